Context: an optimization exercise on an open-source flow, tuned for small area and a short achievable clock period. The choices shown serve that exercise and are no tape-out recipe. At most, simulation tests tie the RTL to the original design; equivalence was not proved. The runs stand in the order in which they began. Some may have run side by side, so a run need not build on the results above it, and the first need not be the original design. Not every run is shown, and edits may drop behaviour that the tests do not exercise. Function not checked in runs 3 and 4: the RTL went through the layout flow alone.

<file path="constraint.sdc">
create_clock -name core_clock -period 8.0 [get_ports {clk}]
set_input_delay 1.6000 -clock core_clock [delete_from_list [all_inputs] [get_ports {clk}]]
set_output_delay 1.6000 -clock core_clock [all_outputs]
set_load 0.01 [all_outputs]
</file>
<file path="config.mk">
export PLATFORM = sky130hd
export DESIGN_NAME = mmu_array
export DESIGN_NICKNAME = mmu_array
export VERILOG_FILES = /design/flow/design.v
export SDC_FILE = /design/flow/constraint.sdc
export NUM_CORES = 4
export LEC_CHECK = 0
export CAP_MARGIN = 20
export CORE_MARGIN = 2
export CORE_UTILIZATION = 40
export SLEW_MARGIN = 20
</file>
<file path="design.v">
module mac #(
    parameter int DW = 8,
    parameter int AW = 32
) (
    input logic clk,  
    input logic [DW-1:0] act_in,  
    input logic [DW-1:0] weight_in,  
    output logic [DW-1:0] act_out,  
    output logic [DW-1:0] weight_out,  
    input logic valid_i,  
    output logic valid_o,  
    output logic signed [AW-1:0] psum_o  
);
    logic [DW-1:0] a_q, w_q;  
    always_ff @(posedge clk) begin
        a_q <= act_in;
        w_q <= weight_in;
    end
    assign act_out = a_q;
    assign weight_out = w_q;
    logic signed [AW-1:0] acc_r;  
    always_ff @(posedge clk) begin
        valid_o <= valid_i;
        if (valid_i) 
            acc_r <= acc_r + $signed(act_in) * $signed(weight_in);
        else
            acc_r <= '0;
    end
    assign psum_o = acc_r;
endmodule
module mmu_array #(
    parameter int N = 4,
    parameter int DW = 8,
    parameter int AW = 32
) (
    input logic clk,
    input logic valid_i,  
    input logic [N*DW-1:0] activation_rows,  
    input logic [N*DW-1:0] weight_columns,  
    output logic valid_o,
    output logic [N*N*AW-1:0] psums  
);
    logic [DW-1:0] a_bus [N][N+1];
    logic [DW-1:0] w_bus [N+1][N];
    logic valid_bus [N][N];
    logic signed [AW-1:0] psum_bus [N][N];
    for (genvar r = 0; r < N; r++) assign a_bus[r][0] = activation_rows[r*DW +: DW];
    for (genvar c = 0; c < N; c++) assign w_bus[0][c] = weight_columns[c*DW +: DW];
    generate
        for (genvar i = 0; i < N; i++) begin : ROW
            for (genvar j = 0; j < N; j++) begin : COL
                logic valid_in;
                logic [DW-1:0] act_out_wire;
                logic [DW-1:0] weight_out_wire;
                logic valid_out_wire;
                logic signed [AW-1:0] psum_out_wire;
                if (j == 0) begin
                    assign valid_in = valid_i;
                end else begin
                    assign valid_in = valid_bus[i][j-1];
                end
                mac #(.DW(DW), .AW(AW)) mac_i (
                    .clk(clk),
                    .valid_i(valid_in),
                    .valid_o(valid_out_wire),
                    .act_in(a_bus[i][j]), 
                    .weight_in(w_bus[i][j]),
                    .act_out(act_out_wire),
                    .weight_out(weight_out_wire),
                    .psum_o(psum_out_wire)
                );
                assign valid_bus[i][j] = valid_out_wire;
                assign a_bus[i][j+1] = act_out_wire;
                assign w_bus[i+1][j] = weight_out_wire;
                assign psum_bus[i][j] = psum_out_wire;
            end
        end
    endgenerate
    for (genvar i = 0; i < N; i++) begin
        for (genvar j = 0; j < N; j++) begin
            assign psums[(i*N+j)*AW +: AW] = psum_bus[i][j];
        end
    end
    assign valid_o = valid_bus[N-1][N-1];
endmodule
</file>
<file path="run.sh">
#!/bin/bash
# synth_recipe.tcl (not shown) runs the flow's synth.tcl, then flattens the netlist and writes it again
# the make line also repeats each setting of config.mk as NAME=value (left out here)
make -C /OpenROAD-flow-scripts/flow DESIGN_CONFIG=/design/flow/config.mk WORK_HOME=/design/flow/orfs CLKGATE_MAP_FILE= SYNTH_SCRIPT=/design/flow/synth_recipe.tcl finish
</file>
==> results of run 1 <==
state kept, by name (all words and copies together) (netlist names):
register               flops
ROW.COL.mac_i.a_q         96
ROW.COL.mac_i.acc_r      512
ROW.COL.mac_i.valid_o      4
ROW.COL.mac_i.w_q         96
layout make-up:
cell class | count | area share, %
clock inverters | 29 | 0.5610
clock buffers | 151 | 3.100
inverters | 1459 | 5.640
diodes | 6 | 0.01544
multi-input cells | 6670 | 61.89
flip-flops and latches | 708 | 14.58
well taps | 2640 | 3.397
repair buffers | 1204 | 10.81
logic make-up (layout without fill, tap and decap cells):
kind of cell,after synthesis,in the layout,share of synthesized area (%)
buffers and inverters,1534,2843,7.215
multiplexers,26,26,0.3527
adder cells (fa/ha/maj),1888,1888,38.03
XOR/XNOR,654,654,7.215
flip-flops,708,708,17.76
other,0,6,0
AND/OR/NAND/NOR,2576,2576,16.68
AO/OA/AOI/OAI,1526,1526,12.75
how the worst max path moves through the flow:
stage / start / to / slack, ns
floorplan: activation_rows[29] / ROW[3].COL[0].mac_i.acc_r[30] / 0.04
global placement: activation_rows[11] / ROW[1].COL[0].mac_i.acc_r[31] / -0.75
detailed placement: activation_rows[2] / ROW[0].COL[0].mac_i.acc_r[30] / -0.74
CTS: weight_columns[0] / ROW[0].COL[0].mac_i.acc_r[30] / 0.03
global route: weight_columns[26] / ROW[0].COL[3].mac_i.acc_r[26] / -0.07
finish: weight_columns[25] / ROW[0].COL[3].mac_i.acc_r[26] / 0.17
metrics by stage:
stage | utilization (%) | hold WS, ns | instances | setup slack (ns)
after global routing | 49.15 | 0.5108 | 12866 | -0.07255
after CTS | 48.98 | 0.4939 | 12854 | 0.03035
after detailed placement | 47.18 | 0.4844 | 12674 | -0.7447
after floorplan | - | 0.3789 | 8912 | 0.04309
after global placement | 47.18 | 0.4867 | 12674 | -0.7515
final | 49.15 | 0.4894 | 12867 | 0.1679
critical path, stage by stage:
cell	delay [ns]
clkdlybuf4s50_1	0.50
and2_1	0.22
fa_1	0.50
inv_1	0.05
fa_1	0.49
inv_1	0.05
fa_1	0.53
inv_1	0.05
fa_1	0.47
inv_1	0.04
ha_1	0.31
nor2b_1	0.17
o41ai_2	0.34
o21ai_1	0.17
o41a_1	0.36
xnor2_2	0.26
buf_4	0.23
ha_1	0.25
a21oi_1	0.20
o21bai_1	0.09
a2111oi_1	0.41
buf_4	0.18
a211oi_1	0.11
o41ai_2	0.29
buf_4	0.17
o21bai_1	0.08
xor2_1	0.14
and2_1	0.15
timing repair:
action / 4_1_cts / 5_1_grt
setup endpoints to repair: 0 / 42
resized for setup: 0 / 55
buffers inserted: 0 / 7
routing by layer:
layer | track usage [%] | up-vias | part of all wire (%)
met4 | 5.942 | 24 | 2.8
met2 | 35.90 | 976 | 49
li1 | - | 31673 | -
met1 | 25.20 | 31151 | 43
met3 | 4.141 | 275 | 4.9
met5 | 0 | - | 0.075
layout by cell type (no fill, tap or decap), types with 17 or more instances in the layout:
master,count
a2111oi_0,17
a211oi_1,61
a21o_1,233
a21oi_1,460
a21oi_2,18
a31oi_1,49
and2_1,787
and3_1,55
buf_4,625
clkbuf_1,19
clkbuf_16,100
clkbuf_8,32
clkdlybuf4s50_1,571
dfxtp_1,705
fa_1,896
ha_1,992
inv_1,1455
mux2_2,17
nand2_1,424
nand2b_1,84
nand3_1,100
nand4_1,43
nor2_1,649
nor2b_1,161
nor3_1,113
nor3b_1,22
nor4_1,17
o211ai_1,24
o21a_1,72
o21ai_0,220
o21ai_1,27
o21bai_1,90
o31ai_1,22
or2_2,25
or3_1,36
xnor2_1,421
xor2_1,218
==> run summary, run 1 <==
* Status: timing/DRC/antenna clean
* FF-to-FF End: ROW[3].COL[2].mac_i.acc_r[28]
* CTS tree: built
* Num CTS Buffers at 98
* Minimum clock period at 7.832 ns
* Crit share post-route at 97.90%
* CP max FO at 9
* Largest net degree at the start of global routing at 75
* Avg Inst Size Synth at 8.955 µm²
* Syn. warnings at 10
* EDFF count, synth at 0
* Syn_nets at 10866
* Antenna Nets Post-Route at 0
* Seq/Total Area, Yosys at 17.76%
* Post-synth top flop: dfxtp_1
* Netlist cell types at 94
* Die Area at 203100 µm²
* Area leader, netlist: fa_1
* GPL Wtd Cong at 0.8852
* WL/cell at 16.17 µm
* Clock Latency Late Sink at 0.76 ns
* Seq cells post-synth at 708
* Area of the multi-input gates at 60180 µm²
* FMAX at 127.7 MHz
* Post-synth top area share at 22.48%
* R2R Setup Slk at 0.50 ns
* Critical Path AT at 8.46 ns
* Depth of the CTS H-tree at 3
* Final Cell Area at 97240 µm²
* Worst hold path type: flop to flop
* Root buf cell: clkbuf_16
* # IOs at 579
* Total Routing Usage GR at 20.46%
* Vias in the first global route at 66906
* DRT Wirelength at 208.1 mm
* Die height at 450.7 µm
* Site Rows at 163
* DP Area at 93340 µm²
* Post-synthesis async set-or-reset flop share at 0%
* Area grow syn2layout at 21.84%
* Slew Viols, Final at 0
* Hold worst-path end: ROW[2].COL[0].mac_i.w_q[4]
* Drt drc at 0
* # setup viols final at 0
* Worst hold start: ROW[1].COL[0].mac_i.w_q[4]
* Layout cells sized above 1 at 9.246%
* R2R depth at 27
* Fill cell count at 18690
* Post-synthesis cell area at 79810 µm²
* Post-synthesis cell count at 8912
* Largest cells by area after synthesis: fa_1, dfxtp_1, ha_1, inv_1, and2_1
* Slew Limit Headroom at 38.28%
* Storage cell area at 14180 µm²
* Slew @ Worst Pin at 0.9192 ns
* Post-synth top cells: inv_1, ha_1, fa_1
* Clock Tree Buf Depth at 3
* Max Cap Viol at 0
* Number of vias per cell at 4.982
* Setup TNS Final at 0 ns
* Post-CTS Hold Buffers at 0
* First-pass GRT wire length at 342.9 mm
* Startpoint types: input port
* Core Area at 197800 µm²
* CTS sink cnt at 708
* Worst endpoint required time at 8.63 ns
* Horiz. Die Dim at 450.7 µm
* Crit end category: flop
* Vias at 64099
* # nets final at 12095
* 1st-iter DRT viols at 2492
* Setup CP Type: input port to flop
* TritonRoute pass-1 iters at 5
* WHS Path Cells at 0
* Clk_skew at 0.03733 ns
* Initial Util at 40.34%
* Port buffer count at 578
* Worst-path clk slew at 0.05 ns
* Overflow left after global routing at 0
* Cell with the most instances after synthesis: inv_1
* Endpoints failing hold at 0
* RR Startpoint: ROW[3].COL[1].mac_i.a_q[5]
* Initial antenna violation count at 17
* Post-DP HPWL at 170.6 mm
Power of run 1 is left out: the tool's default activity adds up to more than one toggle a clock period on the data nets, which glitch-free logic cannot reach.
==> run 2, diff against run 1 <==
==> design.v (replaced) <==
module mac (
    input  logic        clk,
    input  logic        v,
    input  logic [7:0]  a,
    input  logic [7:0]  w,
    output logic [31:0] acc_o
);
    logic [15:0] L, U;
    logic up, dn;
    wire pp0 = (a[0] & w[0]);
    wire pp1 = (a[0] & w[1]);
    wire pp2 = (a[0] & w[2]);
    wire pp3 = (a[0] & w[3]);
    wire pp4 = (a[0] & w[4]);
    wire pp5 = (a[0] & w[5]);
    wire pp6 = (a[0] & w[6]);
    wire pp7 = ~(a[0] & w[7]);
    wire pp8 = (a[1] & w[0]);
    wire pp9 = (a[1] & w[1]);
    wire pp10 = (a[1] & w[2]);
    wire pp11 = (a[1] & w[3]);
    wire pp12 = (a[1] & w[4]);
    wire pp13 = (a[1] & w[5]);
    wire pp14 = (a[1] & w[6]);
    wire pp15 = ~(a[1] & w[7]);
    wire pp16 = (a[2] & w[0]);
    wire pp17 = (a[2] & w[1]);
    wire pp18 = (a[2] & w[2]);
    wire pp19 = (a[2] & w[3]);
    wire pp20 = (a[2] & w[4]);
    wire pp21 = (a[2] & w[5]);
    wire pp22 = (a[2] & w[6]);
    wire pp23 = ~(a[2] & w[7]);
    wire pp24 = (a[3] & w[0]);
    wire pp25 = (a[3] & w[1]);
    wire pp26 = (a[3] & w[2]);
    wire pp27 = (a[3] & w[3]);
    wire pp28 = (a[3] & w[4]);
    wire pp29 = (a[3] & w[5]);
    wire pp30 = (a[3] & w[6]);
    wire pp31 = ~(a[3] & w[7]);
    wire pp32 = (a[4] & w[0]);
    wire pp33 = (a[4] & w[1]);
    wire pp34 = (a[4] & w[2]);
    wire pp35 = (a[4] & w[3]);
    wire pp36 = (a[4] & w[4]);
    wire pp37 = (a[4] & w[5]);
    wire pp38 = (a[4] & w[6]);
    wire pp39 = ~(a[4] & w[7]);
    wire pp40 = (a[5] & w[0]);
    wire pp41 = (a[5] & w[1]);
    wire pp42 = (a[5] & w[2]);
    wire pp43 = (a[5] & w[3]);
    wire pp44 = (a[5] & w[4]);
    wire pp45 = (a[5] & w[5]);
    wire pp46 = (a[5] & w[6]);
    wire pp47 = ~(a[5] & w[7]);
    wire pp48 = (a[6] & w[0]);
    wire pp49 = (a[6] & w[1]);
    wire pp50 = (a[6] & w[2]);
    wire pp51 = (a[6] & w[3]);
    wire pp52 = (a[6] & w[4]);
    wire pp53 = (a[6] & w[5]);
    wire pp54 = (a[6] & w[6]);
    wire pp55 = ~(a[6] & w[7]);
    wire pp56 = ~(a[7] & w[0]);
    wire pp57 = ~(a[7] & w[1]);
    wire pp58 = ~(a[7] & w[2]);
    wire pp59 = ~(a[7] & w[3]);
    wire pp60 = ~(a[7] & w[4]);
    wire pp61 = ~(a[7] & w[5]);
    wire pp62 = ~(a[7] & w[6]);
    wire pp63 = (a[7] & w[7]);
    wire s64 = L[5] ^ pp5;
    wire c65 = L[5] & pp5;
    wire s66 = L[6] ^ pp6 ^ pp13;
    wire c67 = (L[6] & pp6) | (pp13 & (L[6] ^ pp6));
    wire s68 = pp20 ^ pp27;
    wire c69 = pp20 & pp27;
    wire s70 = L[7] ^ pp7 ^ pp14;
    wire c71 = (L[7] & pp7) | (pp14 & (L[7] ^ pp7));
    wire s72 = pp21 ^ pp28 ^ pp35;
    wire c73 = (pp21 & pp28) | (pp35 & (pp21 ^ pp28));
    wire s74 = pp42 ^ pp49;
    wire c75 = pp42 & pp49;
    wire s76 = 1'b1 ^ L[8] ^ pp15;
    wire c77 = (1'b1 & L[8]) | (pp15 & (1'b1 ^ L[8]));
    wire s78 = pp22 ^ pp29 ^ pp36;
    wire c79 = (pp22 & pp29) | (pp36 & (pp22 ^ pp29));
    wire s80 = pp43 ^ pp50 ^ pp57;
    wire c81 = (pp43 & pp50) | (pp57 & (pp43 ^ pp50));
    wire s82 = L[9] ^ pp23 ^ pp30;
    wire c83 = (L[9] & pp23) | (pp30 & (L[9] ^ pp23));
    wire s84 = pp37 ^ pp44 ^ pp51;
    wire c85 = (pp37 & pp44) | (pp51 & (pp37 ^ pp44));
    wire s86 = L[10] ^ pp31 ^ pp38;
    wire c87 = (L[10] & pp31) | (pp38 & (L[10] ^ pp31));
    wire s88 = L[3] ^ pp3;
    wire c89 = L[3] & pp3;
    wire s90 = L[4] ^ pp4 ^ pp11;
    wire c91 = (L[4] & pp4) | (pp11 & (L[4] ^ pp4));
    wire s92 = pp18 ^ pp25;
    wire c93 = pp18 & pp25;
    wire s94 = pp12 ^ pp19 ^ pp26;
    wire c95 = (pp12 & pp19) | (pp26 & (pp12 ^ pp19));
    wire s96 = pp33 ^ pp40 ^ s64;
    wire c97 = (pp33 & pp40) | (s64 & (pp33 ^ pp40));
    wire s98 = pp34 ^ pp41 ^ pp48;
    wire c99 = (pp34 & pp41) | (pp48 & (pp34 ^ pp41));
    wire s100 = c65 ^ s68 ^ s66;
    wire c101 = (c65 & s68) | (s66 & (c65 ^ s68));
    wire s102 = pp56 ^ c69 ^ s74;
    wire c103 = (pp56 & c69) | (s74 & (pp56 ^ c69));
    wire s104 = c67 ^ s70 ^ s72;
    wire c105 = (c67 & s70) | (s72 & (c67 ^ s70));
    wire s106 = c75 ^ c71 ^ c73;
    wire c107 = (c75 & c71) | (c73 & (c75 ^ c71));
    wire s108 = s76 ^ s78 ^ s80;
    wire c109 = (s76 & s78) | (s80 & (s76 ^ s78));
    wire s110 = pp58 ^ c77 ^ c79;
    wire c111 = (pp58 & c77) | (c79 & (pp58 ^ c77));
    wire s112 = c81 ^ s82 ^ s84;
    wire c113 = (c81 & s82) | (s84 & (c81 ^ s82));
    wire s114 = pp45 ^ pp52 ^ pp59;
    wire c115 = (pp45 & pp52) | (pp59 & (pp45 ^ pp52));
    wire s116 = c83 ^ c85 ^ s86;
    wire c117 = (c83 & c85) | (s86 & (c83 ^ c85));
    wire s118 = L[11] ^ pp39 ^ pp46;
    wire c119 = (L[11] & pp39) | (pp46 & (L[11] ^ pp39));
    wire s120 = pp53 ^ pp60 ^ c87;
    wire c121 = (pp53 & pp60) | (c87 & (pp53 ^ pp60));
    wire s122 = L[12] ^ pp47 ^ pp54;
    wire c123 = (L[12] & pp47) | (pp54 & (L[12] ^ pp47));
    wire s124 = L[2] ^ pp2;
    wire c125 = L[2] & pp2;
    wire s126 = pp10 ^ pp17 ^ pp24;
    wire c127 = (pp10 & pp17) | (pp24 & (pp10 ^ pp17));
    wire s128 = pp32 ^ c89 ^ s92;
    wire c129 = (pp32 & c89) | (s92 & (pp32 ^ c89));
    wire s130 = c93 ^ c91 ^ s94;
    wire c131 = (c93 & c91) | (s94 & (c93 ^ c91));
    wire s132 = c95 ^ s98 ^ c97;
    wire c133 = (c95 & s98) | (c97 & (c95 ^ s98));
    wire s134 = c99 ^ s102 ^ c101;
    wire c135 = (c99 & s102) | (c101 & (c99 ^ s102));
    wire s136 = c103 ^ c105 ^ s106;
    wire c137 = (c103 & c105) | (s106 & (c103 ^ c105));
    wire s138 = c107 ^ c109 ^ s110;
    wire c139 = (c107 & c109) | (s110 & (c107 ^ c109));
    wire s140 = s114 ^ c111 ^ c113;
    wire c141 = (s114 & c111) | (c113 & (s114 ^ c111));
    wire s142 = c115 ^ s118 ^ c117;
    wire c143 = (c115 & s118) | (c117 & (c115 ^ s118));
    wire s144 = pp61 ^ c119 ^ s122;
    wire c145 = (pp61 & c119) | (s122 & (pp61 ^ c119));
    wire s146 = L[13] ^ pp55 ^ pp62;
    wire c147 = (L[13] & pp55) | (pp62 & (L[13] ^ pp55));
    wire s148 = L[1] ^ pp1;
    wire c149 = L[1] & pp1;
    wire s150 = pp9 ^ pp16 ^ s124;
    wire c151 = (pp9 & pp16) | (s124 & (pp9 ^ pp16));
    wire s152 = c125 ^ s88 ^ s126;
    wire c153 = (c125 & s88) | (s126 & (c125 ^ s88));
    wire s154 = c127 ^ s90 ^ s128;
    wire c155 = (c127 & s90) | (s128 & (c127 ^ s90));
    wire s156 = c129 ^ s96 ^ s130;
    wire c157 = (c129 & s96) | (s130 & (c129 ^ s96));
    wire s158 = c131 ^ s100 ^ s132;
    wire c159 = (c131 & s100) | (s132 & (c131 ^ s100));
    wire s160 = s104 ^ c133 ^ s134;
    wire c161 = (s104 & c133) | (s134 & (s104 ^ c133));
    wire s162 = s108 ^ c135 ^ s136;
    wire c163 = (s108 & c135) | (s136 & (s108 ^ c135));
    wire s164 = s112 ^ c137 ^ s138;
    wire c165 = (s112 & c137) | (s138 & (s112 ^ c137));
    wire s166 = s116 ^ c139 ^ s140;
    wire c167 = (s116 & c139) | (s140 & (s116 ^ c139));
    wire s168 = s120 ^ c141 ^ s142;
    wire c169 = (s120 & c141) | (s142 & (s120 ^ c141));
    wire s170 = s144 ^ c121 ^ c143;
    wire c171 = (s144 & c121) | (c143 & (s144 ^ c121));
    wire s172 = s146 ^ c123 ^ c145;
    wire c173 = (s146 & c123) | (c145 & (s146 ^ c123));
    wire s174 = L[14] ^ pp63 ^ c147;
    wire c175 = (L[14] & pp63) | (c147 & (L[14] ^ pp63));
    wire s176 = 1'b1 ^ L[15];
    wire c177 = 1'b1 & L[15];
    wire [17:0] tx = {1'b1, c177, c175, c173, c171, c169, c167, c165, c163, c161, c159, c157, c155, c153, c151, c149, s148, L[0]};
    wire [17:0] ty = {1'b0, 1'b1, s176, s174, s172, s170, s168, s166, s164, s162, s160, s158, s156, s154, s152, s150, pp8, pp0};
    wire [17:0] T = tx + ty;
    wire [15:0] R = U + {{15{dn}}, up | dn};
    always_ff @(posedge clk) begin
        if (v) begin
            L <= T[15:0];
            U <= R;
            up <= T[16] & ~T[17];
            dn <= T[17];
        end else begin
            L <= '0;
            U <= '0;
            up <= 1'b0;
            dn <= 1'b0;
        end
    end
    assign acc_o = {R, L};
endmodule
module mmu_array #(
    parameter int N = 4,
    parameter int DW = 8,
    parameter int AW = 32
) (
    input  logic clk,
    input  logic valid_i,
    input  logic [N*DW-1:0] activation_rows,    
    input  logic [N*DW-1:0] weight_columns,     
    output logic valid_o,
    output logic [N*N*AW-1:0] psums             
);
    logic [N-1:0] vq;
    always_ff @(posedge clk) vq <= {vq[N-2:0], valid_i};
    assign valid_o = vq[N-1];
    logic [DW-1:0] a_bus [N][N];
    logic [DW-1:0] w_bus [N][N];
    for (genvar r = 0; r < N; r++) begin : ROW
        for (genvar c = 0; c < N; c++) begin : COL
            logic v;
            if (c == 0) begin : A0
                assign a_bus[r][c] = activation_rows[r*DW +: DW];
                assign v = valid_i;
            end else begin : AQ
                logic [DW-1:0] a_q;
                always_ff @(posedge clk) a_q <= a_bus[r][c-1];
                assign a_bus[r][c] = a_q;
                assign v = vq[c-1];
            end
            if (r == 0) begin : W0
                assign w_bus[r][c] = weight_columns[c*DW +: DW];
            end else begin : WQ
                logic [DW-1:0] w_q;
                always_ff @(posedge clk) w_q <= w_bus[r-1][c];
                assign w_bus[r][c] = w_q;
            end
            mac pe (
                .clk(clk), .v(v), .a(a_bus[r][c]), .w(w_bus[r][c]),
                .acc_o(psums[(r*N+c)*AW +: AW])
            );
        end
    end
endmodule
==> run 2 against run 1 <==
Against the previous run:
- die area down 17%
- fmax grew 25%
- hold slack gained 0.0050 ns
- synthesized area shrank 17%
- critical path type is now flop to primary output
- highest routed layer is now met4
==> run summary, run 2 <==
* FMAX at 159.2 MHz
* Post-synthesis async set-or-reset flop share at 0%
* Post-synth top flop: dfxtp_1
* Avg Inst Size Synth at 9.307 µm²
* Slowest cell delay on critical path at 0.64 ns
* Clk_skew at 0.03485 ns
* Worst hold path type: flop to flop
* Num CTS Buffers at 96
* CTS sink cnt at 740
* RSZ-0062 raised after global routing: no
* WHS Path Cells at 0
* Critical Path, Cell by Cell: or2_2 -> ha_1 -> inv_1 -> fa_1 -> nor2b_1 -> o21a_1 -> a311o_2 -> a311oi_4 -> o21bai_2 -> a41oi_2 -> xnor2_1 -> clkdlybuf4s50_1
* Dpl ws at 1.317 ns
* Post-synth top cells: inv_1, and2_1, fa_1
* Post-synthesis cell area at 66010 µm²
* Post-route worst setup slack at 1.719 ns
* WP buf/inv at 2
* Final Cell Area at 77550 µm²
* Number of vias per cell at 4.945
* DRT Wirelength at 178.8 mm
* Depth of the CTS H-tree at 3
* Site Rows at 149
* Syn_nets at 8599
* First-pass GRT wire length at 288.2 mm
* WL/cell at 17.94 µm
* TritonRoute pass-1 iters at 7
* Drt drc at 0
* Largest regs: ROW.COL.pe.L: 256 flops, ROW.COL.pe.U: 256 flops
* Overflow left after global routing at 0
* Post-CTS Hold Buffers at 0
* Critical Path Start: ROW[2].COL[1].pe.dn
* Most frequent cells in the layout: inv_1, and2_1, fa_1
* Total Routing Usage GR at 21.48%
* # setup viols final at 0
* Netlist cell types at 85
* Max Cap Viol at 0
* Vias at 49297
* Critical Path AT at 4.68 ns
* CP max FO at 17
* Setup CP Type: flop to primary output
* Clock Tree Buf Depth at 3
* Fin util at 47.16%
* # nets final at 9207
* Crit share post-route at 78.51%
* Die height at 410.2 µm
* Area leader, netlist: fa_1
* Worst-path clk slew at 0.06 ns
* Startpoint types: flop
* # IOs at 579
* Antenna Nets Post-Route at 0
* Slew Limit Headroom at 32.97%
* Critical path depth in cells at 12
* Vias in the first global route at 52270
* Core Area at 164400 µm²
* Root buf cell: clkbuf_16
* RR Startpoint: ROW[1].COL[2].WQ.w_q[5]
* Post-DP HPWL at 140.6 mm
* Minimum clock period at 6.281 ns
* Syn. warnings at 6
* Top delay family on crit path: compound AO/OA/AOI/OAI gates
* Initial antenna violation count at 1
* Initial Util at 40.15%
* PostCTS Resize Cnt at 0
* Setup TNS Final at 0 ns
* EDFF count, synth at 0
* Port buffer count at 578
* Seq/Total Area, Yosys at 22.44%
* Horiz. Die Dim at 410.2 µm
* GPL Wtd Cong at 0.8797
* R2R depth at 16
* Post-synthesis cell count at 7093
* Area grow syn2layout at 17.48%
* Slew @ Worst Pin at 1.005 ns
* Largest cells by area after synthesis: fa_1, dfxtp_1, ha_1, and2_1, inv_1
* Most common cell after layout, fill and taps aside: inv_1
* Status: timing/DRC/antenna clean
* Layout cells sized above 1 at 3.008%
* Die Area at 168300 µm²
* Worst endpoint required time at 6.40 ns
* Clock Latency Late Sink at 0.71 ns
* Worst hold start: ROW[2].COL[2].WQ.w_q[0]
* Post-CTS Repair Setup Buffers at 0
* Slowest cell on crit path: clkdlybuf4s50_1
* Cell with the most instances after synthesis: inv_1
* Seq cells post-synth at 740
* Endpoints failing hold at 0
* Largest net degree at the start of global routing at 86
* DP Area at 74260 µm²
* Post-synth top area share at 24.26%
* CTS tree: built
* 1st-iter DRT viols at 2354
* Slew Viols, Final at 0
* Fill cell count at 15775
* Crit end category: primary output
==> run 2: cell types whose count changed after synthesis, sizes merged, moves of 57 or more <==
| cell | change |
|---|---|
| nor3 | -57 |
| inv | -328 |
| nor2 | -278 |
| ha | -352 |
| and2 | +309 |
| o21bai | -61 |
| a21o | -88 |
| xnor2 | -167 |
| nor2b | -84 |
| nand3 | -58 |
| xor2 | -87 |
| fa | -96 |
| a21oi | -192 |
==> run 2: metrics by stage <==
step,instances,hold slack [ns]
3_3_place_gp,9792,0.5016
5_1_grt,9969,0.5280
6_report,9970,0.4944
2_1_floorplan,7093,0.3475
4_1_cts,9969,0.5059
3_5_place_dp,9792,0.4959
==> run 2: final timing paths <==
kind                             end  slack, ns
max                       psums[318]       1.72
max reg2reg      ROW[1].COL[2].pe.up       3.03
min reg2reg  ROW[3].COL[2].WQ.w_q[0]       0.49
min          ROW[3].COL[2].WQ.w_q[0]       0.49
==> run 2: cell type report <==
class,instances,area (µm²),share of cell area [%]
antenna,1,2.502,0.003227
clock buffer,125,2714,3.500
clock inverter,52,575.6,0.7422
inverter,1129,4238,5.465
multi-input combinational,5147,46610,60.11
sequential,740,14820,19.11
tap,2189,2739,3.532
timing repair buffer,587,5848,7.541
==> run 2: layer usage <==
layer	vias up	track usage (%)	part of all wire [%]
met5	-	0	0
met4	0	5.128	2.4
met3	233	5.015	5.9
met2	924	36.58	48
met1	24251	27.42	44
li1	23889	-	-
==> run 2: cells by family after synthesis <==
logic type / after synthesis / share of synthesized area [%]
multiplexers: 3 / 0.04549
XOR/XNOR: 399 / 5.294
AO/OA/AOI/OAI: 1062 / 10.57
flip-flops: 740 / 22.44
buffers and inverters: 1206 / 6.949
AND/OR/NAND/NOR: 2243 / 18.31
adder cells (fa/ha/maj): 1440 / 36.39
Power of run 2 is not shown: the default activity estimate is doubtful for this run.
==> run 3, diff against run 2 <==
--- a/design.v
+++ b/design.v
@@ -204,6 +204,496 @@
     end
     assign acc_o = {R, L};
 endmodule
+module mac_cs (
+    input  logic        clk,
+    input  logic        v,
+    input  logic [7:0]  a,
+    input  logic [7:0]  w,
+    output logic [31:0] acc_o
+);
+    logic [15:0] S, C, U;
+    logic [2:0] H;
+    wire zg0 = S[0] & C[0];
+    wire zg1 = S[1] & C[1];
+    wire zg2 = S[2] & C[2];
+    wire zg3 = S[3] & C[3];
+    wire zg4 = S[4] & C[4];
+    wire zg5 = S[5] & C[5];
+    wire zg6 = S[6] & C[6];
+    wire zg7 = S[7] & C[7];
+    wire zg8 = S[8] & C[8];
+    wire zg9 = S[9] & C[9];
+    wire zg10 = S[10] & C[10];
+    wire zg11 = S[11] & C[11];
+    wire zg12 = S[12] & C[12];
+    wire zg13 = S[13] & C[13];
+    wire zg14 = S[14] & C[14];
+    wire zg15 = S[15] & C[15];
+    wire zp16 = S[0] ^ C[0];
+    wire zp17 = S[1] ^ C[1];
+    wire zp18 = S[2] ^ C[2];
+    wire zp19 = S[3] ^ C[3];
+    wire zp20 = S[4] ^ C[4];
+    wire zp21 = S[5] ^ C[5];
+    wire zp22 = S[6] ^ C[6];
+    wire zp23 = S[7] ^ C[7];
+    wire zp24 = S[8] ^ C[8];
+    wire zp25 = S[9] ^ C[9];
+    wire zp26 = S[10] ^ C[10];
+    wire zp27 = S[11] ^ C[11];
+    wire zp28 = S[12] ^ C[12];
+    wire zp29 = S[13] ^ C[13];
+    wire zp30 = S[14] ^ C[14];
+    wire zp31 = S[15] ^ C[15];
+    wire zG32 = zg1 | (zp17 & zg0);
+    wire zP33 = zp17 & zp16;
+    wire zG34 = zg3 | (zp19 & zg2);
+    wire zP35 = zp19 & zp18;
+    wire zG36 = zg5 | (zp21 & zg4);
+    wire zP37 = zp21 & zp20;
+    wire zG38 = zg7 | (zp23 & zg6);
+    wire zP39 = zp23 & zp22;
+    wire zG40 = zg9 | (zp25 & zg8);
+    wire zP41 = zp25 & zp24;
+    wire zG42 = zg11 | (zp27 & zg10);
+    wire zP43 = zp27 & zp26;
+    wire zG44 = zg13 | (zp29 & zg12);
+    wire zP45 = zp29 & zp28;
+    wire zG46 = zg15 | (zp31 & zg14);
+    wire zP47 = zp31 & zp30;
+    wire zG48 = zg2 | (zp18 & zG32);
+    wire zP49 = zp18 & zP33;
+    wire zG50 = zG34 | (zP35 & zG32);
+    wire zP51 = zP35 & zP33;
+    wire zG52 = zg6 | (zp22 & zG36);
+    wire zP53 = zp22 & zP37;
+    wire zG54 = zG38 | (zP39 & zG36);
+    wire zP55 = zP39 & zP37;
+    wire zG56 = zg10 | (zp26 & zG40);
+    wire zP57 = zp26 & zP41;
+    wire zG58 = zG42 | (zP43 & zG40);
+    wire zP59 = zP43 & zP41;
+    wire zG60 = zg14 | (zp30 & zG44);
+    wire zP61 = zp30 & zP45;
+    wire zG62 = zG46 | (zP47 & zG44);
+    wire zP63 = zP47 & zP45;
+    wire zG64 = zg4 | (zp20 & zG50);
+    wire zP65 = zp20 & zP51;
+    wire zG66 = zG36 | (zP37 & zG50);
+    wire zP67 = zP37 & zP51;
+    wire zG68 = zG52 | (zP53 & zG50);
+    wire zP69 = zP53 & zP51;
+    wire zG70 = zG54 | (zP55 & zG50);
+    wire zP71 = zP55 & zP51;
+    wire zG72 = zg12 | (zp28 & zG58);
+    wire zP73 = zp28 & zP59;
+    wire zG74 = zG44 | (zP45 & zG58);
+    wire zP75 = zP45 & zP59;
+    wire zG76 = zG60 | (zP61 & zG58);
+    wire zP77 = zP61 & zP59;
+    wire zG78 = zG62 | (zP63 & zG58);
+    wire zP79 = zP63 & zP59;
+    wire zG80 = zg8 | (zp24 & zG70);
+    wire zP81 = zp24 & zP71;
+    wire zG82 = zG40 | (zP41 & zG70);
+    wire zP83 = zP41 & zP71;
+    wire zG84 = zG56 | (zP57 & zG70);
+    wire zP85 = zP57 & zP71;
+    wire zG86 = zG58 | (zP59 & zG70);
+    wire zP87 = zP59 & zP71;
+    wire zG88 = zG72 | (zP73 & zG70);
+    wire zP89 = zP73 & zP71;
+    wire zG90 = zG74 | (zP75 & zG70);
+    wire zP91 = zP75 & zP71;
+    wire zG92 = zG76 | (zP77 & zG70);
+    wire zP93 = zP77 & zP71;
+    wire zG94 = zG78 | (zP79 & zG70);
+    wire zP95 = zP79 & zP71;
+    wire zs96 = zp17 ^ zg0;
+    wire zs97 = zp18 ^ zG32;
+    wire zs98 = zp19 ^ zG48;
+    wire zs99 = zp20 ^ zG50;
+    wire zs100 = zp21 ^ zG64;
+    wire zs101 = zp22 ^ zG66;
+    wire zs102 = zp23 ^ zG68;
+    wire zs103 = zp24 ^ zG70;
+    wire zs104 = zp25 ^ zG80;
+    wire zs105 = zp26 ^ zG82;
+    wire zs106 = zp27 ^ zG84;
+    wire zs107 = zp28 ^ zG86;
+    wire zs108 = zp29 ^ zG88;
+    wire zs109 = zp30 ^ zG90;
+    wire zs110 = zp31 ^ zG92;
+    wire rg111 = U[0] & H[0];
+    wire rg112 = U[1] & H[1];
+    wire rg113 = U[2] & H[2];
+    wire rg114 = U[3] & H[2];
+    wire rg115 = U[4] & H[2];
+    wire rg116 = U[5] & H[2];
+    wire rg117 = U[6] & H[2];
+    wire rg118 = U[7] & H[2];
+    wire rg119 = U[8] & H[2];
+    wire rg120 = U[9] & H[2];
+    wire rg121 = U[10] & H[2];
+    wire rg122 = U[11] & H[2];
+    wire rg123 = U[12] & H[2];
+    wire rg124 = U[13] & H[2];
+    wire rg125 = U[14] & H[2];
+    wire rg126 = U[15] & H[2];
+    wire rp127 = U[0] ^ H[0];
+    wire rp128 = U[1] ^ H[1];
+    wire rp129 = U[2] ^ H[2];
+    wire rp130 = U[3] ^ H[2];
+    wire rp131 = U[4] ^ H[2];
+    wire rp132 = U[5] ^ H[2];
+    wire rp133 = U[6] ^ H[2];
+    wire rp134 = U[7] ^ H[2];
+    wire rp135 = U[8] ^ H[2];
+    wire rp136 = U[9] ^ H[2];
+    wire rp137 = U[10] ^ H[2];
+    wire rp138 = U[11] ^ H[2];
+    wire rp139 = U[12] ^ H[2];
+    wire rp140 = U[13] ^ H[2];
+    wire rp141 = U[14] ^ H[2];
+    wire rp142 = U[15] ^ H[2];
+    wire rG143 = rg112 | (rp128 & rg111);
+    wire rP144 = rp128 & rp127;
+    wire rG145 = rg114 | (rp130 & rg113);
+    wire rP146 = rp130 & rp129;
+    wire rG147 = rg116 | (rp132 & rg115);
+    wire rP148 = rp132 & rp131;
+    wire rG149 = rg118 | (rp134 & rg117);
+    wire rP150 = rp134 & rp133;
+    wire rG151 = rg120 | (rp136 & rg119);
+    wire rP152 = rp136 & rp135;
+    wire rG153 = rg122 | (rp138 & rg121);
+    wire rP154 = rp138 & rp137;
+    wire rG155 = rg124 | (rp140 & rg123);
+    wire rP156 = rp140 & rp139;
+    wire rG157 = rg126 | (rp142 & rg125);
+    wire rP158 = rp142 & rp141;
+    wire rG159 = rg113 | (rp129 & rG143);
+    wire rP160 = rp129 & rP144;
+    wire rG161 = rG145 | (rP146 & rG143);
+    wire rP162 = rP146 & rP144;
+    wire rG163 = rg117 | (rp133 & rG147);
+    wire rP164 = rp133 & rP148;
+    wire rG165 = rG149 | (rP150 & rG147);
+    wire rP166 = rP150 & rP148;
+    wire rG167 = rg121 | (rp137 & rG151);
+    wire rP168 = rp137 & rP152;
+    wire rG169 = rG153 | (rP154 & rG151);
+    wire rP170 = rP154 & rP152;
+    wire rG171 = rg125 | (rp141 & rG155);
+    wire rP172 = rp141 & rP156;
+    wire rG173 = rG157 | (rP158 & rG155);
+    wire rP174 = rP158 & rP156;
+    wire rG175 = rg115 | (rp131 & rG161);
+    wire rP176 = rp131 & rP162;
+    wire rG177 = rG147 | (rP148 & rG161);
+    wire rP178 = rP148 & rP162;
+    wire rG179 = rG163 | (rP164 & rG161);
+    wire rP180 = rP164 & rP162;
+    wire rG181 = rG165 | (rP166 & rG161);
+    wire rP182 = rP166 & rP162;
+    wire rG183 = rg123 | (rp139 & rG169);
+    wire rP184 = rp139 & rP170;
+    wire rG185 = rG155 | (rP156 & rG169);
+    wire rP186 = rP156 & rP170;
+    wire rG187 = rG171 | (rP172 & rG169);
+    wire rP188 = rP172 & rP170;
+    wire rG189 = rG173 | (rP174 & rG169);
+    wire rP190 = rP174 & rP170;
+    wire rG191 = rg119 | (rp135 & rG181);
+    wire rP192 = rp135 & rP182;
+    wire rG193 = rG151 | (rP152 & rG181);
+    wire rP194 = rP152 & rP182;
+    wire rG195 = rG167 | (rP168 & rG181);
+    wire rP196 = rP168 & rP182;
+    wire rG197 = rG169 | (rP170 & rG181);
+    wire rP198 = rP170 & rP182;
+    wire rG199 = rG183 | (rP184 & rG181);
+    wire rP200 = rP184 & rP182;
+    wire rG201 = rG185 | (rP186 & rG181);
+    wire rP202 = rP186 & rP182;
+    wire rG203 = rG187 | (rP188 & rG181);
+    wire rP204 = rP188 & rP182;
+    wire rG205 = rG189 | (rP190 & rG181);
+    wire rP206 = rP190 & rP182;
+    wire rc207 = rg111 | (rp127 & Z[16]);
+    wire rc208 = rG143 | (rP144 & Z[16]);
+    wire rc209 = rG159 | (rP160 & Z[16]);
+    wire rc210 = rG161 | (rP162 & Z[16]);
+    wire rc211 = rG175 | (rP176 & Z[16]);
+    wire rc212 = rG177 | (rP178 & Z[16]);
+    wire rc213 = rG179 | (rP180 & Z[16]);
+    wire rc214 = rG181 | (rP182 & Z[16]);
+    wire rc215 = rG191 | (rP192 & Z[16]);
+    wire rc216 = rG193 | (rP194 & Z[16]);
+    wire rc217 = rG195 | (rP196 & Z[16]);
+    wire rc218 = rG197 | (rP198 & Z[16]);
+    wire rc219 = rG199 | (rP200 & Z[16]);
+    wire rc220 = rG201 | (rP202 & Z[16]);
+    wire rc221 = rG203 | (rP204 & Z[16]);
+    wire rc222 = rG205 | (rP206 & Z[16]);
+    wire rs223 = rp127 ^ Z[16];
+    wire rs224 = rp128 ^ rc207;
+    wire rs225 = rp129 ^ rc208;
+    wire rs226 = rp130 ^ rc209;
+    wire rs227 = rp131 ^ rc210;
+    wire rs228 = rp132 ^ rc211;
+    wire rs229 = rp133 ^ rc212;
+    wire rs230 = rp134 ^ rc213;
+    wire rs231 = rp135 ^ rc214;
+    wire rs232 = rp136 ^ rc215;
+    wire rs233 = rp137 ^ rc216;
+    wire rs234 = rp138 ^ rc217;
+    wire rs235 = rp139 ^ rc218;
+    wire rs236 = rp140 ^ rc219;
+    wire rs237 = rp141 ^ rc220;
+    wire rs238 = rp142 ^ rc221;
+    wire [16:0] Z = {zG94, zs110, zs109, zs108, zs107, zs106, zs105, zs104, zs103, zs102, zs101, zs100, zs99, zs98, zs97, zs96, zp16};
+    wire [15:0] R = {rs238, rs237, rs236, rs235, rs234, rs233, rs232, rs231, rs230, rs229, rs228, rs227, rs226, rs225, rs224, rs223};
+    wire nz16 = ~Z[16];
+    wire pp0 = (a[0] & w[0]);
+    wire pp1 = (a[0] & w[1]);
+    wire pp2 = (a[0] & w[2]);
+    wire pp3 = (a[0] & w[3]);
+    wire pp4 = (a[0] & w[4]);
+    wire pp5 = (a[0] & w[5]);
+    wire pp6 = (a[0] & w[6]);
+    wire pp7 = ~(a[0] & w[7]);
+    wire pp8 = (a[1] & w[0]);
+    wire pp9 = (a[1] & w[1]);
+    wire pp10 = (a[1] & w[2]);
+    wire pp11 = (a[1] & w[3]);
+    wire pp12 = (a[1] & w[4]);
+    wire pp13 = (a[1] & w[5]);
+    wire pp14 = (a[1] & w[6]);
+    wire pp15 = ~(a[1] & w[7]);
+    wire pp16 = (a[2] & w[0]);
+    wire pp17 = (a[2] & w[1]);
+    wire pp18 = (a[2] & w[2]);
+    wire pp19 = (a[2] & w[3]);
+    wire pp20 = (a[2] & w[4]);
+    wire pp21 = (a[2] & w[5]);
+    wire pp22 = (a[2] & w[6]);
+    wire pp23 = ~(a[2] & w[7]);
+    wire pp24 = (a[3] & w[0]);
+    wire pp25 = (a[3] & w[1]);
+    wire pp26 = (a[3] & w[2]);
+    wire pp27 = (a[3] & w[3]);
+    wire pp28 = (a[3] & w[4]);
+    wire pp29 = (a[3] & w[5]);
+    wire pp30 = (a[3] & w[6]);
+    wire pp31 = ~(a[3] & w[7]);
+    wire pp32 = (a[4] & w[0]);
+    wire pp33 = (a[4] & w[1]);
+    wire pp34 = (a[4] & w[2]);
+    wire pp35 = (a[4] & w[3]);
+    wire pp36 = (a[4] & w[4]);
+    wire pp37 = (a[4] & w[5]);
+    wire pp38 = (a[4] & w[6]);
+    wire pp39 = ~(a[4] & w[7]);
+    wire pp40 = (a[5] & w[0]);
+    wire pp41 = (a[5] & w[1]);
+    wire pp42 = (a[5] & w[2]);
+    wire pp43 = (a[5] & w[3]);
+    wire pp44 = (a[5] & w[4]);
+    wire pp45 = (a[5] & w[5]);
+    wire pp46 = (a[5] & w[6]);
+    wire pp47 = ~(a[5] & w[7]);
+    wire pp48 = (a[6] & w[0]);
+    wire pp49 = (a[6] & w[1]);
+    wire pp50 = (a[6] & w[2]);
+    wire pp51 = (a[6] & w[3]);
+    wire pp52 = (a[6] & w[4]);
+    wire pp53 = (a[6] & w[5]);
+    wire pp54 = (a[6] & w[6]);
+    wire pp55 = ~(a[6] & w[7]);
+    wire pp56 = ~(a[7] & w[0]);
+    wire pp57 = ~(a[7] & w[1]);
+    wire pp58 = ~(a[7] & w[2]);
+    wire pp59 = ~(a[7] & w[3]);
+    wire pp60 = ~(a[7] & w[4]);
+    wire pp61 = ~(a[7] & w[5]);
+    wire pp62 = ~(a[7] & w[6]);
+    wire pp63 = (a[7] & w[7]);
+    wire s64 = S[7] ^ C[7];
+    wire c65 = S[7] & C[7];
+    wire s66 = 1'b1 ^ S[8] ^ C[8];
+    wire c67 = (1'b1 & S[8]) | (C[8] & (1'b1 ^ S[8]));
+    wire s68 = S[4] ^ C[4];
+    wire c69 = S[4] & C[4];
+    wire s70 = S[5] ^ C[5] ^ pp5;
+    wire c71 = (S[5] & C[5]) | (pp5 & (S[5] ^ C[5]));
+    wire s72 = pp12 ^ pp19;
+    wire c73 = pp12 & pp19;
+    wire s74 = S[6] ^ C[6] ^ pp6;
+    wire c75 = (S[6] & C[6]) | (pp6 & (S[6] ^ C[6]));
+    wire s76 = pp13 ^ pp20 ^ pp27;
+    wire c77 = (pp13 & pp20) | (pp27 & (pp13 ^ pp20));
+    wire s78 = pp34 ^ pp41;
+    wire c79 = pp34 & pp41;
+    wire s80 = s64 ^ pp7 ^ pp14;
+    wire c81 = (s64 & pp7) | (pp14 & (s64 ^ pp7));
+    wire s82 = pp21 ^ pp28 ^ pp35;
+    wire c83 = (pp21 & pp28) | (pp35 & (pp21 ^ pp28));
+    wire s84 = pp42 ^ pp49 ^ pp56;
+    wire c85 = (pp42 & pp49) | (pp56 & (pp42 ^ pp49));
+    wire s86 = c65 ^ s66 ^ pp15;
+    wire c87 = (c65 & s66) | (pp15 & (c65 ^ s66));
+    wire s88 = pp22 ^ pp29 ^ pp36;
+    wire c89 = (pp22 & pp29) | (pp36 & (pp22 ^ pp29));
+    wire s90 = pp43 ^ pp50 ^ pp57;
+    wire c91 = (pp43 & pp50) | (pp57 & (pp43 ^ pp50));
+    wire s92 = S[9] ^ C[9] ^ c67;
+    wire c93 = (S[9] & C[9]) | (c67 & (S[9] ^ C[9]));
+    wire s94 = pp23 ^ pp30 ^ pp37;
+    wire c95 = (pp23 & pp30) | (pp37 & (pp23 ^ pp30));
+    wire s96 = pp44 ^ pp51 ^ pp58;
+    wire c97 = (pp44 & pp51) | (pp58 & (pp44 ^ pp51));
+    wire s98 = S[10] ^ C[10] ^ pp31;
+    wire c99 = (S[10] & C[10]) | (pp31 & (S[10] ^ C[10]));
+    wire s100 = pp38 ^ pp45 ^ pp52;
+    wire c101 = (pp38 & pp45) | (pp52 & (pp38 ^ pp45));
+    wire s102 = S[11] ^ C[11] ^ pp39;
+    wire c103 = (S[11] & C[11]) | (pp39 & (S[11] ^ C[11]));
+    wire s104 = S[2] ^ C[2];
+    wire c105 = S[2] & C[2];
+    wire s106 = S[3] ^ C[3] ^ pp3;
+    wire c107 = (S[3] & C[3]) | (pp3 & (S[3] ^ C[3]));
+    wire s108 = pp10 ^ pp17;
+    wire c109 = pp10 & pp17;
+    wire s110 = s68 ^ pp4 ^ pp11;
+    wire c111 = (s68 & pp4) | (pp11 & (s68 ^ pp4));
+    wire s112 = pp18 ^ pp25 ^ pp32;
+    wire c113 = (pp18 & pp25) | (pp32 & (pp18 ^ pp25));
+    wire s114 = c69 ^ pp26 ^ pp33;
+    wire c115 = (c69 & pp26) | (pp33 & (c69 ^ pp26));
+    wire s116 = pp40 ^ s72 ^ s70;
+    wire c117 = (pp40 & s72) | (s70 & (pp40 ^ s72));
+    wire s118 = pp48 ^ c73 ^ s78;
+    wire c119 = (pp48 & c73) | (s78 & (pp48 ^ c73));
+    wire s120 = c71 ^ s74 ^ s76;
+    wire c121 = (c71 & s74) | (s76 & (c71 ^ s74));
+    wire s122 = c79 ^ c75 ^ c77;
+    wire c123 = (c79 & c75) | (c77 & (c79 ^ c75));
+    wire s124 = s80 ^ s82 ^ s84;
+    wire c125 = (s80 & s82) | (s84 & (s80 ^ s82));
+    wire s126 = c81 ^ c83 ^ c85;
+    wire c127 = (c81 & c83) | (c85 & (c81 ^ c83));
+    wire s128 = s86 ^ s88 ^ s90;
+    wire c129 = (s86 & s88) | (s90 & (s86 ^ s88));
+    wire s130 = s92 ^ c87 ^ c89;
+    wire c131 = (s92 & c87) | (c89 & (s92 ^ c87));
+    wire s132 = c91 ^ s94 ^ s96;
+    wire c133 = (c91 & s94) | (s96 & (c91 ^ s94));
+    wire s134 = c93 ^ pp59 ^ c95;
+    wire c135 = (c93 & pp59) | (c95 & (c93 ^ pp59));
+    wire s136 = c97 ^ s98 ^ s100;
+    wire c137 = (c97 & s98) | (s100 & (c97 ^ s98));
+    wire s138 = pp46 ^ pp53 ^ pp60;
+    wire c139 = (pp46 & pp53) | (pp60 & (pp46 ^ pp53));
+    wire s140 = c99 ^ c101 ^ s102;
+    wire c141 = (c99 & c101) | (s102 & (c99 ^ c101));
+    wire s142 = S[12] ^ C[12] ^ pp47;
+    wire c143 = (S[12] & C[12]) | (pp47 & (S[12] ^ C[12]));
+    wire s144 = pp54 ^ pp61 ^ c103;
+    wire c145 = (pp54 & pp61) | (c103 & (pp54 ^ pp61));
+    wire s146 = S[13] ^ C[13] ^ pp55;
+    wire c147 = (S[13] & C[13]) | (pp55 & (S[13] ^ C[13]));
+    wire s148 = S[1] ^ C[1];
+    wire c149 = S[1] & C[1];
+    wire s150 = s104 ^ pp2 ^ pp9;
+    wire c151 = (s104 & pp2) | (pp9 & (s104 ^ pp2));
+    wire s152 = c105 ^ pp24 ^ s108;
+    wire c153 = (c105 & pp24) | (s108 & (c105 ^ pp24));
+    wire s154 = c109 ^ c107 ^ s110;
+    wire c155 = (c109 & c107) | (s110 & (c109 ^ c107));
+    wire s156 = c111 ^ c113 ^ s114;
+    wire c157 = (c111 & c113) | (s114 & (c111 ^ c113));
+    wire s158 = c115 ^ s118 ^ c117;
+    wire c159 = (c115 & s118) | (c117 & (c115 ^ s118));
+    wire s160 = c119 ^ c121 ^ s122;
+    wire c161 = (c119 & c121) | (s122 & (c119 ^ c121));
+    wire s162 = c123 ^ c125 ^ s126;
+    wire c163 = (c123 & c125) | (s126 & (c123 ^ c125));
+    wire s164 = c127 ^ c129 ^ s130;
+    wire c165 = (c127 & c129) | (s130 & (c127 ^ c129));
+    wire s166 = c131 ^ c133 ^ s134;
+    wire c167 = (c131 & c133) | (s134 & (c131 ^ c133));
+    wire s168 = s138 ^ c135 ^ c137;
+    wire c169 = (s138 & c135) | (c137 & (s138 ^ c135));
+    wire s170 = c139 ^ s142 ^ c141;
+    wire c171 = (c139 & s142) | (c141 & (c139 ^ s142));
+    wire s172 = pp62 ^ c143 ^ s146;
+    wire c173 = (pp62 & c143) | (s146 & (pp62 ^ c143));
+    wire s174 = S[14] ^ C[14] ^ pp63;
+    wire c175 = (S[14] & C[14]) | (pp63 & (S[14] ^ C[14]));
+    wire s176 = 1'b1 ^ S[15];
+    wire c177 = 1'b1 & S[15];
+    wire s178 = S[0] ^ C[0];
+    wire c179 = S[0] & C[0];
+    wire s180 = s148 ^ pp1 ^ pp8;
+    wire c181 = (s148 & pp1) | (pp8 & (s148 ^ pp1));
+    wire s182 = c149 ^ pp16 ^ s150;
+    wire c183 = (c149 & pp16) | (s150 & (c149 ^ pp16));
+    wire s184 = c151 ^ s106 ^ s152;
+    wire c185 = (c151 & s106) | (s152 & (c151 ^ s106));
+    wire s186 = s112 ^ c153 ^ s154;
+    wire c187 = (s112 & c153) | (s154 & (s112 ^ c153));
+    wire s188 = c155 ^ s156 ^ s116;
+    wire c189 = (c155 & s156) | (s116 & (c155 ^ s156));
+    wire s190 = c157 ^ s120 ^ s158;
+    wire c191 = (c157 & s120) | (s158 & (c157 ^ s120));
+    wire s192 = s124 ^ c159 ^ s160;
+    wire c193 = (s124 & c159) | (s160 & (s124 ^ c159));
+    wire s194 = s128 ^ c161 ^ s162;
+    wire c195 = (s128 & c161) | (s162 & (s128 ^ c161));
+    wire s196 = s132 ^ c163 ^ s164;
+    wire c197 = (s132 & c163) | (s164 & (s132 ^ c163));
+    wire s198 = s136 ^ c165 ^ s166;
+    wire c199 = (s136 & c165) | (s166 & (s136 ^ c165));
+    wire s200 = s140 ^ c167 ^ s168;
+    wire c201 = (s140 & c167) | (s168 & (s140 ^ c167));
+    wire s202 = s144 ^ c169 ^ s170;
+    wire c203 = (s144 & c169) | (s170 & (s144 ^ c169));
+    wire s204 = s172 ^ c145 ^ c171;
+    wire c205 = (s172 & c145) | (c171 & (s172 ^ c145));
+    wire s206 = s174 ^ c147 ^ c173;
+    wire c207 = (s174 & c147) | (c173 & (s174 ^ c147));
+    wire s208 = C[15] ^ s176 ^ c175;
+    wire c209 = (C[15] & s176) | (c175 & (C[15] ^ s176));
+    wire s210 = c177 ^ nz16;
+    wire c211 = c177 & nz16;
+    wire hg212 = c209 & s210;
+    wire hg213 = c211 & 1'b1;
+    wire hg214 = 1'b1 & 1'b0;
+    wire hp215 = c209 ^ s210;
+    wire hp216 = c211 ^ 1'b1;
+    wire hp217 = 1'b1 ^ 1'b0;
+    wire hG218 = hg213 | (hp216 & hg212);
+    wire hP219 = hp216 & hp215;
+    wire hG220 = hg214 | (hp217 & hG218);
+    wire hP221 = hp217 & hP219;
+    wire hs222 = hp216 ^ hg212;
+    wire hs223 = hp217 ^ hG218;
+    always_ff @(posedge clk) begin
+        if (v) begin
+            S <= {c207, c205, c203, c201, c199, c197, c195, c193, c191, c189, c187, c185, c183, c181, c179, s178};
+            C <= {s208, s206, s204, s202, s200, s198, s196, s194, s192, s190, s188, s186, s184, s182, s180, pp0};
+            H <= {hs223, hs222, hp215};
+            U <= R;
+        end else begin
+            S <= '0;
+            C <= '0;
+            H <= '0;
+            U <= '0;
+        end
+    end
+    assign acc_o = {R, Z[15:0]};
+endmodule
 module mmu_array #(
     parameter int N = 4,
     parameter int DW = 8,
@@ -240,10 +730,17 @@
                 always_ff @(posedge clk) w_q <= w_bus[r-1][c];
                 assign w_bus[r][c] = w_q;
             end
-            mac pe (
-                .clk(clk), .v(v), .a(a_bus[r][c]), .w(w_bus[r][c]),
-                .acc_o(psums[(r*N+c)*AW +: AW])
-            );
+            if (r == 0 || c == 0) begin : CS
+                mac_cs pe (
+                    .clk(clk), .v(v), .a(a_bus[r][c]), .w(w_bus[r][c]),
+                    .acc_o(psums[(r*N+c)*AW +: AW])
+                );
+            end else begin : CP
+                mac pe (
+                    .clk(clk), .v(v), .a(a_bus[r][c]), .w(w_bus[r][c]),
+                    .acc_o(psums[(r*N+c)*AW +: AW])
+                );
+            end
         end
     end
 endmodule
==> run 3 against run 2 <==
Against the previous run:
- still clean on timing, DRC and antenna
- synthesized cell count grew 7.3%
- register-to-register slack got worse by 0.21 ns
- via count up 1.7%
- hold slack lost 0.037 ns
- flip-flop and latch count grew 112
- critical endpoint is now psums[127]
- largest cell class unchanged
==> run summary, run 3 <==
* Status: timing/DRC/antenna clean
* Slowest cell delay on critical path at 0.56 ns
* Die Area at 182600 µm²
* FMAX at 147.6 MHz
* Post-synth top cells: inv_1, and2_1, fa_1
* WL/cell at 17.74 µm
* Layout cells sized above 1 at 3.028%
* Setup TNS Final at 0 ns
* Most frequent cells in the layout: inv_1, and2_1, fa_1
* Crit end category: primary output
* # setup viols final at 0
* Minimum clock period at 6.773 ns
* # IOs at 579
* Worst-path clk slew at 0.06 ns
* Post-Layout Cell Count at 10461
* Slew Limit Headroom at 36.30%
* Root buf cell: clkbuf_16
* Overflow left after global routing at 0
* Post-synth top area share at 26.06%
* RSZ-0062 raised after global routing: no
* Syn. warnings at 7
* Post-synthesis async set-or-reset flop share at 0%
* CTS sink cnt at 852
* Area leader, netlist: fa_1
* Fill cell count at 17009
* Critical Path AT at 5.17 ns
* Horiz. Die Dim at 427.3 µm
* Most common cell after layout, fill and taps aside: inv_1
* Worst hold path type: flop to flop
* Clock Tree Buf Depth at 3
* Seq cells post-synth at 852
* Post-synthesis cell count at 7608
* Slowest cell on crit path: clkdlybuf4s50_1
* Syn_nets at 9219
* Drt drc at 0
* Post-CTS Hold Buffers at 0
* Endpoints failing hold at 0
* Largest cells by area after synthesis: fa_1, dfxtp_1, ha_1, and2_1, inv_1
* Site Rows at 155
* Largest regs: ROW.COL.CP.pe.L: 144 flops, ROW.COL.CP.pe.U: 144 flops
* First-pass GRT wire length at 296.6 mm
* Depth of the CTS H-tree at 3
* Slew Viols, Final at 0
* CP max FO at 4
* Initial antenna violation count at 24
* Placed cells at 10249
* Post-CTS Repair Setup Buffers at 0
* Slew @ Worst Pin at 0.9554 ns
* TritonRoute pass-1 iters at 7
* Setup CP Type: flop to primary output
* CTS tree: built
* Crit share post-route at 84.66%
* # nets final at 9615
* Port buffer count at 578
* Core Area at 178200 µm²
* Netlist cell types at 77
* Cell with the most instances after synthesis: inv_1
* Clock Latency Late Sink at 0.77 ns
* Die height at 427.3 µm
* Worst endpoint required time at 6.40 ns
* Vias at 50129
* Initial Util at 40.22%
* Number of vias per cell at 4.792
* DRT Wirelength at 185.6 mm
* Clk_skew at 0.04169 ns
* Area grow syn2layout at 14.65%
* Final Cell Area at 82180 µm²
* Critical Path, Cell by Cell: ha_1 -> inv_1 -> fa_1 -> nor2b_1 -> o21ai_0 -> a21o_1 -> a31oi_1 -> a21oi_1 -> o31a_1 -> nor2_1 -> nor2_1 -> inv_1 -> a21oi_1 -> o311ai_1 -> o31ai_1 -> o21bai_1 -> xnor2_1 -> clkdlybuf4s50_1
* Vias in the first global route at 54034
* Antenna Nets Post-Route at 0
* Largest net degree at the start of global routing at 109
* Max Cap Viol at 0
* Post-synth top flop: dfxtp_1
* EDFF count, synth at 0
* Total Routing Usage GR at 20.69%
* Post-synthesis cell area at 71680 µm²
* Seq/Total Area, Yosys at 23.79%
* Num CTS Buffers at 108
* Post-DP HPWL at 147.3 mm
* PostCTS Resize Cnt at 0
* Avg Inst Size Synth at 9.422 µm²
* Startpoint types: flop
* 1st-iter DRT viols at 1994
* GPL Wtd Cong at 0.8850
* DP Area at 78500 µm²
run 3: layer usage:
layer  GRT usage, %  vias up  wire length (µm)
li1               -    24169                 -
met1          24.56    24697             75540
met2          36.09      932             91740
met3          4.190      321              9603
met4          8.955       10              8680
met5              0        -                64
run 3: path summary, 6_finish.rpt:
check / start / endpoint / slack, ns / cells past startpoint
setup reg to reg: ROW[3].COL[1].AQ.a_q[4] / ROW[3].COL[1].CP.pe.L[15] / 2.82 / 20
hold / removal: ROW[1].COL[1].WQ.w_q[0] / ROW[2].COL[1].WQ.w_q[0] / 0.46 / 0
hold reg to reg: ROW[1].COL[1].WQ.w_q[0] / ROW[2].COL[1].WQ.w_q[0] / 0.46 / 0
setup / recovery: ROW[0].COL[3].CS.pe.C[0] / psums[127] / 1.23 / 18
run 3: worst max-delay path, delay by kind of cell, from the launching register on:
kind / cells / cell delay [ns]
buffers and inverters: 3 / 0.77
XOR/XNOR: 1 / 0.16
AO/OA/AOI/OAI: 9 / 2.29
flip-flops: 1 / 0.31
adder cells (fa/ha/maj): 2 / 0.57
AND/OR/NAND/NOR: 3 / 0.30
run 3: area by class of cell:
cell class	instances	area, µm²	area share [%]
antenna	16	40.04	0.04872
clock buffer	150	3123	3.800
multi-input combinational	5061	47390	57.67
clock inverter	46	518.0	0.6303
sequential	852	17070	20.77
timing repair buffer	590	5873	7.147
inverter	1391	5221	6.353
tap	2355	2947	3.585
run 3: per-stage QoR:
step                util, %  hold WS, ns  setup WS [ns]
floorplan                 -       0.3737          3.037
global placement      44.05       0.4689          2.069
detailed placement    44.05       0.4703          2.037
CTS                   46.09       0.4640          1.155
global route          46.10       0.4936         0.7955
finish                46.11       0.4576          1.227
run 3: kinds of logic after synthesis:
| family | count (synthesis) | share of synthesized area (%) |
|---|---|---|
| DFF | 852 | 23.79 |
| buffers and inverters | 1695 | 10.10 |
| and+or+nand+nor | 2375 | 17.68 |
| xor gates and xnor gates | 359 | 4.397 |
| adders and majority gates | 1545 | 36.74 |
| AOI/OAI and AO/OA | 759 | 6.970 |
| muxes | 23 | 0.3229 |
Power of run 3 is not shown: the default activity estimate is doubtful for this run.
==> run 4, diff against run 3 <==
--- a/design.v
+++ b/design.v
@@ -420,40 +420,183 @@
     wire rP204 = rP188 & rP182;
     wire rG205 = rG189 | (rP190 & rG181);
     wire rP206 = rP190 & rP182;
-    wire rc207 = rg111 | (rp127 & Z[16]);
-    wire rc208 = rG143 | (rP144 & Z[16]);
-    wire rc209 = rG159 | (rP160 & Z[16]);
-    wire rc210 = rG161 | (rP162 & Z[16]);
-    wire rc211 = rG175 | (rP176 & Z[16]);
-    wire rc212 = rG177 | (rP178 & Z[16]);
-    wire rc213 = rG179 | (rP180 & Z[16]);
-    wire rc214 = rG181 | (rP182 & Z[16]);
-    wire rc215 = rG191 | (rP192 & Z[16]);
-    wire rc216 = rG193 | (rP194 & Z[16]);
-    wire rc217 = rG195 | (rP196 & Z[16]);
-    wire rc218 = rG197 | (rP198 & Z[16]);
-    wire rc219 = rG199 | (rP200 & Z[16]);
-    wire rc220 = rG201 | (rP202 & Z[16]);
-    wire rc221 = rG203 | (rP204 & Z[16]);
-    wire rc222 = rG205 | (rP206 & Z[16]);
-    wire rs223 = rp127 ^ Z[16];
-    wire rs224 = rp128 ^ rc207;
-    wire rs225 = rp129 ^ rc208;
-    wire rs226 = rp130 ^ rc209;
-    wire rs227 = rp131 ^ rc210;
-    wire rs228 = rp132 ^ rc211;
-    wire rs229 = rp133 ^ rc212;
-    wire rs230 = rp134 ^ rc213;
-    wire rs231 = rp135 ^ rc214;
-    wire rs232 = rp136 ^ rc215;
-    wire rs233 = rp137 ^ rc216;
-    wire rs234 = rp138 ^ rc217;
-    wire rs235 = rp139 ^ rc218;
-    wire rs236 = rp140 ^ rc219;
-    wire rs237 = rp141 ^ rc220;
-    wire rs238 = rp142 ^ rc221;
+    wire rc207 = rg111 | (rp127 & 1'b0);
+    wire rc208 = rG143 | (rP144 & 1'b0);
+    wire rc209 = rG159 | (rP160 & 1'b0);
+    wire rc210 = rG161 | (rP162 & 1'b0);
+    wire rc211 = rG175 | (rP176 & 1'b0);
+    wire rc212 = rG177 | (rP178 & 1'b0);
+    wire rc213 = rG179 | (rP180 & 1'b0);
+    wire rc214 = rG181 | (rP182 & 1'b0);
+    wire rc215 = rG191 | (rP192 & 1'b0);
+    wire rc216 = rG193 | (rP194 & 1'b0);
+    wire rc217 = rG195 | (rP196 & 1'b0);
+    wire rc218 = rG197 | (rP198 & 1'b0);
+    wire rc219 = rG199 | (rP200 & 1'b0);
+    wire rc220 = rG201 | (rP202 & 1'b0);
+    wire rc221 = rG203 | (rP204 & 1'b0);
+    wire rc222 = rG205 | (rP206 & 1'b0);
+    wire rs223 = rp128 ^ rc207;
+    wire rs224 = rp129 ^ rc208;
+    wire rs225 = rp130 ^ rc209;
+    wire rs226 = rp131 ^ rc210;
+    wire rs227 = rp132 ^ rc211;
+    wire rs228 = rp133 ^ rc212;
+    wire rs229 = rp134 ^ rc213;
+    wire rs230 = rp135 ^ rc214;
+    wire rs231 = rp136 ^ rc215;
+    wire rs232 = rp137 ^ rc216;
+    wire rs233 = rp138 ^ rc217;
+    wire rs234 = rp139 ^ rc218;
+    wire rs235 = rp140 ^ rc219;
+    wire rs236 = rp141 ^ rc220;
+    wire rs237 = rp142 ^ rc221;
+    wire qg238 = U[0] & H[0];
+    wire qg239 = U[1] & H[1];
+    wire qg240 = U[2] & H[2];
+    wire qg241 = U[3] & H[2];
+    wire qg242 = U[4] & H[2];
+    wire qg243 = U[5] & H[2];
+    wire qg244 = U[6] & H[2];
+    wire qg245 = U[7] & H[2];
+    wire qg246 = U[8] & H[2];
+    wire qg247 = U[9] & H[2];
+    wire qg248 = U[10] & H[2];
+    wire qg249 = U[11] & H[2];
+    wire qg250 = U[12] & H[2];
+    wire qg251 = U[13] & H[2];
+    wire qg252 = U[14] & H[2];
+    wire qg253 = U[15] & H[2];
+    wire qp254 = U[0] ^ H[0];
+    wire qp255 = U[1] ^ H[1];
+    wire qp256 = U[2] ^ H[2];
+    wire qp257 = U[3] ^ H[2];
+    wire qp258 = U[4] ^ H[2];
+    wire qp259 = U[5] ^ H[2];
+    wire qp260 = U[6] ^ H[2];
+    wire qp261 = U[7] ^ H[2];
+    wire qp262 = U[8] ^ H[2];
+    wire qp263 = U[9] ^ H[2];
+    wire qp264 = U[10] ^ H[2];
+    wire qp265 = U[11] ^ H[2];
+    wire qp266 = U[12] ^ H[2];
+    wire qp267 = U[13] ^ H[2];
+    wire qp268 = U[14] ^ H[2];
+    wire qp269 = U[15] ^ H[2];
+    wire qG270 = qg239 | (qp255 & qg238);
+    wire qP271 = qp255 & qp254;
+    wire qG272 = qg241 | (qp257 & qg240);
+    wire qP273 = qp257 & qp256;
+    wire qG274 = qg243 | (qp259 & qg242);
+    wire qP275 = qp259 & qp258;
+    wire qG276 = qg245 | (qp261 & qg244);
+    wire qP277 = qp261 & qp260;
+    wire qG278 = qg247 | (qp263 & qg246);
+    wire qP279 = qp263 & qp262;
+    wire qG280 = qg249 | (qp265 & qg248);
+    wire qP281 = qp265 & qp264;
+    wire qG282 = qg251 | (qp267 & qg250);
+    wire qP283 = qp267 & qp266;
+    wire qG284 = qg253 | (qp269 & qg252);
+    wire qP285 = qp269 & qp268;
+    wire qG286 = qg240 | (qp256 & qG270);
+    wire qP287 = qp256 & qP271;
+    wire qG288 = qG272 | (qP273 & qG270);
+    wire qP289 = qP273 & qP271;
+    wire qG290 = qg244 | (qp260 & qG274);
+    wire qP291 = qp260 & qP275;
+    wire qG292 = qG276 | (qP277 & qG274);
+    wire qP293 = qP277 & qP275;
+    wire qG294 = qg248 | (qp264 & qG278);
+    wire qP295 = qp264 & qP279;
+    wire qG296 = qG280 | (qP281 & qG278);
+    wire qP297 = qP281 & qP279;
+    wire qG298 = qg252 | (qp268 & qG282);
+    wire qP299 = qp268 & qP283;
+    wire qG300 = qG284 | (qP285 & qG282);
+    wire qP301 = qP285 & qP283;
+    wire qG302 = qg242 | (qp258 & qG288);
+    wire qP303 = qp258 & qP289;
+    wire qG304 = qG274 | (qP275 & qG288);
+    wire qP305 = qP275 & qP289;
+    wire qG306 = qG290 | (qP291 & qG288);
+    wire qP307 = qP291 & qP289;
+    wire qG308 = qG292 | (qP293 & qG288);
+    wire qP309 = qP293 & qP289;
+    wire qG310 = qg250 | (qp266 & qG296);
+    wire qP311 = qp266 & qP297;
+    wire qG312 = qG282 | (qP283 & qG296);
+    wire qP313 = qP283 & qP297;
+    wire qG314 = qG298 | (qP299 & qG296);
+    wire qP315 = qP299 & qP297;
+    wire qG316 = qG300 | (qP301 & qG296);
+    wire qP317 = qP301 & qP297;
+    wire qG318 = qg246 | (qp262 & qG308);
+    wire qP319 = qp262 & qP309;
+    wire qG320 = qG278 | (qP279 & qG308);
+    wire qP321 = qP279 & qP309;
+    wire qG322 = qG294 | (qP295 & qG308);
+    wire qP323 = qP295 & qP309;
+    wire qG324 = qG296 | (qP297 & qG308);
+    wire qP325 = qP297 & qP309;
+    wire qG326 = qG310 | (qP311 & qG308);
+    wire qP327 = qP311 & qP309;
+    wire qG328 = qG312 | (qP313 & qG308);
+    wire qP329 = qP313 & qP309;
+    wire qG330 = qG314 | (qP315 & qG308);
+    wire qP331 = qP315 & qP309;
+    wire qG332 = qG316 | (qP317 & qG308);
+    wire qP333 = qP317 & qP309;
+    wire qc334 = qg238 | (qp254 & 1'b1);
+    wire qc335 = qG270 | (qP271 & 1'b1);
+    wire qc336 = qG286 | (qP287 & 1'b1);
+    wire qc337 = qG288 | (qP289 & 1'b1);
+    wire qc338 = qG302 | (qP303 & 1'b1);
+    wire qc339 = qG304 | (qP305 & 1'b1);
+    wire qc340 = qG306 | (qP307 & 1'b1);
+    wire qc341 = qG308 | (qP309 & 1'b1);
+    wire qc342 = qG318 | (qP319 & 1'b1);
+    wire qc343 = qG320 | (qP321 & 1'b1);
+    wire qc344 = qG322 | (qP323 & 1'b1);
+    wire qc345 = qG324 | (qP325 & 1'b1);
+    wire qc346 = qG326 | (qP327 & 1'b1);
+    wire qc347 = qG328 | (qP329 & 1'b1);
+    wire qc348 = qG330 | (qP331 & 1'b1);
+    wire qc349 = qG332 | (qP333 & 1'b1);
+    wire qs350 = qp254 ^ 1'b1;
+    wire qs351 = qp255 ^ qc334;
+    wire qs352 = qp256 ^ qc335;
+    wire qs353 = qp257 ^ qc336;
+    wire qs354 = qp258 ^ qc337;
+    wire qs355 = qp259 ^ qc338;
+    wire qs356 = qp260 ^ qc339;
+    wire qs357 = qp261 ^ qc340;
+    wire qs358 = qp262 ^ qc341;
+    wire qs359 = qp263 ^ qc342;
+    wire qs360 = qp264 ^ qc343;
+    wire qs361 = qp265 ^ qc344;
+    wire qs362 = qp266 ^ qc345;
+    wire qs363 = qp267 ^ qc346;
+    wire qs364 = qp268 ^ qc347;
+    wire qs365 = qp269 ^ qc348;
+    wire rm366 = Z[16] ? qs350 : rp127;
+    wire rm367 = Z[16] ? qs351 : rs223;
+    wire rm368 = Z[16] ? qs352 : rs224;
+    wire rm369 = Z[16] ? qs353 : rs225;
+    wire rm370 = Z[16] ? qs354 : rs226;
+    wire rm371 = Z[16] ? qs355 : rs227;
+    wire rm372 = Z[16] ? qs356 : rs228;
+    wire rm373 = Z[16] ? qs357 : rs229;
+    wire rm374 = Z[16] ? qs358 : rs230;
+    wire rm375 = Z[16] ? qs359 : rs231;
+    wire rm376 = Z[16] ? qs360 : rs232;
+    wire rm377 = Z[16] ? qs361 : rs233;
+    wire rm378 = Z[16] ? qs362 : rs234;
+    wire rm379 = Z[16] ? qs363 : rs235;
+    wire rm380 = Z[16] ? qs364 : rs236;
+    wire rm381 = Z[16] ? qs365 : rs237;
     wire [16:0] Z = {zG94, zs110, zs109, zs108, zs107, zs106, zs105, zs104, zs103, zs102, zs101, zs100, zs99, zs98, zs97, zs96, zp16};
-    wire [15:0] R = {rs238, rs237, rs236, rs235, rs234, rs233, rs232, rs231, rs230, rs229, rs228, rs227, rs226, rs225, rs224, rs223};
+    wire [15:0] R = {rm381, rm380, rm379, rm378, rm377, rm376, rm375, rm374, rm373, rm372, rm371, rm370, rm369, rm368, rm367, rm366};
     wire nz16 = ~Z[16];
     wire pp0 = (a[0] & w[0]);
     wire pp1 = (a[0] & w[1]);
--- a/config.mk
+++ b/config.mk
@@ -8,4 +8,6 @@
 export CAP_MARGIN = 20
 export CORE_MARGIN = 2
 export CORE_UTILIZATION = 40
+export SETUP_SLACK_MARGIN = 3.5
 export SLEW_MARGIN = 20
+export TNS_END_PERCENT = 10
==> run 4 against run 3 <==
Against the previous run:
- sequential share of layout area is 0.81 points lower
- synthesized cell count is 0.17% higher
- clock skew down 0.0025 ns
- die area increased by 0.91%
- hold slack gained 0.0036 ns
- critical path depth down 4
- critical endpoint is now psums[63]
==> run summary, run 4 <==
* Minimum clock period at 5.292 ns
* Area leader, netlist: fa_1
* Depth of the CTS H-tree at 3
* Most common cell after layout, fill and taps aside: inv_1
* Post-synthesis cell area at 72340 µm²
* WP buf/inv at 3
* Number of vias per cell at 4.866
* Critical Path AT at 3.69 ns
* Post-synth top flop: dfxtp_1
* Placed cells at 10274
* Crit end category: primary output
* Max Cap Viol at 0
* Largest regs: ROW.COL.CP.pe.L: 144 flops, ROW.COL.CP.pe.U: 144 flops
* Core Area at 180200 µm²
* Area grow syn2layout at 18.80%
* # nets final at 9769
* Netlist cell types at 85
* Worst-path clk slew at 0.06 ns
* CTS sink cnt at 852
* Initial antenna violation count at 14
* Total Routing Usage GR at 20.95%
* Largest net degree at the start of global routing at 105
* CP max FO at 4
* Setup TNS Final at 0 ns
* RSZ-0062 raised after global routing: yes
* Syn. warnings at 7
* Post-DP HPWL at 148.6 mm
* # setup viols final at 0
* Num CTS Buffers at 109
* Vias in the first global route at 55868
* Critical Path, Cell by Cell: ha_2 -> inv_2 -> fa_2 -> nand2b_4 -> a21o_1 -> a32oi_4 -> or3b_4 -> a21bo_1 -> a21oi_2 -> or4_4 -> buf_4 -> a211oi_2 -> nor3_2 -> buf_2
* Crit share post-route at 66.15%
* Slew Limit Headroom at 31.60%
* Slew @ Worst Pin at 1.026 ns
* Top delay family on crit path: simple AND/OR/NAND/NOR gates
* Drt drc at 0
* Post-CTS Hold Buffers at 0
* Setup CP Type: flop to primary output
* TritonRoute pass-1 iters at 5
* Post-synth top area share at 25.63%
* Slowest cell delay on critical path at 0.43 ns
* CTS tree: built
* Die height at 429.3 µm
* Vias at 51712
* Cell with the most instances after synthesis: inv_1
* Worst hold path type: flop to flop
* Seq/Total Area, Yosys at 23.58%
* Syn_nets at 9234
* 1st-iter DRT viols at 1831
* First-pass GRT wire length at 306.4 mm
* Antenna Nets Post-Route at 0
* Post-synthesis cell count at 7621
* Startpoint types: flop
* Clock Latency Late Sink at 0.78 ns
* Layout cells sized above 1 at 9.599%
* Post-Layout Cell Count at 10627
* Clock Tree Buf Depth at 3
* Overflow left after global routing at 0
* DRT Wirelength at 192.3 mm
* Port buffer count at 578
* Most frequent cells in the layout: inv_1, and2_1, fa_1
* Worst endpoint required time at 6.40 ns
* Largest cells by area after synthesis: fa_1, dfxtp_1, ha_1, and2_1, inv_1
* Avg Inst Size Synth at 9.492 µm²
* Clk_skew at 0.03914 ns
* WL/cell at 18.09 µm
* Slowest cell on crit path: or3b_4
* Post-synth top cells: inv_1, and2_1, fa_1
* EDFF count, synth at 0
* # IOs at 579
* Slew Viols, Final at 0
* FMAX at 189.0 MHz
* Endpoints failing hold at 0
* Site Rows at 156
* Status: timing/DRC/antenna clean
* Root buf cell: clkbuf_16
* Die Area at 184300 µm²
* Post-synthesis async set-or-reset flop share at 0%
* Seq cells post-synth at 852
* Fill cell count at 16908
* GPL Wtd Cong at 0.8782
* Horiz. Die Dim at 429.3 µm
* Initial Util at 40.15%
run 4: cell count changes after synthesis, sizes merged, moves of 18 or more:
cell / change
a21oi: +70
inv: -139
nand2: +21
nand2b: +19
nor2: -54
nor3: -18
o21ai: -18
or3: +23
xor2: +50
run 4: kinds of logic after synthesis:
| logic type | share of synthesized area [%] |
|---|---|
| AOI/OAI and AO/OA | 8.033 |
| xor gates and xnor gates | 4.988 |
| adders and majority gates | 36.37 |
| buffers and inverters | 9.283 |
| DFF | 23.58 |
| muxes | 0.1522 |
| and+or+nand+nor | 17.60 |
run 4: final timing paths:
path,startpoint,endpoint,slack [ns],depth (start not counted)
setup reg to reg,ROW[1].COL[2].WQ.w_q[5],ROW[1].COL[2].CP.pe.up,2.84,15
hold reg to reg,ROW[2].COL[2].WQ.w_q[7],ROW[3].COL[2].WQ.w_q[7],0.46,0
hold / removal,ROW[2].COL[2].WQ.w_q[7],ROW[3].COL[2].WQ.w_q[7],0.46,0
setup / recovery,ROW[0].COL[1].CS.pe.S[0],psums[63],2.71,14
run 4: cell type report:
class	count	area, µm²	share of cell area, %
Clock inverter	68	877.1	1.021
Sequential cell	852	17150	19.95
Antenna cell	6	15.01	0.01747
Clock buffer	138	3050	3.550
Inverter	1252	4705	5.474
Timing Repair Buffer	728	6710	7.808
Multi-Input combinational cell	5213	50470	58.72
Tap cell	2370	2965	3.451
run 4: timing repair:
item | in CTS | in global routing
endpoints found under the setup margin | 377 | 377
pin swaps | 156 | 101
setup buffers | 89 | 52
gates resized for setup | 496 | 288
hold endpoints to repair | 0 | 0
run 4: worst reg2reg max path: stages, from the launching register on:
cell	delay, ns
dfxtp_1	0.77
nand2_1	0.17
fa_1	0.43
fa_1	0.55
inv_1	0.06
fa_1	0.50
fa_1	0.50
ha_1	0.34
a21oi_1	0.24
nor2b_1	0.08
a311o_1	0.42
a2111oi_2	0.41
o21bai_1	0.14
a21oi_1	0.21
xnor2_1	0.09
a211oi_1	0.19
run 4: through the flow:
stage	setup slack, ns	hold WS, ns	area, µm²	util, %
after floorplan	3.459	0.3833	72340	-
after global placement	2.483	0.4394	79150	43.93
after global routing	2.514	0.4787	85930	47.69
after CTS	2.488	0.4575	84750	47.04
final	2.708	0.4612	85940	47.70
after detailed placement	2.389	0.4494	79150	43.93
run 4: metal layers:
metal | global-route usage (%) | part of all wire [%]
met3 | 3.753 | 4.4
met5 | 0 | 0.060
met2 | 36.95 | 50
met4 | 8.915 | 4.7
met1 | 24.93 | 41
Power of run 4 is not shown: the default activity estimate is doubtful for this run.
==> run 5, diff against run 4 <==
==> design.v: back to that of run 2 <==
==> run 5 against run 4 <==
Against the previous run:
- synthesized cell count down 6.9%
- synthesized area down 8.7%
- clock skew shrank 0.018 ns
- critical path depth stayed put
- final cell count shrank 4.4%
- die area is 8.7% lower
- setup slack better by 0.20 ns
- flip-flop and latch count fell by 112
- via count is 2.6% lower
- critical endpoint is now psums[382]
==> run summary, run 5 <==
* Depth of the CTS H-tree at 3
* TritonRoute pass-1 iters at 7
* 1st-iter DRT viols at 2252
* First-pass GRT wire length at 288.5 mm
* Post-Synth Adder-Cell Area at 36.39%
* Post-synthesis async set-or-reset flop share at 0%
* GPL Wtd Cong at 0.8759
* # nets final at 9396
* Area grow syn2layout at 23.80%
* Die height at 410.2 µm
* RSZ-0062 raised after global routing: yes
* Most frequent cells in the layout: inv_1, and2_1, fa_1
* Post-DP HPWL at 140.6 mm
* Netlist cell types at 85
* Avg Inst Size Synth at 9.307 µm²
* Largest family of logic cells by synthesized area: adder cells
* Layout cells sized above 1 at 12.35%
* Endpoints failing hold at 0
* CTS tree: built
* Total Routing Usage GR at 21.47%
* Seq/Total Area, Yosys at 22.44%
* Largest regs: ROW.COL.pe.L: 256 flops, ROW.COL.pe.U: 256 flops
* Crit share post-route at 63.62%
* Setup TNS Final at 0 ns
* Root buf cell: clkbuf_16
* # setup viols final at 0
* Setup CP Type: flop to primary output
* EDFF count, synth at 0
* Vias in the first global route at 52973
* Worst hold path type: flop to flop
* Initial Util at 40.15%
* Max Cap Viol at 0
* Clock Tree Buf Depth at 3
* Crit end category: primary output
* Post-synth top cells: inv_1, and2_1, fa_1
* Minimum clock period at 5.089 ns
* Overflow left after global routing at 0
* Post-synth top flop: dfxtp_1
* Horiz. Die Dim at 410.2 µm
* CTS sink cnt at 740
* Num CTS Buffers at 98
* Seq cells post-synth at 740
* Worst-path clk slew at 0.06 ns
* Critical Path AT at 3.49 ns
* Status: timing/DRC/antenna clean
* Slew Viols, Final at 0
* Top delay family on crit path: compound AO/OA/AOI/OAI gates
* Most common cell after layout, fill and taps aside: inv_1
* Core Area at 164400 µm²
* Startpoint types: flop
* Drt drc at 0
* Clk_skew at 0.02101 ns
* Die Area at 168300 µm²
* Post-synthesis cell area at 66010 µm²
* Slowest cell delay on critical path at 0.41 ns
* # IOs at 579
* WL/cell at 17.99 µm
* Simple-gate share of the synthesized area at 18.31%
* Worst endpoint required time at 6.40 ns
* Syn_nets at 8599
* Most frequent cell on the critical path: o21a_1
* Area share of xor/xnor cells in the synthesized design at 5.294%
* Post-synth top area share at 24.26%
* Slew Limit Headroom at 37.57%
* Largest net degree at the start of global routing at 85
* Compound-gate portion of the synthesized area at 10.57%
* Fill cell count at 15431
* Mux cell area share after synthesis at 0.04549%
* Port buffer count at 578
* Post-synthesis cell count at 7093
* FMAX at 196.5 MHz
* Vias at 50388
* Site Rows at 149
* Post-CTS Hold Buffers at 0
* DRT Wirelength at 182.7 mm
* Syn. warnings at 6
* Area leader, netlist: fa_1
* Clock Latency Late Sink at 0.71 ns
* Number of vias per cell at 4.962
* Slowest cell on crit path: a311o_1
* Slew @ Worst Pin at 0.9364 ns
* Cell with the most instances after synthesis: inv_1
* WP buf/inv at 3
* Initial antenna violation count at 4
* Antenna Nets Post-Route at 0
* Critical Path, Cell by Cell: or2_4 -> ha_4 -> inv_2 -> fa_2 -> nor2b_1 -> o21a_1 -> a311o_1 -> o41ai_4 -> buf_4 -> o22ai_2 -> o21a_1 -> o21ai_2 -> o31a_1 -> buf_2
* CP max FO at 3
* Largest cells by area after synthesis: fa_1, dfxtp_1, ha_1, and2_1, inv_1
[run 5: layout make-up]
type	instances	area, µm²	area share (%)
multi-input combinational	5147	49340	60.38
sequential	740	14880	18.21
clock inverter	34	447.9	0.5481
timing repair buffer	774	7316	8.952
inverter	1129	4239	5.187
clock buffer	141	2754	3.370
tap	2189	2739	3.351
antenna	1	2.502	0.003062
[run 5: logic make-up after synthesis]
kind of cell	count (synthesis)
AO/OA/AOI/OAI	1062
adder cells (fa/ha/maj)	1440
multiplexers	3
buffers and inverters	1206
flip-flops	740
XOR/XNOR	399
AND/OR/NAND/NOR	2243
[run 5: timing repair]
item | CTS | global route
gates resized for setup | 479 | 734
setup buffers | 105 | 80
setup endpoints to repair | 342 | 319
cloned | 0 | 2
pin swaps | 135 | 234
[run 5: worst paths after layout]
check / start / endpoint / slack, ns / depth (start not counted)
max: ROW[2].COL[3].pe.dn / psums[382] / 2.91 / 14
min: ROW[1].COL[2].AQ.a_q[1] / ROW[1].COL[3].AQ.a_q[1] / 0.49 / 0
min reg2reg: ROW[1].COL[2].AQ.a_q[1] / ROW[1].COL[3].AQ.a_q[1] / 0.49 / 0
max reg2reg: ROW[2].COL[1].AQ.a_q[6] / ROW[2].COL[1].pe.up / 3.14 / 15
[run 5: metal layers]
metal  track usage [%]  wire length, µm  part of all wire (%)
met1             26.89            78750                    43
met2             36.97            88410                    48
met3             4.935            10660                   5.8
met4             5.667             4910                   2.7
met5                 0                0                     0
[run 5: worst register-to-register path, cell delays in order, from the launching register on]
cell and delay, ns:
dfxtp_1 0.67, and2_1 0.22, ha_1 0.25, fa_1 0.54
inv_1 0.05, fa_1 0.49, inv_1 0.05, fa_1 0.48
ha_1 0.35, a2111oi_0 0.40, o2bb2ai_1 0.25, o31ai_1 0.20
a21o_1 0.23, nor2b_1 0.13, nor4_1 0.34, nor3_1 0.08
[run 5: per-stage QoR]
stage / utilization, % / cells / worst slack, ns / area, µm² / hold slack, ns
final: 49.70 / 10155 / 2.911 / 81730 / 0.4904
after global placement: 45.33 / 9792 / 1.783 / 74530 / 0.4757
after global routing: 49.70 / 10154 / 2.752 / 81720 / 0.5119
after floorplan: - / 7093 / 2.676 / 66310 / 0.3475
after CTS: 48.25 / 10072 / 2.780 / 79340 / 0.5047
after detailed placement: 45.33 / 9792 / 1.689 / 74530 / 0.4830
Power of run 5 is not shown: the default activity estimate is doubtful for this run.
==> run 6, diff against run 5 <==
--- a/design.v
+++ b/design.v
@@ -14,7 +14,7 @@
     wire pp4 = (a[0] & w[4]);
     wire pp5 = (a[0] & w[5]);
     wire pp6 = (a[0] & w[6]);
-    wire pp7 = ~(a[0] & w[7]);
+    wire pp7 = (~a[0] | ~w[7]);
     wire pp8 = (a[1] & w[0]);
     wire pp9 = (a[1] & w[1]);
     wire pp10 = (a[1] & w[2]);
@@ -22,7 +22,7 @@
     wire pp12 = (a[1] & w[4]);
     wire pp13 = (a[1] & w[5]);
     wire pp14 = (a[1] & w[6]);
-    wire pp15 = ~(a[1] & w[7]);
+    wire pp15 = (~a[1] | ~w[7]);
     wire pp16 = (a[2] & w[0]);
     wire pp17 = (a[2] & w[1]);
     wire pp18 = (a[2] & w[2]);
@@ -30,7 +30,7 @@
     wire pp20 = (a[2] & w[4]);
     wire pp21 = (a[2] & w[5]);
     wire pp22 = (a[2] & w[6]);
-    wire pp23 = ~(a[2] & w[7]);
+    wire pp23 = (~a[2] | ~w[7]);
     wire pp24 = (a[3] & w[0]);
     wire pp25 = (a[3] & w[1]);
     wire pp26 = (a[3] & w[2]);
@@ -38,7 +38,7 @@
     wire pp28 = (a[3] & w[4]);
     wire pp29 = (a[3] & w[5]);
     wire pp30 = (a[3] & w[6]);
-    wire pp31 = ~(a[3] & w[7]);
+    wire pp31 = (~a[3] | ~w[7]);
     wire pp32 = (a[4] & w[0]);
     wire pp33 = (a[4] & w[1]);
     wire pp34 = (a[4] & w[2]);
@@ -46,7 +46,7 @@
     wire pp36 = (a[4] & w[4]);
     wire pp37 = (a[4] & w[5]);
     wire pp38 = (a[4] & w[6]);
-    wire pp39 = ~(a[4] & w[7]);
+    wire pp39 = (~a[4] | ~w[7]);
     wire pp40 = (a[5] & w[0]);
     wire pp41 = (a[5] & w[1]);
     wire pp42 = (a[5] & w[2]);
@@ -54,7 +54,7 @@
     wire pp44 = (a[5] & w[4]);
     wire pp45 = (a[5] & w[5]);
     wire pp46 = (a[5] & w[6]);
-    wire pp47 = ~(a[5] & w[7]);
+    wire pp47 = (~a[5] | ~w[7]);
     wire pp48 = (a[6] & w[0]);
     wire pp49 = (a[6] & w[1]);
     wire pp50 = (a[6] & w[2]);
@@ -62,14 +62,14 @@
     wire pp52 = (a[6] & w[4]);
     wire pp53 = (a[6] & w[5]);
     wire pp54 = (a[6] & w[6]);
-    wire pp55 = ~(a[6] & w[7]);
-    wire pp56 = ~(a[7] & w[0]);
-    wire pp57 = ~(a[7] & w[1]);
-    wire pp58 = ~(a[7] & w[2]);
-    wire pp59 = ~(a[7] & w[3]);
-    wire pp60 = ~(a[7] & w[4]);
-    wire pp61 = ~(a[7] & w[5]);
-    wire pp62 = ~(a[7] & w[6]);
+    wire pp55 = (~a[6] | ~w[7]);
+    wire pp56 = (~a[7] | ~w[0]);
+    wire pp57 = (~a[7] | ~w[1]);
+    wire pp58 = (~a[7] | ~w[2]);
+    wire pp59 = (~a[7] | ~w[3]);
+    wire pp60 = (~a[7] | ~w[4]);
+    wire pp61 = (~a[7] | ~w[5]);
+    wire pp62 = (~a[7] | ~w[6]);
     wire pp63 = (a[7] & w[7]);
     wire s64 = L[5] ^ pp5;
     wire c65 = L[5] & pp5;
@@ -185,21 +185,237 @@
     wire c175 = (L[14] & pp63) | (c147 & (L[14] ^ pp63));
     wire s176 = 1'b1 ^ L[15];
     wire c177 = 1'b1 & L[15];
-    wire [17:0] tx = {1'b1, c177, c175, c173, c171, c169, c167, c165, c163, c161, c159, c157, c155, c153, c151, c149, s148, L[0]};
-    wire [17:0] ty = {1'b0, 1'b1, s176, s174, s172, s170, s168, s166, s164, s162, s160, s158, s156, s154, s152, s150, pp8, pp0};
-    wire [17:0] T = tx + ty;
-    wire [15:0] R = U + {{15{dn}}, up | dn};
+    wire tg178 = L[0] & pp0;
+    wire tg179 = s148 & pp8;
+    wire tg180 = c149 & s150;
+    wire tg181 = c151 & s152;
+    wire tg182 = c153 & s154;
+    wire tg183 = c155 & s156;
+    wire tg184 = c157 & s158;
+    wire tg185 = c159 & s160;
+    wire tg186 = c161 & s162;
+    wire tg187 = c163 & s164;
+    wire tg188 = c165 & s166;
+    wire tg189 = c167 & s168;
+    wire tg190 = c169 & s170;
+    wire tg191 = c171 & s172;
+    wire tg192 = c173 & s174;
+    wire tg193 = c175 & s176;
+    wire tg194 = c177 & 1'b1;
+    wire tg195 = 1'b1 & 1'b0;
+    wire tp196 = L[0] ^ pp0;
+    wire tp197 = s148 ^ pp8;
+    wire tp198 = c149 ^ s150;
+    wire tp199 = c151 ^ s152;
+    wire tp200 = c153 ^ s154;
+    wire tp201 = c155 ^ s156;
+    wire tp202 = c157 ^ s158;
+    wire tp203 = c159 ^ s160;
+    wire tp204 = c161 ^ s162;
+    wire tp205 = c163 ^ s164;
+    wire tp206 = c165 ^ s166;
+    wire tp207 = c167 ^ s168;
+    wire tp208 = c169 ^ s170;
+    wire tp209 = c171 ^ s172;
+    wire tp210 = c173 ^ s174;
+    wire tp211 = c175 ^ s176;
+    wire tp212 = c177 ^ 1'b1;
+    wire tp213 = 1'b1 ^ 1'b0;
+    wire tG214 = tg179 | (tp197 & tg178);
+    wire tP215 = tp197 & tp196;
+    wire tG216 = tg181 | (tp199 & tg180);
+    wire tP217 = tp199 & tp198;
+    wire tG218 = tg183 | (tp201 & tg182);
+    wire tP219 = tp201 & tp200;
+    wire tG220 = tg185 | (tp203 & tg184);
+    wire tP221 = tp203 & tp202;
+    wire tG222 = tg187 | (tp205 & tg186);
+    wire tP223 = tp205 & tp204;
+    wire tG224 = tg189 | (tp207 & tg188);
+    wire tP225 = tp207 & tp206;
+    wire tG226 = tg191 | (tp209 & tg190);
+    wire tP227 = tp209 & tp208;
+    wire tG228 = tg193 | (tp211 & tg192);
+    wire tP229 = tp211 & tp210;
+    wire tG230 = tg195 | (tp213 & tg194);
+    wire tP231 = tp213 & tp212;
+    wire tG232 = tg180 | (tp198 & tG214);
+    wire tP233 = tp198 & tP215;
+    wire tG234 = tG216 | (tP217 & tG214);
+    wire tP235 = tP217 & tP215;
+    wire tG236 = tg184 | (tp202 & tG218);
+    wire tP237 = tp202 & tP219;
+    wire tG238 = tG220 | (tP221 & tG218);
+    wire tP239 = tP221 & tP219;
+    wire tG240 = tg188 | (tp206 & tG222);
+    wire tP241 = tp206 & tP223;
+    wire tG242 = tG224 | (tP225 & tG222);
+    wire tP243 = tP225 & tP223;
+    wire tG244 = tg192 | (tp210 & tG226);
+    wire tP245 = tp210 & tP227;
+    wire tG246 = tG228 | (tP229 & tG226);
+    wire tP247 = tP229 & tP227;
+    wire tG248 = tg182 | (tp200 & tG234);
+    wire tP249 = tp200 & tP235;
+    wire tG250 = tG218 | (tP219 & tG234);
+    wire tP251 = tP219 & tP235;
+    wire tG252 = tG236 | (tP237 & tG234);
+    wire tP253 = tP237 & tP235;
+    wire tG254 = tG238 | (tP239 & tG234);
+    wire tP255 = tP239 & tP235;
+    wire tG256 = tg190 | (tp208 & tG242);
+    wire tP257 = tp208 & tP243;
+    wire tG258 = tG226 | (tP227 & tG242);
+    wire tP259 = tP227 & tP243;
+    wire tG260 = tG244 | (tP245 & tG242);
+    wire tP261 = tP245 & tP243;
+    wire tG262 = tG246 | (tP247 & tG242);
+    wire tP263 = tP247 & tP243;
+    wire tG264 = tg186 | (tp204 & tG254);
+    wire tP265 = tp204 & tP255;
+    wire tG266 = tG222 | (tP223 & tG254);
+    wire tP267 = tP223 & tP255;
+    wire tG268 = tG240 | (tP241 & tG254);
+    wire tP269 = tP241 & tP255;
+    wire tG270 = tG242 | (tP243 & tG254);
+    wire tP271 = tP243 & tP255;
+    wire tG272 = tG256 | (tP257 & tG254);
+    wire tP273 = tP257 & tP255;
+    wire tG274 = tG258 | (tP259 & tG254);
+    wire tP275 = tP259 & tP255;
+    wire tG276 = tG260 | (tP261 & tG254);
+    wire tP277 = tP261 & tP255;
+    wire tG278 = tG262 | (tP263 & tG254);
+    wire tP279 = tP263 & tP255;
+    wire tG280 = tg194 | (tp212 & tG278);
+    wire tP281 = tp212 & tP279;
+    wire tG282 = tG230 | (tP231 & tG278);
+    wire tP283 = tP231 & tP279;
+    wire ts284 = tp197 ^ tg178;
+    wire ts285 = tp198 ^ tG214;
+    wire ts286 = tp199 ^ tG232;
+    wire ts287 = tp200 ^ tG234;
+    wire ts288 = tp201 ^ tG248;
+    wire ts289 = tp202 ^ tG250;
+    wire ts290 = tp203 ^ tG252;
+    wire ts291 = tp204 ^ tG254;
+    wire ts292 = tp205 ^ tG264;
+    wire ts293 = tp206 ^ tG266;
+    wire ts294 = tp207 ^ tG268;
+    wire ts295 = tp208 ^ tG270;
+    wire ts296 = tp209 ^ tG272;
+    wire ts297 = tp210 ^ tG274;
+    wire ts298 = tp211 ^ tG276;
+    wire ts299 = tp212 ^ tG278;
+    wire ts300 = tp213 ^ tG280;
+    wire rn301 = ~U[0];
+    wire rn302 = ~U[1];
+    wire rn303 = ~U[2];
+    wire rn304 = ~U[3];
+    wire rn305 = ~U[4];
+    wire rn306 = ~U[5];
+    wire rn307 = ~U[6];
+    wire rn308 = ~U[7];
+    wire rn309 = ~U[8];
+    wire rn310 = ~U[9];
+    wire rn311 = ~U[10];
+    wire rn312 = ~U[11];
+    wire rn313 = ~U[12];
+    wire rn314 = ~U[13];
+    wire rn315 = ~U[14];
+    wire rn316 = ~U[15];
+    wire ra317 = U[1] & U[0];
+    wire rz318 = rn302 & rn301;
+    wire ra319 = U[3] & U[2];
+    wire rz320 = rn304 & rn303;
+    wire ra321 = U[5] & U[4];
+    wire rz322 = rn306 & rn305;
+    wire ra323 = U[7] & U[6];
+    wire rz324 = rn308 & rn307;
+    wire ra325 = U[9] & U[8];
+    wire rz326 = rn310 & rn309;
+    wire ra327 = U[11] & U[10];
+    wire rz328 = rn312 & rn311;
+    wire ra329 = U[13] & U[12];
+    wire rz330 = rn314 & rn313;
+    wire ra331 = U[15] & U[14];
+    wire rz332 = rn316 & rn315;
+    wire ra333 = U[2] & ra317;
+    wire rz334 = rn303 & rz318;
+    wire ra335 = ra319 & ra317;
+    wire rz336 = rz320 & rz318;
+    wire ra337 = U[6] & ra321;
+    wire rz338 = rn307 & rz322;
+    wire ra339 = ra323 & ra321;
+    wire rz340 = rz324 & rz322;
+    wire ra341 = U[10] & ra325;
+    wire rz342 = rn311 & rz326;
+    wire ra343 = ra327 & ra325;
+    wire rz344 = rz328 & rz326;
+    wire ra345 = U[14] & ra329;
+    wire rz346 = rn315 & rz330;
+    wire ra347 = ra331 & ra329;
+    wire rz348 = rz332 & rz330;
+    wire ra349 = U[4] & ra335;
+    wire rz350 = rn305 & rz336;
+    wire ra351 = ra321 & ra335;
+    wire rz352 = rz322 & rz336;
+    wire ra353 = ra337 & ra335;
+    wire rz354 = rz338 & rz336;
+    wire ra355 = ra339 & ra335;
+    wire rz356 = rz340 & rz336;
+    wire ra357 = U[12] & ra343;
+    wire rz358 = rn313 & rz344;
+    wire ra359 = ra329 & ra343;
+    wire rz360 = rz330 & rz344;
+    wire ra361 = ra345 & ra343;
+    wire rz362 = rz346 & rz344;
+    wire ra363 = ra347 & ra343;
+    wire rz364 = rz348 & rz344;
+    wire ra365 = U[8] & ra355;
+    wire rz366 = rn309 & rz356;
+    wire ra367 = ra325 & ra355;
+    wire rz368 = rz326 & rz356;
+    wire ra369 = ra341 & ra355;
+    wire rz370 = rz342 & rz356;
+    wire ra371 = ra343 & ra355;
+    wire rz372 = rz344 & rz356;
+    wire ra373 = ra357 & ra355;
+    wire rz374 = rz358 & rz356;
+    wire ra375 = ra359 & ra355;
+    wire rz376 = rz360 & rz356;
+    wire ra377 = ra361 & ra355;
+    wire rz378 = rz362 & rz356;
+    wire ra379 = ra363 & ra355;
+    wire rz380 = rz364 & rz356;
+    wire ro381 = U[0] ^ (up | dn);
+    wire ro382 = U[1] ^ ((up & U[0]) | (dn & rn301));
+    wire ro383 = U[2] ^ ((up & ra317) | (dn & rz318));
+    wire ro384 = U[3] ^ ((up & ra333) | (dn & rz334));
+    wire ro385 = U[4] ^ ((up & ra335) | (dn & rz336));
+    wire ro386 = U[5] ^ ((up & ra349) | (dn & rz350));
+    wire ro387 = U[6] ^ ((up & ra351) | (dn & rz352));
+    wire ro388 = U[7] ^ ((up & ra353) | (dn & rz354));
+    wire ro389 = U[8] ^ ((up & ra355) | (dn & rz356));
+    wire ro390 = U[9] ^ ((up & ra365) | (dn & rz366));
+    wire ro391 = U[10] ^ ((up & ra367) | (dn & rz368));
+    wire ro392 = U[11] ^ ((up & ra369) | (dn & rz370));
+    wire ro393 = U[12] ^ ((up & ra371) | (dn & rz372));
+    wire ro394 = U[13] ^ ((up & ra373) | (dn & rz374));
+    wire ro395 = U[14] ^ ((up & ra375) | (dn & rz376));
+    wire ro396 = U[15] ^ ((up & ra377) | (dn & rz378));
+    wire [15:0] R = {ro396, ro395, ro394, ro393, ro392, ro391, ro390, ro389, ro388, ro387, ro386, ro385, ro384, ro383, ro382, ro381};
     always_ff @(posedge clk) begin
         if (v) begin
-            L <= T[15:0];
+            L <= {ts298, ts297, ts296, ts295, ts294, ts293, ts292, ts291, ts290, ts289, ts288, ts287, ts286, ts285, ts284, tp196};
+            up <= ts299 & ~ts300;
+            dn <= ts300;
             U <= R;
-            up <= T[16] & ~T[17];
-            dn <= T[17];
         end else begin
             L <= '0;
-            U <= '0;
             up <= 1'b0;
             dn <= 1'b0;
+            U <= '0;
         end
     end
     assign acc_o = {R, L};
==> run 6 against run 5 <==
Against the previous run:
- die area down 4.5%
- via count shrank 10%
- clock skew grew 0.027 ns
- flip-flop and latch count unchanged
- final cell count shrank 8.3%
- count of clock-buffer cells in the layout is 8 lower
- still clean on timing, DRC and antenna
- final area down 8.9%
- synthesized area down 4.6%
- synthesized cell count shrank 4.0%
- fmax rose by 7.3%
- critical path type unchanged
- first-iteration DRC count decreased by 14%
- setup slack better by 0.35 ns
==> run summary, run 6 <==
* Largest net degree at the start of global routing at 63
* Clk_skew at 0.04791 ns
* Crit share post-route at 59.28%
* Minimum clock period at 4.743 ns
* Post-DP HPWL at 134.5 mm
* Root buf cell: clkbuf_16
* R2R depth at 14
* First-pass GRT wire length at 268.7 mm
* Slowest cell delay on critical path at 0.58 ns
* Syn. warnings at 6
* Die height at 400.9 µm
* Top delay family on crit path: simple AND/OR/NAND/NOR gates
* Clock Latency Late Sink at 0.71 ns
* Antenna Nets Post-Route at 0
* Port buffer count at 578
* Slew @ Worst Pin at 0.8304 ns
* Site Rows at 145
* Horiz. Die Dim at 400.9 µm
* Met2 Usage GRT at 37.29%
* Overflow left after global routing at 0
* Critical Path, Cell by Cell: nand4_1 -> or4_4 -> nor3_2 -> mux2i_1 -> xnor2_1 -> clkdlybuf4s50_1
* WP buf/inv at 1
* Seq/Total Area, Yosys at 23.51%
* Num CTS Buffers at 93
* Post-synth top cells: inv_1, and2_1, fa_1
* Vias in the first global route at 47684
* Critical Path AT at 3.14 ns
* WL/cell at 18.36 µm
* Status: timing/DRC/antenna clean
* Number of vias per cell at 4.859
* WHS Path Cells at 0
* GR Util met3 at 5.208%
* Slew Viols, Final at 0
* Setup CP Type: flop to primary output
* Most frequent cells in the layout: inv_1, and2_1, fa_1
* Worst endpoint required time at 6.40 ns
* Largest regs: ROW.COL.pe.L: 256 flops, ROW.COL.pe.U: 256 flops
* TritonRoute pass-1 iters at 5
* Clock Tree Buf Depth at 3
* Die Area at 160700 µm²
* Post-synthesis cell area at 63010 µm²
* Worst hold path type: flop to flop
* Netlist cell types at 72
* Post-synth top area share at 26.43%
* Slowest cell on crit path: or4_4
* Area leader, netlist: fa_1
* Most common cell after layout, fill and taps aside: inv_1
* Vias at 45270
* Post-synthesis cell count at 6806
* Worst-path clk slew at 0.06 ns
* Hold worst-path end: ROW[3].COL[3].WQ.w_q[6]
* Worst hold start: ROW[2].COL[3].WQ.w_q[6]
* CTS tree: built
* DRT Wirelength at 171.0 mm
* Max Cap Viol at 0
* Crit end category: primary output
* CTS sink cnt at 740
* EDFF count, synth at 0
* RR Startpoint: ROW[2].COL[1].AQ.a_q[2]
* Post-synthesis async set-or-reset flop share at 0%
* # nets final at 8448
* Slew Limit Headroom at 44.13%
* FF-to-FF End: ROW[2].COL[1].pe.L[9]
* RSZ-0062 raised after global routing: yes
* Setup TNS Final at 0 ns
* # setup viols final at 0
* Core Area at 156400 µm²
* CP max FO at 6
* Largest cells by area after synthesis: fa_1, dfxtp_1, and2_1, inv_1, ha_1
* Endpoints failing hold at 0
* Post-synth top flop: dfxtp_1
* Depth of the CTS H-tree at 3
* Area grow syn2layout at 18.13%
* Initial antenna violation count at 3
* Startpoint types: flop
* Seq cells post-synth at 740
* Drt drc at 0
* FMAX at 210.9 MHz
* Initial Util at 40.29%
* Busiest grt layer: met2
* Syn_nets at 8072
* Post-CTS Hold Buffers at 0
* GPL Wtd Cong at 0.8752
* Avg Inst Size Synth at 9.258 µm²
* Met1 usage at 25.73%
* Cell with the most instances after synthesis: inv_1
* 1st-iter DRT viols at 1927
* # IOs at 579
* R2R Setup Slk at 3.38 ns
* Total Routing Usage GR at 21.20%
* Layout cells sized above 1 at 9.398%
==> run 6: changes by cell type after synthesis, sizes merged, moves of 83 or more <==
cell,previous run,this run
o21ai,214,91
inv,1129,1239
nor2,371,247
ha,640,368
nand2,381,491
buf,17,282
a21oi,286,126
a21o,145,62
==> run 6: timing repair <==
| action | in CTS | in global routing |
|---|---|---|
| setup endpoints to repair | 282 | 290 |
| buffers inserted | 44 | 27 |
| gates resized for setup | 474 | 386 |
| hold endpoints to repair | 0 | 0 |
| cloned | 0 | 1 |
| pin swaps | 60 | 96 |
==> run 6: metrics by stage <==
step | util, % | area, µm² | cells | hold slack, ns | setup WS [ns]
after floorplan | - | 63270 | 6806 | 0.3290 | 2.960
after global placement | 44.28 | 69250 | 9073 | 0.4529 | 1.910
after detailed placement | 44.28 | 69250 | 9073 | 0.4651 | 1.860
after CTS | 47.02 | 73530 | 9287 | 0.4530 | 3.205
after global routing | 47.59 | 74430 | 9315 | 0.4426 | 3.097
final | 47.59 | 74430 | 9317 | 0.4307 | 3.258
==> run 6: final cells by class <==
| type | count | area, µm² |
|---|---|---|
| inverters | 1241 | 4659 |
| multi-input cells | 4445 | 42580 |
| flip-flops and latches | 740 | 14920 |
| clock inverters | 37 | 590.6 |
| diodes | 2 | 5.005 |
| well taps | 2058 | 2575 |
| fillers | 14864 | 81960 |
| clock buffers | 133 | 2743 |
| repair buffers | 661 | 6356 |
==> run 6: worst reg2reg max path: cells and delay by family (launching register included) <==
family	cells	cell delay, ns
DFF	1	0.57
buffers and inverters	2	0.09
xor gates and xnor gates	1	0.17
adders and majority gates	5	2.17
and+or+nand+nor	3	0.45
AOI/OAI and AO/OA	3	1.04
==> run 6: kinds of logic (layout without fill, tap and decap cells) <==
group | count (synthesis) | in the layout | synth area share, %
simple gates | 2293 | 2293 | 19.85
buf+inv | 1621 | 2072 | 11.29
fa+ha+maj | 1200 | 1200 | 33.74
flops | 740 | 740 | 23.51
compound gates | 538 | 538 | 5.709
xor+xnor | 371 | 371 | 5.181
mux | 43 | 43 | 0.7228
other cells | 0 | 2 | 0
==> run 6: metal layers <==
layer	share of wire, %	wire [µm]	vias up
li1	-	-	21607
met1	42	71220	22548
met2	50	84730	897
met3	6.1	10470	218
met4	2.7	4605	0
met5	0	0	-
==> run 6: worst max path at each step <==
stage,from,end,slack [ns],depth (start not counted)
3_3_place_gp,weight_columns[14],ROW[0].COL[1].pe.L[15],1.91,15
2_1_floorplan,activation_rows[16],ROW[2].COL[0].pe.L[8],2.96,13
3_5_place_dp,weight_columns[14],ROW[0].COL[1].pe.L[15],1.86,15
5_1_grt,ROW[2].COL[1].pe.U[3],psums[319],3.10,6
6_report,ROW[1].COL[0].pe.U[0],psums[158],3.26,6
4_1_cts,ROW[1].COL[0].pe.U[0],psums[158],3.21,6
Power of run 6 is not shown: the default activity estimate is doubtful for this run.
==> run 7, diff against run 6 <==
==> flow/run.sh (new file) <==
#!/bin/bash
# Standard synthesis and layout; the only change is the cell used to buffer the
# ports (buf_2 instead of the resizer's default pick, a slow delay cell).
set -euo pipefail
bash standard.sh "BUFFER_PORTS_ARGS=-buffer_cell sky130_fd_sc_hd__buf_2" finish > standard_flow.log 2>&1
==> standard.sh (new file) <==
#!/bin/bash
# synth_recipe.tcl (not shown) runs the flow's synth.tcl, then flattens the netlist and writes it again
# the make line also repeats each setting of config.mk as NAME=value (left out here)
make -C /OpenROAD-flow-scripts/flow DESIGN_CONFIG=/design/flow/config.mk WORK_HOME=/design/flow/orfs CLKGATE_MAP_FILE= SYNTH_SCRIPT=/design/flow/synth_recipe.tcl "${@:-finish}"
removed: run.sh
==> run 7 against run 6 <==
Against the previous run:
- via count hardly changed
- count of clock-buffer cells in the layout is 12 lower
- synthesized area stayed put
- setup slack gained 0.082 ns
- flip-flop and latch count did not move
- still clean on timing, DRC and antenna
- final area fell by 4.1%
- die area did not move
- hold slack worse by 0.013 ns
- register-to-register slack better by 0.10 ns
- routed wire length is 1.0% lower
- global-route usage shrank 0.23 points
==> run summary, run 7 <==
* Setup TNS Final at 0 ns
* Startpoint types: input port
* Top delay family on crit path: adder cells
* Layout cells sized above 1 at 15.26%
* Worst hold start: ROW[1].COL[2].WQ.w_q[3]
* Critical Path, Cell by Cell: buf_4 -> and2_4 -> fa_1 -> inv_1 -> fa_2 -> fa_1 -> inv_1 -> fa_1 -> inv_2 -> ha_4 -> a21o_1 -> nand2b_1 -> nand4b_1 -> or3_4 -> o31ai_4 -> mux2i_1
* RSZ-0062 raised after global routing: yes
* Post-synthesis async set-or-reset flop share at 0%
* Most frequent cell on the critical path: fa_1
* CP max FO at 9
* Max Cap Viol at 0
* Status: timing/DRC/antenna clean
* Minimum clock period at 4.660 ns
* Worst endpoint required time at 8.62 ns
* WP buf/inv at 4
* # nets final at 8415
* Post-synth top area share at 26.43%
* Port buffer count at 578
* Seq cells post-synth at 740
* Overflow left after global routing at 0
* Die height at 400.9 µm
* Horiz. Die Dim at 400.9 µm
* Slew @ Worst Pin at 0.8799 ns
* # setup viols final at 0
* Worst hold path type: flop to flop
* Number of vias per cell at 4.877
* Most frequent cells in the layout: inv_1, and2_1, fa_1
* Endpoints failing hold at 0
* Drt drc at 0
* WL/cell at 18.24 µm
* Core Area at 156400 µm²
* Critical Path Start: weight_columns[9]
* Initial Util at 40.29%
* Vias in the first global route at 47162
* Critical Path AT at 5.29 ns
* RR Startpoint: ROW[2].COL[1].AQ.a_q[5]
* Post-DP HPWL at 134.5 mm
* FMAX at 214.6 MHz
* Crit end category: flop
* Clk_skew at 0.04580 ns
* Site Rows at 145
* Clock Tree Buf Depth at 3
* DRT Wirelength at 169.2 mm
* Crit share post-route at 58.25%
* Most common cell after layout, fill and taps aside: inv_1
* Mux cell area share after synthesis at 0.7228%
* # IOs at 579
* Antenna Nets Post-Route at 0
* Total Routing Usage GR at 20.97%
* Area grow syn2layout at 13.30%
* CTS sink cnt at 740
* CTS tree: built
* Area share of xor/xnor cells in the synthesized design at 5.181%
* Root buf cell: clkbuf_16
* Slew Viols, Final at 0
* Diode count at 0
* Die Area at 160700 µm²
* Largest regs: ROW.COL.pe.L: 256 flops, ROW.COL.pe.U: 256 flops
* Syn_nets at 8072
* Initial antenna violation count at 9
* Post-synthesis cell count at 6806
* GPL Wtd Cong at 0.8858
* Area leader, netlist: fa_1
* First-pass GRT wire length at 265.9 mm
* Largest cells by area after synthesis: fa_1, dfxtp_1, and2_1, inv_1, ha_1
* 1st-iter DRT viols at 2051
* Syn. warnings at 6
* TritonRoute pass-1 iters at 5
* Seq/Total Area, Yosys at 23.51%
* Post-Synth Adder-Cell Area at 33.74%
* EDFF count, synth at 0
* Simple-gate share of the synthesized area at 19.85%
* Post-synth top flop: dfxtp_1
* Cell with the most instances after synthesis: inv_1
* Clock Latency Late Sink at 0.73 ns
* Vias at 45261
* Netlist cell types at 72
* Worst-path clk slew at 0.06 ns
* Avg Inst Size Synth at 9.258 µm²
* Largest net degree at the start of global routing at 65
* Compound-gate portion of the synthesized area at 5.709%
* Depth of the CTS H-tree at 3
* Post-synthesis cell area at 63010 µm²
* Largest family of logic cells by synthesized area: adder cells
* Slowest cell on crit path: fa_1
* Slew Limit Headroom at 41.34%
* Num CTS Buffers at 96
* Post-synth top cells: inv_1, and2_1, fa_1
* Setup CP Type: input port to flop
* Slowest cell delay on critical path at 0.50 ns
[run 7: cell count changes in the layout (fill, tap and decap cells not counted), sizes merged]
cell,before,now
buf,145,616
bufinv,13,15
clkbuf,140,130
dlygate4sd2,38,0
clkdlybuf4s15,9,0
dlymetal6s2s,7,0
diode,2,0
clkinv,12,25
clkdlybuf4s50,455,0
clkinvlp,11,10
[run 7: timing repair]
| item | in CTS | in global routing |
|---|---|---|
| setup endpoints to repair | 173 | 203 |
| setup buffers | 12 | 24 |
| resized for setup | 87 | 286 |
| cloned | 0 | 1 |
| hold buffers | 0 | 0 |
| pin swaps | 20 | 80 |
[run 7: final cells by class]
| class | instances | area [µm²] |
|---|---|---|
| Multi-Input combinational cell | 4445 | 42280 |
| Clock inverter | 51 | 742.0 |
| Tap cell | 2058 | 2575 |
| Timing Repair Buffer | 625 | 3483 |
| Clock buffer | 121 | 2709 |
| Inverter | 1241 | 4658 |
| Sequential cell | 740 | 14940 |
| Fill cell | 15055 | 85000 |
[run 7: cell families (layout without fill, tap and decap cells)]
kind of cell	Yosys count	in the layout
compound gates	538	538
xor+xnor	371	371
fa+ha+maj	1200	1200
buf+inv	1621	2038
flops	740	740
mux	43	43
simple gates	2293	2293
[run 7: per-layer routing]
layer | vias to the layer above | global-route usage (%) | part of all wire, %
li1 | 21519 | - | -
met1 | 22531 | 25.88 | 42
met2 | 948 | 36.08 | 49
met3 | 257 | 4.809 | 6.0
met4 | 6 | 6.852 | 3.5
met5 | - | 0 | 0.021
[run 7: final timing paths]
kind / to / cells after the start / slack (ns)
setup / recovery: ROW[0].COL[1].pe.L[15] / 16 / 3.34
hold reg to reg: ROW[2].COL[2].WQ.w_q[3] / 0 / 0.42
hold / removal: ROW[2].COL[2].WQ.w_q[3] / 0 / 0.42
setup reg to reg: ROW[2].COL[1].pe.L[14] / 14 / 3.48
[run 7: metrics by stage]
stage	hold slack [ns]	std cells	utilization, %	instance area [µm²]	worst slack [ns]
6_report	0.4172	9281	45.65	71390	3.340
5_1_grt	0.4194	9281	45.65	71390	3.184
4_1_cts	0.4590	9256	44.89	70200	3.310
3_5_place_dp	0.4634	9072	42.43	66360	2.435
3_3_place_gp	0.4507	9072	42.43	66360	2.497
2_1_floorplan	0.3290	6806	-	63270	2.960
Power of run 7 is not shown: the default activity estimate is doubtful for this run.
==> run 8, diff against run 7 <==
--- a/config.mk
+++ b/config.mk
@@ -7,7 +7,7 @@
 export LEC_CHECK = 0
 export CAP_MARGIN = 20
 export CORE_MARGIN = 2
-export CORE_UTILIZATION = 40
+export CORE_UTILIZATION = 60
 export SETUP_SLACK_MARGIN = 3.5
 export SLEW_MARGIN = 20
 export TNS_END_PERCENT = 10
==> run 8 against run 7 <==
Against the previous run:
- via count fell by 0.93%
- synthesized area did not move
- hold slack got worse by 0.043 ns
- flip-flop and latch count did not move
- clock skew fell by 0.022 ns
- synthesized cell count did not move
- highest routed layer unchanged
==> run summary, run 8 <==
* Status: timing/DRC/antenna clean
* Largest regs: ROW.COL.pe.L: 256 flops, ROW.COL.pe.U: 256 flops
* Crit end category: flop
* EDFF count, synth at 0
* Setup TNS Final at 0 ns
* Core Area at 103800 µm²
* Clock Tree Buf Depth at 3
* Worst-path clk slew at 0.06 ns
* Post-synth top area share at 26.43%
* Drt drc at 0
* Layout cells sized above 1 at 13.94%
* Horiz. Die Dim at 328.1 µm
* Cell with the most instances after synthesis: inv_1
* Largest cells by area after synthesis: fa_1, dfxtp_1, and2_1, inv_1, ha_1
* Critical Path AT at 5.38 ns
* CP max FO at 9
* DRT Wirelength at 155.1 mm
* Post-synthesis cell area at 63010 µm²
* Top delay family on crit path: adder cells
* Slew @ Worst Pin at 1.015 ns
* Initial Util at 60.71%
* Syn. warnings at 6
* Most common cell after layout, fill and taps aside: inv_1
* Vias in the first global route at 46424
* Post-synth top cells: inv_1, and2_1, fa_1
* TritonRoute pass-1 iters at 5
* CTS sink cnt at 740
* CTS tree: built
* Avg Inst Size Synth at 9.258 µm²
* Most frequent cell on the critical path: fa_1
* Slowest cell delay on critical path at 0.51 ns
* FMAX at 209.4 MHz
* WL/cell at 18.05 µm
* Netlist cell types at 72
* Worst hold path type: flop to flop
* Setup CP Type: input port to flop
* First-pass GRT wire length at 248.7 mm
* Overflow left after global routing at 0
* Seq cells post-synth at 740
* Fill cell count at 8696
* Area leader, netlist: fa_1
* Post-synthesis cell count at 6806
* Startpoint types: input port
* Most frequent cells in the layout: inv_1, and2_1, fa_1
* Initial antenna violation count at 16
* # setup viols final at 0
* Slew Viols, Final at 0
* Number of vias per cell at 5.219
* WP buf/inv at 4
* Num CTS Buffers at 89
* Site Rows at 118
* Post-synthesis async set-or-reset flop share at 0%
* Clock Latency Late Sink at 0.68 ns
* Critical Path, Cell by Cell: buf_2 -> and2_1 -> fa_1 -> inv_1 -> fa_1 -> inv_1 -> fa_1 -> fa_1 -> inv_1 -> ha_1 -> a21o_1 -> nand2b_1 -> nand4b_1 -> or3_4 -> o31ai_4 -> mux2i_1
* Antenna Nets Post-Route at 0
* GPL Wtd Cong at 0.9192
* # nets final at 8398
* Endpoints failing hold at 0
* Post-DP HPWL at 121.2 mm
* Die height at 328.1 µm
* Slew Limit Headroom at 32.34%
* Vias at 44840
* Post-CTS Hold Buffers at 0
* Syn_nets at 8072
* Post-synth top flop: dfxtp_1
* RSZ-0062 raised after global routing: yes
* Largest net degree at the start of global routing at 108
* Root buf cell: clkbuf_16
* Max Cap Viol at 0
* # IOs at 579
* Seq/Total Area, Yosys at 23.51%
* Clk_skew at 0.02427 ns
* Port buffer count at 578
* Die Area at 107600 µm²
* Crit share post-route at 59.69%
* Depth of the CTS H-tree at 3
* Worst endpoint required time at 8.60 ns
* Minimum clock period at 4.775 ns
* Slowest cell on crit path: fa_1
* Area grow syn2layout at 10.53%
* Total Routing Usage GR at 29.16%
* 1st-iter DRT viols at 1932
run 8: cell counts after synthesis:
No cell type changed its count.
run 8: layout make-up:
class                      count  area [µm²]  share of cell area (%)
antenna                        9       22.52                 0.03234
clock buffer                 121        2562                   3.680
clock inverter                41       504.2                  0.7241
inverter                    1241        4658                   6.689
multi-input combinational   4445       41920                   60.20
sequential                   740       14930                   21.43
tap                         1380        1727                   2.479
timing repair buffer         615        3319                   4.767
run 8: worst register-to-register path, delay by kind of cell, from the launching register on:
kind                     cells  cell delay [ns]
AO/OA/AOI/OAI                4             0.93
flip-flops                   1             0.65
AND/OR/NAND/NOR              3             0.55
buffers and inverters        3             0.14
adder cells (fa/ha/maj)      5             2.26
run 8: path summary, 6_finish.rpt:
path                            from                endpoint  slack [ns]  depth (start not counted)
max               weight_columns[15]  ROW[0].COL[1].pe.L[15]        3.23                         16
min                            vq[0]                   vq[1]        0.37                          0
max reg2reg  ROW[1].COL[2].WQ.w_q[3]  ROW[1].COL[2].pe.L[14]        3.42                         15
min reg2reg                    vq[0]                   vq[1]        0.37                          0
run 8: what timing repair did:
action / in CTS / in global routing
pin swaps: 18 / 43
endpoints found under the hold margin: 0 / 0
gates resized for setup: 55 / 188
gates cloned: 0 / 2
endpoints found under the setup margin: 144 / 205
setup buffers: 17 / 10
run 8: per-layer routing:
layer | GRT usage, % | vias up | share of wire [%]
met3 | 7.065 | 258 | 6.2
met2 | 50.06 | 949 | 49
met1 | 35.66 | 22123 | 41
met4 | 10.47 | 14 | 3.9
met5 | 0 | - | 0.060
li1 | - | 21496 | -
run 8: per-stage QoR:
| step | cells | hold WS (ns) | area, µm² | setup slack (ns) | util (%) |
|---|---|---|---|---|---|
| 2_1_floorplan | 6806 | 0.3290 | 63270 | 2.960 | - |
| 3_3_place_gp | 8392 | 0.3689 | 65490 | 2.488 | 63.10 |
| 3_5_place_dp | 8392 | 0.3681 | 65490 | 2.444 | 63.10 |
| 4_1_cts | 8571 | 0.3782 | 68900 | 3.263 | 66.39 |
| 5_1_grt | 8590 | 0.3876 | 69640 | 3.137 | 67.09 |
| 6_report | 8592 | 0.3741 | 69640 | 3.225 | 67.10 |
run 8: cells by family after synthesis:
logic type,synth area share (%)
buf+inv,11.29
mux,0.7228
fa+ha+maj,33.74
flops,23.51
simple gates,19.85
compound gates,5.709
xor+xnor,5.181
Power of run 8 is not shown: the default activity estimate is doubtful for this run.
==> run 9, diff against run 8 <==
--- a/config.mk
+++ b/config.mk
@@ -7,7 +7,7 @@
 export LEC_CHECK = 0
 export CAP_MARGIN = 20
 export CORE_MARGIN = 2
-export CORE_UTILIZATION = 60
-export SETUP_SLACK_MARGIN = 3.5
+export CORE_UTILIZATION = 40
+export SETUP_SLACK_MARGIN = 5.0
 export SLEW_MARGIN = 20
-export TNS_END_PERCENT = 10
+export TNS_END_PERCENT = 100
==> run 9 against run 8 <==
Against the previous run:
- still clean on timing, DRC and antenna
- clock skew up 0.0062 ns
- highest routed layer is now met4
- setup slack improved by 0.080 ns
- utilization down 12 points
- register-to-register slack gained 0.30 ns
- routed wire length up 18%
- critical path depth is 10 lower
- via count increased by 8.3%
- fmax grew 1.7%
- first-iteration DRC count decreased by 5.5%
==> run summary, run 9 <==
* Status: timing/DRC/antenna clean
* Syn_nets at 8072
* Slew Viols, Final at 0
* WHS at 0.4263 ns
* Number of vias per cell at 4.869
* Total Routing Usage GR at 21.96%
* Seq/Total Area, Yosys at 23.51%
* Post-synthesis cell count at 6806
* Critical Path, Cell by Cell: or4b_4 -> or4_4 -> or4_4 -> mux2i_4 -> xor2_2 -> buf_2
* WL/cell at 18.32 µm
* Slowest cell delay on critical path at 0.51 ns
* Netlist cell types at 72
* Worst hold path type: flop to flop
* Slew @ Worst Pin at 0.9471 ns
* Largest net degree at the start of global routing at 91
* Minimum clock period at 4.695 ns
* Most frequent cells in the layout: inv_1, and2_1, fa_1
* Horiz. Die Dim at 400.9 µm
* Drt drc at 0
* CTS tree: built
* Area grow syn2layout at 37.13%
* Post-Layout Cell Count at 9977
* Vias at 48582
* CTS sink cnt at 740
* Die height at 400.9 µm
* Crit share post-route at 58.69%
* Root buf cell: clkbuf_16
* Die Area at 160700 µm²
* Overflow left after global routing at 0
* Worst hold start: ROW[3].COL[2].AQ.a_q[6]
* Setup CP Type: flop to primary output
* Depth of the CTS H-tree at 3
* First-pass GRT wire length at 283.1 mm
* Vias in the first global route at 51313
* Post-DP HPWL at 131.0 mm
* DP Area at 69020 µm²
* Avg Inst Size Synth at 9.258 µm²
* CP max FO at 3
* Clock Latency Late Sink at 0.72 ns
* Post-synthesis async set-or-reset flop share at 0%
* Startpoint types: flop
* Cell with the most instances after synthesis: inv_1
* Slowest cell on crit path: or4b_4
* Initial Util at 40.29%
* EDFF count, synth at 0
* Port buffer count at 578
* Worst-path clk slew at 0.06 ns
* # setup viols final at 0
* Fill cell count at 13460
* GPL Wtd Cong at 0.8654
* Clock Tree Buf Depth at 3
* Most frequent cell on the critical path: or4_4
* Slew Limit Headroom at 36.86%
* Storage cell area at 15620 µm²
* Initial antenna violation count at 4
* Placed cells at 9070
* RSZ-0062 raised after global routing: yes
* Syn. warnings at 6
* # nets final at 9103
* Layout cells sized above 1 at 41.09%
* Crit end category: primary output
* Critical Path AT at 3.10 ns
* DRT Wirelength at 182.8 mm
* FMAX at 213.0 MHz
* Worst endpoint required time at 6.40 ns
* TritonRoute pass-1 iters at 5
* Endpoints failing hold at 0
* Largest cells by area after synthesis: fa_1, dfxtp_1, and2_1, inv_1, ha_1
* Post-synth top flop: dfxtp_1
* Area leader, netlist: fa_1
* Max Cap Viol at 0
* 1st-iter DRT viols at 1825
* Antenna Nets Post-Route at 0
* Core Area at 156400 µm²
* Seq cells post-synth at 740
* Site Rows at 145
* Final Cell Area at 86400 µm²
* Post-synth top cells: inv_1, and2_1, fa_1
* Post-synth top area share at 26.43%
* Largest regs: ROW.COL.pe.L: 256 flops, ROW.COL.pe.U: 256 flops
* Post-synthesis cell area at 63010 µm²
* Area of the multi-input gates at 49940 µm²
* # IOs at 579
* Critical Path Start: ROW[3].COL[2].pe.dn
* Most common cell after layout, fill and taps aside: inv_1
* RR Startpoint: ROW[0].COL[1].AQ.a_q[6]
* Setup TNS Final at 0 ns
* Clk_skew at 0.03045 ns
* Num CTS Buffers at 94
## run 9: final cells by class
class	count	share of cell area, %
antenna	3	0.008689
clock buffer	132	3.216
clock inverter	43	0.6459
inverter	1241	5.409
multi-input combinational	4445	57.80
sequential	740	18.08
tap	2058	2.980
timing repair buffer	1315	11.86
## run 9: logic make-up after synthesis
family | synth area share [%]
simple gates | 19.85
buf+inv | 11.29
fa+ha+maj | 33.74
flops | 23.51
compound gates | 5.709
xor+xnor | 5.181
mux | 0.7228
## run 9: worst paths after layout
| kind | depth (start not counted) | slack, ns | end |
|---|---|---|---|
| worst max register to register | 15 | 3.72 | ROW[0].COL[1].pe.L[15] |
| worst min-delay path | 0 | 0.43 | ROW[3].COL[3].AQ.a_q[6] |
| worst max-delay path | 6 | 3.30 | psums[478] |
| worst min register to register | 0 | 0.43 | ROW[3].COL[3].AQ.a_q[6] |
## run 9: what timing repair did
action,in CTS,in global routing
gates cloned,3,4
pin swaps,558,514
gates resized for setup,1175,801
hold buffers,0,0
endpoints found under the setup margin,480,494
buffers inserted,474,248
## run 9: worst max-delay path: cells and delay by family (launching register included)
| kind | cells | cell delay [ns] |
|---|---|---|
| buffers and inverters | 1 | 0.16 |
| XOR/XNOR | 1 | 0.18 |
| multiplexers | 1 | 0.18 |
| AND/OR/NAND/NOR | 3 | 1.50 |
| flip-flops | 1 | 0.38 |
## run 9: stage by stage
| step | setup slack, ns | utilization, % |
|---|---|---|
| 2_1_floorplan | 2.964 | - |
| 3_3_place_gp | 2.600 | 44.13 |
| 3_5_place_dp | 2.553 | 44.13 |
| 4_1_cts | 3.252 | 51.67 |
| 5_1_grt | 3.197 | 55.24 |
| 6_report | 3.305 | 55.25 |
## run 9: metal layers
layer  global-route usage, %  vias up  wire [µm]
li1                        -    22888          -
met1                   27.79    24502      77780
met2                   38.00      935      90730
met3                   4.578      257       9353
met4                   5.680        0       4887
met5                       0        -          0
Power of run 9 is not shown: the default activity estimate is doubtful for this run.
==> run 10, diff against run 9 <==
--- a/config.mk
+++ b/config.mk
@@ -8,6 +8,7 @@
 export CAP_MARGIN = 20
 export CORE_MARGIN = 2
 export CORE_UTILIZATION = 40
-export SETUP_SLACK_MARGIN = 5.0
+export CTS_BUF_LIST = sky130_fd_sc_hd__clkbuf_8
+export SETUP_SLACK_MARGIN = 3.5
 export SLEW_MARGIN = 20
-export TNS_END_PERCENT = 100
+export TNS_END_PERCENT = 10
==> run 10 against run 9 <==
Against the previous run:
- first-iteration DRC count rose by 11%
- clock skew is 0.030 ns higher
- sequential share of layout area increased by 3.1 points
- hold slack improved by 0.011 ns
- global-route usage decreased by 0.80 points
- register-to-register slack got worse by 0.39 ns
- routed wire length decreased by 7.0%
- critical endpoint unchanged
==> run summary, run 10 <==
* Avg Inst Size Synth at 9.258 µm²
* Worst-path clk slew at 0.05 ns
* Slowest cell on crit path: or4b_4
* Crit share post-route at 59.87%
* Post-DP HPWL at 134.5 mm
* Number of vias per cell at 4.851
* Most frequent cell on the critical path: or4_4
* Core Area at 156400 µm²
* Syn_nets at 8072
* Fill cell count at 15240
* Slowest cell delay on critical path at 0.54 ns
* Minimum clock period at 4.790 ns
* Top delay family on crit path: simple AND/OR/NAND/NOR gates
* Largest cells by area after synthesis: fa_1, dfxtp_1, and2_1, inv_1, ha_1
* Most frequent cells in the layout: inv_1, and2_1, fa_1
* Layout cells sized above 1 at 15.12%
* Site Rows at 145
* Total Routing Usage GR at 21.16%
* Port buffer count at 578
* Startpoint types: flop
* WP buf/inv at 1
* Critical Path, Cell by Cell: or4b_4 -> or4_4 -> or4_4 -> mux2i_4 -> xor2_2 -> buf_2
* Worst hold path type: flop to flop
* # setup viols final at 0
* Post-synthesis async set-or-reset flop share at 0%
* Root buf cell: clkbuf_8
* Post-synth top flop: dfxtp_1
* # IOs at 579
* Post-synth top area share at 26.43%
* Antenna Nets Post-Route at 0
* Initial Util at 40.29%
* DRT Wirelength at 169.9 mm
* FMAX at 208.8 MHz
* Largest net degree at the start of global routing at 65
* Largest regs: ROW.COL.pe.L: 256 flops, ROW.COL.pe.U: 256 flops
* Syn. warnings at 6
* CTS sink cnt at 740
* # nets final at 8471
* Initial antenna violation count at 15
* Area grow syn2layout at 11.95%
* Max Cap Viol at 0
* Die height at 400.9 µm
* Most common cell after layout, fill and taps aside: inv_1
* Setup CP Type: flop to primary output
* Horiz. Die Dim at 400.9 µm
* Endpoints failing hold at 0
* Worst endpoint required time at 6.40 ns
* GPL Wtd Cong at 0.8858
* EDFF count, synth at 0
* Clock Latency Late Sink at 0.93 ns
* CP max FO at 3
* TritonRoute pass-1 iters at 5
* Status: timing/DRC/antenna clean
* WL/cell at 18.09 µm
* Overflow left after global routing at 0
* Seq cells post-synth at 740
* Setup TNS Final at 0 ns
* Critical Path AT at 3.19 ns
* Post-synthesis cell count at 6806
* Post-synthesis cell area at 63010 µm²
* Num CTS Buffers at 147
* Seq/Total Area, Yosys at 23.51%
* Slew @ Worst Pin at 0.8590 ns
* Cell with the most instances after synthesis: inv_1
* Post-synth top cells: inv_1, and2_1, fa_1
* Slew Viols, Final at 0
* Slew Limit Headroom at 42.73%
* Die Area at 160700 µm²
* Depth of the CTS H-tree at 4
* Drt drc at 0
* Crit end category: primary output
* CTS tree: built
* Netlist cell types at 72
* 1st-iter DRT viols at 2022
* First-pass GRT wire length at 267.2 mm
* RSZ-0062 raised after global routing: yes
* Vias at 45555
* Clk_skew at 0.06010 ns
* Area leader, netlist: fa_1
* Clock Tree Buf Depth at 3
* Vias in the first global route at 47694
-- run 10: cell counts after synthesis --
No cell type changed its count.
-- run 10: worst paths after layout --
check | from | endpoint | slack (ns) | depth (start not counted)
worst max-delay path | ROW[3].COL[2].pe.U[0] | psums[478] | 3.21 | 6
worst max register to register | ROW[1].COL[3].WQ.w_q[3] | ROW[1].COL[3].pe.L[9] | 3.33 | 14
worst min register to register | ROW[2].COL[1].WQ.w_q[3] | ROW[3].COL[1].WQ.w_q[3] | 0.44 | 0
worst min-delay path | ROW[2].COL[1].WQ.w_q[3] | ROW[3].COL[1].WQ.w_q[3] | 0.44 | 0
-- run 10: final cells by class --
class                   count  area, µm²  area share (%)
multi-input cells        4445      41920           59.42
diodes                     11      27.53         0.03902
clock buffers             177       2436           3.454
inverters                1241       4662           6.609
well taps                2058       2575           3.650
repair buffers            630       3302           4.681
clock inverters            89      689.4          0.9774
flip-flops and latches    740      14930           21.17
-- run 10: kinds of logic after synthesis --
group                      count (synthesis)  synth area share, %
buffers and inverters                   1621                11.29
DFF                                      740                23.51
and+or+nand+nor                         2293                19.85
AOI/OAI and AO/OA                        538                5.709
muxes                                     43               0.7228
adders and majority gates               1200                33.74
xor gates and xnor gates                 371                5.181
-- run 10: worst register-to-register path: stages (launching register included) --
cell,delay [ns]
dfxtp_1,0.57
and2_1,0.23
fa_1,0.44
fa_1,0.49
inv_1,0.05
fa_1,0.47
inv_1,0.04
ha_1,0.34
and3_1,0.17
a41o_1,0.25
a211oi_1,0.52
o21ai_0,0.32
fa_1,0.45
xnor2_1,0.17
nor2_1,0.05
-- run 10: what timing repair did --
| action | 4_1_cts | 5_1_grt |
|---|---|---|
| hold endpoints to repair | 0 | 0 |
| setup endpoints to repair | 158 | 233 |
| hold buffers | 0 | 0 |
| gates resized for setup | 72 | 120 |
| setup buffers | 18 | 24 |
| pin swaps | 24 | 37 |
-- run 10: routing by layer --
metal | up-vias | share of wire, % | track usage, %
met5 | - | 0.045 | 0
met4 | 12 | 3.6 | 7.620
met3 | 302 | 6.3 | 5.332
li1 | 21666 | - | -
met1 | 22593 | 42 | 25.86
met2 | 982 | 48 | 36.01
-- run 10: stage by stage --
stage                     instance area, µm²  cells  hold slack, ns  util [%]  setup slack, ns
after floorplan                        63270   6806          0.3290         -            2.960
final                                  70540   9391          0.4377     45.10            3.210
after detailed placement               66360   9072          0.4634     42.43            2.435
after global placement                 66360   9072          0.4507     42.43            2.497
after CTS                              69890   9356          0.4485     44.69            3.096
after global routing                   70530   9387          0.4491     45.10            3.038
Power of run 10 is not shown: the default activity estimate is doubtful for this run.
==> run 11, diff against run 10 <==
==> flow/run.sh (replaced) <==
#!/bin/bash
# Standard synthesis and layout; the only change is the cell used to buffer the
# ports (buf_1 instead of the resizer's default pick, a slow delay cell).
set -euo pipefail
bash standard.sh "BUFFER_PORTS_ARGS=-buffer_cell sky130_fd_sc_hd__buf_1" finish > standard_flow.log 2>&1
--- a/config.mk
+++ b/config.mk
@@ -8,7 +8,6 @@
 export CAP_MARGIN = 20
 export CORE_MARGIN = 2
 export CORE_UTILIZATION = 40
-export CTS_BUF_LIST = sky130_fd_sc_hd__clkbuf_8
 export SETUP_SLACK_MARGIN = 3.5
 export SLEW_MARGIN = 20
 export TNS_END_PERCENT = 10
==> run 11 against run 10 <==
Against the previous run:
- utilization decreased by 0.066 points
- critical path type is now input port to flop
- die area unchanged
- sequential share of layout area about the same
- still clean
- count of clock-buffer cells in the layout decreased by 50
- first-iteration DRC count increased by 0.49%
- setup slack improved by 0.029 ns
==> run summary, run 11 <==
* Worst endpoint required time at 8.63 ns
* Total Routing Usage GR at 20.87%
* Area leader, netlist: fa_1
* Area grow syn2layout at 11.79%
* Setup TNS Final at 0 ns
* Largest cells by area after synthesis: fa_1, dfxtp_1, and2_1, inv_1, ha_1
* Num CTS Buffers at 95
* Overflow left after global routing at 0
* WHS Path Cells at 0
* Antenna Nets Post-Route at 0
* Layout cells sized above 1 at 7.815%
* Critical Path AT at 5.40 ns
* Area of the multi-input gates at 42030 µm²
* Clock Latency Late Sink at 0.73 ns
* Vias at 45287
* Initial Util at 40.29%
* Storage cell area at 14890 µm²
* CP max FO at 9
* Initial antenna violation count at 8
* Drt drc at 0
* Syn_nets at 8072
* # setup viols final at 0
* Status: timing/DRC/antenna clean
* Die Area at 160700 µm²
* WL/cell at 18.03 µm
* First-pass GRT wire length at 264.8 mm
* Slew @ Worst Pin at 0.9162 ns
* Syn. warnings at 6
* Worst hold start: ROW[1].COL[2].WQ.w_q[3]
* RSZ-0062 raised after global routing: yes
* Worst hold path type: flop to flop
* R2R Setup Slk at 3.39 ns
* Post-synthesis cell area at 63010 µm²
* Max Cap Viol at 0
* Worst-path clk slew at 0.06 ns
* Post-DP HPWL at 132.5 mm
* GPL Wtd Cong at 0.8654
* Vias in the first global route at 47304
* CTS tree: built
* Post-synthesis async set-or-reset flop share at 0%
* Die height at 400.9 µm
* Slew Viols, Final at 0
* Site Rows at 145
* Slowest cell on crit path: fa_1
* Crit end category: flop
* # IOs at 579
* CTS sink cnt at 740
* Root buf cell: clkbuf_16
* Horiz. Die Dim at 400.9 µm
* Post-CTS Hold Buffers at 0
* Startpoint types: input port
* Netlist cell types at 72
* Endpoints failing hold at 0
* Top delay family on crit path: adder cells
* Crit share post-route at 59.51%
* WP buf/inv at 4
* Cell with the most instances after synthesis: inv_1
* Largest net degree at the start of global routing at 92
* Fill cell count at 15271
* EDFF count, synth at 0
* Most common cell after layout, fill and taps aside: inv_1
* Setup CP Type: input port to flop
* 1st-iter DRT viols at 2032
* Post-synth top flop: dfxtp_1
* TritonRoute pass-1 iters at 5
* Post-synthesis cell count at 6806
* Most frequent cells in the layout: inv_1, and2_1, fa_1
* FF-to-FF End: ROW[3].COL[3].pe.dn
* Slew Limit Headroom at 38.92%
* Post-synth top cells: inv_1, and2_1, fa_1
* Minimum clock period at 4.761 ns
* Clk_skew at 0.04007 ns
* Port buffer count at 578
* Largest regs: ROW.COL.pe.L: 256 flops, ROW.COL.pe.U: 256 flops
* Number of vias per cell at 4.875
* FMAX at 210.1 MHz
* R2R depth at 14
* Seq/Total Area, Yosys at 23.51%
* Slowest cell delay on critical path at 0.51 ns
* Post-synth top area share at 26.43%
* Seq cells post-synth at 740
* Clock Tree Buf Depth at 3
* Core Area at 156400 µm²
* Depth of the CTS H-tree at 3
* Hold worst-path end: ROW[2].COL[2].WQ.w_q[3]
* RR Startpoint: ROW[3].COL[3].AQ.a_q[3]
* Critical Path, Cell by Cell: buf_1 -> and2_1 -> fa_1 -> inv_1 -> fa_2 -> fa_1 -> inv_1 -> fa_1 -> inv_1 -> ha_4 -> a21o_1 -> a31oi_1 -> a31oi_1 -> or3b_4 -> a21oi_1
* # nets final at 8423
* Avg Inst Size Synth at 9.258 µm²
* DRT Wirelength at 167.5 mm
[run 11: changes by cell type in the layout (fill, tap and decap cells not counted), moves of 33 or more]
cell | before | now
inv_1 | 1264 | 1207
buf_1 | 0 | 504
clkbuf_16 | 0 | 98
dfxtp_2 | 66 | 31
dfxtp_1 | 665 | 698
buf_2 | 577 | 29
clkbuf_8 | 177 | 19
[run 11: cells by family after synthesis]
group	count (synthesis)	synth area share, %
AND/OR/NAND/NOR	2293	19.85
buffers and inverters	1621	11.29
adder cells (fa/ha/maj)	1200	33.74
flip-flops	740	23.51
AO/OA/AOI/OAI	538	5.709
XOR/XNOR	371	5.181
multiplexers	43	0.7228
[run 11: repair_timing]
item	CTS	global route
cloned	0	2
pin swaps	16	59
setup endpoints to repair	189	206
setup buffers	17	26
gates resized for setup	138	284
[run 11: how the worst max path moves through the flow]
| stage | from | to | depth (start not counted) | slack (ns) |
|---|---|---|---|---|
| floorplan | activation_rows[16] | ROW[2].COL[0].pe.L[8] | 13 | 2.96 |
| global placement | weight_columns[14] | ROW[0].COL[1].pe.L[15] | 15 | 2.26 |
| detailed placement | weight_columns[14] | ROW[0].COL[1].pe.up | 14 | 2.15 |
| CTS | activation_rows[3] | ROW[0].COL[0].pe.dn | 15 | 3.27 |
| global route | ROW[0].COL[3].pe.U[0] | psums[123] | 6 | 3.12 |
| finish | activation_rows[23] | ROW[2].COL[0].pe.L[14] | 15 | 3.24 |
[run 11: per-stage QoR]
stage,setup WS [ns],instances,instance area [µm²],utilization (%),hold WS (ns)
6_report,3.239,9290,70440,45.04,0.4427
5_1_grt,3.120,9288,70430,45.04,0.4551
4_1_cts,3.269,9260,69400,44.37,0.4504
3_5_place_dp,2.151,9073,65640,41.98,0.4641
3_3_place_gp,2.261,9073,65640,41.98,0.4472
2_1_floorplan,2.960,6806,63270,-,0.3290
[run 11: layer usage]
| metal | GRT usage (%) | routed length [µm] | vias to the layer above |
|---|---|---|---|
| met5 | 0 | 56 | - |
| met4 | 7.276 | 6097 | 8 |
| met3 | 4.678 | 10100 | 238 |
| met2 | 35.68 | 81010 | 949 |
| met1 | 25.84 | 70210 | 22559 |
| li1 | - | - | 21533 |
[run 11: final cells by class]
| type | instances | area share, % |
|---|---|---|
| inverter | 1241 | 6.613 |
| sequential | 740 | 21.15 |
| clock inverter | 43 | 0.7923 |
| clock buffer | 127 | 3.846 |
| multi-input combinational | 4445 | 59.68 |
| timing repair buffer | 634 | 4.263 |
| antenna | 2 | 0.007106 |
| tap | 2058 | 3.656 |
Power of run 11 is not shown: the default activity estimate is doubtful for this run.
==> run 12, diff against run 11 <==
==> flow/run.sh (replaced) <==
#!/bin/bash
# Standard synthesis and layout; the only change is the cell used to buffer the
# ports (buf_2 instead of the resizer's default pick, a slow delay cell).
set -euo pipefail
bash standard.sh "BUFFER_PORTS_ARGS=-buffer_cell sky130_fd_sc_hd__buf_2" finish > standard_flow.log 2>&1
--- a/config.mk
+++ b/config.mk
@@ -8,6 +8,7 @@
 export CAP_MARGIN = 20
 export CORE_MARGIN = 2
 export CORE_UTILIZATION = 40
+export GPL_TIMING_DRIVEN = 1
 export SETUP_SLACK_MARGIN = 3.5
 export SLEW_MARGIN = 20
 export TNS_END_PERCENT = 10
==> run 12 against run 11 <==
Against the previous run:
- clock skew up 0.0057 ns
- count of clock-buffer cells in the layout is 6 lower
- via count about the same
- first-iteration DRC count is 0.94% higher
- final area increased by 1.4%
- final cell count about the same
- global-route usage up 0.10 points
- still clean on timing, DRC and antenna
- synthesized area is the same
- synthesized cell count unchanged
- critical path depth grew 1
- die area unchanged
==> run summary, run 12 <==
* Slew Viols, Final at 0
* Endpoints failing hold at 0
* Clock Tree Buf Depth at 3
* Compound-gate portion of the synthesized area at 5.709%
* Slowest cell delay on critical path at 0.50 ns
* EDFF count, synth at 0
* Fin util at 45.65%
* Largest regs: ROW.COL.pe.L: 256 flops, ROW.COL.pe.U: 256 flops
* Syn. warnings at 6
* Post-synthesis cell area at 63010 µm²
* Setup CP Type: input port to flop
* Seq/Total Area, Yosys at 23.51%
* Initial antenna violation count at 9
* Post-synthesis async set-or-reset flop share at 0%
* Most frequent cell on the critical path: fa_1
* Drt drc at 0
* Worst hold path type: flop to flop
* Initial Util at 40.29%
* Post-DP HPWL at 134.5 mm
* FMAX at 214.6 MHz
* CTS sink cnt at 740
* First-pass GRT wire length at 265.9 mm
* Seq cells post-synth at 740
* R2R depth at 14
* RSZ-0062 raised after global routing: yes
* Startpoint types: input port
* Post-synth top flop: dfxtp_1
* DRT Wirelength at 169.2 mm
* Post-Layout Cell Count at 9281
* Largest cells by area after synthesis: fa_1, dfxtp_1, and2_1, inv_1, ha_1
* Slew @ Worst Pin at 0.8799 ns
* CTS tree: built
* Status: timing/DRC/antenna clean
* Crit share post-route at 58.25%
* Simple-gate share of the synthesized area at 19.85%
* Most frequent cells in the layout: inv_1, and2_1, fa_1
* Root buf cell: clkbuf_16
* Vias at 45261
* Layout cells sized above 1 at 15.26%
* # nets final at 8415
* Slew Limit Headroom at 41.34%
* Post-synth top cells: inv_1, and2_1, fa_1
* Minimum clock period at 4.660 ns
* Largest net degree at the start of global routing at 65
* Area share of xor/xnor cells in the synthesized design at 5.181%
* Clock Latency Late Sink at 0.73 ns
* Diode count at 0
* Horiz. Die Dim at 400.9 µm
* Critical Path AT at 5.29 ns
* TritonRoute pass-1 iters at 5
* WL/cell at 18.24 µm
* CP max FO at 9
* Port buffer count at 578
* Crit end category: flop
* Syn_nets at 8072
* Area grow syn2layout at 13.30%
* Slowest cell on crit path: fa_1
* Most common cell after layout, fill and taps aside: inv_1
* Cell with the most instances after synthesis: inv_1
* Post-synthesis cell count at 6806
* Die height at 400.9 µm
* Site Rows at 145
* Netlist cell types at 72
* Core Area at 156400 µm²
* Mux cell area share after synthesis at 0.7228%
* Post-synth top area share at 26.43%
* Antenna Nets Post-Route at 0
* # setup viols final at 0
* Post-Synth Adder-Cell Area at 33.74%
* Placed cells at 9072
* Num CTS Buffers at 96
* Area leader, netlist: fa_1
* Avg Inst Size Synth at 9.258 µm²
* Largest family of logic cells by synthesized area: adder cells
* Depth of the CTS H-tree at 3
* 1st-iter DRT viols at 2051
* Clk_skew at 0.04580 ns
* Critical Path, Cell by Cell: buf_4 -> and2_4 -> fa_1 -> inv_1 -> fa_2 -> fa_1 -> inv_1 -> fa_1 -> inv_2 -> ha_4 -> a21o_1 -> nand2b_1 -> nand4b_1 -> or3_4 -> o31ai_4 -> mux2i_1
* Overflow left after global routing at 0
* Die Area at 160700 µm²
* Number of vias per cell at 4.877
* Max Cap Viol at 0
* Vias in the first global route at 47162
* Total Routing Usage GR at 20.97%
* WHS Path Cells at 0
* Worst endpoint required time at 8.62 ns
* Setup TNS Final at 0 ns
* Worst-path clk slew at 0.06 ns
* # IOs at 579
* GPL Wtd Cong at 0.8858
run 12: worst paths after layout:
kind	slack, ns	to	start
setup / recovery	3.34	ROW[0].COL[1].pe.L[15]	weight_columns[9]
hold / removal	0.42	ROW[2].COL[2].WQ.w_q[3]	ROW[1].COL[2].WQ.w_q[3]
setup reg to reg	3.48	ROW[2].COL[1].pe.L[14]	ROW[2].COL[1].AQ.a_q[5]
hold reg to reg	0.42	ROW[2].COL[2].WQ.w_q[3]	ROW[1].COL[2].WQ.w_q[3]
run 12: logic make-up (layout without fill, tap and decap cells):
group | count (synthesis) | count (layout)
muxes | 43 | 43
xor gates and xnor gates | 371 | 371
AOI/OAI and AO/OA | 538 | 538
buffers and inverters | 1621 | 2038
and+or+nand+nor | 2293 | 2293
DFF | 740 | 740
adders and majority gates | 1200 | 1200
run 12: routing by layer:
metal / wire [µm] / global-route usage (%) / part of all wire, %
met1: 71030 / 25.88 / 42
met2: 82090 / 36.08 / 49
met3: 10210 / 4.809 / 6.0
met4: 5870 / 6.852 / 3.5
met5: 36 / 0 / 0.021
run 12: repair_timing:
action / in CTS / in global routing
setup buffers: 12 / 24
cloned: 0 / 1
pin swaps: 20 / 80
resized for setup: 87 / 286
hold buffers: 0 / 0
setup endpoints to repair: 173 / 203
run 12: cell type report:
type	count	area, µm²
fillers	15055	85000
multi-input cells	4445	42280
flip-flops and latches	740	14940
inverters	1241	4658
repair buffers	625	3483
clock buffers	121	2709
well taps	2058	2575
clock inverters	51	742.0
run 12: worst max-delay path: cells and delay by family:
kind / cells / cell delay (ns)
fa+ha+maj: 5 / 2.03
simple gates: 4 / 0.71
compound gates: 2 / 0.44
buf+inv: 4 / 0.30
mux: 1 / 0.20
run 12: stage by stage:
stage          hold WS, ns  worst slack [ns]  cell area, µm²
2_1_floorplan       0.3290             2.960           63270
6_report            0.4172             3.340           71390
5_1_grt             0.4194             3.184           71390
3_5_place_dp        0.4634             2.435           66360
4_1_cts             0.4590             3.310           70200
3_3_place_gp        0.4507             2.497           66360
Power of run 12 is not shown: the default activity estimate is doubtful for this run.
==> run 13, diff against run 12 <==
--- a/config.mk
+++ b/config.mk
@@ -8,7 +8,6 @@
 export CAP_MARGIN = 20
 export CORE_MARGIN = 2
 export CORE_UTILIZATION = 40
-export GPL_TIMING_DRIVEN = 1
-export SETUP_SLACK_MARGIN = 3.5
+export SETUP_SLACK_MARGIN = 3.0
 export SLEW_MARGIN = 20
 export TNS_END_PERCENT = 10
==> run 13 against run 12 <==
Against the previous run:
- still clean
- flip-flop and latch count stayed put
- setup slack got worse by 0.39 ns
- final cell count fell by 0.33%
- register-to-register slack worse by 0.53 ns
- final area is 2.5% lower
- critical path depth shrank 1
- synthesized area stayed put
- hold slack better by 0.038 ns
- utilization shrank 1.1 points
- first-iteration DRC count up 0.59%
- die area is the same
- clock skew decreased by 0.012 ns
- highest routed layer unchanged
==> run summary, run 13 <==
* Status: timing/DRC/antenna clean
* Netlist cell types at 72
* Slowest cell on crit path: dfxtp_1
* RSZ-0062 raised after global routing: yes
* # setup viols final at 0
* Top delay family on crit path: adder cells
* Post-CTS Repair Setup Buffers at 0
* Antenna Nets Post-Route at 0
* Syn. warnings at 6
* Clock Tree Buf Depth at 3
* Endpoints failing hold at 0
* Final Cell Area at 69590 µm²
* Largest family of logic cells by synthesized area: adder cells
* Worst endpoint required time at 8.52 ns
* Post-Layout Cell Count at 9250
* Minimum clock period at 5.055 ns
* Worst hold path type: flop to flop
* Area grow syn2layout at 10.45%
* Placed cells at 9071
* Overflow left after global routing at 0
* Vias in the first global route at 47103
* Post-synthesis async set-or-reset flop share at 0%
* Slew Limit Headroom at 32.26%
* # nets final at 8376
* CP max FO at 9
* Post-synthesis cell count at 6806
* Post-synth top area share at 26.43%
* Crit share post-route at 63.19%
* Most frequent cells in the layout: inv_1, and2_1, fa_1
* Simple-gate share of the synthesized area at 19.85%
* Avg Inst Size Synth at 9.258 µm²
* Largest regs: ROW.COL.pe.L: 256 flops, ROW.COL.pe.U: 256 flops
* Slew @ Worst Pin at 1.016 ns
* Cell with the most instances after synthesis: inv_1
* Startpoint types: flop
* Post-synthesis cell area at 63010 µm²
* Setup CP Type: flop to flop
* Compound-gate portion of the synthesized area at 5.709%
* EDFF count, synth at 0
* Seq cells post-synth at 740
* Core Area at 156400 µm²
* DRT Wirelength at 168.2 mm
* Initial Util at 40.29%
* Clk_skew at 0.03349 ns
* Root buf cell: clkbuf_16
* WL/cell at 18.18 µm
* Layout cells sized above 1 at 11.40%
* Site Rows at 145
* Die height at 400.9 µm
* Worst-path clk slew at 0.06 ns
* Largest cells by area after synthesis: fa_1, dfxtp_1, and2_1, inv_1, ha_1
* Most frequent cell on the critical path: fa_1
* Mux cell area share after synthesis at 0.7228%
* Initial antenna violation count at 20
* Largest net degree at the start of global routing at 100
* Clock Latency Late Sink at 0.71 ns
* Drt drc at 0
* WP buf/inv at 3
* Setup TNS Final at 0 ns
* Port buffer count at 578
* Area share of xor/xnor cells in the synthesized design at 5.181%
* 1st-iter DRT viols at 2063
* Most common cell after layout, fill and taps aside: inv_1
* Area leader, netlist: fa_1
* Post-synth top flop: dfxtp_1
* FMAX at 197.8 MHz
* Depth of the CTS H-tree at 3
* CTS sink cnt at 740
* Die Area at 160700 µm²
* Post-CTS Hold Buffers at 0
* Seq/Total Area, Yosys at 23.51%
* Crit end category: flop
* # IOs at 579
* Post-Synth Adder-Cell Area at 33.74%
* TritonRoute pass-1 iters at 6
* Vias at 45001
* Num CTS Buffers at 95
* Post-DP HPWL at 134.0 mm
* First-pass GRT wire length at 266.4 mm
* Critical Path, Cell by Cell: nand2_1 -> fa_1 -> inv_1 -> fa_1 -> fa_1 -> inv_1 -> fa_1 -> inv_1 -> ha_1 -> a21oi_1 -> nor2_1 -> a211oi_1 -> a21oi_1 -> o21a_1 -> nor4_1
* Horiz. Die Dim at 400.9 µm
* Slowest cell delay on critical path at 0.71 ns
* Post-synth top cells: inv_1, and2_1, fa_1
* Max Cap Viol at 0
* Critical Path AT at 5.58 ns
* Slew Viols, Final at 0
* CTS tree: built
* DP Area at 66280 µm²
* Number of vias per cell at 4.865
* Syn_nets at 8072
* GPL Wtd Cong at 0.8963
* Total Routing Usage GR at 21.03%
run 13: cell families after synthesis:
logic type      after synthesis
simple gates               2293
buf+inv                    1621
fa+ha+maj                  1200
flops                       740
compound gates              538
xor+xnor                    371
mux                          43
run 13: what timing repair did:
action	CTS	global route
cloned	0	0
resized for setup	2	3
pin swaps	0	0
endpoints found under the setup margin	10	29
run 13: final timing paths:
| kind | start | to | slack [ns] | cells past startpoint |
|---|---|---|---|---|
| hold reg to reg | ROW[2].COL[0].pe.L[15] | ROW[2].COL[0].pe.dn | 0.46 | 1 |
| setup reg to reg | ROW[1].COL[2].AQ.a_q[5] | ROW[1].COL[2].pe.dn | 2.95 | 15 |
| hold / removal | ROW[2].COL[0].pe.L[15] | ROW[2].COL[0].pe.dn | 0.46 | 1 |
| setup / recovery | ROW[1].COL[2].AQ.a_q[5] | ROW[1].COL[2].pe.dn | 2.95 | 15 |
run 13: worst reg2reg max path, stage by stage, from the launching register on:
cell and delay (ns):
dfxtp_1 0.71, nand2_1 0.18, fa_1 0.56, inv_1 0.05, fa_1 0.39, fa_1 0.51, inv_1 0.05, fa_1 0.47
inv_1 0.04, ha_1 0.34, a21oi_1 0.22, nor2_1 0.07, a211oi_1 0.37, a21oi_1 0.16, o21a_1 0.22, nor4_1 0.54
run 13: through the flow:
| step | utilization, % | setup slack [ns] | hold slack (ns) |
|---|---|---|---|
| after floorplan | - | 2.940 | 0.3290 |
| after global placement | 42.38 | 2.498 | 0.4439 |
| after CTS | 44.48 | 2.870 | 0.4548 |
| final | 44.50 | 2.945 | 0.4556 |
| after global routing | 44.49 | 2.739 | 0.4873 |
| after detailed placement | 42.38 | 2.434 | 0.4449 |
run 13: layout make-up:
type | count | area (µm²)
clock inverter | 42 | 584.3
antenna | 5 | 12.51
sequential | 740 | 14820
tap | 2058 | 2575
clock buffer | 132 | 2688
fill | 15300 | 86800
timing repair buffer | 587 | 2960
multi-input combinational | 4445 | 41290
inverter | 1241 | 4658
run 13: layer usage:
layer  routed length [µm]  up-vias  global-route usage [%]
li1                     -    21448                       -
met1                71330    22296                   26.27
met2                80860     1012                   36.03
met3                10360      233                   4.686
met4                 5580       12                   6.561
met5                   74        -                       0
Power of run 13 is not shown: the default activity estimate is doubtful for this run.
==> run 14, diff against run 13 <==
--- a/config.mk
+++ b/config.mk
@@ -8,6 +8,6 @@
 export CAP_MARGIN = 20
 export CORE_MARGIN = 2
 export CORE_UTILIZATION = 40
-export SETUP_SLACK_MARGIN = 3.0
+export SETUP_SLACK_MARGIN = 4.0
 export SLEW_MARGIN = 20
 export TNS_END_PERCENT = 10
==> run 14 against run 13 <==
Against the previous run:
- still clean on timing, DRC and antenna
- non-clock buffer count up 189
- final cell count up 2.1%
- utilization up 2.8 points
- synthesized cell count unchanged
- via count up 2.1%
- sequential share of layout area down 0.71 points
- critical path depth unchanged
- critical endpoint is now ROW[3].COL[0].pe.L[9]
==> run summary, run 14 <==
* Critical Path, Cell by Cell: buf_4 -> and2_1 -> fa_1 -> fa_1 -> inv_1 -> fa_1 -> inv_1 -> ha_1 -> and3_1 -> a41oi_2 -> nand2_1 -> a31o_2 -> fa_1 -> xnor2_1 -> nor2_1
* DRT Wirelength at 173.5 mm
* Seq/Total Area, Yosys at 23.51%
* Port buffer count at 578
* Die Area at 160700 µm²
* Post-synthesis cell count at 6806
* Syn. warnings at 6
* Horiz. Die Dim at 400.9 µm
* Slew Limit Headroom at 42.94%
* Fill cell count at 14756
* R2R depth at 14
* Post-synth top area share at 26.43%
* Crit share post-route at 58.16%
* Storage cell area at 15240 µm²
* Slowest cell delay on critical path at 0.49 ns
* Post-DP HPWL at 134.1 mm
* Netlist cell types at 72
* Area grow syn2layout at 17.50%
* WHS Path Cells at 0
* Number of vias per cell at 4.867
* RSZ-0062 raised after global routing: yes
* Largest cells by area after synthesis: fa_1, dfxtp_1, and2_1, inv_1, ha_1
* Top delay family on crit path: adder cells
* Core Area at 156400 µm²
* Cell with the most instances after synthesis: inv_1
* Avg Inst Size Synth at 9.258 µm²
* Placed cells at 9070
* R2R Setup Slk at 3.51 ns
* Slowest cell on crit path: fa_1
* Antenna Nets Post-Route at 0
* # setup viols final at 0
* Area leader, netlist: fa_1
* WP buf/inv at 3
* Root buf cell: clkbuf_16
* Drt drc at 0
* Worst hold path type: flop to flop
* Slew @ Worst Pin at 0.8559 ns
* Endpoints failing hold at 0
* WL/cell at 18.37 µm
* Post-CTS Hold Buffers at 0
* Worst-path clk slew at 0.06 ns
* Largest regs: ROW.COL.pe.L: 256 flops, ROW.COL.pe.U: 256 flops
* Most frequent cells in the layout: inv_1, and2_1, fa_1
* Initial antenna violation count at 8
* Site Rows at 145
* Post-synth top flop: dfxtp_1
* Hold worst-path end: ROW[2].COL[3].AQ.a_q[5]
* Post-synthesis cell area at 63010 µm²
* Total Routing Usage GR at 21.32%
* Die height at 400.9 µm
* Depth of the CTS H-tree at 3
* Fin util at 47.34%
* Clock Tree Buf Depth at 3
* Post-synth top cells: inv_1, and2_1, fa_1
* Clk_skew at 0.02500 ns
* 1st-iter DRT viols at 2066
* RR Startpoint: ROW[1].COL[1].AQ.a_q[2]
* GPL Wtd Cong at 0.8678
* FMAX at 214.9 MHz
* Vias at 45956
* TritonRoute pass-1 iters at 7
* Setup TNS Final at 0 ns
* Area of the multi-input gates at 43270 µm²
* Post-synthesis async set-or-reset flop share at 0%
* CTS tree: built
* Clock Latency Late Sink at 0.71 ns
* Worst endpoint required time at 8.55 ns
* Vias in the first global route at 47739
* Status: timing/DRC/antenna clean
* Num CTS Buffers at 98
* Most common cell after layout, fill and taps aside: inv_1
* Largest net degree at the start of global routing at 86
* Initial Util at 40.29%
* Startpoint types: input port
* Max Cap Viol at 0
* EDFF count, synth at 0
* Worst hold start: ROW[2].COL[2].AQ.a_q[5]
* Minimum clock period at 4.653 ns
* Slew Viols, Final at 0
* Critical Path AT at 5.20 ns
* CP max FO at 9
* Most frequent cell on the critical path: fa_1
* CTS sink cnt at 740
* # IOs at 579
* Setup CP Type: input port to flop
* # nets final at 8568
* Post-Layout Cell Count at 9443
* Syn_nets at 8072
* Crit end category: flop
* WHS at 0.4100 ns
* First-pass GRT wire length at 270.0 mm
* Overflow left after global routing at 0
* Seq cells post-synth at 740
* FF-to-FF End: ROW[1].COL[1].pe.dn
* Layout cells sized above 1 at 20.51%
-- run 14: cell counts after synthesis --
Identical to the previous run, type by type.
-- run 14: worst max path at each step --
stage | cells after the start | slack [ns] | to | from
6_report | 15 | 3.35 | ROW[3].COL[0].pe.L[9] | activation_rows[26]
5_1_grt | 7 | 3.28 | psums[479] | ROW[3].COL[2].pe.U[1]
4_1_cts | 15 | 3.31 | ROW[0].COL[1].pe.L[15] | weight_columns[13]
3_5_place_dp | 14 | 2.47 | ROW[3].COL[0].pe.dn | activation_rows[24]
3_3_place_gp | 14 | 2.50 | ROW[1].COL[0].pe.L[8] | activation_rows[10]
2_1_floorplan | 13 | 2.96 | ROW[2].COL[0].pe.L[8] | activation_rows[16]
-- run 14: routing by layer --
layer / GRT usage, % / vias up / routed length [µm]
li1: - / 21836 / -
met1: 26.26 / 22836 / 71930
met2: 36.73 / 1037 / 84570
met3: 4.666 / 243 / 10830
met4: 7.355 / 4 / 6149
met5: 0 / - / 27
-- run 14: logic make-up (layout without fill, tap and decap cells) --
family          after synthesis  count (layout)  synth area share, %
flops                       740             740                23.51
compound gates              538             538                5.709
fa+ha+maj                  1200            1200                33.74
simple gates               2293            2293                19.85
buf+inv                    1621            2195                11.29
xor+xnor                    371             371                5.181
other cells                   0               5                    0
mux                          43              43               0.7228
-- run 14: worst register-to-register path, delay by kind of cell, from the launching register on --
family	cells	cell delay, ns
compound gates	5	1.03
fa+ha+maj	5	2.17
simple gates	2	0.44
buf+inv	2	0.10
flops	1	0.65
-- run 14: area by class of cell --
type	count	share of cell area (%)
Sequential cell	740	20.59
Tap cell	2058	3.478
Antenna cell	5	0.01690
Multi-Input combinational cell	4445	58.44
Clock buffer	136	3.863
Timing Repair Buffer	776	6.577
Inverter	1241	6.292
Clock inverter	42	0.7402
-- run 14: repair_timing --
action / 4_1_cts / 5_1_grt
setup buffers: 93 / 94
setup endpoints to repair: 354 / 349
gates resized for setup: 313 / 496
pin swaps: 90 / 150
cloned: 0 / 3
-- run 14: stage by stage --
step | area [µm²] | setup slack (ns)
after floorplan | 63300 | 2.960
after detailed placement | 66380 | 2.470
after global placement | 66380 | 2.501
after CTS | 71590 | 3.311
after global routing | 74030 | 3.276
final | 74040 | 3.347
Power of run 14 is not shown: the default activity estimate is doubtful for this run.
==> run 15, diff against run 14 <==
--- a/config.mk
+++ b/config.mk
@@ -8,6 +8,8 @@
 export CAP_MARGIN = 20
 export CORE_MARGIN = 2
 export CORE_UTILIZATION = 40
-export SETUP_SLACK_MARGIN = 4.0
+export CTS_CLUSTER_DIAMETER = 100
+export CTS_CLUSTER_SIZE = 22
+export SETUP_SLACK_MARGIN = 3.5
 export SLEW_MARGIN = 20
 export TNS_END_PERCENT = 10
==> run 15 against run 14 <==
Against the previous run:
- still clean
- utilization down 3.0 points
- critical path depth is 1 lower
- die area stayed put
- clock skew up 0.012 ns
==> run summary, run 15 <==
* Status: timing/DRC/antenna clean
* Worst hold path type: flop to flop
* Post-synthesis cell count at 6806
* Vias at 44714
* Seq/Total Area, Yosys at 23.51%
* Die height at 400.9 µm
* Netlist cell types at 72
* Post-DP HPWL at 134.5 mm
* WP buf/inv at 3
* M1 WL at 70.88 mm
* Depth of the CTS H-tree at 2
* Worst endpoint required time at 8.59 ns
* First-pass GRT wire length at 263.3 mm
* CTS sink cnt at 740
* Area grow syn2layout at 9.985%
* Cell with the most instances after synthesis: inv_1
* RSZ-0062 raised after global routing: yes
* Crit share post-route at 58.73%
* Total Routing Usage GR at 20.68%
* Horiz. Die Dim at 400.9 µm
* Slowest cell delay on critical path at 0.50 ns
* Site Rows at 145
* Slew Limit Headroom at 43.26%
* Most common cell after layout, fill and taps aside: inv_1
* Minimum clock period at 4.698 ns
* Initial antenna violation count at 10
* Met2 WL post-DR at 81.76 mm
* Crit end category: flop
* Syn. warnings at 6
* Overflow left after global routing at 0
* Initial Util at 40.29%
* Worst-path clk slew at 0.10 ns
* Highest Signal Layer: met5
* Avg Inst Size Synth at 9.258 µm²
* Die Area at 160700 µm²
* Post-synth top flop: dfxtp_1
* Critical Path AT at 5.29 ns
* WL/cell at 18.23 µm
* Core Area at 156400 µm²
* Number of vias per cell at 4.871
* Largest regs: ROW.COL.pe.L: 256 flops, ROW.COL.pe.U: 256 flops
* Vias in the first global route at 46511
* Post-synthesis cell area at 63010 µm²
* Clock Latency Late Sink at 0.69 ns
* Most frequent cell on the critical path: fa_1
* WHS at 0.4355 ns
* TritonRoute pass-1 iters at 5
* 1st-iter DRT viols at 2030
* Most frequent cells in the layout: inv_1, and2_1, fa_1
* Critical Path, Cell by Cell: buf_2 -> and2_1 -> fa_1 -> inv_1 -> fa_1 -> fa_1 -> fa_1 -> inv_1 -> ha_1 -> a21oi_2 -> nor3_1 -> o31a_1 -> a22o_1 -> o211a_1
* Largest net degree at the start of global routing at 65
* Post-synth top cells: inv_1, and2_1, fa_1
* Layout cells sized above 1 at 13.72%
* Largest cells by area after synthesis: fa_1, dfxtp_1, and2_1, inv_1, ha_1
* CP max FO at 9
* Top delay family on crit path: adder cells
* Antenna Nets Post-Route at 0
* Area leader, netlist: fa_1
* Setup TNS Final at 0 ns
* Slew @ Worst Pin at 0.8511 ns
* # setup viols final at 0
* Clock Tree Buf Depth at 3
* Max Cap Viol at 0
* Syn_nets at 8072
* CTS tree: built
* Post-synthesis async set-or-reset flop share at 0%
* # nets final at 8355
* Post-CTS Hold Buffers at 0
* Slew Viols, Final at 0
* Slowest cell on crit path: fa_1
* Seq cells post-synth at 740
* GPL Wtd Cong at 0.8858
* Drt drc at 0
* Post-synth top area share at 26.43%
* Setup CP Type: input port to flop
* Endpoints failing hold at 0
* Startpoint types: input port
* Clk_skew at 0.03683 ns
* Num CTS Buffers at 50
* Root buf cell: clkbuf_16
* DRT Wirelength at 167.4 mm
* Port buffer count at 578
* FMAX at 212.8 MHz
* # IOs at 579
* EDFF count, synth at 0
* Routed wl met3 at 9.840 mm
[run 15: final timing paths]
path | from | slack (ns) | end | cells after the start
worst max-delay path | weight_columns[30] | 3.30 | ROW[0].COL[3].pe.up | 14
worst min-delay path | ROW[2].COL[2].AQ.a_q[7] | 0.44 | ROW[2].COL[3].AQ.a_q[7] | 0
worst max register to register | ROW[2].COL[1].AQ.a_q[6] | 3.45 | ROW[2].COL[1].pe.L[14] | 14
worst min register to register | ROW[2].COL[2].AQ.a_q[7] | 0.44 | ROW[2].COL[3].AQ.a_q[7] | 0
[run 15: layer usage]
metal / up-vias / global-route usage [%]
met5: - / 0
met4: 6 / 6.038
met3: 192 / 4.199
met2: 913 / 35.91
met1: 22251 / 25.86
li1: 21352 / -
[run 15: final cells by class]
type,count,area (µm²)
fillers,15256,87090
inverters,1241,4658
diodes,2,5.005
flip-flops and latches,740,14950
repair buffers,611,3286
well taps,2058,2575
clock buffers,56,1314
multi-input cells,4445,42120
clock inverters,26,391.6
[run 15: repair_timing]
action	in CTS	in global routing
resized for setup	77	229
pin swaps	13	45
hold endpoints to repair	0	0
endpoints found under the setup margin	174	206
cloned	0	1
setup buffers	8	14
[run 15: worst reg2reg max path: cells and delay by family (launching register included)]
family	cells	cell delay (ns)
simple gates	3	0.79
buf+inv	2	0.09
fa+ha+maj	5	2.01
flops	1	0.61
compound gates	4	0.97
[run 15: logic make-up (layout without fill, tap and decap cells)]
logic type / after synthesis / in the layout / synth area share [%]
XOR/XNOR: 371 / 371 / 5.181
buffers and inverters: 1621 / 1934 / 11.29
AO/OA/AOI/OAI: 538 / 538 / 5.709
AND/OR/NAND/NOR: 2293 / 2293 / 19.85
adder cells (fa/ha/maj): 1200 / 1200 / 33.74
flip-flops: 740 / 740 / 23.51
multiplexers: 43 / 43 / 0.7228
other: 0 / 2 / 0
[run 15: through the flow]
step	cells	worst slack [ns]	utilization [%]	cell area, µm²
floorplan	6806	2.960	-	63270
global placement	9072	2.497	42.43	66360
detailed placement	9072	2.435	42.43	66360
CTS	9162	3.287	43.73	68380
global route	9177	3.177	44.31	69290
finish	9179	3.302	44.31	69300
Power of run 15 is not shown: the default activity estimate is doubtful for this run.
==> run 16, diff against run 15 <==
--- a/config.mk
+++ b/config.mk
@@ -8,8 +8,8 @@
 export CAP_MARGIN = 20
 export CORE_MARGIN = 2
 export CORE_UTILIZATION = 40
-export CTS_CLUSTER_DIAMETER = 100
-export CTS_CLUSTER_SIZE = 22
+export CTS_CLUSTER_DIAMETER = 110
+export CTS_CLUSTER_SIZE = 26
 export SETUP_SLACK_MARGIN = 3.5
 export SLEW_MARGIN = 20
 export TNS_END_PERCENT = 10
==> run 16 against run 15 <==
Against the previous run:
- critical path depth down 1
- synthesized cell count did not move
- hold slack better by 0.0021 ns
- routed wire length is 0.10% lower
- critical endpoint is now ROW[0].COL[0].pe.up
- largest cell class unchanged
- final area is essentially flat
==> run summary, run 16 <==
* Status: timing/DRC/antenna clean
* Largest regs: ROW.COL.pe.L: 256 flops, ROW.COL.pe.U: 256 flops
* RR Startpoint: ROW[3].COL[2].AQ.a_q[2]
* Die Area at 160700 µm²
* Most common cell after layout, fill and taps aside: inv_1
* First-pass GRT wire length at 262.8 mm
* Slew Viols, Final at 0
* GPL Wtd Cong at 0.8858
* Post-DP HPWL at 134.5 mm
* Syn_nets at 8072
* Minimum clock period at 4.708 ns
* Post-synthesis async set-or-reset flop share at 0%
* Slew Limit Headroom at 43.29%
* Startpoint types: input port
* Total Routing Usage GR at 20.64%
* WHS at 0.4376 ns
* Fill cell count at 15251
* Worst endpoint required time at 8.56 ns
* Drt drc at 0
* # setup viols final at 0
* Most frequent cells in the layout: inv_1, and2_1, fa_1
* Setup TNS Final at 0 ns
* Depth of the CTS H-tree at 2
* Initial Util at 40.29%
* Seq cells post-synth at 740
* Post-synth top cells: inv_1, and2_1, fa_1
* CTS sink cnt at 740
* Area leader, netlist: fa_1
* # IOs at 579
* Overflow left after global routing at 0
* TritonRoute pass-1 iters at 5
* Clock Latency Late Sink at 0.67 ns
* Layout cells sized above 1 at 13.99%
* # nets final at 8361
* Avg Inst Size Synth at 9.258 µm²
* Worst-path clk slew at 0.10 ns
* Antenna Nets Post-Route at 0
* Crit end category: flop
* Post-synth top flop: dfxtp_1
* Slew @ Worst Pin at 0.8428 ns
* Largest net degree at the start of global routing at 65
* R2R depth at 13
* CTS tree: built
* Fin util at 44.34%
* Post-CTS Hold Buffers at 0
* CP Capture Point: ROW[0].COL[0].pe.up
* Syn. warnings at 6
* WL/cell at 18.21 µm
* Area grow syn2layout at 10.05%
* FF-to-FF End: ROW[3].COL[2].pe.dn
* DRT Wirelength at 167.2 mm
* Worst hold path type: flop to flop
* FMAX at 212.4 MHz
* RSZ-0062 raised after global routing: yes
* EDFF count, synth at 0
* 1st-iter DRT viols at 1985
* Critical Path AT at 5.26 ns
* Diode count at 0
* Number of vias per cell at 4.865
* Vias at 44672
* Post-synthesis cell area at 63010 µm²
* Vias in the first global route at 46438
* Largest cells by area after synthesis: fa_1, dfxtp_1, and2_1, inv_1, ha_1
* Port buffer count at 578
* Site Rows at 145
* Clk_skew at 0.03394 ns
* Initial antenna violation count at 10
* Crit share post-route at 58.86%
* Endpoints failing hold at 0
* Placed cells at 9072
* Max Cap Viol at 0
* Critical Path Start: activation_rows[3]
* Setup CP Type: input port to flop
* Horiz. Die Dim at 400.9 µm
* Num CTS Buffers at 44
* Post-Layout Cell Count at 9183
* Cell with the most instances after synthesis: inv_1
* CP max FO at 9
* R2R Setup Slk at 3.46 ns
* Netlist cell types at 72
* Core Area at 156400 µm²
* Seq/Total Area, Yosys at 23.51%
* Die height at 400.9 µm
* Area of the multi-input gates at 42150 µm²
* Storage cell area at 14950 µm²
* Post-synthesis cell count at 6806
* Post-synth top area share at 26.43%
* Clock Tree Buf Depth at 3
* Root buf cell: clkbuf_16
==> run 16: cell count changes in the layout (fill, tap and decap cells not counted), sizes merged <==
| cell | before | now |
|---|---|---|
| clkinv | 8 | 13 |
| clkbuf | 66 | 64 |
| buf | 601 | 611 |
| bufinv | 3 | 1 |
| diode | 2 | 0 |
| inv | 1255 | 1249 |
| clkinvlp | 1 | 2 |
==> run 16: per-layer routing <==
layer | up-vias | GRT usage, % | part of all wire (%)
met5 | - | 0 | 0.026
met2 | 850 | 35.97 | 49
met3 | 212 | 3.936 | 5.4
met4 | 6 | 6.005 | 3.1
li1 | 21355 | - | -
met1 | 22249 | 25.88 | 43
==> run 16: layout make-up <==
type                    instances  share of cell area [%]
inverters                    1241                   6.718
flip-flops and latches        740                   21.56
multi-input cells            4445                   60.78
clock buffers                  52                   1.705
well taps                    2058                   3.713
repair buffers                623                   5.002
clock inverters                24                  0.5143
==> run 16: stage by stage <==
| stage | setup slack (ns) | cell area [µm²] |
|---|---|---|
| 5_1_grt | 3.207 | 69340 |
| 2_1_floorplan | 2.960 | 63270 |
| 6_report | 3.292 | 69340 |
| 3_5_place_dp | 2.435 | 66360 |
| 3_3_place_gp | 2.497 | 66360 |
| 4_1_cts | 3.276 | 68190 |
==> run 16: what timing repair did <==
item	in CTS	in global routing
pin swaps	10	63
setup endpoints to repair	173	205
gates resized for setup	79	277
gates cloned	0	1
setup buffers	6	28
==> run 16: logic make-up (layout without fill, tap and decap cells) <==
| group | Yosys count | in the layout | share of synthesized area [%] |
|---|---|---|---|
| AO/OA/AOI/OAI | 538 | 538 | 5.709 |
| flip-flops | 740 | 740 | 23.51 |
| AND/OR/NAND/NOR | 2293 | 2293 | 19.85 |
| multiplexers | 43 | 43 | 0.7228 |
| XOR/XNOR | 371 | 371 | 5.181 |
| adder cells (fa/ha/maj) | 1200 | 1200 | 33.74 |
| buffers and inverters | 1621 | 1940 | 11.29 |
==> run 16: worst min-delay path by stage <==
stage	start	to	slack, ns	cells past startpoint
2_1_floorplan	vq[2]	vq[3]	0.33	0
3_3_place_gp	ROW[1].COL[0].pe.L[15]	ROW[1].COL[0].pe.dn	0.45	1
3_5_place_dp	ROW[2].COL[0].pe.L[15]	ROW[2].COL[0].pe.dn	0.46	1
4_1_cts	ROW[2].COL[3].WQ.w_q[6]	ROW[3].COL[3].WQ.w_q[6]	0.45	0
5_1_grt	ROW[2].COL[3].WQ.w_q[5]	ROW[3].COL[3].WQ.w_q[5]	0.46	0
6_report	ROW[2].COL[3].WQ.w_q[6]	ROW[3].COL[3].WQ.w_q[6]	0.44	0
==> run 16: worst max-delay path: stages <==
cell     delay [ns]
buf_2          0.17
and2_1         0.18
fa_1           0.50
inv_1          0.05
fa_1           0.38
fa_1           0.53
fa_1           0.42
ha_1           0.34
a21oi_1        0.17
o21ai_2        0.09
o31a_1         0.36
a22o_1         0.25
o211a_1        0.21
Power of run 16 is not shown: the default activity estimate is doubtful for this run.
==> run 17, diff against run 16 <==
--- a/design.v
+++ b/design.v
@@ -420,6 +420,425 @@
     end
     assign acc_o = {R, L};
 endmodule
+module mac_b (
+    input  logic        clk,
+    input  logic        v,
+    input  logic        vf,    
+    input  logic [7:0]  a,
+    input  logic [7:0]  w,
+    output logic [31:0] acc_o
+);
+    logic [15:0] L, U;
+    logic pu, pd;
+    wire [15:0] Lg = vf ? L : 16'd0;
+    wire up = vf & pu;
+    wire dn = vf & pd;
+    wire pp0 = (a[0] & w[0]);
+    wire pp1 = (a[0] & w[1]);
+    wire pp2 = (a[0] & w[2]);
+    wire pp3 = (a[0] & w[3]);
+    wire pp4 = (a[0] & w[4]);
+    wire pp5 = (a[0] & w[5]);
+    wire pp6 = (a[0] & w[6]);
+    wire pp7 = (~a[0] | ~w[7]);
+    wire pp8 = (a[1] & w[0]);
+    wire pp9 = (a[1] & w[1]);
+    wire pp10 = (a[1] & w[2]);
+    wire pp11 = (a[1] & w[3]);
+    wire pp12 = (a[1] & w[4]);
+    wire pp13 = (a[1] & w[5]);
+    wire pp14 = (a[1] & w[6]);
+    wire pp15 = (~a[1] | ~w[7]);
+    wire pp16 = (a[2] & w[0]);
+    wire pp17 = (a[2] & w[1]);
+    wire pp18 = (a[2] & w[2]);
+    wire pp19 = (a[2] & w[3]);
+    wire pp20 = (a[2] & w[4]);
+    wire pp21 = (a[2] & w[5]);
+    wire pp22 = (a[2] & w[6]);
+    wire pp23 = (~a[2] | ~w[7]);
+    wire pp24 = (a[3] & w[0]);
+    wire pp25 = (a[3] & w[1]);
+    wire pp26 = (a[3] & w[2]);
+    wire pp27 = (a[3] & w[3]);
+    wire pp28 = (a[3] & w[4]);
+    wire pp29 = (a[3] & w[5]);
+    wire pp30 = (a[3] & w[6]);
+    wire pp31 = (~a[3] | ~w[7]);
+    wire pp32 = (a[4] & w[0]);
+    wire pp33 = (a[4] & w[1]);
+    wire pp34 = (a[4] & w[2]);
+    wire pp35 = (a[4] & w[3]);
+    wire pp36 = (a[4] & w[4]);
+    wire pp37 = (a[4] & w[5]);
+    wire pp38 = (a[4] & w[6]);
+    wire pp39 = (~a[4] | ~w[7]);
+    wire pp40 = (a[5] & w[0]);
+    wire pp41 = (a[5] & w[1]);
+    wire pp42 = (a[5] & w[2]);
+    wire pp43 = (a[5] & w[3]);
+    wire pp44 = (a[5] & w[4]);
+    wire pp45 = (a[5] & w[5]);
+    wire pp46 = (a[5] & w[6]);
+    wire pp47 = (~a[5] | ~w[7]);
+    wire pp48 = (a[6] & w[0]);
+    wire pp49 = (a[6] & w[1]);
+    wire pp50 = (a[6] & w[2]);
+    wire pp51 = (a[6] & w[3]);
+    wire pp52 = (a[6] & w[4]);
+    wire pp53 = (a[6] & w[5]);
+    wire pp54 = (a[6] & w[6]);
+    wire pp55 = (~a[6] | ~w[7]);
+    wire pp56 = (~a[7] | ~w[0]);
+    wire pp57 = (~a[7] | ~w[1]);
+    wire pp58 = (~a[7] | ~w[2]);
+    wire pp59 = (~a[7] | ~w[3]);
+    wire pp60 = (~a[7] | ~w[4]);
+    wire pp61 = (~a[7] | ~w[5]);
+    wire pp62 = (~a[7] | ~w[6]);
+    wire pp63 = (a[7] & w[7]);
+    wire s64 = pp5 ^ pp12;
+    wire c65 = pp5 & pp12;
+    wire s66 = pp6 ^ pp13 ^ pp20;
+    wire c67 = (pp6 & pp13) | (pp20 & (pp6 ^ pp13));
+    wire s68 = pp27 ^ pp34;
+    wire c69 = pp27 & pp34;
+    wire s70 = pp7 ^ pp14 ^ pp21;
+    wire c71 = (pp7 & pp14) | (pp21 & (pp7 ^ pp14));
+    wire s72 = pp28 ^ pp35 ^ pp42;
+    wire c73 = (pp28 & pp35) | (pp42 & (pp28 ^ pp35));
+    wire s74 = pp49 ^ pp56;
+    wire c75 = pp49 & pp56;
+    wire s76 = 1'b1 ^ pp15 ^ pp22;
+    wire c77 = (1'b1 & pp15) | (pp22 & (1'b1 ^ pp15));
+    wire s78 = pp29 ^ pp36 ^ pp43;
+    wire c79 = (pp29 & pp36) | (pp43 & (pp29 ^ pp36));
+    wire s80 = pp50 ^ pp57 ^ Lg[8];
+    wire c81 = (pp50 & pp57) | (Lg[8] & (pp50 ^ pp57));
+    wire s82 = pp23 ^ pp30 ^ pp37;
+    wire c83 = (pp23 & pp30) | (pp37 & (pp23 ^ pp30));
+    wire s84 = pp44 ^ pp51 ^ pp58;
+    wire c85 = (pp44 & pp51) | (pp58 & (pp44 ^ pp51));
+    wire s86 = pp31 ^ pp38 ^ pp45;
+    wire c87 = (pp31 & pp38) | (pp45 & (pp31 ^ pp38));
+    wire s88 = pp3 ^ pp10;
+    wire c89 = pp3 & pp10;
+    wire s90 = pp4 ^ pp11 ^ pp18;
+    wire c91 = (pp4 & pp11) | (pp18 & (pp4 ^ pp11));
+    wire s92 = pp25 ^ pp32;
+    wire c93 = pp25 & pp32;
+    wire s94 = pp19 ^ pp26 ^ pp33;
+    wire c95 = (pp19 & pp26) | (pp33 & (pp19 ^ pp26));
+    wire s96 = pp40 ^ Lg[5] ^ s64;
+    wire c97 = (pp40 & Lg[5]) | (s64 & (pp40 ^ Lg[5]));
+    wire s98 = pp41 ^ pp48 ^ Lg[6];
+    wire c99 = (pp41 & pp48) | (Lg[6] & (pp41 ^ pp48));
+    wire s100 = c65 ^ s68 ^ s66;
+    wire c101 = (c65 & s68) | (s66 & (c65 ^ s68));
+    wire s102 = Lg[7] ^ c69 ^ s74;
+    wire c103 = (Lg[7] & c69) | (s74 & (Lg[7] ^ c69));
+    wire s104 = c67 ^ s70 ^ s72;
+    wire c105 = (c67 & s70) | (s72 & (c67 ^ s70));
+    wire s106 = c75 ^ c71 ^ c73;
+    wire c107 = (c75 & c71) | (c73 & (c75 ^ c71));
+    wire s108 = s76 ^ s78 ^ s80;
+    wire c109 = (s76 & s78) | (s80 & (s76 ^ s78));
+    wire s110 = Lg[9] ^ c77 ^ c79;
+    wire c111 = (Lg[9] & c77) | (c79 & (Lg[9] ^ c77));
+    wire s112 = s82 ^ s84 ^ c81;
+    wire c113 = (s82 & s84) | (c81 & (s82 ^ s84));
+    wire s114 = pp52 ^ pp59 ^ Lg[10];
+    wire c115 = (pp52 & pp59) | (Lg[10] & (pp52 ^ pp59));
+    wire s116 = c83 ^ c85 ^ s86;
+    wire c117 = (c83 & c85) | (s86 & (c83 ^ c85));
+    wire s118 = pp39 ^ pp46 ^ pp53;
+    wire c119 = (pp39 & pp46) | (pp53 & (pp39 ^ pp46));
+    wire s120 = pp60 ^ Lg[11] ^ c87;
+    wire c121 = (pp60 & Lg[11]) | (c87 & (pp60 ^ Lg[11]));
+    wire s122 = pp47 ^ pp54 ^ pp61;
+    wire c123 = (pp47 & pp54) | (pp61 & (pp47 ^ pp54));
+    wire s124 = pp2 ^ pp9;
+    wire c125 = pp2 & pp9;
+    wire s126 = pp17 ^ pp24 ^ Lg[3];
+    wire c127 = (pp17 & pp24) | (Lg[3] & (pp17 ^ pp24));
+    wire s128 = Lg[4] ^ c89 ^ s92;
+    wire c129 = (Lg[4] & c89) | (s92 & (Lg[4] ^ c89));
+    wire s130 = c93 ^ c91 ^ s94;
+    wire c131 = (c93 & c91) | (s94 & (c93 ^ c91));
+    wire s132 = c95 ^ s98 ^ c97;
+    wire c133 = (c95 & s98) | (c97 & (c95 ^ s98));
+    wire s134 = c99 ^ s102 ^ c101;
+    wire c135 = (c99 & s102) | (c101 & (c99 ^ s102));
+    wire s136 = c103 ^ c105 ^ s106;
+    wire c137 = (c103 & c105) | (s106 & (c103 ^ c105));
+    wire s138 = c107 ^ s110 ^ c109;
+    wire c139 = (c107 & s110) | (c109 & (c107 ^ s110));
+    wire s140 = s114 ^ c111 ^ s116;
+    wire c141 = (s114 & c111) | (s116 & (s114 ^ c111));
+    wire s142 = s118 ^ c115 ^ c117;
+    wire c143 = (s118 & c115) | (c117 & (s118 ^ c115));
+    wire s144 = Lg[12] ^ c119 ^ s122;
+    wire c145 = (Lg[12] & c119) | (s122 & (Lg[12] ^ c119));
+    wire s146 = pp55 ^ pp62 ^ Lg[13];
+    wire c147 = (pp55 & pp62) | (Lg[13] & (pp55 ^ pp62));
+    wire s148 = pp1 ^ pp8;
+    wire c149 = pp1 & pp8;
+    wire s150 = pp16 ^ Lg[2] ^ s124;
+    wire c151 = (pp16 & Lg[2]) | (s124 & (pp16 ^ Lg[2]));
+    wire s152 = c125 ^ s88 ^ s126;
+    wire c153 = (c125 & s88) | (s126 & (c125 ^ s88));
+    wire s154 = s90 ^ c127 ^ s128;
+    wire c155 = (s90 & c127) | (s128 & (s90 ^ c127));
+    wire s156 = c129 ^ s96 ^ s130;
+    wire c157 = (c129 & s96) | (s130 & (c129 ^ s96));
+    wire s158 = c131 ^ s100 ^ s132;
+    wire c159 = (c131 & s100) | (s132 & (c131 ^ s100));
+    wire s160 = s104 ^ c133 ^ s134;
+    wire c161 = (s104 & c133) | (s134 & (s104 ^ c133));
+    wire s162 = s108 ^ c135 ^ s136;
+    wire c163 = (s108 & c135) | (s136 & (s108 ^ c135));
+    wire s164 = s112 ^ c137 ^ s138;
+    wire c165 = (s112 & c137) | (s138 & (s112 ^ c137));
+    wire s166 = c113 ^ s140 ^ c139;
+    wire c167 = (c113 & s140) | (c139 & (c113 ^ s140));
+    wire s168 = s120 ^ c141 ^ s142;
+    wire c169 = (s120 & c141) | (s142 & (s120 ^ c141));
+    wire s170 = s144 ^ c121 ^ c143;
+    wire c171 = (s144 & c121) | (c143 & (s144 ^ c121));
+    wire s172 = c123 ^ s146 ^ c145;
+    wire c173 = (c123 & s146) | (c145 & (c123 ^ s146));
+    wire s174 = pp63 ^ Lg[14] ^ c147;
+    wire c175 = (pp63 & Lg[14]) | (c147 & (pp63 ^ Lg[14]));
+    wire s176 = 1'b1 ^ Lg[15];
+    wire c177 = 1'b1 & Lg[15];
+    wire tg178 = pp0 & Lg[0];
+    wire tg179 = s148 & Lg[1];
+    wire tg180 = c149 & s150;
+    wire tg181 = c151 & s152;
+    wire tg182 = c153 & s154;
+    wire tg183 = c155 & s156;
+    wire tg184 = c157 & s158;
+    wire tg185 = c159 & s160;
+    wire tg186 = c161 & s162;
+    wire tg187 = c163 & s164;
+    wire tg188 = c165 & s166;
+    wire tg189 = c167 & s168;
+    wire tg190 = c169 & s170;
+    wire tg191 = c171 & s172;
+    wire tg192 = c173 & s174;
+    wire tg193 = c175 & s176;
+    wire tg194 = c177 & 1'b1;
+    wire tg195 = 1'b1 & 1'b0;
+    wire tp196 = pp0 ^ Lg[0];
+    wire tp197 = s148 ^ Lg[1];
+    wire tp198 = c149 ^ s150;
+    wire tp199 = c151 ^ s152;
+    wire tp200 = c153 ^ s154;
+    wire tp201 = c155 ^ s156;
+    wire tp202 = c157 ^ s158;
+    wire tp203 = c159 ^ s160;
+    wire tp204 = c161 ^ s162;
+    wire tp205 = c163 ^ s164;
+    wire tp206 = c165 ^ s166;
+    wire tp207 = c167 ^ s168;
+    wire tp208 = c169 ^ s170;
+    wire tp209 = c171 ^ s172;
+    wire tp210 = c173 ^ s174;
+    wire tp211 = c175 ^ s176;
+    wire tp212 = c177 ^ 1'b1;
+    wire tp213 = 1'b1 ^ 1'b0;
+    wire tG214 = tg179 | (tp197 & tg178);
+    wire tP215 = tp197 & tp196;
+    wire tG216 = tg181 | (tp199 & tg180);
+    wire tP217 = tp199 & tp198;
+    wire tG218 = tg183 | (tp201 & tg182);
+    wire tP219 = tp201 & tp200;
+    wire tG220 = tg185 | (tp203 & tg184);
+    wire tP221 = tp203 & tp202;
+    wire tG222 = tg187 | (tp205 & tg186);
+    wire tP223 = tp205 & tp204;
+    wire tG224 = tg189 | (tp207 & tg188);
+    wire tP225 = tp207 & tp206;
+    wire tG226 = tg191 | (tp209 & tg190);
+    wire tP227 = tp209 & tp208;
+    wire tG228 = tg193 | (tp211 & tg192);
+    wire tP229 = tp211 & tp210;
+    wire tG230 = tg195 | (tp213 & tg194);
+    wire tP231 = tp213 & tp212;
+    wire tG232 = tg180 | (tp198 & tG214);
+    wire tP233 = tp198 & tP215;
+    wire tG234 = tG216 | (tP217 & tG214);
+    wire tP235 = tP217 & tP215;
+    wire tG236 = tg184 | (tp202 & tG218);
+    wire tP237 = tp202 & tP219;
+    wire tG238 = tG220 | (tP221 & tG218);
+    wire tP239 = tP221 & tP219;
+    wire tG240 = tg188 | (tp206 & tG222);
+    wire tP241 = tp206 & tP223;
+    wire tG242 = tG224 | (tP225 & tG222);
+    wire tP243 = tP225 & tP223;
+    wire tG244 = tg192 | (tp210 & tG226);
+    wire tP245 = tp210 & tP227;
+    wire tG246 = tG228 | (tP229 & tG226);
+    wire tP247 = tP229 & tP227;
+    wire tG248 = tg182 | (tp200 & tG234);
+    wire tP249 = tp200 & tP235;
+    wire tG250 = tG218 | (tP219 & tG234);
+    wire tP251 = tP219 & tP235;
+    wire tG252 = tG236 | (tP237 & tG234);
+    wire tP253 = tP237 & tP235;
+    wire tG254 = tG238 | (tP239 & tG234);
+    wire tP255 = tP239 & tP235;
+    wire tG256 = tg190 | (tp208 & tG242);
+    wire tP257 = tp208 & tP243;
+    wire tG258 = tG226 | (tP227 & tG242);
+    wire tP259 = tP227 & tP243;
+    wire tG260 = tG244 | (tP245 & tG242);
+    wire tP261 = tP245 & tP243;
+    wire tG262 = tG246 | (tP247 & tG242);
+    wire tP263 = tP247 & tP243;
+    wire tG264 = tg186 | (tp204 & tG254);
+    wire tP265 = tp204 & tP255;
+    wire tG266 = tG222 | (tP223 & tG254);
+    wire tP267 = tP223 & tP255;
+    wire tG268 = tG240 | (tP241 & tG254);
+    wire tP269 = tP241 & tP255;
+    wire tG270 = tG242 | (tP243 & tG254);
+    wire tP271 = tP243 & tP255;
+    wire tG272 = tG256 | (tP257 & tG254);
+    wire tP273 = tP257 & tP255;
+    wire tG274 = tG258 | (tP259 & tG254);
+    wire tP275 = tP259 & tP255;
+    wire tG276 = tG260 | (tP261 & tG254);
+    wire tP277 = tP261 & tP255;
+    wire tG278 = tG262 | (tP263 & tG254);
+    wire tP279 = tP263 & tP255;
+    wire tG280 = tg194 | (tp212 & tG278);
+    wire tP281 = tp212 & tP279;
+    wire tG282 = tG230 | (tP231 & tG278);
+    wire tP283 = tP231 & tP279;
+    wire ts284 = tp197 ^ tg178;
+    wire ts285 = tp198 ^ tG214;
+    wire ts286 = tp199 ^ tG232;
+    wire ts287 = tp200 ^ tG234;
+    wire ts288 = tp201 ^ tG248;
+    wire ts289 = tp202 ^ tG250;
+    wire ts290 = tp203 ^ tG252;
+    wire ts291 = tp204 ^ tG254;
+    wire ts292 = tp205 ^ tG264;
+    wire ts293 = tp206 ^ tG266;
+    wire ts294 = tp207 ^ tG268;
+    wire ts295 = tp208 ^ tG270;
+    wire ts296 = tp209 ^ tG272;
+    wire ts297 = tp210 ^ tG274;
+    wire ts298 = tp211 ^ tG276;
+    wire ts299 = tp212 ^ tG278;
+    wire ts300 = tp213 ^ tG280;
+    wire rn301 = ~U[0];
+    wire rn302 = ~U[1];
+    wire rn303 = ~U[2];
+    wire rn304 = ~U[3];
+    wire rn305 = ~U[4];
+    wire rn306 = ~U[5];
+    wire rn307 = ~U[6];
+    wire rn308 = ~U[7];
+    wire rn309 = ~U[8];
+    wire rn310 = ~U[9];
+    wire rn311 = ~U[10];
+    wire rn312 = ~U[11];
+    wire rn313 = ~U[12];
+    wire rn314 = ~U[13];
+    wire rn315 = ~U[14];
+    wire rn316 = ~U[15];
+    wire ra317 = U[1] & U[0];
+    wire rz318 = rn302 & rn301;
+    wire ra319 = U[3] & U[2];
+    wire rz320 = rn304 & rn303;
+    wire ra321 = U[5] & U[4];
+    wire rz322 = rn306 & rn305;
+    wire ra323 = U[7] & U[6];
+    wire rz324 = rn308 & rn307;
+    wire ra325 = U[9] & U[8];
+    wire rz326 = rn310 & rn309;
+    wire ra327 = U[11] & U[10];
+    wire rz328 = rn312 & rn311;
+    wire ra329 = U[13] & U[12];
+    wire rz330 = rn314 & rn313;
+    wire ra331 = U[15] & U[14];
+    wire rz332 = rn316 & rn315;
+    wire ra333 = U[2] & ra317;
+    wire rz334 = rn303 & rz318;
+    wire ra335 = ra319 & ra317;
+    wire rz336 = rz320 & rz318;
+    wire ra337 = U[6] & ra321;
+    wire rz338 = rn307 & rz322;
+    wire ra339 = ra323 & ra321;
+    wire rz340 = rz324 & rz322;
+    wire ra341 = U[10] & ra325;
+    wire rz342 = rn311 & rz326;
+    wire ra343 = ra327 & ra325;
+    wire rz344 = rz328 & rz326;
+    wire ra345 = U[14] & ra329;
+    wire rz346 = rn315 & rz330;
+    wire ra347 = ra331 & ra329;
+    wire rz348 = rz332 & rz330;
+    wire ra349 = U[4] & ra335;
+    wire rz350 = rn305 & rz336;
+    wire ra351 = ra321 & ra335;
+    wire rz352 = rz322 & rz336;
+    wire ra353 = ra337 & ra335;
+    wire rz354 = rz338 & rz336;
+    wire ra355 = ra339 & ra335;
+    wire rz356 = rz340 & rz336;
+    wire ra357 = U[12] & ra343;
+    wire rz358 = rn313 & rz344;
+    wire ra359 = ra329 & ra343;
+    wire rz360 = rz330 & rz344;
+    wire ra361 = ra345 & ra343;
+    wire rz362 = rz346 & rz344;
+    wire ra363 = ra347 & ra343;
+    wire rz364 = rz348 & rz344;
+    wire ra365 = U[8] & ra355;
+    wire rz366 = rn309 & rz356;
+    wire ra367 = ra325 & ra355;
+    wire rz368 = rz326 & rz356;
+    wire ra369 = ra341 & ra355;
+    wire rz370 = rz342 & rz356;
+    wire ra371 = ra343 & ra355;
+    wire rz372 = rz344 & rz356;
+    wire ra373 = ra357 & ra355;
+    wire rz374 = rz358 & rz356;
+    wire ra375 = ra359 & ra355;
+    wire rz376 = rz360 & rz356;
+    wire ra377 = ra361 & ra355;
+    wire rz378 = rz362 & rz356;
+    wire ra379 = ra363 & ra355;
+    wire rz380 = rz364 & rz356;
+    wire ro381 = U[0] ^ (up | dn);
+    wire ro382 = U[1] ^ ((up & U[0]) | (dn & rn301));
+    wire ro383 = U[2] ^ ((up & ra317) | (dn & rz318));
+    wire ro384 = U[3] ^ ((up & ra333) | (dn & rz334));
+    wire ro385 = U[4] ^ ((up & ra335) | (dn & rz336));
+    wire ro386 = U[5] ^ ((up & ra349) | (dn & rz350));
+    wire ro387 = U[6] ^ ((up & ra351) | (dn & rz352));
+    wire ro388 = U[7] ^ ((up & ra353) | (dn & rz354));
+    wire ro389 = U[8] ^ ((up & ra355) | (dn & rz356));
+    wire ro390 = U[9] ^ ((up & ra365) | (dn & rz366));
+    wire ro391 = U[10] ^ ((up & ra367) | (dn & rz368));
+    wire ro392 = U[11] ^ ((up & ra369) | (dn & rz370));
+    wire ro393 = U[12] ^ ((up & ra371) | (dn & rz372));
+    wire ro394 = U[13] ^ ((up & ra373) | (dn & rz374));
+    wire ro395 = U[14] ^ ((up & ra375) | (dn & rz376));
+    wire ro396 = U[15] ^ ((up & ra377) | (dn & rz378));
+    wire [15:0] R = {ro396, ro395, ro394, ro393, ro392, ro391, ro390, ro389, ro388, ro387, ro386, ro385, ro384, ro383, ro382, ro381};
+    always_ff @(posedge clk) begin
+        L <= {ts298, ts297, ts296, ts295, ts294, ts293, ts292, ts291, ts290, ts289, ts288, ts287, ts286, ts285, ts284, tp196};
+        pu <= ts299 & ~ts300;
+        pd <= ts300;
+        U <= v ? R : '0;
+    end
+    assign acc_o = {R, Lg};
+endmodule
 module mmu_array #(
     parameter int N = 4,
     parameter int DW = 8,
@@ -456,10 +875,17 @@
                 always_ff @(posedge clk) w_q <= w_bus[r-1][c];
                 assign w_bus[r][c] = w_q;
             end
-            mac pe (
-                .clk(clk), .v(v), .a(a_bus[r][c]), .w(w_bus[r][c]),
-                .acc_o(psums[(r*N+c)*AW +: AW])
-            );
+            if (r == 0 || c == 0) begin : B
+                mac_b pe (
+                    .clk(clk), .v(v), .vf(vq[c]), .a(a_bus[r][c]), .w(w_bus[r][c]),
+                    .acc_o(psums[(r*N+c)*AW +: AW])
+                );
+            end else begin : I
+                mac pe (
+                    .clk(clk), .v(v), .a(a_bus[r][c]), .w(w_bus[r][c]),
+                    .acc_o(psums[(r*N+c)*AW +: AW])
+                );
+            end
         end
     end
 endmodule
--- a/config.mk
+++ b/config.mk
@@ -8,8 +8,8 @@
 export CAP_MARGIN = 20
 export CORE_MARGIN = 2
 export CORE_UTILIZATION = 40
-export CTS_CLUSTER_DIAMETER = 110
-export CTS_CLUSTER_SIZE = 26
+export CTS_CLUSTER_DIAMETER = 100
+export CTS_CLUSTER_SIZE = 22
 export SETUP_SLACK_MARGIN = 3.5
 export SLEW_MARGIN = 20
 export TNS_END_PERCENT = 10
==> run 17 against run 16 <==
Against the previous run:
- clock skew grew 0.0013 ns
- global-route usage down 0.61 points
- hold slack got worse by 0.0055 ns
- non-clock buffer count decreased by 24
- critical endpoint is now ROW[0].COL[3].B.pe.L[14]
- largest cell class unchanged
==> run summary, run 17 <==
* Status: timing/DRC/antenna clean
* Initial antenna violation count at 7
* Site Rows at 145
* Antenna Nets Post-Route at 0
* Area leader, netlist: fa_1
* Slowest cell on crit path: fa_1
* Depth of the CTS H-tree at 2
* Setup TNS Final at 0 ns
* Die Area at 161100 µm²
* Root buf cell: clkbuf_16
* Clock Tree Buf Depth at 3
* Post-synth top area share at 26.38%
* Hold worst-path end: ROW[3].COL[1].WQ.w_q[2]
* # nets final at 8415
* DP Area at 66490 µm²
* DRT Wirelength at 160.4 mm
* Syn_nets at 8144
* 1st-iter DRT viols at 1821
* RSZ-0062 raised after global routing: yes
* Area grow syn2layout at 9.059%
* Drt drc at 0
* Most frequent cell on the critical path: fa_1
* FF-to-FF End: ROW[1].COL[3].I.pe.dn
* Critical Path, Cell by Cell: buf_2 -> and2_1 -> fa_1 -> inv_1 -> fa_1 -> inv_1 -> fa_1 -> fa_1 -> inv_1 -> ha_1 -> a21o_1 -> a21oi_1 -> o21ai_1 -> a211oi_2 -> o21bai_1 -> xor2_1
* Top delay family on crit path: adder cells
* Fill cell count at 15385
* Horiz. Die Dim at 401.3 µm
* Final Cell Area at 68870 µm²
* Vias at 44291
* CP max FO at 9
* Cell with the most instances after synthesis: inv_1
* Critical Path AT at 5.19 ns
* Post-synthesis cell area at 63150 µm²
* Setup CP Type: input port to flop
* Core Area at 156600 µm²
* Largest cells by area after synthesis: fa_1, dfxtp_1, and2_1, inv_1, ha_1
* WHS at 0.4321 ns
* RR Startpoint: ROW[1].COL[3].AQ.a_q[4]
* Post-synth top flop: dfxtp_1
* Largest regs: ROW.COL.I.pe.L: 144 flops, ROW.COL.I.pe.U: 144 flops
* Endpoints failing hold at 0
* Worst hold path type: flop to flop
* Worst-path clk slew at 0.09 ns
* Clock Latency Late Sink at 0.67 ns
* Number of vias per cell at 4.795
* R2R depth at 14
* Overflow left after global routing at 0
* Most common cell after layout, fill and taps aside: inv_1
* Most frequent cells in the layout: inv_1, and2_1, fa_1
* Seq/Total Area, Yosys at 23.46%
* WHS Path Cells at 0
* Startpoint types: input port
* Post-DP HPWL at 127.9 mm
* Critical path depth in cells at 16
* Slowest cell delay on critical path at 0.53 ns
* # IOs at 579
* Seq cells post-synth at 740
* CTS sink cnt at 740
* Minimum clock period at 4.646 ns
* Clk_skew at 0.03521 ns
* Crit end category: flop
* EDFF count, synth at 0
* Crit share post-route at 58.08%
* Met2 Usage GRT at 34.37%
* Slew Viols, Final at 0
* Post-synth top cells: inv_1, and2_1, fa_1
* R2R Setup Slk at 3.48 ns
* Max Cap Viol at 0
* CTS tree: built
* First-pass GRT wire length at 257.7 mm
* Vias in the first global route at 46803
* Busiest grt layer: met2
* Post-synthesis cell count at 6878
* Met1 usage at 25.24%
* GR Util met3 at 3.844%
* Syn. warnings at 7
* Total Routing Usage GR at 20.02%
* Avg Inst Size Synth at 9.181 µm²
* Post-synthesis async set-or-reset flop share at 0%
* TritonRoute pass-1 iters at 6
* Initial Util at 40.33%
* # setup viols final at 0
* GPL Wtd Cong at 0.8758
* Netlist cell types at 67
* WL/cell at 17.36 µm
* Layout cells sized above 1 at 13.35%
* Largest net degree at the start of global routing at 92
* Worst hold start: ROW[2].COL[1].WQ.w_q[2]
* FMAX at 215.2 MHz
* Slew Limit Headroom at 37.56%
* Port buffer count at 578
* Num CTS Buffers at 48
* Die height at 401.3 µm
* Worst endpoint required time at 8.55 ns
* Slew @ Worst Pin at 0.9365 ns
* WP buf/inv at 4
## run 17: changes by cell type after synthesis, moves of 20 or more
| cell | delta |
|---|---|
| and2_1 | +24 |
| nand2_1 | +67 |
| nor2_1 | -29 |
| nor2b_1 | +23 |
| nor3_1 | -20 |
| o21ai_0 | +35 |
| xor2_1 | +28 |
## run 17: how the worst max path moves through the flow
stage	endpoint	from
final	ROW[0].COL[3].B.pe.L[14]	weight_columns[31]
after global routing	ROW[0].COL[0].B.pe.pd	weight_columns[7]
after CTS	psums[478]	ROW[3].COL[2].I.pe.U[0]
after detailed placement	ROW[2].COL[0].B.pe.pu	activation_rows[16]
after global placement	ROW[2].COL[0].B.pe.pu	activation_rows[16]
after floorplan	ROW[0].COL[0].B.pe.pd	weight_columns[6]
## run 17: repair_timing
action,4_1_cts,5_1_grt
pin swaps,5,39
hold endpoints to repair,0,0
hold buffers,0,0
gates resized for setup,55,219
buffers inserted,5,8
endpoints found under the setup margin,162,209
## run 17: through the flow
step	util, %	std cells	setup WS [ns]
2_1_floorplan	-	6878	3.084
5_1_grt	43.98	9236	3.227
3_3_place_gp	42.46	9144	2.666
4_1_cts	43.55	9227	3.324
3_5_place_dp	42.46	9144	2.586
6_report	43.99	9237	3.354
## run 17: area by class of cell
| type | count | area (µm²) | area share [%] |
|---|---|---|---|
| multi-input combinational | 4518 | 41970 | 60.94 |
| sequential | 740 | 15040 | 21.84 |
| inverter | 1242 | 4664 | 6.773 |
| timing repair buffer | 599 | 3144 | 4.566 |
| tap | 2058 | 2575 | 3.739 |
| clock buffer | 58 | 1280 | 1.859 |
| clock inverter | 20 | 187.7 | 0.2725 |
| antenna | 2 | 5.005 | 0.007267 |
## run 17: per-layer routing
| metal | vias to the layer above | wire, µm |
|---|---|---|
| met5 | - | 25 |
| met4 | 4 | 5531 |
| met3 | 191 | 8179 |
| met2 | 743 | 77010 |
| met1 | 21928 | 69620 |
| li1 | 21425 | - |
## run 17: kinds of logic (layout without fill, tap and decap cells)
logic type | Yosys count | count (layout) | synth area share [%]
multiplexers | 32 | 32 | 0.5092
AND/OR/NAND/NOR | 2354 | 2354 | 20.27
adder cells (fa/ha/maj) | 1200 | 1200 | 33.67
XOR/XNOR | 393 | 393 | 5.451
flip-flops | 740 | 740 | 23.46
other | 0 | 2 | 0
buffers and inverters | 1620 | 1919 | 11.26
AO/OA/AOI/OAI | 539 | 539 | 5.382
Power of run 17 is not shown: the default activity estimate is doubtful for this run.

[separate check: timing with driven ports]
In the flow no input, the clock included, has a driving cell. The finished layouts below were timed again as built, in two steps.
Step 1: set_driving_cell puts a clkbuf_16 on clk and a buf_2 on each other input, an assumption about the parent block.
Step 2 adds t to the input delays and takes it off the output delays; t is the mean of the earliest and latest rising clock arrival at the registers after step 1. Input paths then give back, and output paths get back, about the clock's delay inside the block.
a / b / c = ideal ports / drivers / drivers and shift; a / b = the first two.
run	t, ns	setup WS [ns]	hold WS [ns]	clock arrival spread, ns	cell pins on the clock port's net
run 1	0.825	0.168 / 0.217 / -0.608	0.489 / 0.489 / 0.489	0.046 / 0.046	1
run 2	0.770	1.719 / 1.640 / 1.317	0.494 / 0.494 / 0.494	0.035 / 0.035	1
run 3	0.827	1.227 / 1.148 / 1.975	0.458 / 0.458 / 0.458	0.046 / 0.046	1
run 4	0.834	2.708 / 2.629 / 2.839	0.461 / 0.461 / 0.461	0.046 / 0.045	1
run 5	0.772	2.911 / 2.833 / 2.203	0.490 / 0.490 / 0.490	0.025 / 0.025	1
run 6	0.768	3.257 / 3.177 / 2.545	0.431 / 0.431 / 0.431	0.054 / 0.055	1
run 7	0.782	3.340 / 3.332 / 2.561	0.417 / 0.417 / 0.417	0.047 / 0.047	1
run 8	0.740	3.225 / 3.248 / 2.512	0.374 / 0.374 / 0.374	0.026 / 0.026	1
run 9	0.780	3.305 / 3.232 / 2.627	0.426 / 0.426 / 0.426	0.035 / 0.034	1
run 10	0.970	3.210 / 3.140 / 2.388	0.438 / 0.438 / 0.438	0.069 / 0.069	1
run 11	0.783	3.239 / 3.207 / 2.424	0.443 / 0.443 / 0.443	0.046 / 0.046	1
run 12	0.782	3.340 / 3.332 / 2.561	0.417 / 0.417 / 0.417	0.047 / 0.047	1
run 13	0.770	2.945 / 2.945 / 2.410	0.456 / 0.456 / 0.456	0.037 / 0.037	1
run 14	0.774	3.347 / 3.317 / 2.589	0.410 / 0.410 / 0.410	0.029 / 0.029	1
run 15	0.748	3.302 / 3.290 / 2.542	0.435 / 0.435 / 0.435	0.039 / 0.038	1
run 16	0.731	3.292 / 3.269 / 2.573	0.438 / 0.438 / 0.438	0.035 / 0.036	1
run 17	0.738	3.354 / 3.353 / 2.671	0.432 / 0.432 / 0.432	0.036 / 0.036	1
Met with ideal ports but missed after step 2: setup timing in run 1. The setup slack of run 10, which loses most, moves by -0.070 ns with the drivers and by -0.822 ns with both steps.
